Source: an optimization exercise on an open RTL-to-GDS flow (aim: small area). Production flows keep margins and buffers that such runs may drop. At most, simulation tests tie the RTL to the original design; equivalence was not proved. The runs stand in the order in which they began. Some may have run side by side, so a run need not build on the results above it, and the first need not be the original design. The series may have gaps, and a smaller design here may also do less where the tests do not look. For runs 1, 4, 5, 13 and 15 to 17, only the layout was checked, not whether the RTL still works. No activity file was given, so power comes from the tool's default toggle rates.

$ cat flow/design.v
`timescale 1ns / 1ps
module VGA(
	input clk,					 
	input rst,					 
	input [5:0] data,			 
	output [8:0] io,			 
	output [6:0] hor_addr,	 
	output [7:0] ver_addr,	 
	output read,				 
	output write				 
    );
	 reg [9:0] ver_cntr;		 
	 reg [10:0] hor_cntr;		 
	 always @ (posedge clk)
	 begin
		if (rst) begin						 
			ver_cntr <= 10'd1;
			hor_cntr <= 11'd1;
		end
		else begin
			if (hor_cntr == 11'd1040) begin						 
				hor_cntr <= 11'd1;
				if (ver_cntr == 10'd666) ver_cntr <= 10'd1;	 
				else ver_cntr <= ver_cntr + 1'b1;				 
			end
			else hor_cntr <= hor_cntr + 1'b1;					 
		end
	 end
	 wire visible;
	 assign visible = ((ver_cntr >= 10'd1) && (ver_cntr <= 10'd600) &&	 
							 (hor_cntr >= 11'd200) && (hor_cntr <= 11'd603));	 
	 assign hor_addr = visible ? hor_cntr[8:2] : hor_cntr[6:0];
	 assign ver_addr = ver_cntr[9:2];
	 assign read = visible;
	 assign write = ((ver_cntr >= 10'd1) && (ver_cntr <= 10'd600) &&
						  (hor_cntr >= 11'd690) && (hor_cntr <= 11'd790));
	 assign io[0] = 1'b0;							 
	 assign io[1] = visible && data[0];			 
	 assign io[2] = visible && data[1];			 
	 assign io[3] = visible && data[2];			 
	 assign io[4] = visible && data[3];			 
	 assign io[5] = visible && data[4];			 
	 assign io[6] = visible && data[5];			 
	 assign io[7] = ((ver_cntr <= 10'd643) && (ver_cntr > 10'd637));	 
	 assign io[8] = ((hor_cntr <= 11'd976) && (hor_cntr > 11'd856));	 
endmodule
`timescale 1ns / 1ps
module SRAM_256kx16(
	input clk,						 
	input rst,						 
	input write,					 
	output [5:0] mem_data,		 
	input [6:0] ball_hor,		 
	input [9:0] ball_ver,		 
	input [7:0] platform0_ver,
	input [6:0] platform0_hor,
	input [5:0] platform0_width,
	input [6:0] platform1_ver,
	input [6:0] platform1_hor,
	input [4:0] platform1_width,
	input [5:0] platform2_ver,
	input [6:0] platform2_hor,
	input [4:0] platform2_width,
	input [4:0] platform3_ver,
	input [6:0] platform3_hor,
	input [4:0] platform3_width,
	input [7:0] out_platform_ver,
	input [6:0] out_platform_hor,
	input [5:0] out_platform_width,
	input over					 
	);
	reg [5:0] data;
	reg [9:0] ver_cntr;	 
	reg [6:0] hor_cntr;		 
	always @ (posedge clk)
	begin
		if (rst || ~(write)) begin			 
			hor_cntr <= 7'd1;
			if (rst) ver_cntr <= 10'd1;	 
		end
		else begin
			if (hor_cntr == 7'd101)												 
				if (ver_cntr != 10'd600) ver_cntr <= ver_cntr + 1'b1;	 
				else ver_cntr <= 10'd1;											 
			else
				hor_cntr <= hor_cntr + 1'b1;									 
		end
	end
	always @ (*)		 
	begin
		if (over) data <= 000001;	 
		else begin
			if ((ver_cntr >= 1'd0) && (ver_cntr <= 6'd39) && (hor_cntr >= 3'd6) && (hor_cntr <= 7'd96))
				data <= 6'b000000;
			else if (((ver_cntr >= {out_platform_ver, 2'b00}) && (ver_cntr <= {out_platform_ver, 2'b00} + 5'd19) && (hor_cntr >= out_platform_hor - out_platform_width) && (hor_cntr <= out_platform_hor + out_platform_width)) ||
						((ver_cntr >= {platform0_ver, 2'b00}) && (ver_cntr <= {platform0_ver, 2'b00} + 5'd19) && (hor_cntr >= platform0_hor - platform0_width) && (hor_cntr <= platform0_hor + platform0_width)) ||
						((ver_cntr >= {platform1_ver, 2'b00}) && (ver_cntr <= {platform1_ver, 2'b00} + 5'd19) && (hor_cntr >= platform1_hor - platform1_width) && (hor_cntr <= platform1_hor + platform1_width)) ||
						((ver_cntr >= {platform2_ver, 2'b00}) && (ver_cntr <= {platform2_ver, 2'b00} + 5'd19) && (hor_cntr >= platform2_hor - platform2_width) && (hor_cntr <= platform2_hor + platform2_width)) ||
						((ver_cntr >= {platform3_ver, 2'b00}) && (ver_cntr <= {platform3_ver, 2'b00} + 5'd19) && (hor_cntr >= platform3_hor - platform2_width) && (hor_cntr <= platform3_hor + platform3_width)))
				data <= 6'b001100;
			else if (((ver_cntr > ball_ver-5'd20) && (ver_cntr <= ball_ver-5'd16) && (hor_cntr >= ball_hor-1'd1) && (hor_cntr <= ball_hor+1'd1)) || 
						((ver_cntr > ball_ver-5'd16) && (ver_cntr <= ball_ver-4'd8)  && (hor_cntr >= ball_hor-2'd3) && (hor_cntr <= ball_hor+2'd3)) ||
						((ver_cntr > ball_ver-4'd8)  && (ver_cntr <= ball_ver+4'd8)  && (hor_cntr >= ball_hor-3'd4) && (hor_cntr <= ball_hor+3'd4)) ||
						((ver_cntr > ball_ver+4'd8)  && (ver_cntr <= ball_ver+5'd16) && (hor_cntr >= ball_hor-2'd3) && (hor_cntr <= ball_hor+2'd3)) ||
						((ver_cntr > ball_ver+5'd16) && (ver_cntr <= ball_ver+5'd20) && (hor_cntr >= ball_hor-1'd1) && (hor_cntr <= ball_hor+1'd1)))	
				data <= 6'b000011;
			else
				data <= 6'b110100;
		end	
	end
	assign mem_data = data;
endmodule
`timescale 1ns / 1ps
module Accelo(
	input clk,			 
	input rst,			 
	output [2:0] bo,	 
	input bi,			 
	output right,		 
	output left,		 
	output middle		 
    );
	 reg MOSI, SCLK, nCS;	 
	 reg [9:0] cntr;			 
	 reg [7:0] out;			 
	 reg [4:0] sclk_cntr;	 
	 reg sclk_en;				 
	 reg read;			 
	 reg measure;		 
	 reg range;		 
	 reg [5:0] act_address;	 
	 reg [1:0] act_data_cntr;	 
	 always @ (posedge clk)
	 begin
		if (rst) begin						 
			cntr <= 10'b0;
			SCLK <= 1'b0;
			sclk_cntr <= 5'b0;
			sclk_en <= 1'b1;				 
			act_data_cntr <= 2'b0;
			measure = 1'b1;				 
			range = 1'b0;
			act_address <= 6'h2D;		 
			read <= 1'b0;					 
			nCS <= 1'b1;					 
			MOSI <= 1'b0;
			out <= 8'b0;					 
		end
		else if (cntr == 10'd999) begin					 
			cntr <= 10'b0;
			if (SCLK) begin										 
				if (sclk_cntr == 5'd19) begin					 
					if (act_data_cntr == 2'b00) begin		 
						measure = 1'b0;							 
						range = 1'b1;								 
						act_address <= 6'h31;					 
						act_data_cntr <= act_data_cntr + 1'b1;
						end
					else if (act_data_cntr == 2'b01) begin	 
						measure = 1'b0;							 
						range = 1'b0;
						act_address <= 6'h34;					 
						act_data_cntr <= act_data_cntr + 1'b1;
						read <= 1'b1;								 
					end
					sclk_cntr <= 5'b0;
				end
				else
					sclk_cntr <= sclk_cntr + 1'b1;
				case(sclk_cntr)							 
					5'd0: nCS <= 1'b1;					 
					5'd1: nCS <= 1'b0;					 
					5'd2: begin
								MOSI <= read;				 
								sclk_en <= 1'b0;			 
							end
					5'd3: MOSI <= 1'b0; 					 
					5'd4: MOSI <= act_address[5];		 
					5'd5: MOSI <= act_address[4];
					5'd6: MOSI <= act_address[3];
					5'd7: MOSI <= act_address[2];
					5'd8: MOSI <= act_address[1];
					5'd9: MOSI <= act_address[0];
					5'd10: MOSI <= 1'b0;					 
					5'd11: MOSI <= 1'b0;					 
					5'd12: MOSI <= 1'b0;					 
					5'd13: MOSI <= 1'b0;
					5'd14: MOSI <= measure;
					5'd15: MOSI <= 1'b0;
					5'd16: MOSI <= 1'b0;
					5'd17: MOSI <= range;
					5'd19: begin
								nCS <= 1'b1;				 
								sclk_en <= 1'b1;			 
							 end
					default: begin							 
									nCS <= 1'b0;
									sclk_en <= 1'b0;
								end
				endcase
			end
			else 											 
				case (sclk_cntr)
					5'd11: out[7] <= bi && read;	 
					5'd12: out[6] <= bi && read;
					5'd13: out[5] <= bi && read;
					5'd14: out[4] <= bi && read;
					5'd15: out[3] <= bi && read;
					5'd16: out[2] <= bi && read;
					5'd17: out[1] <= bi && read;
					5'd18: out[0] <= bi && read;
				endcase
			SCLK <= ~SCLK;					 
		end
		else cntr <= cntr + 1'b1;
	 end
	 assign bo[0] = nCS;
	 assign bo[1] = MOSI;
	 assign bo[2] = sclk_en || SCLK;
	 assign left = out[7] && (out[6:0] <= 7'd96);
	 assign right = ~out[7] && (out[6:0] >= 7'd32);
	 assign middle = ~(left && right);
endmodule
`timescale 1ns / 1ps
module random(
	input [6:0] max,							 
	input trigger,								 
	input clk,									 
	input rst,									 
	output reg [6:0] out						 
    );
	 reg [6:0] cntr;					 
	 always @ (posedge clk)
	 begin
		if (rst) cntr <= 7'b0;			 
		else if (cntr == max) cntr <= 7'b0;	 
		else cntr <= cntr + 1'b1;			 
		if (trigger) out <= cntr;			 
	 end
endmodule
`timescale 1ns / 1ps
module ball_movement(
	input clk,						 
	input rst,						 
	input right,					 
	input left,						 
	input middle,					 
	output reg [9:0] ball_ver,	 
	output reg [6:0] ball_hor,	 
	output reg [7:0] platform0_ver,
	output reg [6:0] platform0_hor,
	output reg [5:0] platform0_width,
	output reg [6:0] platform1_ver,
	output reg [6:0] platform1_hor,
	output reg [4:0] platform1_width,
	output reg [5:0] platform2_ver,
	output reg [6:0] platform2_hor,
	output reg [4:0] platform2_width,
	output reg [4:0] platform3_ver,
	output reg [6:0] platform3_hor,
	output reg [4:0] platform3_width,
	output reg [7:0] out_platform_ver,
	output reg [6:0] out_platform_hor,
	output reg [5:0] out_platform_width,
	output reg over			 
    );
	 reg [12:0] cntr;					 
	 reg [1:0] upper_cntr;	 
	 reg up;								 
	 reg [19:0] score;				 
	 wire [6:0] platform4_hor;		 
	 wire [6:0] randout;
	 wire [6:0] max;
	 assign max = 7'd100 - platform3_width - platform3_width - 3'd3; 		 
	 random RAND(.clk(clk), .rst(rst), .trigger(middle), .max(max), .out(randout));	 
	 assign platform4_hor = randout + platform3_width + 3'd3;				 
	 always @ (posedge clk)
	 begin
		if (rst) begin					 
			ball_hor <= 7'd50;		 
			ball_ver <= 10'd499;
			out_platform_width <= 6'd48;
			out_platform_ver <= 8'd130;
			out_platform_hor <= 7'd51;
			platform0_width <= 6'd48;
			platform0_ver <= 8'd130;
			platform0_hor <= 7'd51;
			platform1_width <= 6'd20;
			platform1_ver <= 7'd94;
			platform1_hor <= 7'd25;
			platform2_width <= 6'd20;
			platform2_ver <= 6'd58;
			platform2_hor <= 7'd60;
			platform3_width <= 6'd20;
			platform3_ver <= 5'd22;
			platform3_hor <= 7'd30;
			over <= 1'b0;				 
			score <= 20'd0;			 
			cntr <= 13'b0;				 
			upper_cntr <= 2'b0;
			up <= 1;						 
		end
		else begin
			cntr <= cntr + 1'b1;
		end
		if (cntr[12] == 1) begin	 
			cntr <= 13'b0;
			if (up) begin				 
				if (ball_ver <= {platform0_ver, 2'b00} - 10'd213) begin			 
					if (upper_cntr == 2'b11) begin	 
						upper_cntr <= 2'b0;
						up <= 0;								 
					end
					else upper_cntr <= upper_cntr + 1'b1;
				end
				else if(ball_ver <= {platform0_ver, 2'b00} - 10'd181) ball_ver <= ball_ver - 10'd4;		 
				else if(ball_ver <= {platform0_ver, 2'b00} - 10'd117) ball_ver <= ball_ver - 10'd8;		 
				else ball_ver <= ball_ver - 10'd12;									 
				end
			else begin					 
				if (ball_ver >= 10'd600) over <= 1;	 
				else if((ball_ver == {platform1_ver, 2'b00} - 5'd21) && (ball_hor >= platform1_hor - platform1_width - 2'd2) && (ball_hor <= platform1_hor + platform1_width + 2'd2))
				begin													 
					up <= 1;											 
					score <= score + 1'd1;						 
					if (score[19] == 1) over <= 1'b1;		 
					out_platform_ver <= platform0_ver;		 
					out_platform_hor <= platform0_hor;
					out_platform_width <= platform0_width;
					platform0_ver <= platform1_ver;
					platform0_hor <= platform1_hor;
					platform0_width <= platform1_width;
					platform1_ver <= platform2_ver;
					platform1_hor <= platform2_hor;
					platform1_width <= platform2_width;
					platform2_ver <= platform3_ver;
					platform2_hor <= platform3_hor;
					platform2_width <= platform3_width;
					platform3_ver <= 5'd0;						 
					platform3_hor <= platform4_hor;			 
					if (score[1] && score[0] && (platform3_width >= 4'd10)) platform3_width <= platform3_width - 1'd1;  
				end
				else if((ball_ver == {platform0_ver, 2'b00} - 10'd21) && (ball_hor >= platform0_hor - platform0_width - 2'd2) && (ball_hor <= platform0_hor + platform0_width + 2'd2)) up <= 1;									 
				else if(ball_ver >= {platform0_ver, 2'b00} - 10'd117) ball_ver <= ball_ver + 10'd12;	 
				else if(ball_ver >= {platform0_ver, 2'b00} - 10'd181) ball_ver <= ball_ver + 10'd8;	 
				else ball_ver <= ball_ver + 10'd4;									 
			end
			if (platform0_ver <= 8'd130) begin		 
				if (out_platform_ver <= 10'd150) out_platform_ver <= out_platform_ver + 1'd1;
				platform0_ver <= platform0_ver + 1'd1;
				platform1_ver <= platform1_ver + 1'd1;
				platform2_ver <= platform2_ver + 1'd1;
				if (platform2_ver >= 8'd36) platform3_ver <= platform3_ver + 1'd1;
			end
			if (left && (ball_hor > 7'd6))  	 
				ball_hor <= ball_hor - 1'b1;
			if (right && (ball_hor < 7'd95))	 
				ball_hor <= ball_hor + 1'b1;
		end
	 end
endmodule
`timescale 1ns / 1ps
module Top_module(
	input clk,					 
	input rstbt,				 
	output [8:0] aio,			 
	output [2:0] bo,			 
	input bi,					 
	output [17:0] mem_addr,	 
	input [5:0] mem_data_in,	 
	output [5:0] mem_data_out,	 
	output mem_wen,			 
	output mem_lbn,			 
	output sram_csn,			 
	output sram_oen,			 
	output sdram_csn			 
    );
	 assign sdram_csn = 1;	 
	 wire [7:0] ver_addr;	 
	 wire [6:0] hor_addr;	 
	 wire read;					 
	 wire write;				 
	 assign mem_addr = {5'b0, ver_addr, hor_addr};	 
	 assign mem_wen = ~write;								 
	 assign mem_lbn = ~(read || write);
	 assign sram_csn = ~(read || write);
	 assign sram_oen = ~(read || write);
	 VGA VGA(
		.clk(clk),
		.rst(~rstbt),
		.data(mem_data_in),
		.io(aio),
		.hor_addr(hor_addr),
		.ver_addr(ver_addr),
		.read(read),
		.write(write)
		);
	 wire [6:0] ball_hor;
	 wire [9:0] ball_ver;
	 wire [7:0] platform0_ver;
	 wire [6:0] platform0_hor;
	 wire [5:0] platform0_width;
	 wire [6:0] platform1_ver;
	 wire [6:0] platform1_hor;
	 wire [4:0] platform1_width;
	 wire [5:0] platform2_ver;
	 wire [6:0] platform2_hor;
	 wire [4:0] platform2_width;
	 wire [4:0] platform3_ver;
	 wire [6:0] platform3_hor;
	 wire [4:0] platform3_width;
	 wire [7:0] out_platform_ver;
	 wire [6:0] out_platform_hor;
	 wire [5:0] out_platform_width;
	 wire right;
	 wire left;
	 wire middle;
	 wire over;
	 SRAM_256kx16 SRAM_256kx16(
		.clk(clk),
		.rst(~rstbt),
		.write(write),
		.mem_data(mem_data_out),
		.ball_hor(ball_hor),
		.ball_ver(ball_ver),
		.platform0_ver(platform0_ver),
		.platform0_hor(platform0_hor),
		.platform0_width(platform0_width),
		.platform1_ver(platform1_ver),
		.platform1_hor(platform1_hor),
		.platform1_width(platform1_width),
		.platform2_ver(platform2_ver),
		.platform2_hor(platform2_hor),
		.platform2_width(platform2_width),
		.platform3_ver(platform3_ver),
		.platform3_hor(platform3_hor),
		.platform3_width(platform3_width),
		.out_platform_ver(out_platform_ver),
		.out_platform_hor(out_platform_hor),
		.out_platform_width(out_platform_width),
		.over(over)
		);
	 Accelo Accelo(
		.clk(clk),
		.rst(~rstbt),
		.bo(bo),
		.bi(bi),
		.right(right),
		.left(left),
		.middle(middle)
		);
	 ball_movement ball(
		.clk(clk),
		.rst(~rstbt),
		.right(right),
		.left(left),
		.middle(middle),
		.ball_ver(ball_ver),
		.ball_hor(ball_hor),
		.platform0_ver(platform0_ver),
		.platform0_hor(platform0_hor),
		.platform0_width(platform0_width),
		.platform1_ver(platform1_ver),
		.platform1_hor(platform1_hor),
		.platform1_width(platform1_width),
		.platform2_ver(platform2_ver),
		.platform2_hor(platform2_hor),
		.platform2_width(platform2_width),
		.platform3_ver(platform3_ver),
		.platform3_hor(platform3_hor),
		.platform3_width(platform3_width),
		.out_platform_ver(out_platform_ver),
		.out_platform_hor(out_platform_hor),
		.out_platform_width(out_platform_width),
		.over(over)
		);
endmodule
$ cat flow/run.sh
#!/bin/bash
# synth_recipe.tcl (not shown) runs the flow's synth.tcl, then flattens the netlist and writes it again
# the make line also repeats each setting of config.mk as NAME=value (left out here)
make -C /OpenROAD-flow-scripts/flow DESIGN_CONFIG=/design/flow/config.mk WORK_HOME=/design/flow/orfs CLKGATE_MAP_FILE= SYNTH_SCRIPT=/design/flow/synth_recipe.tcl finish
$ cat flow/config.mk
export PLATFORM = sky130hd
export DESIGN_NAME = Top_module
export DESIGN_NICKNAME = Top_module
export VERILOG_FILES = /design/flow/design.v
export SDC_FILE = /design/flow/constraint.sdc
export NUM_CORES = 4
export LEC_CHECK = 0
export CAP_MARGIN = 20
export CORE_MARGIN = 2
export CORE_UTILIZATION = 40
export SLEW_MARGIN = 20
$ cat flow/constraint.sdc
create_clock -name core_clock -period 10.0 [get_ports {clk}]
set_input_delay 2.0000 -clock core_clock [delete_from_list [all_inputs] [get_ports {clk}]]
set_output_delay 2.0000 -clock core_clock [all_outputs]
set_load 0.01 [all_outputs]
==> results of run 1 <==
-- cells in the mapped netlist (8+ instances only) --
| library cell | n |
|---|---|
| sky130_fd_sc_hd__o21ai_0 | 173 |
| sky130_fd_sc_hd__xor2_1 | 88 |
| sky130_fd_sc_hd__mux2_2 | 9 |
| sky130_fd_sc_hd__edfxtp_1 | 20 |
| sky130_fd_sc_hd__nand4_1 | 48 |
| sky130_fd_sc_hd__fa_1 | 11 |
| sky130_fd_sc_hd__buf_4 | 18 |
| sky130_fd_sc_hd__o21bai_1 | 10 |
| sky130_fd_sc_hd__clkbuf_1 | 87 |
| sky130_fd_sc_hd__a2111oi_0 | 10 |
| sky130_fd_sc_hd__a31oi_1 | 20 |
| sky130_fd_sc_hd__and2_1 | 15 |
| sky130_fd_sc_hd__o22ai_1 | 25 |
| sky130_fd_sc_hd__nand2b_1 | 17 |
| sky130_fd_sc_hd__nor2b_1 | 26 |
| sky130_fd_sc_hd__or2_2 | 9 |
| sky130_fd_sc_hd__xnor2_1 | 142 |
| sky130_fd_sc_hd__buf_2 | 14 |
| sky130_fd_sc_hd__nor2_1 | 273 |
| sky130_fd_sc_hd__and3_1 | 52 |
| sky130_fd_sc_hd__o31ai_1 | 13 |
| sky130_fd_sc_hd__nand3_1 | 146 |
| sky130_fd_sc_hd__o211ai_1 | 17 |
| sky130_fd_sc_hd__a21oi_1 | 210 |
| sky130_fd_sc_hd__a211oi_1 | 25 |
| sky130_fd_sc_hd__a22oi_1 | 12 |
| sky130_fd_sc_hd__or3_1 | 15 |
| sky130_fd_sc_hd__nor3_1 | 72 |
| sky130_fd_sc_hd__inv_1 | 169 |
| sky130_fd_sc_hd__nand2_1 | 216 |
| sky130_fd_sc_hd__mux2i_1 | 21 |
| sky130_fd_sc_hd__a21o_1 | 48 |
| sky130_fd_sc_hd__buf_1 | 15 |
| sky130_fd_sc_hd__a211o_1 | 8 |
| sky130_fd_sc_hd__nor4_1 | 14 |
| sky130_fd_sc_hd__ha_1 | 393 |
| sky130_fd_sc_hd__dfxtp_1 | 218 |
| sky130_fd_sc_hd__o21a_1 | 22 |
-- state kept, by name, summed over array words and instances (netlist names), 6 cells and up --
register                 count
ball.score                  20
ball.cntr                   13
VGA.hor_cntr                11
Accelo.cntr                 10
SRAM_256kx16.ver_cntr       10
VGA.ver_cntr                10
ball.ball_ver               10
Accelo.out                   8
ball.out_platform_ver        8
ball.platform0_ver           8
SRAM_256kx16.hor_cntr        7
ball.RAND.cntr               7
ball.RAND.out                7
ball.ball_hor                7
ball.out_platform_hor        7
ball.platform0_hor           7
ball.platform1_hor           7
ball.platform1_ver           7
ball.platform2_hor           7
ball.platform3_hor           7
ball.out_platform_width      6
ball.platform0_width         6
ball.platform2_ver           6
-- metal layers --
| layer | GRT usage | vias to the layer above | routed length [um] |
|---|---|---|---|
| li1 | - | 9950 | - |
| met1 | 0.292 | 9567 | 29600 |
| met2 | 0.372 | 529 | 29200 |
| met3 | 0.0209 | 109 | 3050 |
| met4 | 0.0634 | 0 | 1630 |
| met5 | 0 | - | 0 |
-- cell type report --
| type | instances | area (um^2) |
|---|---|---|
| flip-flops and latches | 238 | 4960 |
| multi-input cells | 2279 | 16100 |
| well taps | 748 | 936 |
| inverters | 177 | 664 |
| clock inverters | 8 | 78.8 |
| clock buffers | 45 | 888 |
| fillers | 5453 | 30800 |
| repair buffers | 74 | 663 |
-- kinds of logic (layout without fill, tap and decap cells) --
logic type	count (synthesis)	in the layout	synth area share
AOI/OAI and AO/OA	656	656	0.181
xor gates and xnor gates	230	230	0.0904
adders and majority gates	405	405	0.231
buffers and inverters	314	304	0.0574
DFF	238	238	0.223
muxes	30	30	0.0140
other	2	12	0.000337
and+or+nand+nor	946	946	0.203
-- how the worst max path moves through the flow --
stage,end,from,cells past startpoint
after CTS,mem_data_out[4],ball.platform2_width[1]$_DFF_P_,15
after floorplan,mem_data_out[5],ball.ball_ver[8]$_DFF_P_,17
after global placement,mem_data_out[4],ball.platform2_width[1]$_DFF_P_,15
after detailed placement,mem_data_out[4],ball.platform2_width[1]$_DFF_P_,15
after global routing,mem_data_out[0],ball.ball_ver[4]$_DFF_P_,16
final,mem_data_out[0],ball.platform2_width[1]$_DFF_P_,15
-- metrics by stage --
stage / hold slack [ns] / instance area (um^2) / util / setup slack, ns / std cells
CTS: 0.418 / 24300 / 0.441 / 2.85 / 3569
floorplan: 0.384 / 22300 / - / 4.42 / 2831
global placement: 0.395 / 23300 / 0.423 / 3.54 / 3516
global route: 0.446 / 24300 / 0.441 / 2.50 / 3569
finish: 0.415 / 24300 / 0.441 / 2.81 / 3569
detailed placement: 0.404 / 23300 / 0.423 / 3.48 / 3516
-- power by group --
part	switching, W	internal, W
Combinational	0.0000701	0.0000395
Clock	0.000456	0.000634
Sequential	0.00000796	0.000969
==> reports/qor.log, run 1 <==
[worst_setup_path] dominant cell type by count on the critical path sky130_fd_sc_hd__a21o_1
[worst_setup_path] Critical Path End Type output pin
[drt] number of nets still failing antenna checks after routing 0
[run_status] status no timing/DRC/antenna violations
[layout] most frequent cells in the layout sky130_fd_sc_hd__ha_1 (393), sky130_fd_sc_hd__nor2_1 (273), sky130_fd_sc_hd__dfxtp_1 (218)
[synth] top cell type's share of synthesized area 0.221
[clock_tree] CTS root buffer sky130_fd_sc_hd__clkbuf_16
[worst_setup_path] type of the worst setup path reg2out
[clock_tree] number of sinks on the clock net 238
[global_route] global router's overall resource usage 0.218
[synth] number of flops mapped to enable cells by yosys 20
[placement] final weighted congestion in routability-driven placement 0.888
[power] Power Dens Cells 89.6 mW/mm^2
[worst_setup_path] gate family responsible for the most delay along the worst path compound AO/OA/AOI/OAI gates
[worst_setup_path] largest incremental delay on the critical path 0.78 ns
[clock_tree] register clock-pin slew on the reported worst setup and hold paths 0.06 ns
[global_route] wire length of the first global-routing pass 103000 um
[global_route] pin count of the biggest net entering global routing 75
[placement] number of buffers inserted by port buffering 44
[global_route] gr ovfl total 0
[worst_setup_path] launch point of the worst reg-to-reg path ball.platform1_width[1]$_DFF_P_
[worst_setup_path] Worst R2R Path Depth 20
[global_route] vias in the first global route 19700
[timing] pin slew with the least headroom to its limit 1.11 ns
[synth] post-synthesis instance area 0.0223 mm^2
[hold_path] beginning of the worst hold path VGA.hor_cntr[0]$_SDFF_PP1_
[clock_tree] H-tree depth 1
[drt] Pre-antenna DRT Iters 5
[timing] Worst Clk Skew 0.0173 ns
[hold_path] Hold Crit Class reg2reg
[power] total leakage power 10.5 nW
[layout] post-synthesis to final-layout area growth 8.99%
[layout] number of nets at the end of the flow 3213
[synth] Post-synth top flop sky130_fd_sc_hd__dfxtp_1
[floorplanning] Placement Rows 86
[clock_tree] total CTS buffers 30
[power] post-layout total power 0.00218 W
[timing] RSZ-0062 raised after global routing no
[worst_setup_path] slack of the worst reg-to-reg path 4.56 ns
[floorplanning] horizontal die dimension 240 um
[clock_tree] CTS tree done
[timing] total of endpoints with negative setup slack in the final report 0
[clock_tree] clock tree buffer depth 3
[floorplanning] IO Pins 50
[drt] drt first-iter violations 1268
[synth] largest area contributor in the netlist sky130_fd_sc_hd__ha_1
[drt] routed wire length 63500 um
[global_route] number of antenna violations at the first check in global routing 0
[drt] detail-routed net length per standard cell 17.8 um
[floorplanning] Die Span Y 240 um
[worst_setup_path] Critical Path Slowest Stage Cell sky130_fd_sc_hd__o311ai_0
[drt] via total after detailed routing 20200
[layout] most frequent standard cell in the layout excluding fill and tap cells sky130_fd_sc_hd__ha_1
[hold_path] number of cells on the worst hold path 1
[floorplanning] total core area 0.0551 mm^2
[worst_setup_path] worst path bufs/invs 2
[timing] clock period minus worst slack 7.19 ns
[drt] average vias per placed instance 5.65
[timing] summed negative setup slack over all endpoints 0 ns
[clock_tree] number of instances resized during post-cts repair 0
[timing] maximum clock frequency 0.139 GHz
[timing] tightest slew margin relative to the limit 0.262
[synth] share of synthesized registers carrying an async set or reset 0
[clock_tree] number of hold buffers added after CTS 0
[worst_setup_path] signal arrival time at the worst endpoint 5.19 ns
[clock_tree] clock latency (worst-skew pair) 0.59 ns
[timing] count of pins over their slew limit 0
[worst_setup_path] Reg2Reg Capture Point ball.platform2_ver[2]$_DFF_P_
[synth] top cells by area in the synthesized netlist sky130_fd_sc_hd__ha_1 (22%), sky130_fd_sc_hd__dfxtp_1 (20%), sky130_fd_sc_hd__xnor2_1 (5.6%), sky130_fd_sc_hd__a21oi_1 (4.7%), sky130_fd_sc_hd__nor2_1 (4.6%)
[placement] HPWL after DPL 45500 um
[worst_setup_path] kind of launch point of the worst setup path register
[layout] fraction of final layout cells sized beyond drive strength 1 0.0401
[timing] final critical-path share of the clock period 0.719
[synth] register area share after synthesis 0.223
[worst_setup_path] highest fanout seen on the critical path 5
[hold_path] worst min-delay path endpoint VGA.hor_cntr[0]$_SDFF_PP1_
[synth] Gate Count Post-Synth 2821
[power] worst voltage drop across the vdd grid 134 uV
[worst_setup_path] chain of cells forming the critical path inv_1 > ha_1 > a21o_1 > a21o_1 > a21o_1 > a21oi_1 > xnor2_1 > ha_1 > o21ai_0 > a21oi_1 > o311ai_0 > nand4_1 > or2_2 > o31ai_1 > clkdlybuf4s50_1
[timing] final-report hold violation count 0
[clock_tree] total setup buffers inserted after CTS 0
[synth] count of state elements after synthesis 238
[layout] antenna diode count 0
[flow_run] max-cap violations 0
[synth] Synth Area per Inst 7.90 um^2
[synth] yosys warns 5
[floorplanning] overall die area 0.0576 mm^2
[drt] final routed DRC violation total 0
[worst_setup_path] Crit path required time 8.00 ns
[synth] number of distinct library cells after synthesis 90
[floorplanning] effective utilization at floorplan 0.405
==> inputs of run 2 (changes only) <==
==> flow/design.v (replaced) <==
`timescale 1ns / 1ps
module Top_module(
	input clk,
	input rstbt,
	output [8:0] aio,
	output [2:0] bo,
	input bi,
	output [17:0] mem_addr,
	input [5:0] mem_data_in,
	output [5:0] mem_data_out,
	output mem_wen,
	output mem_lbn,
	output sram_csn,
	output sram_oen,
	output sdram_csn
    );
	wire rst = ~rstbt;
	reg [10:0] hc;		 
	reg [9:0] vc;		 
	wire hc_end = hc[10] & hc[4];					 
	wire vc_end = vc[9] & vc[7] & vc[4] & vc[3] & vc[1];	 
	always @(posedge clk)
		if (rst) begin
			hc <= 11'd1;
			vc <= 10'd1;
		end else if (hc_end) begin
			hc <= 11'd1;
			vc <= vc_end ? 10'd1 : vc + 1'b1;
		end else
			hc <= hc + 1'b1;
	wire vrow = (vc <= 10'd600);
	wire visible = vrow && (hc >= 11'd200) && (hc <= 11'd603);
	wire write = vrow && (hc >= 11'd690) && (hc <= 11'd790);
	assign aio[0] = 1'b0;
	assign aio[6:1] = visible ? mem_data_in : 6'd0;
	assign aio[7] = (vc >= 10'd638) && (vc <= 10'd643);
	assign aio[8] = (hc >= 11'd857) && (hc <= 11'd976);
	assign mem_addr = {5'b0, vc[9:2], write ? hc[6:0] : hc[8:2]};
	assign mem_wen = ~write;
	assign mem_lbn = ~(visible | write);
	assign sram_csn = ~(visible | write);
	assign sram_oen = ~(visible | write);
	assign sdram_csn = 1'b1;
	reg [9:0] acnt;		 
	reg sclk;
	reg [4:0] n;		 
	reg [1:0] act;		 
	reg [7:0] tilt;
	wire a_end = (acnt == 10'd999);
	always @(posedge clk)
		if (rst) begin
			acnt <= 10'd0;
			sclk <= 1'b0;
			n <= 5'd0;
			act <= 2'd0;
			tilt <= 8'd0;
		end else if (a_end) begin
			acnt <= 10'd0;
			sclk <= ~sclk;
			if (sclk) begin
				if (n == 5'd19) begin
					n <= 5'd0;
					if (act != 2'd3) act <= act + 1'b1;
				end else
					n <= n + 1'b1;
			end else begin
				case (n)
					5'd11: tilt[7] <= bi & act[1];
					5'd12: tilt[6] <= bi & act[1];
					5'd13: tilt[5] <= bi & act[1];
					5'd14: tilt[4] <= bi & act[1];
					5'd15: tilt[3] <= bi & act[1];
					5'd16: tilt[2] <= bi & act[1];
					5'd17: tilt[1] <= bi & act[1];
					5'd18: tilt[0] <= bi & act[1];
					default: ;
				endcase
			end
		end else
			acnt <= acnt + 1'b1;
	reg mosi;
	wire [5:0] addr = (act == 2'd0) ? 6'h2D : (act == 2'd1) ? 6'h31 : 6'h34;
	always @(*)
		case (n)
			5'd3: mosi = act[1];
			5'd5: mosi = addr[5];
			5'd6: mosi = addr[4];
			5'd7: mosi = addr[3];
			5'd8: mosi = addr[2];
			5'd9: mosi = addr[1];
			5'd10: mosi = addr[0];
			5'd15: mosi = (act == 2'd0);
			5'd18, 5'd19: mosi = (act == 2'd1);
			5'd0, 5'd1, 5'd2: mosi = (act == 2'd2);
			default: mosi = 1'b0;
		endcase
	wire ncs = (n == 5'd0) | (n == 5'd1);
	wire sclk_en = (n == 5'd0) | (n == 5'd1) | (n == 5'd2);
	assign bo = {sclk_en | sclk, mosi, ncs};
	wire left = tilt[7] & (tilt[6:0] <= 7'd96);
	wire right = ~tilt[7] & (tilt[6:0] >= 7'd32);
	reg [12:0] tcnt;		 
	wire tick = tcnt[12];
	reg [6:0] bq;			 
	reg [6:0] bh;			 
	reg up;
	reg [1:0] uc;
	reg over;
	reg [5:0] P;			 
	reg [1:0] lo;			 
	reg [3:0] Q;			 
	reg [13:0] hi;			 
	reg [6:0] Bo, B0, B1, B2, B3;	 
	reg [6:0] rc;			 
	reg [6:0] rq;			 
	wire hz = (hi == 14'd0);
	wire ge12 = ~hz | (Q >= 4'd12);
	wire s0 = hz & (Q == 4'd0) & (lo == 2'd0);
	wire s01 = hz & (Q == 4'd0) & (lo[1] == 1'b0);
	wire [3:0] m3 = ge12 ? 4'd11 : Q;
	wire rc_end = (rc == {1'b1, 1'b0, m3, 1'b0});
	always @(posedge clk) begin
		if (rst) rc <= 7'd7;
		else if (rc_end) rc <= 7'd7;
		else rc <= rc + 1'b1;
		rq <= rc;
	end
	function [3:0] mfun(input [3:0] q, input b, input g12);
		mfun = g12 ? 4'd11 : (q == 4'd0) ? 4'd0 : q - b;
	endfunction
	wire [6:0] cK = hc[6:0] + 7'd83;		 
	wire [7:0] r8 = {1'b0, vc[9:2]};
	wire [7:0] Gp = r8 - {2'b0, P};			 
	wire sel0 = (Gp >= 8'd95) && (Gp <= 8'd99);
	wire sel1 = (Gp >= 8'd59) && (Gp <= 8'd63);
	wire sel2 = (Gp >= 8'd23) && (Gp <= 8'd27);
	wire selo = ~s0 && (Gp >= 8'd131) && (Gp <= 8'd135);
	wire sel3 = (P >= 6'd13) ? ((Gp >= 8'd243) && (Gp <= 8'd247)) : (vc[9:2] <= 8'd4);
	wire [6:0] Bsel = ({7{sel0}} & B0) | ({7{sel1}} & B1) | ({7{sel2}} & B2) | ({7{selo}} & Bo) | ({7{sel3}} & B3);
	wire bsel = (sel2 & (lo < 2'd1)) | (sel1 & (lo < 2'd2)) | (sel0 & (lo < 2'd3)) | selo;
	wire [3:0] msel = mfun(Q, bsel, ge12);
	wire [1:0] kmod = sel2 ? 2'd1 : sel1 ? 2'd2 : sel0 ? 2'd3 : 2'd0;	 
	wire qok = hz & (selo ? ((Q >= 4'd2) && (Q <= 4'd12)) : ((Q >= 4'd1) && (Q <= 4'd11)));
	wire dsel = qok & (lo == kmod);			 
	wire w48 = (sel0 & s0) | (selo & s01);
	wire [5:0] wsel = w48 ? 6'd48 : 6'd20 - {2'b0, msel};
	wire [7:0] t2 = {1'b0, cK} - {1'b0, Bsel} - {7'b0, dsel & ~sel3};
	wire [6:0] lim = {wsel, dsel & sel3};
	wire green = (sel0 | sel1 | sel2 | selo | sel3) & ~t2[7] & (t2[6:0] <= lim);
	wire [7:0] g = Gp - {1'b0, bq};			 
	wire [6:0] dh = cK - bh;				 
	wire h1 = (dh == 7'd127) | (dh == 7'd0) | (dh == 7'd1);
	wire h3 = (dh >= 7'd125) | (dh <= 7'd3);
	wire h4 = (dh >= 7'd124) | (dh <= 7'd4);
	wire ball = ((g == 8'd252 || g == 8'd5) & h1) |
	            ((g == 8'd253 || g == 8'd254 || g == 8'd3 || g == 8'd4) & h3) |
	            ((g == 8'd255 || g <= 8'd2) & h4);
	wire strip = (vc <= 10'd39) && (cK >= 7'd10) && (cK <= 7'd100);
	wire nrm = ~over & ~strip;
	assign mem_data_out[0] = over | (~strip & ~green & ball);
	assign mem_data_out[1] = nrm & ~green & ball;
	assign mem_data_out[2] = nrm & (green | ~ball);
	assign mem_data_out[3] = nrm & green;
	assign mem_data_out[4] = nrm & ~green & ~ball;
	assign mem_data_out[5] = nrm & ~green & ~ball;
	wire at1 = (bq == 7'd53);
	wire at0 = (bq == 7'd89);
	wire [6:0] Bl = at1 ? B1 : B0;
	wire bl = at1 ? (lo < 2'd2) : (lo < 2'd3);
	wire [3:0] ml = mfun(Q, bl, ge12);
	wire dl = hz & (Q >= 4'd1) & (Q <= 4'd11) & (lo == (at1 ? 2'd2 : 2'd3));
	wire [5:0] wl = (~at1 & s0) ? 6'd48 : 6'd20 - {2'b0, ml};
	wire [7:0] u = {1'b0, bh} + 8'd2 - {1'b0, Bl} - {7'b0, dl};
	wire onp = ~u[7] & (u[6:0] <= {wl + 6'd2, 1'b0});
	wire land = ~up & ~(bq >= 7'd114) & at1 & onp;
	wire bounce = ~up & ~(bq >= 7'd114) & at0 & onp;
	wire scroll = (P <= 6'd35);
	wire s_top = hz & (Q == 4'd0) & (lo == 2'd0);
	reg [2:0] dsum;	 
	always @(*) begin
		if (up) begin
			if (bq <= 7'd41) dsum = 3'd0;
			else if (bq <= 7'd49) dsum = 3'b111;	 
			else if (bq <= 7'd65) dsum = 3'b110;	 
			else dsum = 3'b101;			 
		end else begin
			if (bq >= 7'd114 || land || bounce) dsum = 3'd0;
			else if (bq >= 7'd65) dsum = 3'd3;
			else if (bq >= 7'd49) dsum = 3'd2;
			else dsum = 3'd1;
		end
	end
	wire s_max = (lo == 2'd0) && (Q == 4'd0) && (hi == 14'd8192);
	always @(posedge clk) begin
		if (rst) begin
			tcnt <= 13'd0;
			bq <= 7'd89;
			bh <= 7'd54;
			up <= 1'b1;
			uc <= 2'd0;
			over <= 1'b0;
			P <= 6'd35;
			lo <= 2'd0;
			Q <= 4'd0;
			hi <= 14'd0;
			B0 <= 7'd7;
			Bo <= 7'd7;
			B1 <= 7'd9;
			B2 <= 7'd44;
			B3 <= 7'd14;
		end else if (tick) begin
			tcnt <= 13'd0;
			if (up && bq <= 7'd41) begin
				if (uc == 2'd3) begin
					uc <= 2'd0;
					up <= 1'b0;
				end else
					uc <= uc + 1'b1;
			end
			if (~up && bq >= 7'd114) over <= 1'b1;
			if (bounce) up <= 1'b1;
			if (land) begin
				up <= 1'b1;
				{hi, Q, lo} <= {hi, Q, lo} + 1'b1;
				if (s_max) over <= 1'b1;
				Bo <= B0;
				B0 <= B1;
				B1 <= B2;
				B2 <= B3;
				B3 <= rq;
				P <= 6'd0;
				bq <= 7'd89;
			end else begin
				if (scroll) P <= P + 1'b1;
				bq <= bq + {{4{dsum[2]}}, dsum} - {6'd0, scroll};
			end
			if (left && bh > 7'd10) bh <= bh - 1'b1;
			if (right && bh < 7'd99) bh <= bh + 1'b1;
		end else
			tcnt <= tcnt + 1'b1;
	end
endmodule
==> run 2 against run 1 <==
Still clean. Cell area is 50% lower. Clock-buffer cell count is 25 lower. Clock power is 37% lower. Sequential power is 35% lower. Hold slack worse by 0.027 ns. Synthesized area is 50% lower. Setup slack worse by 1.9 ns. Via count is 52% lower. Routed wire length is 58% lower. Critical path type unchanged. Largest power group unchanged.
==> reports/qor.log, run 2 <==
[synth] post-synthesis instance area 0.0111 mm^2
[worst_setup_path] signal arrival time at the worst endpoint 7.13 ns
[global_route] wire length of the first global-routing pass 45300 um
[timing] count of pins over their slew limit 0
[timing] clock period minus worst slack 9.13 ns
[timing] total of endpoints with negative setup slack in the final report 0
[synth] top cells by area in the synthesized netlist sky130_fd_sc_hd__dfxtp_1 (28%), sky130_fd_sc_hd__ha_1 (12%), sky130_fd_sc_hd__nand2_1 (5.2%), sky130_fd_sc_hd__nand3_1 (4.3%), sky130_fd_sc_hd__nor2_1 (4.0%)
[timing] pin slew with the least headroom to its limit 0.970 ns
[placement] number of buffers inserted by port buffering 44
[floorplanning] effective utilization at floorplan 0.409
[drt] number of nets still failing antenna checks after routing 0
[synth] register area share after synthesis 0.277
[layout] antenna diode count 0
[floorplanning] Placement Rows 60
[drt] final routed DRC violation total 0
[clock_tree] number of instances resized during post-cts repair 0
[placement] HPWL after DPL 19600 um
[floorplanning] total core area 0.0270 mm^2
[hold_path] Hold Crit Class reg2reg
[floorplanning] horizontal die dimension 170 um
[timing] Hold Slack 0.388 ns
[clock_tree] register clock-pin slew on the reported worst setup and hold paths 0.07 ns
[synth] largest area contributor in the netlist sky130_fd_sc_hd__dfxtp_1
[timing] summed negative setup slack over all endpoints 0 ns
[drt] Pre-antenna DRT Iters 5
[layout] number of nets at the end of the flow 1529
[synth] Gate Count Post-Synth 1412
[layout] area occupied by multi-input gates 0.00724 mm^2
[layout] number of fill cells 2687
[worst_setup_path] Crit path required time 8.00 ns
[synth] top cell type's share of synthesized area 0.277
[clock_tree] total setup buffers inserted after CTS 0
[synth] number of flops mapped to enable cells by yosys 0
[global_route] vias in the first global route 9013
[floorplanning] IO Pins 50
[worst_setup_path] Critical Path End Type output pin
[drt] average vias per placed instance 5.46
[power] Power Dens Cells 122 mW/mm^2
[global_route] pin count of the biggest net entering global routing 66
[floorplanning] overall die area 0.0290 mm^2
[worst_setup_path] worst path bufs/invs 5
[layout] combined flip-flop and latch cell area 0.00306 mm^2
[flow_run] max-cap violations 0
[layout] fraction of final layout cells sized beyond drive strength 1 0.0522
[drt] via total after detailed routing 9603
[clock_tree] CTS tree done
[placement] final weighted congestion in routability-driven placement 0.866
[synth] Post-synth top flop sky130_fd_sc_hd__dfxtp_1
[layout] register name with the most flops hi
[global_route] number of antenna violations at the first check in global routing 0
[layout] largest registers ranked by flip-flop count hi: 14 flops, tcnt: 13 flops, hc: 11 flops
[synth] Synth Area per Inst 7.83 um^2
[synth] share of synthesized registers carrying an async set or reset 0
[clock_tree] clock tree buffer depth 2
[timing] Worst Clk Skew 0.0109 ns
[worst_setup_path] highest fanout seen on the critical path 12
[timing] RSZ-0062 raised after global routing no
[placement] number of placed instances with taps included 1726
[layout] count of placed standard cells in the final layout, fillers left out 1758
[drt] met2 wire length 12100 um
[worst_setup_path] gate family responsible for the most delay along the worst path simple AND/OR/NAND/NOR gates
[drt] wire length the detailed router placed on met1 12900 um
[run_status] status no timing/DRC/antenna violations
[clock_tree] clock latency (worst-skew pair) 0.44 ns
[drt] routed wire length 26700 um
[synth] count of state elements after synthesis 153
[clock_tree] total CTS buffers 17
[worst_setup_path] type of the worst setup path reg2out
[synth] most numerous cell in the Yosys netlist sky130_fd_sc_hd__nand2_1
[worst_setup_path] kind of launch point of the worst setup path register
[drt] uppermost layer routed met4
[timing] final-report hold violation count 0
[timing] tightest slew margin relative to the limit 0.348
[layout] post-synthesis to final-layout area growth 10.8%
[synth] commonest cells in the netlist sky130_fd_sc_hd__nand2_1 (154), sky130_fd_sc_hd__dfxtp_1 (153), sky130_fd_sc_hd__nor2_1 (117)
[global_route] gr ovfl total 0
[clock_tree] number of hold buffers added after CTS 0
[synth] yosys warns 1
[layout] most frequent standard cell in the layout excluding fill and tap cells sky130_fd_sc_hd__nand2_1
[power] total leakage power 5.03 nW
[timing] final critical-path share of the clock period 0.913
[layout] most frequent cells in the layout sky130_fd_sc_hd__nand2_1 (154), sky130_fd_sc_hd__dfxtp_1 (153), sky130_fd_sc_hd__nor2_1 (117)
[clock_tree] H-tree depth 4
[timing] maximum clock frequency 0.109 GHz
[layout] number of flip-flops in the largest register 14
[clock_tree] number of sinks on the clock net 153
[clock_tree] CTS root buffer sky130_fd_sc_hd__clkbuf_16
[floorplanning] Die Span Y 170 um
[worst_setup_path] Critical Path Slowest Stage Cell sky130_fd_sc_hd__or4_1
[worst_setup_path] largest incremental delay on the critical path 0.55 ns
[drt] detail-routed net length per standard cell 15.2 um
[global_route] global router's overall resource usage 0.192
[synth] number of distinct library cells after synthesis 84
[power] worst voltage drop across the vdd grid 85.0 uV
[drt] wire length on met3 1280 um
[drt] drt first-iter violations 562
-- run 2: changes by cell type in the layout (fill, tap and decap cells not counted), moves of 65 or more --
cell / delta
sky130_fd_sc_hd__a21oi_1: -136
sky130_fd_sc_hd__o21ai_0: -108
sky130_fd_sc_hd__inv_1: -67
sky130_fd_sc_hd__ha_1: -287
sky130_fd_sc_hd__dfxtp_1: -65
sky130_fd_sc_hd__xnor2_1: -96
sky130_fd_sc_hd__nor2_1: -156
-- run 2: final timing paths --
path	from	endpoint	slack [ns]	cells after the start
max reg2reg	hi[0]$_SDFFE_PN0P_	bq[6]$_SDFFE_PN1P_	2.91	31
min	rc[6]$_SDFF_PP0_	rq[6]$_DFF_P_	0.39	0
min reg2reg	rc[6]$_SDFF_PP0_	rq[6]$_DFF_P_	0.39	0
max	P[0]$_SDFFE_PN1P_	mem_data_out[1]	0.87	30
-- run 2: layer usage --
metal,vias up,global-route usage
met4,0,0.0502
met3,27,0.0435
met5,-,0
li1,4917,-
met2,201,0.311
met1,4458,0.257
-- run 2: cell type report --
cell class                      instances  share of cell area
Sequential cell                       153               0.250
Inverter                              103              0.0316
Multi-Input combinational cell       1075               0.591
Clock buffer                           20              0.0381
Clock inverter                         12              0.0125
Timing Repair Buffer                   54              0.0417
Tap cell                              341              0.0348
-- run 2: worst reg2reg max path: cells and delay by family, from the launching register on --
kind / cells / cell delay (ns)
AOI/OAI and AO/OA: 14 / 2.56
xor gates and xnor gates: 1 / 0.16
adders and majority gates: 8 / 2.33
buffers and inverters: 1 / 0.04
DFF: 1 / 0.34
and+or+nand+nor: 7 / 1.52
-- run 2: where the power goes --
group / total (W) / internal (W) / switching [W] / leakage, nW
registers: 0.000636 / 0.000621 / 0.0000150 / 1.24
logic: 0.000167 / 0.0000695 / 0.0000973 / 3.49
clock network: 0.000688 / 0.000397 / 0.000292 / 0.300
total: 0.00149 / 0.00109 / 0.000404 / 5.03
-- run 2: metrics by stage --
| step | total power, W | utilization | instance area, um^2 | worst slack [ns] |
|---|---|---|---|---|
| floorplan | 0.000779 | - | 11100 | 2.22 |
| global placement | 0.000813 | 0.430 | 11600 | 1.52 |
| detailed placement | 0.000816 | 0.430 | 11600 | 1.36 |
| CTS | 0.00151 | 0.453 | 12200 | 0.885 |
| global route | 0.00156 | 0.453 | 12200 | 0.326 |
| finish | 0.00149 | 0.453 | 12200 | 0.866 |
-- run 2: logic make-up (layout without fill, tap and decap cells) --
group	Yosys count	count (layout)	synth area share
buffers and inverters	187	189	0.0701
adder cells (fa/ha/maj)	116	116	0.138
other	2	5	0.000680
XOR/XNOR	86	86	0.0701
multiplexers	28	28	0.0264
AO/OA/AOI/OAI	290	290	0.174
AND/OR/NAND/NOR	550	550	0.244
flip-flops	153	153	0.277
==> inputs of run 3 (changes only) <==
--- a/flow/design.v
+++ b/flow/design.v
@@ -17,2 +17,33 @@
 	wire rst = ~rstbt;
+	function [7:0] rsub8(input [7:0] a, input [7:0] b, input bin);	 
+		integer i; reg c; reg [7:0] r;
+		begin
+			c = ~bin;
+			for (i = 0; i < 8; i = i + 1) begin
+				r[i] = a[i] ^ ~b[i] ^ c;
+				c = (a[i] & ~b[i]) | (a[i] & c) | (~b[i] & c);
+			end
+			rsub8 = r;
+		end
+	endfunction
+	function [7:0] radd8(input [7:0] a, input [7:0] b, input cin);	 
+		integer i; reg c; reg [7:0] r;
+		begin
+			c = cin;
+			for (i = 0; i < 8; i = i + 1) begin
+				r[i] = a[i] ^ b[i] ^ c;
+				c = (a[i] & b[i]) | (a[i] & c) | (b[i] & c);
+			end
+			radd8 = r;
+		end
+	endfunction
+	function rle7(input [6:0] a, input [6:0] b);	 
+		integer i; reg c;
+		begin
+			c = 1'b1;
+			for (i = 0; i < 7; i = i + 1)
+				c = (~a[i] & b[i]) | (~a[i] & c) | (b[i] & c);
+			rle7 = c;
+		end
+	endfunction
 	reg [10:0] hc;		 
@@ -48,3 +79,4 @@
 	reg [7:0] tilt;
-	wire a_end = (acnt == 10'd999);
+	wire a_end = (acnt == 10'd690);	 
+	wire [9:0] acnt_nx = {acnt[8:0], ~(acnt[9] ^ acnt[6])};
 	always @(posedge clk)
@@ -79,3 +111,3 @@
 		end else
-			acnt <= acnt + 1'b1;
+			acnt <= acnt_nx;
 	reg mosi;
@@ -102,3 +134,4 @@
 	reg [12:0] tcnt;		 
-	wire tick = tcnt[12];
+	wire tick = (tcnt == 13'd5427);	 
+	wire [12:0] tcnt_nx = {tcnt[11:0], ~(tcnt[12] ^ tcnt[3] ^ tcnt[2] ^ tcnt[0])};
 	reg [6:0] bq;			 
@@ -132,3 +165,3 @@
 	wire [7:0] r8 = {1'b0, vc[9:2]};
-	wire [7:0] Gp = r8 - {2'b0, P};			 
+	wire [7:0] Gp = rsub8(r8, {2'b0, P}, 1'b0);			 
 	wire sel0 = (Gp >= 8'd95) && (Gp <= 8'd99);
@@ -146,7 +179,8 @@
 	wire [5:0] wsel = w48 ? 6'd48 : 6'd20 - {2'b0, msel};
-	wire [7:0] t2 = {1'b0, cK} - {1'b0, Bsel} - {7'b0, dsel & ~sel3};
+	wire [7:0] t2 = rsub8({1'b0, cK}, {1'b0, Bsel}, dsel & ~sel3);
 	wire [6:0] lim = {wsel, dsel & sel3};
-	wire green = (sel0 | sel1 | sel2 | selo | sel3) & ~t2[7] & (t2[6:0] <= lim);
-	wire [7:0] g = Gp - {1'b0, bq};			 
-	wire [6:0] dh = cK - bh;				 
+	wire green = (sel0 | sel1 | sel2 | selo | sel3) & ~t2[7] & rle7(t2[6:0], lim);
+	wire [7:0] g = rsub8(Gp, {1'b0, bq}, 1'b0);			 
+	wire [7:0] dh8 = rsub8({1'b0, cK}, {1'b0, bh}, 1'b0);
+	wire [6:0] dh = dh8[6:0];				 
 	wire h1 = (dh == 7'd127) | (dh == 7'd0) | (dh == 7'd1);
@@ -172,4 +206,4 @@
 	wire [5:0] wl = (~at1 & s0) ? 6'd48 : 6'd20 - {2'b0, ml};
-	wire [7:0] u = {1'b0, bh} + 8'd2 - {1'b0, Bl} - {7'b0, dl};
-	wire onp = ~u[7] & (u[6:0] <= {wl + 6'd2, 1'b0});
+	wire [7:0] u = rsub8(radd8({1'b0, bh}, 8'd2, 1'b0), {1'b0, Bl}, dl);
+	wire onp = ~u[7] & rle7(u[6:0], {wl + 6'd2, 1'b0});
 	wire land = ~up & ~(bq >= 7'd114) & at1 & onp;
@@ -192,3 +226,5 @@
 	end
-	wire s_max = (lo == 2'd0) && (Q == 4'd0) && (hi == 14'd8192);
+	wire s_max = (lo == 2'd0) && (Q == 4'd0) && (hi == 14'd11557);	 
+	wire [2:0] delta = dsum - {2'b0, scroll};		 
+	wire [7:0] bqn = radd8({1'b0, bq}, {{5{delta[2]}}, delta}, 1'b0);
 	always @(posedge clk) begin
@@ -223,3 +259,4 @@
 				up <= 1'b1;
-				{hi, Q, lo} <= {hi, Q, lo} + 1'b1;
+				{Q, lo} <= {Q, lo} + 1'b1;
+				if ({Q, lo} == 6'd63) hi <= {hi[12:0], ~(hi[13] ^ hi[4] ^ hi[2] ^ hi[0])};
 				if (s_max) over <= 1'b1;
@@ -234,3 +271,3 @@
 				if (scroll) P <= P + 1'b1;
-				bq <= bq + {{4{dsum[2]}}, dsum} - {6'd0, scroll};
+				bq <= bqn[6:0];
 			end
@@ -239,3 +276,3 @@
 		end else
-			tcnt <= tcnt + 1'b1;
+			tcnt <= tcnt_nx;
 	end
==> run 3 against run 2 <==
Clock-buffer cell count fell by 2. Clock skew is 0.0017 ns higher. Routed wire length fell by 8.8%. Synthesized cell count decreased by 15%. Sequential cell count unchanged. Combinational power is 59% lower. First-iteration DRC count grew 19%. Register-to-register slack got worse by 1.4 ns. Synthesized area is 11% lower. Hold slack worse by 0.0016 ns. Cell area is 7.2% lower. Critical endpoint is now mem_data_out[0]. Largest power group unchanged. Highest routed layer unchanged.
==> reports/qor.log, run 3 <==
[placement] final weighted congestion in routability-driven placement 0.878
[layout] number of nets at the end of the flow 1331
[placement] number of buffers inserted by port buffering 44
[clock_tree] number of sinks on the clock net 153
[drt] final routed DRC violation total 0
[timing] Worst Clk Skew 0.0126 ns
[drt] detail-routed net length per standard cell 15.5 um
[clock_tree] register clock-pin slew on the reported worst setup and hold paths 0.07 ns
[timing] final-report hold violation count 0
[layout] antenna diode count 0
[power] clock share of power 0.481
[worst_setup_path] dominant cell type by count on the critical path sky130_fd_sc_hd__fa_2
[timing] count of pins over their slew limit 0
[drt] via total after detailed routing 8471
[worst_setup_path] signal arrival time at the worst endpoint 7.81 ns
[synth] count of state elements after synthesis 153
[worst_setup_path] Crit path required time 8.00 ns
[global_route] vias in the first global route 7916
[floorplanning] horizontal die dimension 161 um
[synth] commonest cells in the netlist sky130_fd_sc_hd__nand2_1 (207), sky130_fd_sc_hd__dfxtp_1 (153), sky130_fd_sc_hd__nor2_1 (87)
[drt] average vias per placed instance 5.38
[power] total leakage power 4.55 nW
[global_route] pin count of the biggest net entering global routing 68
[power] Seq pwr share 0.468
[timing] RSZ-0062 raised after global routing yes
[synth] yosys warns 1
[layout] most frequent cells in the layout sky130_fd_sc_hd__nand2_1 (207), sky130_fd_sc_hd__dfxtp_1 (151), sky130_fd_sc_hd__nor2_1 (87)
[synth] top cells by area in the synthesized netlist sky130_fd_sc_hd__dfxtp_1 (31%), sky130_fd_sc_hd__nand2_1 (7.9%), sky130_fd_sc_hd__fa_1 (7.3%), sky130_fd_sc_hd__ha_1 (6.2%), sky130_fd_sc_hd__a21oi_1 (3.6%)
[layout] largest registers ranked by flip-flop count hi: 14 flops, tcnt: 13 flops, hc: 11 flops
[worst_setup_path] kind of launch point of the worst setup path register
[layout] fraction of final layout cells sized beyond drive strength 1 0.106
[global_route] wire length of the first global-routing pass 40100 um
[layout] number of fill cells 2364
[synth] Gate Count Post-Synth 1204
[power] Logic pwr share 0.051
[layout] number of flip-flops in the largest register 14
[synth] Post-synth top flop sky130_fd_sc_hd__dfxtp_1
[synth] share of synthesized registers carrying an async set or reset 0
[drt] routed wire length 24400 um
[synth] most numerous cell in the Yosys netlist sky130_fd_sc_hd__nand2_1
[flow_run] max-cap violations 0
[global_route] global router's overall resource usage 0.191
[layout] post-synthesis to final-layout area growth 15.4%
[worst_setup_path] largest incremental delay on the critical path 0.51 ns
[synth] register area share after synthesis 0.311
[placement] number of placed instances with taps included 1537
[clock_tree] number of hold buffers added after CTS 0
[floorplanning] Placement Rows 57
[power] worst voltage drop across the vdd grid 99.1 uV
[clock_tree] clock tree buffer depth 2
[timing] total of endpoints with negative setup slack in the final report 0
[clock_tree] clock latency (worst-skew pair) 0.43 ns
[worst_setup_path] Critical Path End Type output pin
[power] Power Dens Cells 119 mW/mm^2
[drt] Pre-antenna DRT Iters 6
[power] power dissipated by switching net loads 0.000347 W
[floorplanning] total core area 0.0242 mm^2
[synth] largest area contributor in the netlist sky130_fd_sc_hd__dfxtp_1
[synth] number of flops mapped to enable cells by yosys 0
[synth] Synth Area per Inst 8.17 um^2
[worst_setup_path] Critical Path Slowest Stage Cell sky130_fd_sc_hd__fa_1
[worst_setup_path] type of the worst setup path reg2out
[drt] drt first-iter violations 666
[floorplanning] Die Span Y 161 um
[global_route] gr ovfl total 0
[clock_tree] total CTS buffers 17
[drt] number of nets still failing antenna checks after routing 0
[hold_path] Hold Crit Class reg2reg
[layout] most frequent standard cell in the layout excluding fill and tap cells sky130_fd_sc_hd__nand2_1
[clock_tree] CTS tree done
[power] internal power summed over all cells 0.00100 W
[timing] pin slew with the least headroom to its limit 1.10 ns
[synth] post-synthesis instance area 0.00984 mm^2
[synth] top cell type's share of synthesized area 0.311
[placement] HPWL after DPL 17600 um
[floorplanning] IO Pins 50
[timing] clock period minus worst slack 9.81 ns
[timing] summed negative setup slack over all endpoints 0 ns
[worst_setup_path] highest fanout seen on the critical path 3
[timing] maximum clock frequency 0.102 GHz
[run_status] status no timing/DRC/antenna violations
[timing] final critical-path share of the clock period 0.981
[global_route] number of antenna violations at the first check in global routing 0
[floorplanning] effective utilization at floorplan 0.406
[layout] count of placed standard cells in the final layout, fillers left out 1574
[clock_tree] H-tree depth 4
[timing] tightest slew margin relative to the limit 0.257
[layout] register name with the most flops hi
[synth] number of distinct library cells after synthesis 78
[power] proportion of total power due to net switching 0.257
[floorplanning] overall die area 0.0259 mm^2
[clock_tree] CTS root buffer sky130_fd_sc_hd__clkbuf_16
run 3: final timing paths:
kind                 startpoint                  to  slack, ns  cells after the start
min            rc[6]$_SDFF_PP0_       rq[6]$_DFF_P_       0.39                      0
min reg2reg    rc[6]$_SDFF_PP0_       rq[6]$_DFF_P_       0.39                      0
max reg2reg  bq[5]$_SDFFE_PN0P_  bq[5]$_SDFFE_PN0P_       1.50                     28
max          vc[2]$_SDFFE_PN0P_     mem_data_out[0]       0.19                     28
run 3: kinds of logic after synthesis:
group           Yosys count  synth area share
other cells               2          0.000763
flops                   153             0.311
compound gates          214             0.145
mux                      33            0.0345
buf+inv                 144            0.0636
xor+xnor                 64            0.0584
simple gates            508             0.250
fa+ha+maj                86             0.137
run 3: timing repair:
item	in CTS	in global routing
endpoints found under the setup margin	6	6
pin swaps	6	8
buffers inserted	5	0
gates resized for setup	30	24
run 3: power groups by stage:
stage          combinational [W]  clock [W]  sequential [W]
6_report               0.0000686   0.000649        0.000631
5_1_grt                0.0000778   0.000687        0.000633
4_1_cts                0.0000691   0.000665        0.000631
3_5_place_dp           0.0000680          0        0.000645
3_3_place_gp           0.0000661          0        0.000645
2_1_floorplan          0.0000541          0        0.000639
run 3: final cells by class:
class,count,area (um^2),share of cell area
multi-input cells,910,6290,0.554
flip-flops and latches,153,3070,0.270
repair buffers,90,757,0.0667
clock buffers,18,429,0.0378
well taps,324,405,0.0357
inverters,65,244,0.0215
clock inverters,14,163,0.0143
run 3: layer usage:
layer,global-route usage,part of all wire,vias to the layer above
li1,-,-,4214
met1,0.251,0.46,4036
met2,0.321,0.48,185
met3,0.0318,0.044,36
met4,0.0629,0.020,0
met5,0,0,-
run 3: metrics by stage:
| step | hold slack [ns] | total power [W] | util | cell area (um^2) | worst slack [ns] |
|---|---|---|---|---|---|
| after floorplan | 0.329 | 0.000693 | - | 9860 | 0.00942 |
| after global placement | 0.379 | 0.000711 | 0.439 | 10600 | -0.528 |
| after detailed placement | 0.375 | 0.000713 | 0.439 | 10600 | -0.734 |
| after CTS | 0.386 | 0.00136 | 0.466 | 11300 | 0.00347 |
| after global routing | 0.396 | 0.00140 | 0.468 | 11400 | -0.106 |
| final | 0.387 | 0.00135 | 0.468 | 11400 | 0.188 |
run 3: critical path: cells and delay by family, from the launching register on:
family,cells,cell delay [ns]
AO/OA/AOI/OAI,7,1.39
flip-flops,1,0.32
buffers and inverters,4,0.30
AND/OR/NAND/NOR,3,0.72
adder cells (fa/ha/maj),13,4.50
XOR/XNOR,1,0.12
==> inputs of run 4 (changes only) <==
--- a/flow/design.v
+++ b/flow/design.v
@@ -52,11 +52,8 @@
 	wire vc_end = vc[9] & vc[7] & vc[4] & vc[3] & vc[1];	 
-	always @(posedge clk)
-		if (rst) begin
-			hc <= 11'd1;
-			vc <= 10'd1;
-		end else if (hc_end) begin
-			hc <= 11'd1;
-			vc <= vc_end ? 10'd1 : vc + 1'b1;
-		end else
-			hc <= hc + 1'b1;
+	wire [9:0] vc_nx = rst ? 10'd1 : hc_end ? (vc_end ? 10'd1 : vc + 1'b1) : vc;
+	always @(posedge clk) begin
+		vc <= vc_nx;
+		if (rst | hc_end) hc <= 11'd1;
+		else hc <= hc + 1'b1;
+	end
 	wire vrow = (vc <= 10'd600);
@@ -142,2 +139,3 @@
 	reg [5:0] P;			 
+	wire [5:0] P_nx;
 	reg [1:0] lo;			 
@@ -165,3 +163,3 @@
 	wire [7:0] r8 = {1'b0, vc[9:2]};
-	wire [7:0] Gp = rsub8(r8, {2'b0, P}, 1'b0);			 
+	reg [7:0] Gp;
 	wire sel0 = (Gp >= 8'd95) && (Gp <= 8'd99);
@@ -228,2 +226,7 @@
 	wire [2:0] delta = dsum - {2'b0, scroll};		 
+	assign P_nx = rst ? 6'd35 : (tick & land) ? 6'd0 : (tick & scroll) ? P + 1'b1 : P;
+	always @(posedge clk) begin
+		P <= P_nx;
+		Gp <= rsub8({1'b0, vc_nx[9:2]}, {2'b0, P_nx}, 1'b0);
+	end
 	wire [7:0] bqn = radd8({1'b0, bq}, {{5{delta[2]}}, delta}, 1'b0);
@@ -237,3 +240,2 @@
 			over <= 1'b0;
-			P <= 6'd35;
 			lo <= 2'd0;
@@ -267,6 +269,4 @@
 				B3 <= rq;
-				P <= 6'd0;
 				bq <= 7'd89;
 			end else begin
-				if (scroll) P <= P + 1'b1;
 				bq <= bqn[6:0];
==> flow/flow/run.sh (new file) <==
#!/bin/bash
# Own flow: the standard layout, with the combinational logic of the standard
# synthesis re-mapped for area by ABC. Registers (instances, names, cell types)
# are those of the standard synthesis.
set -euo pipefail
WORK=$(pwd)
R=$WORK/orfs/results/$FLOW_PLATFORM/Top_module/base
LIB=$FLOW_HOME/platforms/$FLOW_PLATFORM/lib/sky130_fd_sc_hd__tt_025C_1v80.lib
YOSYS=$FLOW_HOME/../tools/install/yosys/bin/yosys
[ -x "$YOSYS" ] || YOSYS=yosys

# 1. standard synthesis
bash standard.sh synth > $WORK/1_standard_synth.log 2>&1

# 2. re-map the combinational logic for area
mkdir -p $WORK/remap
cp $R/1_2_yosys.v $WORK/remap/standard.v
DONT_USE=""
for c in $(grep -o "\-dont_use [^ ]*" $WORK/orfs/logs/$FLOW_PLATFORM/Top_module/base/1_2_yosys.log | awk '{print $2}' | sort -u); do
  DONT_USE="$DONT_USE -dont_use $c"
done
REMAP_LIB=$LIB REMAP_DONT_USE="$DONT_USE" REMAP_IN=$WORK/remap/standard.v REMAP_TOP=$FLOW_TOP \
  REMAP_SCRIPT=$WORK/flow/remap.abc REMAP_OUT=$WORK/remap/remapped.v \
  $YOSYS -c $WORK/flow/remap.tcl > $WORK/2_remap.log 2>&1

# 3. the standard layout of the re-mapped netlist
bash standard.sh clean_synth > $WORK/3_clean_synth.log 2>&1
bash standard.sh SYNTH_NETLIST_FILES=$WORK/remap/remapped.v finish > $WORK/4_layout.log 2>&1
==> flow/flow/remap.abc (new file) <==
strash
&get -n
&deepsyn -T 30
&put
dch -f
map -a
topo
==> flow/flow/remap.tcl (new file) <==
# Re-map the combinational logic of the standard synthesis netlist for area.
# Registers stay as they are (same instances, names and cell types).
yosys -import
set lib $::env(REMAP_LIB)
set dont_use $::env(REMAP_DONT_USE)
read_liberty -ignore_miss_func $lib
read_verilog $::env(REMAP_IN)
hierarchy -check -top $::env(REMAP_TOP)
# registers and clock cells keep their hierarchy (they are not re-mapped)
foreach pat {sky130_fd_sc_hd__df* sky130_fd_sc_hd__edf* sky130_fd_sc_hd__sdf* sky130_fd_sc_hd__dl* sky130_fd_sc_hd__sedf*} {
  catch { setattr -mod -set keep_hierarchy 1 $pat }
}
flatten
opt_clean -purge
techmap
opt -fast -purge
abc -liberty $lib {*}$dont_use -script $::env(REMAP_SCRIPT)
opt_clean -purge
splitnets
opt_clean -purge
hilomap -singleton -hicell sky130_fd_sc_hd__conb_1 HI -locell sky130_fd_sc_hd__conb_1 LO
insbuf -buf sky130_fd_sc_hd__buf_4 A X
opt_clean -purge
select -module $::env(REMAP_TOP)
stat -liberty $lib
write_verilog -noattr -nohex -nodec -selected $::env(REMAP_OUT)
==> flow/standard.sh (new file) <==
#!/bin/bash
# synth_recipe.tcl (not shown) runs the flow's synth.tcl, then flattens the netlist and writes it again
# the make line also repeats each setting of config.mk as NAME=value (left out here)
make -C /OpenROAD-flow-scripts/flow DESIGN_CONFIG=/design/flow/config.mk WORK_HOME=/design/flow/orfs CLKGATE_MAP_FILE= SYNTH_SCRIPT=/design/flow/synth_recipe.tcl "${@:-finish}"
removed: flow/run.sh
==> run 4 against run 3 <==
Still clean. Sequential cell count is 8 higher. Sequential power increased by 3.8%. Clock skew hardly changed. Setup slack gained 2.1 ns.
==> reports/qor.log, run 4 <==
[run_status] status no timing/DRC/antenna violations
[clock_tree] CTS tree done
[worst_setup_path] Worst R2R Path Depth 32
[floorplanning] IO Pins 50
[layout] number of flip-flops in the largest register 14
[hold_path] worst min-delay path endpoint rq[1]$_DFF_P_
[clock_tree] total CTS buffers 17
[placement] HPWL after DPL 17000 um
[timing] maximum clock frequency 0.129 GHz
[clock_tree] clock tree buffer depth 2
[floorplanning] overall die area 0.0229 mm^2
[layout] Layout Utilization 0.471
[clock_tree] CTS root buffer sky130_fd_sc_hd__clkbuf_16
[worst_setup_path] Reg2Reg Capture Point bq[6]$_SDFFE_PN1P_
[placement] pre-CTS worst setup slack 2.71 ns
[worst_setup_path] kind of launch point of the worst setup path register
[layout] number of nets at the end of the flow 1375
[worst_setup_path] highest fanout seen on the critical path 7
[power] internal power summed over all cells 0.00102 W
[worst_setup_path] type of the worst setup path reg2out
[clock_tree] clock latency (worst-skew pair) 0.43 ns
[timing] clock period minus worst slack 7.76 ns
[floorplanning] effective utilization at floorplan 0.410
[timing] Worst Clk Skew 0.0125 ns
[timing] Worst Slack Setup Final 2.24 ns
[power] Power Dens Cells 137 mW/mm^2
[synth] Gate Count Post-Synth 1310
[synth] yosys warns 0
[worst_setup_path] Critical Path End Type output pin
[power] total leakage power 3.55 nW
[placement] number of buffers inserted by port buffering 44
[layout] antenna diode count 0
[hold_path] Hold Crit Class reg2reg
[drt] detail-routed net length per standard cell 13.6 um
[layout] post-synthesis to final-layout area growth 15.0%
[global_route] vias in the first global route 7591
[power] proportion of total power due to net switching 0.251
[global_route] pin count of the biggest net entering global routing 35
[drt] drt first-iter violations 479
[synth] Synth Area per Inst 6.62 um^2
[global_route] number of antenna violations at the first check in global routing 0
[floorplanning] Placement Rows 53
[global_route] wire length of the first global-routing pass 37100 um
[timing] final-report hold violation count 0
[power] worst voltage drop across the vdd grid 104 uV
[placement] final weighted congestion in routability-driven placement 0.884
[clock_tree] number of sinks on the clock net 161
[clock_tree] total setup buffers inserted after CTS 0
[clock_tree] number of instances resized during post-cts repair 0
[timing] tightest slew margin relative to the limit 0.313
[worst_setup_path] slack of the worst reg-to-reg path 3.82 ns
[global_route] global router's overall resource usage 0.204
[power] clock share of power 0.475
[timing] pin slew with the least headroom to its limit 1.03 ns
[layout] most frequent standard cell in the layout excluding fill and tap cells sky130_fd_sc_hd__nor2_1
[synth] post-synthesis instance area 0.00867 mm^2
[power] Seq pwr share 0.481
[worst_setup_path] Crit path required time 8.00 ns
[floorplanning] Die Span Y 151 um
[flow_run] max-cap violations 0
[timing] Hold Slack 0.373 ns
[timing] RSZ-0062 raised after global routing no
[worst_setup_path] Critical Path Slowest Stage Cell sky130_fd_sc_hd__clkdlybuf4s50_1
[drt] routed wire length 22500 um
[drt] via total after detailed routing 8477
[layout] most frequent cells in the layout sky130_fd_sc_hd__nor2_1 (243), sky130_fd_sc_hd__clkinv_1 (238), sky130_fd_sc_hd__nand2_1 (170)
[clock_tree] register clock-pin slew on the reported worst setup and hold paths 0.07 ns
[hold_path] number of cells on the worst hold path 0
[worst_setup_path] launch point of the worst reg-to-reg path bq[4]$_SDFFE_PN1P_
[timing] final critical-path share of the clock period 0.776
[worst_setup_path] signal arrival time at the worst endpoint 5.76 ns
[drt] average vias per placed instance 5.13
[global_route] gr ovfl total 0
[drt] number of nets still failing antenna checks after routing 0
[hold_path] beginning of the worst hold path rc[1]$_SDFF_PP1_
[layout] register name with the most flops hi
[timing] count of pins over their slew limit 0
[power] power dissipated by switching net loads 0.000342 W
[floorplanning] total core area 0.0212 mm^2
[clock_tree] H-tree depth 4
[layout] fraction of final layout cells sized beyond drive strength 1 0.0435
[timing] summed negative setup slack over all endpoints 0 ns
[timing] total of endpoints with negative setup slack in the final report 0
[worst_setup_path] dominant cell type by count on the critical path sky130_fd_sc_hd__clkinv_1
[power] Logic pwr share 0.044
[floorplanning] horizontal die dimension 151 um
[drt] Pre-antenna DRT Iters 5
[clock_tree] number of hold buffers added after CTS 0
[layout] largest registers ranked by flip-flop count hi: 14 flops, tcnt: 13 flops, hc: 11 flops
[drt] final routed DRC violation total 0
[worst_setup_path] largest incremental delay on the critical path 0.54 ns
==> run 4: cell type report <==
class | count | area, um^2
multi-input combinational | 898 | 4450
fill | 2177 | 11200
clock inverter | 14 | 148
sequential | 161 | 3220
clock buffer | 18 | 429
tap | 275 | 344
timing repair buffer | 50 | 485
inverter | 238 | 893
==> run 4: metal layers <==
| metal | up-vias | routed length (um) | track usage |
|---|---|---|---|
| li1 | 4487 | - | - |
| met1 | 3781 | 11000 | 0.274 |
| met2 | 178 | 10100 | 0.331 |
| met3 | 31 | 1060 | 0.0373 |
| met4 | 0 | 396 | 0.0645 |
| met5 | - | 0 | 0 |
==> run 4: critical path: cells and delay by family, from the launching register on <==
| family | cells | cell delay (ns) |
|---|---|---|
| buf+inv | 7 | 1.30 |
| compound gates | 8 | 1.17 |
| simple gates | 17 | 2.49 |
| flops | 1 | 0.36 |
==> run 4: power groups by stage <==
stage               Clock, W  Sequential (W)  Combinational (W)
floorplan                  0        0.000667          0.0000421
global placement           0        0.000670          0.0000595
detailed placement         0        0.000670          0.0000599
CTS                 0.000664        0.000655          0.0000602
global route        0.000692        0.000656          0.0000682
finish              0.000648        0.000655          0.0000601
==> run 4: metrics by stage <==
step           power (W)  instance area [um^2]  instances
2_1_floorplan   0.000710                  8680       1313
3_3_place_gp    0.000729                  9390       1622
3_5_place_dp    0.000730                  9390       1622
4_1_cts          0.00138                  9970       1654
5_1_grt          0.00142                  9970       1654
6_report         0.00136                  9970       1654
==> run 4: worst max path at each step <==
stage                 startpoint               to  slack (ns)  cells past startpoint
2_1_floorplan  Q[2]$_SDFFE_PN0P_  mem_data_out[5]        3.76                     31
3_3_place_gp   Q[2]$_SDFFE_PN0P_  mem_data_out[2]        2.91                     32
3_5_place_dp   Q[2]$_SDFFE_PN0P_  mem_data_out[4]        2.71                     32
4_1_cts        Q[2]$_SDFFE_PN0P_  mem_data_out[4]        2.22                     32
5_1_grt        Q[2]$_SDFFE_PN0P_  mem_data_out[2]        1.56                     32
6_report       Q[2]$_SDFFE_PN0P_  mem_data_out[2]        2.24                     32
==> inputs of run 5 (changes only) <==
==> flow/run.sh (new file) <==
#!/bin/bash
# synth_recipe.tcl (not shown) runs the flow's synth.tcl, then flattens the netlist and writes it again
# the make line also repeats each setting of config.mk as NAME=value (left out here)
make -C /OpenROAD-flow-scripts/flow DESIGN_CONFIG=/design/flow/config.mk WORK_HOME=/design/flow/orfs CLKGATE_MAP_FILE= SYNTH_SCRIPT=/design/flow/synth_recipe.tcl finish
removed: flow/flow/run.sh
removed: flow/flow/remap.abc
removed: flow/flow/remap.tcl
removed: flow/standard.sh
==> run 5 against run 4 <==
Critical endpoint unchanged. Synthesized cell count shrank 3.9%. Setup slack got worse by 1.3 ns. Non-clock buffer count increased by 6. Utilization shrank 1.6 points. Still clean. Routed wire length rose by 19%.
==> reports/qor.log, run 5 <==
[drt] Pre-antenna DRT Iters 8
[synth] post-synthesis instance area 0.0103 mm^2
[clock_tree] number of sinks on the clock net 161
[power] internal power summed over all cells 0.00104 W
[run_status] status no timing/DRC/antenna violations
[placement] number of buffers inserted by port buffering 44
[worst_setup_path] Crit path required time 8.00 ns
[layout] post-synthesis to final-layout area growth 11.5%
[synth] top cells by area in the synthesized netlist sky130_fd_sc_hd__dfxtp_1 (31%), sky130_fd_sc_hd__fa_1 (7.0%), sky130_fd_sc_hd__ha_1 (6.0%), sky130_fd_sc_hd__nand3_1 (4.9%), sky130_fd_sc_hd__nand2_1 (4.5%)
[clock_tree] H-tree depth 4
[layout] fraction of final layout cells sized beyond drive strength 1 0.0619
[layout] number of nets at the end of the flow 1342
[floorplanning] effective utilization at floorplan 0.408
[timing] summed negative setup slack over all endpoints 0 ns
[placement] HPWL after DPL 18900 um
[synth] top cell type's share of synthesized area 0.313
[worst_setup_path] kind of launch point of the worst setup path register
[global_route] met2 Use GR 0.320
[timing] pin slew with the least headroom to its limit 1.03 ns
[global_route] wire length of the first global-routing pass 44100 um
[power] worst voltage drop across the vdd grid 101 uV
[global_route] pin count of the biggest net entering global routing 68
[synth] share of synthesized registers carrying an async set or reset 0
[layout] antenna diode count 0
[layout] most frequent cells in the layout sky130_fd_sc_hd__dfxtp_1 (161), sky130_fd_sc_hd__nand2_1 (123), sky130_fd_sc_hd__nand3_1 (101)
[power] Seq pwr share 0.469
[clock_tree] clock latency (worst-skew pair) 0.43 ns
[timing] RSZ-0062 raised after global routing no
[synth] Synth Area per Inst 8.17 um^2
[floorplanning] Die Span Y 164 um
[clock_tree] number of instances resized during post-cts repair 0
[synth] count of state elements after synthesis 161
[clock_tree] number of hold buffers added after CTS 0
[floorplanning] horizontal die dimension 164 um
[layout] most frequent standard cell in the layout excluding fill and tap cells sky130_fd_sc_hd__dfxtp_1
[power] power dissipated by switching net loads 0.000374 W
[synth] number of flops mapped to enable cells by yosys 0
[synth] Post-synth top flop sky130_fd_sc_hd__dfxtp_1
[placement] pre-CTS worst setup slack 1.41 ns
[clock_tree] CTS tree done
[drt] number of nets still failing antenna checks after routing 0
[floorplanning] Placement Rows 58
[hold_path] Hold Crit Class reg2reg
[clock_tree] total setup buffers inserted after CTS 0
[synth] number of distinct library cells after synthesis 79
[layout] number of flip-flops in the largest register 14
[global_route] met1 demand-to-capacity share in global routing 0.282
[drt] via total after detailed routing 8954
[drt] detail-routed net length per standard cell 16.8 um
[synth] register area share after synthesis 0.313
[clock_tree] CTS root buffer sky130_fd_sc_hd__clkbuf_16
[worst_setup_path] type of the worst setup path reg2out
[floorplanning] IO Pins 50
[layout] register name with the most flops hi
[power] proportion of total power due to net switching 0.264
[floorplanning] overall die area 0.0270 mm^2
[power] clock share of power 0.480
[floorplanning] total core area 0.0252 mm^2
[placement] final weighted congestion in routability-driven placement 0.913
[synth] largest area contributor in the netlist sky130_fd_sc_hd__dfxtp_1
[global_route] gr ovfl total 0
[power] Logic pwr share 0.051
[global_route] global routing met3 resource utilization 0.0351
[clock_tree] total CTS buffers 17
[power] Power Dens Cells 123 mW/mm^2
[worst_setup_path] signal arrival time at the worst endpoint 7.07 ns
[global_route] number of antenna violations at the first check in global routing 0
[global_route] global router's overall resource usage 0.203
[timing] Worst Slack Setup Final 0.932 ns
[flow_run] max-cap violations 0
[global_route] most used routing layer met2
[timing] Worst Clk Skew 0.0155 ns
[drt] routed wire length 26800 um
[timing] count of pins over their slew limit 0
[clock_tree] clock tree buffer depth 2
[timing] final-report hold violation count 0
[worst_setup_path] Critical Path End Type output pin
[timing] clock period minus worst slack 9.07 ns
[clock_tree] register clock-pin slew on the reported worst setup and hold paths 0.07 ns
[synth] Gate Count Post-Synth 1259
[timing] final critical-path share of the clock period 0.907
[synth] most numerous cell in the Yosys netlist sky130_fd_sc_hd__dfxtp_1
[drt] average vias per placed instance 5.63
[worst_setup_path] highest fanout seen on the critical path 9
[timing] total of endpoints with negative setup slack in the final report 0
[timing] tightest slew margin relative to the limit 0.314
[drt] drt first-iter violations 809
[global_route] vias in the first global route 8513
[synth] commonest cells in the netlist sky130_fd_sc_hd__dfxtp_1 (161), sky130_fd_sc_hd__nand2_1 (123), sky130_fd_sc_hd__nand3_1 (101)
[power] total leakage power 4.43 nW
[layout] largest registers ranked by flip-flop count hi: 14 flops, tcnt: 13 flops, hc: 11 flops
[drt] final routed DRC violation total 0
[timing] maximum clock frequency 0.110 GHz
[synth] yosys warns 1
-- run 5: path summary, 6_finish.rpt --
path | startpoint | end | slack [ns] | depth (start not counted)
worst min register to register | rc[6]$_SDFF_PP0_ | rq[6]$_DFF_P_ | 0.39 | 0
worst max register to register | bq[2]$_SDFFE_PN0P_ | Gp[7]$_DFF_P_ | 1.59 | 30
worst max-delay path | P[1]$_DFF_P_ | mem_data_out[2] | 0.93 | 20
worst min-delay path | rc[6]$_SDFF_PP0_ | rq[6]$_DFF_P_ | 0.39 | 0
-- run 5: final cells by class --
class                      count  area, um^2
multi-input combinational    932        6390
sequential                   161        3220
fill                        2485       13700
clock buffer                  17         425
timing repair buffer          56         526
clock inverter                15         191
tap                          330         413
inverter                      80         300
-- run 5: metal layers --
layer  routed length (um)  vias up
met1                12500     4261
met3                 1390       42
met5                    0        -
li1                     -     4397
met2                12300      254
met4                  572        0
-- run 5: kinds of logic after synthesis --
| logic type | synth area share |
|---|---|
| XOR/XNOR | 0.0562 |
| AO/OA/AOI/OAI | 0.175 |
| AND/OR/NAND/NOR | 0.235 |
| buffers and inverters | 0.0701 |
| other | 0.000730 |
| adder cells (fa/ha/maj) | 0.132 |
| multiplexers | 0.0182 |
| flip-flops | 0.313 |
-- run 5: power by group through the flow --
| stage | combinational [W] | clock [W] | sequential, W |
|---|---|---|---|
| after floorplan | 0.0000569 | 0 | 0.000672 |
| after global placement | 0.0000702 | 0 | 0.000679 |
| after detailed placement | 0.0000708 | 0 | 0.000679 |
| after CTS | 0.0000715 | 0.000694 | 0.000664 |
| after global routing | 0.0000815 | 0.000723 | 0.000666 |
| final | 0.0000717 | 0.000679 | 0.000664 |
-- run 5: per-stage QoR --
step / hold WS (ns) / power, W / cells / cell area [um^2] / utilization
after CTS: 0.395 / 0.00143 / 1591 / 11500 / 0.455
after global routing: 0.401 / 0.00147 / 1591 / 11500 / 0.455
final: 0.394 / 0.00141 / 1591 / 11500 / 0.455
after floorplan: 0.329 / 0.000729 / 1262 / 10300 / -
after detailed placement: 0.373 / 0.000750 / 1559 / 10800 / 0.431
after global placement: 0.377 / 0.000749 / 1559 / 10800 / 0.431
-- run 5: worst max-delay path, cell delays in order, from the launching register on --
cell and delay, ns:
sky130_fd_sc_hd__dfxtp_1 0.36, sky130_fd_sc_hd__inv_1 0.08, sky130_fd_sc_hd__ha_1 0.17, sky130_fd_sc_hd__nand2b_1 0.13, sky130_fd_sc_hd__a311o_1 0.39, sky130_fd_sc_hd__nand4_1 0.09, sky130_fd_sc_hd__o31ai_1 0.08, sky130_fd_sc_hd__buf_4 0.19
sky130_fd_sc_hd__or4_1 0.55, sky130_fd_sc_hd__fa_1 0.40, sky130_fd_sc_hd__fa_1 0.39, sky130_fd_sc_hd__fa_1 0.39, sky130_fd_sc_hd__fa_1 0.38, sky130_fd_sc_hd__fa_1 0.39, sky130_fd_sc_hd__fa_1 0.38, sky130_fd_sc_hd__fa_1 0.46
sky130_fd_sc_hd__maj3_1 0.37, sky130_fd_sc_hd__a311oi_1 0.47, sky130_fd_sc_hd__o31ai_1 0.22, sky130_fd_sc_hd__a21oi_1 0.18, sky130_fd_sc_hd__clkdlybuf4s50_1 0.55
==> inputs of run 6 (changes only) <==
--- a/flow/design.v
+++ b/flow/design.v
@@ -169,13 +169,23 @@
 	wire sel3 = (P >= 6'd13) ? ((Gp >= 8'd243) && (Gp <= 8'd247)) : (vc[9:2] <= 8'd4);
-	wire [6:0] Bsel = ({7{sel0}} & B0) | ({7{sel1}} & B1) | ({7{sel2}} & B2) | ({7{selo}} & Bo) | ({7{sel3}} & B3);
-	wire bsel = (sel2 & (lo < 2'd1)) | (sel1 & (lo < 2'd2)) | (sel0 & (lo < 2'd3)) | selo;
+	wire at1 = (bq == 7'd53);
+	wire at0 = (bq == 7'd89);
+	wire gs0 = write ? sel0 : ~at1;
+	wire gs1 = write ? sel1 : at1;
+	wire gs2 = write & sel2;
+	wire gso = write & selo;
+	wire gs3 = write & sel3;
+	wire [6:0] Bsel = ({7{gs0}} & B0) | ({7{gs1}} & B1) | ({7{gs2}} & B2) | ({7{gso}} & Bo) | ({7{gs3}} & B3);
+	wire bsel = (gs2 & (lo < 2'd1)) | (gs1 & (lo < 2'd2)) | (gs0 & (lo < 2'd3)) | gso;
 	wire [3:0] msel = mfun(Q, bsel, ge12);
-	wire [1:0] kmod = sel2 ? 2'd1 : sel1 ? 2'd2 : sel0 ? 2'd3 : 2'd0;	 
-	wire qok = hz & (selo ? ((Q >= 4'd2) && (Q <= 4'd12)) : ((Q >= 4'd1) && (Q <= 4'd11)));
+	wire [1:0] kmod = gs2 ? 2'd1 : gs1 ? 2'd2 : gs0 ? 2'd3 : 2'd0;	 
+	wire qok = hz & (gso ? ((Q >= 4'd2) && (Q <= 4'd12)) : ((Q >= 4'd1) && (Q <= 4'd11)));
 	wire dsel = qok & (lo == kmod);			 
-	wire w48 = (sel0 & s0) | (selo & s01);
-	wire [5:0] wsel = w48 ? 6'd48 : 6'd20 - {2'b0, msel};
-	wire [7:0] t2 = rsub8({1'b0, cK}, {1'b0, Bsel}, dsel & ~sel3);
-	wire [6:0] lim = {wsel, dsel & sel3};
-	wire green = (sel0 | sel1 | sel2 | selo | sel3) & ~t2[7] & rle7(t2[6:0], lim);
+	wire w48 = (gs0 & s0) | (gso & s01);
+	wire [5:0] wsel = w48 ? (write ? 6'd48 : 6'd50) : (write ? 6'd20 : 6'd22) - {2'b0, msel};
+	wire [6:0] xa = write ? cK : bh;
+	wire [7:0] t2 = rsub8({1'b0, xa}, {1'b0, Bsel}, dsel & ~gs3);
+	wire [6:0] lim = {wsel, dsel & gs3};
+	wire green = (gs0 | gs1 | gs2 | gso | gs3) & ~t2[7] & rle7(t2[6:0], lim);
+	reg onp;
+	always @(posedge clk) if (~write) onp <= green;
 	wire [7:0] g = rsub8(Gp, {1'b0, bq}, 1'b0);			 
@@ -183,5 +193,5 @@
 	wire [6:0] dh = dh8[6:0];				 
-	wire h1 = (dh == 7'd127) | (dh == 7'd0) | (dh == 7'd1);
-	wire h3 = (dh >= 7'd125) | (dh <= 7'd3);
-	wire h4 = (dh >= 7'd124) | (dh <= 7'd4);
+	wire h1 = (dh >= 7'd125);
+	wire h3 = (dh >= 7'd123) | (dh <= 7'd1);
+	wire h4 = (dh >= 7'd122) | (dh <= 7'd2);
 	wire ball = ((g == 8'd252 || g == 8'd5) & h1) |
@@ -197,11 +207,2 @@
 	assign mem_data_out[5] = nrm & ~green & ~ball;
-	wire at1 = (bq == 7'd53);
-	wire at0 = (bq == 7'd89);
-	wire [6:0] Bl = at1 ? B1 : B0;
-	wire bl = at1 ? (lo < 2'd2) : (lo < 2'd3);
-	wire [3:0] ml = mfun(Q, bl, ge12);
-	wire dl = hz & (Q >= 4'd1) & (Q <= 4'd11) & (lo == (at1 ? 2'd2 : 2'd3));
-	wire [5:0] wl = (~at1 & s0) ? 6'd48 : 6'd20 - {2'b0, ml};
-	wire [7:0] u = rsub8(radd8({1'b0, bh}, 8'd2, 1'b0), {1'b0, Bl}, dl);
-	wire onp = ~u[7] & rle7(u[6:0], {wl + 6'd2, 1'b0});
 	wire land = ~up & ~(bq >= 7'd114) & at1 & onp;
@@ -236,3 +237,3 @@
 			bq <= 7'd89;
-			bh <= 7'd54;
+			bh <= 7'd56;
 			up <= 1'b1;
@@ -273,4 +274,4 @@
 			end
-			if (left && bh > 7'd10) bh <= bh - 1'b1;
-			if (right && bh < 7'd99) bh <= bh + 1'b1;
+			if (left && bh > 7'd12) bh <= bh - 1'b1;
+			if (right && bh < 7'd101) bh <= bh + 1'b1;
 		end else
==> flow/flow/run.sh (new file) <==
#!/bin/bash
# Own flow: the standard layout, with the combinational logic of the standard
# synthesis re-mapped for area by ABC. Registers (instances, names, cell types)
# are those of the standard synthesis.
set -euo pipefail
WORK=$(pwd)
R=$WORK/orfs/results/$FLOW_PLATFORM/Top_module/base
LIB=$FLOW_HOME/platforms/$FLOW_PLATFORM/lib/sky130_fd_sc_hd__tt_025C_1v80.lib
YOSYS=$FLOW_HOME/../tools/install/yosys/bin/yosys
[ -x "$YOSYS" ] || YOSYS=yosys

# 1. standard synthesis
bash standard.sh synth > $WORK/1_standard_synth.log 2>&1

# 2. re-map the combinational logic for area
mkdir -p $WORK/remap
cp $R/1_2_yosys.v $WORK/remap/standard.v
DONT_USE=""
for c in $(grep -o "\-dont_use [^ ]*" $WORK/orfs/logs/$FLOW_PLATFORM/Top_module/base/1_2_yosys.log | awk '{print $2}' | sort -u); do
  DONT_USE="$DONT_USE -dont_use $c"
done
REMAP_LIB=$LIB REMAP_DONT_USE="$DONT_USE" REMAP_IN=$WORK/remap/standard.v REMAP_TOP=$FLOW_TOP \
  REMAP_SCRIPT=$WORK/flow/remap.abc REMAP_OUT=$WORK/remap/remapped.v \
  $YOSYS -c $WORK/flow/remap.tcl > $WORK/2_remap.log 2>&1

# 3. the standard layout of the re-mapped netlist
bash standard.sh clean_synth > $WORK/3_clean_synth.log 2>&1
bash standard.sh SYNTH_NETLIST_FILES=$WORK/remap/remapped.v finish > $WORK/4_layout.log 2>&1
==> flow/flow/remap.abc (new file) <==
strash
&get -n
&deepsyn -T 30
&put
dch -f
map -a
topo
==> flow/flow/remap.tcl (new file) <==
# Re-map the combinational logic of the standard synthesis netlist for area.
# Registers stay as they are (same instances, names and cell types).
yosys -import
set lib $::env(REMAP_LIB)
set dont_use $::env(REMAP_DONT_USE)
read_liberty -ignore_miss_func $lib
read_verilog $::env(REMAP_IN)
hierarchy -check -top $::env(REMAP_TOP)
# registers and clock cells keep their hierarchy (they are not re-mapped)
foreach pat {sky130_fd_sc_hd__df* sky130_fd_sc_hd__edf* sky130_fd_sc_hd__sdf* sky130_fd_sc_hd__dl* sky130_fd_sc_hd__sedf*} {
  catch { setattr -mod -set keep_hierarchy 1 $pat }
}
flatten
opt_clean -purge
techmap
opt -fast -purge
abc -liberty $lib {*}$dont_use -script $::env(REMAP_SCRIPT)
opt_clean -purge
splitnets
opt_clean -purge
hilomap -singleton -hicell sky130_fd_sc_hd__conb_1 HI -locell sky130_fd_sc_hd__conb_1 LO
insbuf -buf sky130_fd_sc_hd__buf_4 A X
opt_clean -purge
select -module $::env(REMAP_TOP)
stat -liberty $lib
write_verilog -noattr -nohex -nodec -selected $::env(REMAP_OUT)
==> flow/standard.sh (new file) <==
#!/bin/bash
# synth_recipe.tcl (not shown) runs the flow's synth.tcl, then flattens the netlist and writes it again
# the make line also repeats each setting of config.mk as NAME=value (left out here)
make -C /OpenROAD-flow-scripts/flow DESIGN_CONFIG=/design/flow/config.mk WORK_HOME=/design/flow/orfs CLKGATE_MAP_FILE= SYNTH_SCRIPT=/design/flow/synth_recipe.tcl "${@:-finish}"
removed: flow/run.sh
==> run 6 against run 5 <==
Synthesized area shrank 20%. Clock power grew 1%. Hold slack lost 0.042 ns. Critical endpoint is now mem_data_out[4]. Highest routed layer unchanged. Cell area shrank 17%.
==> reports/qor.log, run 6 <==
[drt] average vias per placed instance 5.11
[power] worst voltage drop across the vdd grid 113 uV
[run_status] status no timing/DRC/antenna violations
[synth] Synth Area per Inst 6.83 um^2
[floorplanning] total core area 0.0202 mm^2
[placement] final weighted congestion in routability-driven placement 0.877
[timing] clock period minus worst slack 8.89 ns
[worst_setup_path] Reg2Reg Capture Point onp$_DFFE_PP_
[placement] area of placed instances 0.00888 mm^2
[power] power dissipated by switching net loads 0.000296 W
[global_route] vias in the first global route 7164
[worst_setup_path] type of the worst setup path reg2out
[power] Seq pwr share 0.473
[hold_path] number of cells on the worst hold path 0
[clock_tree] number of hold buffers added after CTS 0
[clock_tree] CTS tree done
[layout] post-synthesis to final-layout area growth 16.0%
[floorplanning] overall die area 0.0216 mm^2
[floorplanning] effective utilization at floorplan 0.406
[floorplanning] horizontal die dimension 147 um
[layout] number of flip-flops in the largest register 14
[power] internal power summed over all cells 0.00110 W
[timing] count of pins over their slew limit 0
[worst_setup_path] kind of launch point of the worst setup path register
[worst_setup_path] Worst R2R Path Depth 31
[synth] yosys warns 0
[power] clock share of power 0.494
[power] proportion of total power due to net switching 0.212
[layout] fraction of final layout cells sized beyond drive strength 1 0.0357
[layout] register name with the most flops hi
[timing] summed negative setup slack over all endpoints 0 ns
[flow_run] max-cap violations 0
[layout] antenna diode count 0
[layout] number of fill cells 2067
[clock_tree] number of sinks on the clock net 162
[clock_tree] clock latency (worst-skew pair) 0.43 ns
[worst_setup_path] Critical Path End Type output pin
[floorplanning] Placement Rows 52
[timing] Worst Clk Skew 0.0142 ns
[power] total leakage power 3.33 nW
[layout] number of nets at the end of the flow 1261
[timing] RSZ-0062 raised after global routing no
[drt] final routed DRC violation total 0
[worst_setup_path] Crit path required time 8.00 ns
[worst_setup_path] largest incremental delay on the critical path 0.58 ns
[placement] HPWL after DPL 15600 um
[synth] Gate Count Post-Synth 1198
[global_route] wire length of the first global-routing pass 35000 um
[power] post-layout total power 0.00139 W
[drt] number of nets still failing antenna checks after routing 0
[layout] most frequent standard cell in the layout excluding fill and tap cells sky130_fd_sc_hd__nor2_1
[hold_path] Hold Crit Class reg2reg
[layout] most frequent cells in the layout sky130_fd_sc_hd__nor2_1 (226), sky130_fd_sc_hd__clkinv_1 (221), sky130_fd_sc_hd__dfxtp_1 (161)
[timing] maximum clock frequency 0.113 GHz
[clock_tree] H-tree depth 4
[timing] pin slew with the least headroom to its limit 1.01 ns
[drt] detail-routed net length per standard cell 13.4 um
[timing] tightest slew margin relative to the limit 0.325
[timing] final-report hold violation count 0
[worst_setup_path] slack of the worst reg-to-reg path 4.06 ns
[worst_setup_path] signal arrival time at the worst endpoint 6.89 ns
[placement] number of placed instances with taps included 1503
[drt] drt first-iter violations 408
[worst_setup_path] launch point of the worst reg-to-reg path hc[0]$_SDFF_PP1_
[global_route] number of antenna violations at the first check in global routing 0
[placement] number of buffers inserted by port buffering 44
[layout] largest registers ranked by flip-flop count hi: 14 flops, tcnt: 13 flops, hc: 11 flops
[timing] total of endpoints with negative setup slack in the final report 0
[drt] via total after detailed routing 7835
[clock_tree] total CTS buffers 17
[floorplanning] IO Pins 50
[floorplanning] Die Span Y 147 um
[global_route] gr ovfl total 0
[clock_tree] total setup buffers inserted after CTS 0
[global_route] pin count of the biggest net entering global routing 35
[global_route] global router's overall resource usage 0.197
[drt] Pre-antenna DRT Iters 5
[hold_path] worst min-delay path endpoint rq[6]$_DFF_P_
[power] Power Dens Cells 147 mW/mm^2
[worst_setup_path] Critical Path Slowest Stage Cell sky130_fd_sc_hd__clkdlybuf4s50_1
[clock_tree] clock tree buffer depth 2
[synth] post-synthesis instance area 0.00818 mm^2
[hold_path] beginning of the worst hold path rc[6]$_SDFF_PP0_
[timing] final critical-path share of the clock period 0.889
[clock_tree] CTS root buffer sky130_fd_sc_hd__clkbuf_16
[layout] area of all placed cells without fillers 0.00949 mm^2
[layout] count of placed standard cells in the final layout, fillers left out 1532
[worst_setup_path] highest fanout seen on the critical path 28
[drt] routed wire length 20500 um
[power] Logic pwr share 0.033
[clock_tree] register clock-pin slew on the reported worst setup and hold paths 0.06 ns
[clock_tree] number of instances resized during post-cts repair 0
==> run 6: cell types whose count changed in the layout (fill, tap and decap cells not counted), moves of 21 or more <==
cell and delta:
sky130_fd_sc_hd__clkinv_1 +221, sky130_fd_sc_hd__nor2_1 +151, sky130_fd_sc_hd__inv_1 -79, sky130_fd_sc_hd__nand3_1 -63
sky130_fd_sc_hd__ha_1 -49, sky130_fd_sc_hd__fa_1 -36, sky130_fd_sc_hd__and2_1 -27, sky130_fd_sc_hd__xnor2_1 -26
sky130_fd_sc_hd__o22ai_1 +25, sky130_fd_sc_hd__nand2_1 +24, sky130_fd_sc_hd__o21ai_1 -21
==> run 6: worst max-delay path by stage <==
| stage | startpoint | end | slack (ns) | cells past startpoint |
|---|---|---|---|---|
| global placement | hc[0]$_SDFF_PP1_ | mem_data_out[5] | 1.88 | 33 |
| floorplan | hc[0]$_SDFF_PP1_ | mem_data_out[5] | 2.53 | 32 |
| global route | hc[0]$_SDFF_PP1_ | mem_data_out[5] | 0.39 | 33 |
| finish | hc[0]$_SDFF_PP1_ | mem_data_out[4] | 1.11 | 33 |
| CTS | hc[0]$_SDFF_PP1_ | mem_data_out[5] | 1.11 | 33 |
| detailed placement | hc[0]$_SDFF_PP1_ | mem_data_out[5] | 1.59 | 33 |
==> run 6: critical path: cells and delay by family (launching register included) <==
family                 cells  cell delay [ns]
AOI/OAI and AO/OA          4             1.05
and+or+nand+nor           20             2.97
DFF                        1             0.45
buffers and inverters      9             1.98
==> run 6: metrics by stage <==
| stage | util | hold WS [ns] | worst slack, ns |
|---|---|---|---|
| detailed placement | 0.440 | 0.343 | 1.59 |
| CTS | 0.471 | 0.354 | 1.11 |
| global route | 0.471 | 0.358 | 0.387 |
| floorplan | - | 0.338 | 2.53 |
| finish | 0.471 | 0.353 | 1.11 |
| global placement | 0.440 | 0.347 | 1.88 |
==> run 6: power groups by stage <==
stage	clock (W)	combinational, W	sequential (W)
after floorplan	0	0.0000306	0.000672
after global placement	0	0.0000458	0.000674
after detailed placement	0	0.0000461	0.000674
after CTS	0.000702	0.0000462	0.000659
after global routing	0.000733	0.0000520	0.000660
final	0.000688	0.0000461	0.000659
==> run 6: layer usage <==
| layer | vias up | global-route usage | routed length (um) |
|---|---|---|---|
| met5 | - | 0 | 0 |
| met4 | 0 | 0.0514 | 315 |
| met3 | 20 | 0.0388 | 777 |
| met2 | 157 | 0.316 | 9220 |
| met1 | 3542 | 0.274 | 10200 |
| li1 | 4116 | - | - |
==> run 6: final cells by class <==
class	count	area (um^2)	share of cell area
clock inverter	8	153	0.0161
sequential	162	3250	0.343
tap	270	338	0.0356
multi-input combinational	802	3990	0.420
inverter	221	830	0.0874
timing repair buffer	48	470	0.0496
clock buffer	21	460	0.0485
==> inputs of run 7 (changes only) <==
--- a/flow/config.mk
+++ b/flow/config.mk
@@ -10,2 +10,5 @@
 export CORE_UTILIZATION = 40
+export CTS_BUF_LIST = sky130_fd_sc_hd__clkbuf_8
+export CTS_CLUSTER_DIAMETER = 100
+export CTS_CLUSTER_SIZE = 30
 export SLEW_MARGIN = 20
==> run 7 against run 6 <==
Still clean. Utilization decreased by 0.95 points. Maximum frequency decreased by 0.41%. Hold slack improved by 0.0035 ns. Largest cell class unchanged. Highest routed layer unchanged.
==> reports/qor.log, run 7 <==
[drt] final routed DRC violation total 0
[placement] area of placed instances 0.00888 mm^2
[drt] number of nets still failing antenna checks after routing 0
[clock_tree] total CTS buffers 17
[global_route] pin count of the biggest net entering global routing 35
[layout] post-synthesis to final-layout area growth 13.7%
[floorplanning] Placement Rows 52
[synth] post-synthesis instance area 0.00818 mm^2
[worst_setup_path] Crit path required time 8.00 ns
[timing] final-report hold violation count 0
[clock_tree] clock latency (worst-skew pair) 0.45 ns
[clock_tree] total setup buffers inserted after CTS 0
[placement] pre-CTS worst setup slack 1.59 ns
[placement] number of buffers inserted by port buffering 44
[layout] most frequent cells in the layout sky130_fd_sc_hd__nor2_1 (226), sky130_fd_sc_hd__clkinv_1 (221), sky130_fd_sc_hd__dfxtp_1 (161)
[drt] Pre-antenna DRT Iters 5
[placement] number of placed instances with taps included 1503
[drt] detail-routed net length per standard cell 13.4 um
[timing] final critical-path share of the clock period 0.892
[timing] RSZ-0062 raised after global routing no
[timing] count of pins over their slew limit 0
[drt] via total after detailed routing 7822
[power] Power Dens Cells 132 mW/mm^2
[worst_setup_path] signal arrival time at the worst endpoint 6.92 ns
[clock_tree] H-tree depth 4
[clock_tree] CTS tree done
[power] post-layout total power 0.00122 W
[synth] yosys warns 0
[timing] summed negative setup slack over all endpoints 0 ns
[timing] pin slew with the least headroom to its limit 1.00 ns
[clock_tree] clock tree buffer depth 2
[timing] maximum clock frequency 0.112 GHz
[worst_setup_path] kind of launch point of the worst setup path register
[worst_setup_path] worst path bufs/invs 9
[timing] Worst Clk Skew 0.0167 ns
[timing] total of endpoints with negative setup slack in the final report 0
[layout] count of placed standard cells in the final layout, fillers left out 1532
[worst_setup_path] highest fanout seen on the critical path 28
[global_route] gr ovfl total 0
[clock_tree] number of instances resized during post-cts repair 0
[floorplanning] horizontal die dimension 147 um
[layout] antenna diode count 0
[flow_run] max-cap violations 0
[power] total leakage power 3.25 nW
[floorplanning] IO Pins 50
[floorplanning] overall die area 0.0216 mm^2
[placement] final weighted congestion in routability-driven placement 0.877
[worst_setup_path] gate family responsible for the most delay along the worst path simple AND/OR/NAND/NOR gates
[layout] most frequent standard cell in the layout excluding fill and tap cells sky130_fd_sc_hd__nor2_1
[layout] number of fill cells 2097
[worst_setup_path] type of the worst setup path reg2out
[global_route] number of antenna violations at the first check in global routing 0
[global_route] vias in the first global route 7138
[clock_tree] number of hold buffers added after CTS 0
[layout] register name with the most flops hi
[hold_path] Hold Crit Class reg2reg
[layout] largest registers ranked by flip-flop count hi: 14 flops, tcnt: 13 flops, hc: 11 flops
[timing] tightest slew margin relative to the limit 0.329
[floorplanning] Die Span Y 147 um
[global_route] global router's overall resource usage 0.195
[power] worst voltage drop across the vdd grid 74.1 uV
[global_route] wire length of the first global-routing pass 34800 um
[floorplanning] effective utilization at floorplan 0.406
[worst_setup_path] Critical Path Slowest Stage Cell sky130_fd_sc_hd__clkdlybuf4s50_1
[layout] number of flip-flops in the largest register 14
[layout] number of nets at the end of the flow 1261
[drt] drt first-iter violations 404
[layout] area of all placed cells without fillers 0.00930 mm^2
[floorplanning] total core area 0.0202 mm^2
[clock_tree] register clock-pin slew on the reported worst setup and hold paths 0.08 ns
[layout] fraction of final layout cells sized beyond drive strength 1 0.0357
[worst_setup_path] Critical Path End Type output pin
[drt] average vias per placed instance 5.11
[synth] Gate Count Post-Synth 1198
[timing] clock period minus worst slack 8.92 ns
[drt] routed wire length 20500 um
[clock_tree] CTS root buffer sky130_fd_sc_hd__clkbuf_8
[run_status] status no timing/DRC/antenna violations
[timing] Worst Slack Setup Final 1.08 ns
[placement] HPWL after DPL 15600 um
[clock_tree] number of sinks on the clock net 162
[synth] Synth Area per Inst 6.83 um^2
[worst_setup_path] largest incremental delay on the critical path 0.58 ns
run 7: cell types whose count changed in the layout (fill, tap and decap cells not counted):
cell,before,now
sky130_fd_sc_hd__inv_1,0,2
sky130_fd_sc_hd__clkbuf_16,17,0
sky130_fd_sc_hd__clkbuf_8,2,19
sky130_fd_sc_hd__clkbuf_1,2,0
run 7: through the flow:
stage,hold WS [ns],util
floorplan,0.338,-
global placement,0.347,0.440
detailed placement,0.343,0.440
CTS,0.358,0.461
global route,0.362,0.461
finish,0.356,0.461
run 7: per-layer routing:
metal / wire, um / share of wire / global-route usage
met5: 0 / 0 / 0
met4: 352 / 0.017 / 0.0611
met3: 829 / 0.040 / 0.0298
met1: 10100 / 0.49 / 0.272
met2: 9190 / 0.45 / 0.314
run 7: worst reg2reg max path: cells and delay by family (launching register included):
kind            cells  cell delay (ns)
simple gates       19             2.75
flops               1             0.46
buf+inv             8             1.41
compound gates      4             1.06
run 7: path summary, 6_finish.rpt:
path	startpoint	endpoint	slack, ns	cells past startpoint
min	rc[6]$_SDFF_PP0_	rq[6]$_DFF_P_	0.36	0
min reg2reg	rc[6]$_SDFF_PP0_	rq[6]$_DFF_P_	0.36	0
max reg2reg	hc[0]$_SDFF_PP1_	onp$_DFFE_PP_	4.06	31
max	hc[0]$_SDFF_PP1_	mem_data_out[4]	1.08	33
run 7: area by class of cell:
class,count,area [um^2],area share
Multi-Input combinational cell,802,3990,0.429
Sequential cell,162,3250,0.350
Inverter,221,830,0.0892
Timing Repair Buffer,48,470,0.0506
Tap cell,270,338,0.0363
Clock buffer,19,262,0.0281
Clock inverter,10,160,0.0172
run 7: report_power, final:
group | internal (W) | switching (W)
Sequential | 0.000653 | 0.00000554
Combinational | 0.0000149 | 0.0000312
Clock | 0.000281 | 0.000238
==> inputs of run 8 (changes only) <==
==> flow/flow/remap.abc (replaced) <==
strash
 &get -n
 &deepsyn -T 30
 &put
 dch -f
 amap
 topo
==> run 8 against run 7 <==
Die area shrank 3.0%. Global-route usage grew 0.37 points. Synthesized cell count shrank 9.9%. Non-clock buffer count grew 1.
==> reports/qor.log, run 8 <==
[global_route] number of antenna violations at the first check in global routing 0
[layout] post-synthesis to final-layout area growth 13.8%
[global_route] gr ovfl total 0
[timing] clock period minus worst slack 8.86 ns
[clock_tree] number of instances resized during post-cts repair 0
[synth] yosys warns 0
[layout] register name with the most flops hi
[timing] total of endpoints with negative setup slack in the final report 0
[floorplanning] overall die area 0.0210 mm^2
[power] total leakage power 3.01 nW
[placement] final weighted congestion in routability-driven placement 0.863
[layout] largest registers ranked by flip-flop count hi: 14 flops, tcnt: 13 flops, hc: 11 flops
[synth] Gate Count Post-Synth 1079
[hold_path] number of cells on the worst hold path 0
[timing] count of pins over their slew limit 0
[run_status] status no timing/DRC/antenna violations
[drt] detail-routed net length per standard cell 14.2 um
[power] worst voltage drop across the vdd grid 91.0 uV
[layout] number of fill cells 1976
[worst_setup_path] type of the worst setup path reg2out
[floorplanning] horizontal die dimension 145 um
[worst_setup_path] Critical Path Slowest Stage Cell sky130_fd_sc_hd__clkdlybuf4s50_1
[worst_setup_path] signal arrival time at the worst endpoint 6.86 ns
[global_route] pin count of the biggest net entering global routing 35
[worst_setup_path] largest incremental delay on the critical path 0.53 ns
[power] Power Dens Cells 128 mW/mm^2
[drt] via total after detailed routing 7543
[drt] average vias per placed instance 5.34
[layout] number of flip-flops in the largest register 14
[hold_path] beginning of the worst hold path rc[3]$_SDFF_PP0_
[layout] fraction of final layout cells sized beyond drive strength 1 0.0357
[worst_setup_path] Crit path required time 8.00 ns
[drt] uppermost layer routed met4
[timing] maximum clock frequency 0.113 GHz
[global_route] wire length of the first global-routing pass 33100 um
[synth] Synth Area per Inst 7.35 um^2
[worst_setup_path] Reg2Reg Capture Point onp$_DFFE_PP_
[floorplanning] IO Pins 50
[clock_tree] CTS tree done
[layout] number of nets at the end of the flow 1143
[floorplanning] effective utilization at floorplan 0.407
[worst_setup_path] highest fanout seen on the critical path 22
[placement] HPWL after DPL 15200 um
[timing] summed negative setup slack over all endpoints 0 ns
[drt] routed wire length 20100 um
[drt] Pre-antenna DRT Iters 5
[clock_tree] H-tree depth 4
[worst_setup_path] launch point of the worst reg-to-reg path hc[0]$_SDFF_PP1_
[drt] met2 wire length 9140 um
[hold_path] worst min-delay path endpoint rq[3]$_DFF_P_
[floorplanning] Die Span Y 145 um
[worst_setup_path] worst path bufs/invs 7
[flow_run] max-cap violations 0
[worst_setup_path] Critical Path End Type output pin
[worst_setup_path] Worst R2R Path Depth 32
[worst_setup_path] gate family responsible for the most delay along the worst path simple AND/OR/NAND/NOR gates
[layout] most frequent standard cell in the layout excluding fill and tap cells sky130_fd_sc_hd__nor2_1
[global_route] global router's overall resource usage 0.199
[timing] tightest slew margin relative to the limit 0.361
[synth] post-synthesis instance area 0.00793 mm^2
[drt] final routed DRC violation total 0
[clock_tree] total setup buffers inserted after CTS 0
[placement] number of placed instances with taps included 1380
[clock_tree] total CTS buffers 17
[layout] most frequent cells in the layout sky130_fd_sc_hd__nor2_1 (186), sky130_fd_sc_hd__clkinv_1 (169), sky130_fd_sc_hd__dfxtp_1 (161)
[drt] wire length on met3 1070 um
[timing] final critical-path share of the clock period 0.886
[floorplanning] total core area 0.0195 mm^2
[timing] Worst Clk Skew 0.0164 ns
[hold_path] Hold Crit Class reg2reg
[placement] number of buffers inserted by port buffering 44
[timing] pin slew with the least headroom to its limit 0.953 ns
[timing] RSZ-0062 raised after global routing no
[worst_setup_path] kind of launch point of the worst setup path register
[layout] antenna diode count 0
[global_route] vias in the first global route 6815
[clock_tree] number of sinks on the clock net 162
[drt] wire length the detailed router placed on met1 9520 um
[drt] drt first-iter violations 459
[clock_tree] number of hold buffers added after CTS 0
[floorplanning] Placement Rows 51
[clock_tree] clock tree buffer depth 2
[worst_setup_path] dominant cell type by count on the critical path sky130_fd_sc_hd__nor2_1
[clock_tree] CTS root buffer sky130_fd_sc_hd__clkbuf_8
[timing] final-report hold violation count 0
[clock_tree] register clock-pin slew on the reported worst setup and hold paths 0.09 ns
[clock_tree] clock latency (worst-skew pair) 0.47 ns
[layout] count of placed standard cells in the final layout, fillers left out 1412
[worst_setup_path] slack of the worst reg-to-reg path 4.41 ns
[drt] number of nets still failing antenna checks after routing 0
-- run 8: cell count changes in the layout (fill, tap and decap cells not counted), sizes merged, moves of 13 or more --
cell,before,now
a211oi,5,22
a21oi,80,53
nor2b,0,22
clkinv,223,175
o21ai,87,73
o22ai,29,57
nand2,147,73
or3,2,15
nor2,226,187
xor2,23,0
-- run 8: stage by stage --
stage,worst slack [ns],power [W],utilization,hold WS (ns),area [um^2]
2_1_floorplan,1.62,0.000702,-,0.338,7940
3_3_place_gp,1.55,0.000717,0.444,0.344,8630
3_5_place_dp,1.39,0.000718,0.444,0.346,8640
4_1_cts,0.849,0.00118,0.463,0.362,9010
5_1_grt,0.157,0.00121,0.464,0.374,9020
6_report,1.14,0.00116,0.464,0.360,9020
-- run 8: layout make-up --
cell class | count | area [um^2] | area share
Inverter | 170 | 642 | 0.0712
Clock inverter | 12 | 100 | 0.0111
Multi-Input combinational cell | 734 | 3940 | 0.437
Timing Repair Buffer | 49 | 478 | 0.0530
Clock buffer | 20 | 275 | 0.0305
Tap cell | 265 | 332 | 0.0368
Sequential cell | 162 | 3250 | 0.361
-- run 8: worst max-delay path by stage --
stage | from | end | cells past startpoint
after floorplan | hc[0]$_SDFF_PP1_ | mem_data_out[2] | 34
after global placement | hc[0]$_SDFF_PP1_ | mem_data_out[2] | 36
after detailed placement | hc[0]$_SDFF_PP1_ | mem_data_out[2] | 36
after CTS | hc[0]$_SDFF_PP1_ | mem_data_out[1] | 35
after global routing | hc[0]$_SDFF_PP1_ | mem_data_out[2] | 36
final | hc[0]$_SDFF_PP1_ | mem_data_out[2] | 36
-- run 8: power by group --
part | leakage (nW) | total (W) | internal, W | switching [W]
registers | 1.31 | 0.000657 | 0.000653 | 0.00000449
logic | 1.51 | 0.0000452 | 0.0000146 | 0.0000307
clock network | 0.190 | 0.000456 | 0.000197 | 0.000260
-- run 8: worst register-to-register path: cells and delay by family, from the launching register on --
family          cells  cell delay, ns
compound gates     11            2.00
simple gates       15            1.85
buf+inv             6            1.11
flops               1            0.34
-- run 8: routing by layer --
layer	vias to the layer above	track usage
li1	3951	-
met1	3412	0.256
met2	153	0.332
met3	27	0.0461
met4	0	0.0639
met5	-	0
==> inputs of run 9 (changes only) <==
--- a/flow/flow/run.sh
+++ b/flow/flow/run.sh
@@ -27,2 +27,6 @@
 bash standard.sh clean_synth > $WORK/3_clean_synth.log 2>&1
-bash standard.sh SYNTH_NETLIST_FILES=$WORK/remap/remapped.v finish > $WORK/4_layout.log 2>&1
+if [ -f $WORK/flow/cts_args ]; then
+  bash standard.sh SYNTH_NETLIST_FILES=$WORK/remap/remapped.v "CTS_ARGS=$(cat $WORK/flow/cts_args)" finish > $WORK/4_layout.log 2>&1
+else
+  bash standard.sh SYNTH_NETLIST_FILES=$WORK/remap/remapped.v finish > $WORK/4_layout.log 2>&1
+fi
==> flow/flow/cts_args (new file) <==
-sink_clustering_enable -repair_clock_nets -sink_clustering_size 30 -sink_clustering_max_diameter 100 -buf_list sky130_fd_sc_hd__clkbuf_8 -sink_buffer_max_cap_derate 3.0
==> run 9 against run 8 <==
The run now fails in 4_1_cts. Synthesized area unchanged. Synthesized cell count unchanged.
==> reports/qor.log, run 9 <==
[floorplanning] Die Span Y 145 um
[floorplanning] horizontal die dimension 145 um
[run_status] status aborted with a tool error
[floorplanning] effective utilization at floorplan 0.407
[run_status] last stage reached 4_1_cts
[placement] number of buffers inserted by port buffering 44
[synth] Gate Count Post-Synth 1079
[placement] HPWL after DPL 15200 um
[placement] final weighted congestion in routability-driven placement 0.863
[synth] Synth Area per Inst 7.35 um^2
[synth] post-synthesis instance area 0.00793 mm^2
[floorplanning] Placement Rows 51
[synth] yosys warns 0
[floorplanning] IO Pins 50
[run_status] first reported error [ERROR CTS-0109] sink_buffer_max_cap_derate needs to be between 0 and 1.0.
==> run 9: power by group through the flow <==
stage	Combinational (W)	Sequential, W	Clock [W]
after floorplan	0.0000306	0.000671	0
after global placement	0.0000449	0.000672	0
after detailed placement	0.0000450	0.000673	0
==> run 9: per-stage QoR <==
stage	hold slack, ns	std cells	worst slack (ns)	utilization	instance area (um^2)
detailed placement	0.346	1380	1.39	0.444	8640
global placement	0.344	1380	1.55	0.444	8630
floorplan	0.338	1082	1.62	-	7940
==> run 9: how the worst max path moves through the flow <==
stage                                  to  cells after the start
after floorplan           mem_data_out[2]                     34
after detailed placement  mem_data_out[2]                     36
after global placement    mem_data_out[2]                     36
==> inputs of run 10 (changes only) <==
==> flow/flow/cts_args (replaced) <==
-sink_clustering_enable -repair_clock_nets -sink_clustering_size 30 -sink_clustering_max_diameter 100 -buf_list sky130_fd_sc_hd__clkbuf_8 -sink_buffer_max_cap_derate 1.0
==> run 10 against run 9 <==
Now clean on timing, DRC and antenna. Synthesized area stayed put. Synthesized cell count stayed put.
==> reports/qor.log, run 10 <==
[run_status] status no timing/DRC/antenna violations
[layout] antenna diode count 0
[global_route] global router's overall resource usage 0.199
[clock_tree] total setup buffers inserted after CTS 0
[layout] post-synthesis to final-layout area growth 13.8%
[timing] summed negative setup slack over all endpoints 0 ns
[timing] total of endpoints with negative setup slack in the final report 0
[drt] average vias per placed instance 5.34
[placement] number of placed instances with taps included 1380
[floorplanning] total core area 0.0195 mm^2
[synth] post-synthesis instance area 0.00793 mm^2
[drt] routed wire length 20100 um
[floorplanning] Placement Rows 51
[worst_setup_path] Critical Path Slowest Stage Cell sky130_fd_sc_hd__clkdlybuf4s50_1
[placement] final weighted congestion in routability-driven placement 0.863
[timing] Worst Clk Skew 0.0164 ns
[drt] number of nets still failing antenna checks after routing 0
[synth] Gate Count Post-Synth 1079
[floorplanning] effective utilization at floorplan 0.407
[drt] detail-routed net length per standard cell 14.2 um
[clock_tree] register clock-pin slew on the reported worst setup and hold paths 0.09 ns
[layout] number of flip-flops in the largest register 14
[drt] drt first-iter violations 459
[global_route] number of antenna violations at the first check in global routing 0
[timing] clock period minus worst slack 8.86 ns
[layout] largest registers ranked by flip-flop count hi: 14 flops, tcnt: 13 flops, hc: 11 flops
[drt] final routed DRC violation total 0
[floorplanning] Die Span Y 145 um
[layout] count of placed standard cells in the final layout, fillers left out 1412
[layout] most frequent cells in the layout sky130_fd_sc_hd__nor2_1 (186), sky130_fd_sc_hd__clkinv_1 (169), sky130_fd_sc_hd__dfxtp_1 (161)
[placement] HPWL after DPL 15200 um
[clock_tree] clock latency (worst-skew pair) 0.47 ns
[timing] maximum clock frequency 0.113 GHz
[layout] number of fill cells 1976
[synth] Synth Area per Inst 7.35 um^2
[timing] RSZ-0062 raised after global routing no
[floorplanning] IO Pins 50
[worst_setup_path] dominant cell type by count on the critical path sky130_fd_sc_hd__nor2_1
[layout] most frequent standard cell in the layout excluding fill and tap cells sky130_fd_sc_hd__nor2_1
[power] worst voltage drop across the vdd grid 91.0 uV
[timing] tightest slew margin relative to the limit 0.361
[timing] count of pins over their slew limit 0
[floorplanning] overall die area 0.0210 mm^2
[drt] via total after detailed routing 7543
[flow_run] max-cap violations 0
[clock_tree] number of hold buffers added after CTS 0
[synth] yosys warns 0
[clock_tree] clock tree buffer depth 2
[hold_path] Hold Crit Class reg2reg
[global_route] gr ovfl total 0
[timing] final-report hold violation count 0
[layout] number of nets at the end of the flow 1143
[worst_setup_path] signal arrival time at the worst endpoint 6.86 ns
[layout] register name with the most flops hi
[timing] final critical-path share of the clock period 0.886
[timing] pin slew with the least headroom to its limit 0.953 ns
[clock_tree] number of instances resized during post-cts repair 0
[worst_setup_path] kind of launch point of the worst setup path register
[worst_setup_path] largest incremental delay on the critical path 0.53 ns
[placement] number of buffers inserted by port buffering 44
[timing] Hold Slack 0.360 ns
[clock_tree] number of sinks on the clock net 162
[global_route] wire length of the first global-routing pass 33100 um
[clock_tree] CTS tree done
[clock_tree] H-tree depth 4
[power] Power Dens Cells 128 mW/mm^2
[global_route] pin count of the biggest net entering global routing 35
[clock_tree] total CTS buffers 17
[worst_setup_path] Crit path required time 8.00 ns
[global_route] vias in the first global route 6815
[clock_tree] CTS root buffer sky130_fd_sc_hd__clkbuf_8
[drt] Pre-antenna DRT Iters 5
[layout] fraction of final layout cells sized beyond drive strength 1 0.0357
[floorplanning] horizontal die dimension 145 um
[power] total leakage power 3.01 nW
[layout] Layout Utilization 0.464
[worst_setup_path] type of the worst setup path reg2out
[worst_setup_path] Critical Path End Type output pin
[worst_setup_path] highest fanout seen on the critical path 22
==> run 10: layer usage <==
metal / GRT usage / up-vias / part of all wire
met1: 0.256 / 3412 / 0.47
li1: - / 3951 / -
met3: 0.0461 / 27 / 0.053
met4: 0.0639 / 0 / 0.019
met5: 0 / - / 0
met2: 0.332 / 153 / 0.45
==> run 10: path summary, 6_finish.rpt <==
check / endpoint / depth (start not counted) / from / slack, ns
worst max register to register: onp$_DFFE_PP_ / 32 / hc[0]$_SDFF_PP1_ / 4.41
worst min-delay path: rq[3]$_DFF_P_ / 0 / rc[3]$_SDFF_PP0_ / 0.36
worst min register to register: rq[3]$_DFF_P_ / 0 / rc[3]$_SDFF_PP0_ / 0.36
worst max-delay path: mem_data_out[2] / 36 / hc[0]$_SDFF_PP1_ / 1.14
==> run 10: final cells by class <==
| type | count | area, um^2 | area share |
|---|---|---|---|
| multi-input combinational | 734 | 3940 | 0.437 |
| sequential | 162 | 3250 | 0.361 |
| inverter | 170 | 642 | 0.0712 |
| timing repair buffer | 49 | 478 | 0.0530 |
| tap | 265 | 332 | 0.0368 |
| clock buffer | 20 | 275 | 0.0305 |
| clock inverter | 12 | 100 | 0.0111 |
==> run 10: critical path, delay by kind of cell, from the launching register on <==
kind	cells	cell delay, ns
AOI/OAI and AO/OA	11	1.99
buffers and inverters	7	1.64
DFF	1	0.34
and+or+nand+nor	18	2.39
==> run 10: power by group <==
group	leakage, nW	total (W)	switching [W]	internal, W
clock	0.190	0.000456	0.000260	0.000197
combinational	1.51	0.0000452	0.0000307	0.0000146
sequential	1.31	0.000657	0.00000449	0.000653
==> run 10: stage by stage <==
step                      worst slack [ns]  area [um^2]  power (W)
final                                 1.14         9020    0.00116
after global routing                 0.157         9020    0.00121
after CTS                            0.849         9010    0.00118
after detailed placement              1.39         8640   0.000718
after global placement                1.55         8630   0.000717
after floorplan                       1.62         7940   0.000702
==> inputs of run 11 (changes only) <==
==> flow/flow/cts_args (replaced) <==
-sink_clustering_enable -repair_clock_nets -sink_clustering_size 60 -sink_clustering_max_diameter 250 -buf_list sky130_fd_sc_hd__clkbuf_8
==> run 11 against run 10 <==
Largest cell class unchanged. Still clean. Clock skew is the same. Sequential share of layout area is the same. Highest routed layer unchanged. Synthesized area is the same. Clock power is essentially flat. Combinational power is essentially flat. Cell area is the same. Synthesized cell count is the same. Routed wire length is the same. Die area is the same. Sequential power is essentially flat. Clock-buffer cell count is the same.
==> reports/qor.log, run 11 <==
[drt] final routed DRC violation total 0
[global_route] pin count of the biggest net entering global routing 35
[power] Seq pwr share 0.567
[timing] clock period minus worst slack 8.86 ns
[clock_tree] clock latency (worst-skew pair) 0.47 ns
[drt] Pre-antenna DRT Iters 5
[timing] Worst Clk Skew 0.0164 ns
[power] post-layout total power 0.00116 W
[power] Power Dens Cells 128 mW/mm^2
[floorplanning] Placement Rows 51
[hold_path] Hold Crit Class reg2reg
[timing] final-report hold violation count 0
[timing] count of pins over their slew limit 0
[synth] Gate Count Post-Synth 1079
[drt] average vias per placed instance 5.34
[floorplanning] horizontal die dimension 145 um
[worst_setup_path] type of the worst setup path reg2out
[worst_setup_path] Critical Path Slowest Stage Cell sky130_fd_sc_hd__clkdlybuf4s50_1
[layout] area occupied by multi-input gates 0.00394 mm^2
[synth] Synth Area per Inst 7.35 um^2
[worst_setup_path] kind of launch point of the worst setup path register
[floorplanning] IO Pins 50
[clock_tree] register clock-pin slew on the reported worst setup and hold paths 0.09 ns
[drt] detail-routed net length per standard cell 14.2 um
[global_route] met1 demand-to-capacity share in global routing 0.256
[timing] total of endpoints with negative setup slack in the final report 0
[clock_tree] number of instances resized during post-cts repair 0
[placement] number of buffers inserted by port buffering 44
[drt] via total after detailed routing 7543
[clock_tree] number of hold buffers added after CTS 0
[worst_setup_path] largest incremental delay on the critical path 0.53 ns
[worst_setup_path] highest fanout seen on the critical path 22
[global_route] vias in the first global route 6815
[global_route] met2 Use GR 0.332
[timing] pin slew with the least headroom to its limit 0.953 ns
[clock_tree] total CTS buffers 17
[timing] RSZ-0062 raised after global routing no
[layout] register name with the most flops hi
[layout] post-synthesis to final-layout area growth 13.8%
[power] clock share of power 0.394
[layout] most frequent standard cell in the layout excluding fill and tap cells sky130_fd_sc_hd__nor2_1
[timing] final critical-path share of the clock period 0.886
[synth] post-synthesis instance area 0.00793 mm^2
[layout] number of flip-flops in the largest register 14
[floorplanning] overall die area 0.0210 mm^2
[global_route] wire length of the first global-routing pass 33100 um
[worst_setup_path] signal arrival time at the worst endpoint 6.86 ns
[floorplanning] total core area 0.0195 mm^2
[timing] Worst Slack Setup Final 1.14 ns
[clock_tree] CTS tree done
[global_route] gr ovfl total 0
[floorplanning] effective utilization at floorplan 0.407
[drt] routed wire length 20100 um
[clock_tree] clock tree buffer depth 2
[power] power dissipated by switching net loads 0.000295 W
[layout] combined flip-flop and latch cell area 0.00325 mm^2
[clock_tree] H-tree depth 4
[placement] HPWL after DPL 15200 um
[power] Logic pwr share 0.039
[timing] tightest slew margin relative to the limit 0.361
[layout] number of fill cells 1976
[power] total leakage power 3.01 nW
[timing] maximum clock frequency 0.113 GHz
[power] internal power summed over all cells 0.000864 W
[drt] drt first-iter violations 459
[layout] largest registers ranked by flip-flop count hi: 14 flops, tcnt: 13 flops, hc: 11 flops
[clock_tree] number of sinks on the clock net 162
[timing] summed negative setup slack over all endpoints 0 ns
[layout] number of nets at the end of the flow 1143
[worst_setup_path] Critical Path End Type output pin
[clock_tree] total setup buffers inserted after CTS 0
[layout] antenna diode count 0
[global_route] most used routing layer met2
[worst_setup_path] dominant cell type by count on the critical path sky130_fd_sc_hd__nor2_1
[synth] yosys warns 0
[layout] most frequent cells in the layout sky130_fd_sc_hd__nor2_1 (186), sky130_fd_sc_hd__clkinv_1 (169), sky130_fd_sc_hd__dfxtp_1 (161)
[power] worst voltage drop across the vdd grid 91.0 uV
[floorplanning] Die Span Y 145 um
[worst_setup_path] Crit path required time 8.00 ns
[layout] fraction of final layout cells sized beyond drive strength 1 0.0357
[global_route] global routing met3 resource utilization 0.0461
[placement] pre-CTS worst setup slack 1.39 ns
[flow_run] max-cap violations 0
[power] proportion of total power due to net switching 0.254
[global_route] number of antenna violations at the first check in global routing 0
[clock_tree] CTS root buffer sky130_fd_sc_hd__clkbuf_8
[run_status] status no timing/DRC/antenna violations
[drt] number of nets still failing antenna checks after routing 0
[global_route] global router's overall resource usage 0.199
[placement] final weighted congestion in routability-driven placement 0.863
run 11: cell counts in the layout (fill, tap and decap cells not counted):
No cell type changed its count.
run 11: layer usage:
metal	wire (um)	vias up
li1	-	3951
met1	9520	3412
met2	9140	153
met3	1070	27
met4	376	0
met5	0	-
run 11: path summary, 6_finish.rpt:
check	start	to	slack, ns	cells past startpoint
setup / recovery	hc[0]$_SDFF_PP1_	mem_data_out[2]	1.14	36
hold / removal	rc[3]$_SDFF_PP0_	rq[3]$_DFF_P_	0.36	0
setup reg to reg	hc[0]$_SDFF_PP1_	onp$_DFFE_PP_	4.41	32
hold reg to reg	rc[3]$_SDFF_PP0_	rq[3]$_DFF_P_	0.36	0
run 11: final cells by class:
type,count,area share
clock buffers,20,0.0305
inverters,170,0.0712
flip-flops and latches,162,0.361
clock inverters,12,0.0111
repair buffers,49,0.0530
multi-input cells,734,0.437
well taps,265,0.0368
run 11: critical path, delay by kind of cell, from the launching register on:
kind,cells,cell delay (ns)
buffers and inverters,7,1.64
flip-flops,1,0.34
AND/OR/NAND/NOR,18,2.39
AO/OA/AOI/OAI,11,1.99
run 11: metrics by stage:
stage | utilization | cell area (um^2) | hold slack, ns | cells
global route | 0.464 | 9020 | 0.374 | 1412
floorplan | - | 7940 | 0.338 | 1082
global placement | 0.444 | 8630 | 0.344 | 1380
finish | 0.464 | 9020 | 0.360 | 1412
CTS | 0.463 | 9010 | 0.362 | 1412
detailed placement | 0.444 | 8640 | 0.346 | 1380
run 11: power by group through the flow:
| stage | registers (W) | clock network [W] | logic [W] |
|---|---|---|---|
| floorplan | 0.000671 | 0 | 0.0000306 |
| global placement | 0.000672 | 0 | 0.0000449 |
| detailed placement | 0.000673 | 0 | 0.0000450 |
| CTS | 0.000657 | 0.000473 | 0.0000451 |
| global route | 0.000658 | 0.000499 | 0.0000511 |
| finish | 0.000657 | 0.000456 | 0.0000452 |
==> inputs of run 12 (changes only) <==
--- a/flow/design.v
+++ b/flow/design.v
@@ -227,2 +227,3 @@
 	wire [2:0] delta = dsum - {2'b0, scroll};		 
+	always @(posedge clk) if (tick & land) Bo <= B0;
 	assign P_nx = rst ? 6'd35 : (tick & land) ? 6'd0 : (tick & scroll) ? P + 1'b1 : P;
@@ -245,3 +246,2 @@
 			B0 <= 7'd7;
-			Bo <= 7'd7;
 			B1 <= 7'd9;
@@ -265,3 +265,2 @@
 				if (s_max) over <= 1'b1;
-				Bo <= B0;
 				B0 <= B1;
--- a/flow/flow/run.sh
+++ b/flow/flow/run.sh
@@ -27,6 +27,3 @@
 bash standard.sh clean_synth > $WORK/3_clean_synth.log 2>&1
-if [ -f $WORK/flow/cts_args ]; then
-  bash standard.sh SYNTH_NETLIST_FILES=$WORK/remap/remapped.v "CTS_ARGS=$(cat $WORK/flow/cts_args)" finish > $WORK/4_layout.log 2>&1
-else
-  bash standard.sh SYNTH_NETLIST_FILES=$WORK/remap/remapped.v finish > $WORK/4_layout.log 2>&1
-fi
+# ports get the smallest plain buffer
+bash standard.sh SYNTH_NETLIST_FILES=$WORK/remap/remapped.v "BUFFER_PORTS_ARGS=-buffer_cell sky130_fd_sc_hd__buf_1" finish > $WORK/4_layout.log 2>&1
==> flow/flow/remap.abc (replaced) <==
strash
dc2
&get -n
&deepsyn -T 30
&put
dch -f
amap -F 20 -A 50 -C 5000
topo
removed: flow/flow/cts_args
==> run 12 against run 11 <==
Clock skew is 0.0076 ns higher. Combinational power barely moved. Clock-buffer cell count shrank 3. Critical path depth fell by 2. Critical path type unchanged. Highest routed layer unchanged.
==> reports/qor.log, run 12 <==
[worst_setup_path] timing startpoint of the critical path hc[0]$_SDFF_PP1_
[worst_setup_path] signal arrival time at the worst endpoint 6.83 ns
[placement] HPWL after DPL 14800 um
[worst_setup_path] highest fanout seen on the critical path 22
[clock_tree] number of hold buffers added after CTS 0
[flow_run] max-cap violations 0
[global_route] wire length of the first global-routing pass 32500 um
[timing] total of endpoints with negative setup slack in the final report 0
[clock_tree] CTS tree done
[layout] most frequent cells in the layout sky130_fd_sc_hd__nor2_1 (172), sky130_fd_sc_hd__clkinv_1 (161), sky130_fd_sc_hd__dfxtp_1 (154)
[clock_tree] CTS root buffer sky130_fd_sc_hd__clkbuf_8
[layout] area of all placed cells without fillers 0.00871 mm^2
[clock_tree] total setup buffers inserted after CTS 0
[drt] routed wire length 19600 um
[global_route] number of antenna violations at the first check in global routing 0
[clock_tree] total CTS buffers 17
[global_route] vias in the first global route 6717
[drt] wire length the detailed router placed on met1 9590 um
[worst_setup_path] Crit path required time 8.00 ns
[clock_tree] H-tree depth 4
[worst_setup_path] Critical Path End Type output pin
[synth] yosys warns 0
[placement] final weighted congestion in routability-driven placement 0.925
[worst_setup_path] Reg2Reg Capture Point onp$_DFFE_PP_
[drt] via total after detailed routing 7387
[timing] tightest slew margin relative to the limit 0.363
[hold_path] number of cells on the worst hold path 0
[worst_setup_path] Worst R2R Path Depth 30
[clock_tree] number of instances resized during post-cts repair 0
[hold_path] Hold Crit Class reg2reg
[layout] number of flip-flops in the largest register 14
[floorplanning] total core area 0.0193 mm^2
[placement] pre-CTS worst setup slack 1.69 ns
[layout] antenna diode count 0
[timing] summed negative setup slack over all endpoints 0 ns
[layout] fraction of final layout cells sized beyond drive strength 1 0.0364
[placement] number of buffers inserted by port buffering 44
[drt] detail-routed net length per standard cell 14.4 um
[placement] area of placed instances 0.00829 mm^2
[floorplanning] Die Span Y 144 um
[timing] final critical-path share of the clock period 0.883
[floorplanning] overall die area 0.0208 mm^2
[run_status] status no timing/DRC/antenna violations
[hold_path] worst min-delay path endpoint rq[6]$_DFF_P_
[drt] uppermost layer routed met4
[layout] register name with the most flops hi
[timing] Worst Clk Skew 0.0240 ns
[global_route] gr ovfl total 0
[timing] Worst Slack Setup Final 1.17 ns
[drt] met2 wire length 8680 um
[worst_setup_path] Critical Path Slowest Stage Cell sky130_fd_sc_hd__nor2_1
[drt] average vias per placed instance 5.42
[timing] RSZ-0062 raised after global routing no
[synth] Synth Area per Inst 7.63 um^2
[hold_path] beginning of the worst hold path rc[6]$_SDFF_PP0_
[timing] pin slew with the least headroom to its limit 0.943 ns
[worst_setup_path] largest incremental delay on the critical path 0.46 ns
[power] Power Dens Cells 138 mW/mm^2
[floorplanning] Placement Rows 51
[layout] post-synthesis to final-layout area growth 11.0%
[power] worst voltage drop across the vdd grid 82.0 uV
[timing] count of pins over their slew limit 0
[layout] number of nets at the end of the flow 1095
[timing] clock period minus worst slack 8.83 ns
[worst_setup_path] dominant cell type by count on the critical path sky130_fd_sc_hd__nor2_1
[timing] maximum clock frequency 0.113 GHz
[floorplanning] effective utilization at floorplan 0.406
[worst_setup_path] kind of launch point of the worst setup path register
[clock_tree] clock tree buffer depth 2
[drt] number of nets still failing antenna checks after routing 0
[drt] wire length on met3 881 um
[synth] post-synthesis instance area 0.00785 mm^2
[power] total leakage power 2.89 nW
[drt] drt first-iter violations 598
[synth] Gate Count Post-Synth 1029
[layout] largest registers ranked by flip-flop count hi: 14 flops, tcnt: 13 flops, hc: 11 flops
[global_route] pin count of the biggest net entering global routing 37
[clock_tree] clock latency (worst-skew pair) 0.47 ns
[global_route] global router's overall resource usage 0.197
[floorplanning] horizontal die dimension 144 um
[drt] Pre-antenna DRT Iters 6
[worst_setup_path] type of the worst setup path reg2out
[timing] final-report hold violation count 0
[clock_tree] number of sinks on the clock net 162
[floorplanning] IO Pins 50
[clock_tree] register clock-pin slew on the reported worst setup and hold paths 0.09 ns
[layout] most frequent standard cell in the layout excluding fill and tap cells sky130_fd_sc_hd__nor2_1
[worst_setup_path] launch point of the worst reg-to-reg path hc[0]$_SDFF_PP1_
[worst_setup_path] slack of the worst reg-to-reg path 4.04 ns
[drt] final routed DRC violation total 0
## run 12: changes by cell type in the layout (fill, tap and decap cells not counted), sizes merged, moves of 9 or more
cell / change
buf: +45
clkdlybuf4s50: -44
nor2: -15
nor3: -13
or3: -12
clkinv: -9
nand3: -9
## run 12: worst max-delay path, delay by kind of cell (launching register included)
kind            cells  cell delay, ns
simple gates       17            3.24
compound gates     10            1.61
flops               1            0.44
buf+inv             7            1.08
## run 12: worst max-delay path by stage
stage                     cells past startpoint              end
final                                        34  mem_data_out[0]
after global routing                         34  mem_data_out[0]
after CTS                                    34  mem_data_out[0]
after detailed placement                     34  mem_data_out[0]
after global placement                       34  mem_data_out[0]
after floorplan                              32  mem_data_out[0]
## run 12: routing by layer
layer  up-vias  GRT usage
li1       3844          -
met1      3333      0.261
met2       181      0.316
met3        29     0.0361
met4         0     0.0789
met5         -          0
## run 12: per-stage QoR
step	utilization	power, W	hold WS (ns)	cells
2_1_floorplan	-	0.000709	0.338	1032
3_3_place_gp	0.429	0.000724	0.341	1332
3_5_place_dp	0.429	0.000724	0.347	1332
4_1_cts	0.451	0.00122	0.363	1364
5_1_grt	0.451	0.00125	0.372	1364
6_report	0.451	0.00121	0.362	1364
## run 12: report_power, final
group / total (W) / internal (W) / switching (W)
Sequential: 0.000664 / 0.000657 / 0.00000679
Clock: 0.000497 / 0.000214 / 0.000284
Combinational: 0.0000451 / 0.0000130 / 0.0000321
## run 12: area by class of cell
cell class                 instances  area (um^2)
clock buffer                      17          234
clock inverter                    15          188
fill                            1979        10600
inverter                         161          604
multi-input combinational        693         3810
sequential                       162         3320
tap                              265          332
timing repair buffer              51          219
==> inputs of run 13 (changes only) <==
--- a/flow/design.v
+++ b/flow/design.v
@@ -169,9 +169,10 @@
 	wire sel3 = (P >= 6'd13) ? ((Gp >= 8'd243) && (Gp <= 8'd247)) : (vc[9:2] <= 8'd4);
+	wire rmode = hc[9];
 	wire at1 = (bq == 7'd53);
 	wire at0 = (bq == 7'd89);
-	wire gs0 = write ? sel0 : ~at1;
-	wire gs1 = write ? sel1 : at1;
-	wire gs2 = write & sel2;
-	wire gso = write & selo;
-	wire gs3 = write & sel3;
+	wire gs0 = rmode ? sel0 : ~at1;
+	wire gs1 = rmode ? sel1 : at1;
+	wire gs2 = rmode & sel2;
+	wire gso = rmode & selo;
+	wire gs3 = rmode & sel3;
 	wire [6:0] Bsel = ({7{gs0}} & B0) | ({7{gs1}} & B1) | ({7{gs2}} & B2) | ({7{gso}} & Bo) | ({7{gs3}} & B3);
@@ -183,4 +184,4 @@
 	wire w48 = (gs0 & s0) | (gso & s01);
-	wire [5:0] wsel = w48 ? (write ? 6'd48 : 6'd50) : (write ? 6'd20 : 6'd22) - {2'b0, msel};
-	wire [6:0] xa = write ? cK : bh;
+	wire [5:0] wsel = w48 ? (rmode ? 6'd48 : 6'd50) : (rmode ? 6'd20 : 6'd22) - {2'b0, msel};
+	wire [6:0] xa = rmode ? cK : bh;
 	wire [7:0] t2 = rsub8({1'b0, xa}, {1'b0, Bsel}, dsel & ~gs3);
@@ -189,3 +190,3 @@
 	reg onp;
-	always @(posedge clk) if (~write) onp <= green;
+	always @(posedge clk) if (~rmode) onp <= green;
 	wire [7:0] g = rsub8(Gp, {1'b0, bq}, 1'b0);			 
==> run 13 against run 12 <==
Largest cell class unchanged. Clock power up 1%. Sequential power about the same. Die area grew 0.31%. Still clean. Maximum frequency up 10%. Critical path depth decreased by 4. Highest routed layer unchanged. Total power increased by 0.22%. Synthesized cell count increased by 0.29%.
==> reports/qor.log, run 13 <==
[drt] number of nets still failing antenna checks after routing 0
[layout] number of fill cells 2009
[worst_setup_path] worst path bufs/invs 4
[power] total leakage power 2.96 nW
[layout] post-synthesis to final-layout area growth 10.9%
[floorplanning] Placement Rows 51
[placement] number of buffers inserted by port buffering 44
[timing] clock period minus worst slack 8.01 ns
[hold_path] Hold Crit Class reg2reg
[global_route] gr ovfl total 0
[worst_setup_path] largest incremental delay on the critical path 0.47 ns
[timing] total of endpoints with negative setup slack in the final report 0
[global_route] wire length of the first global-routing pass 32200 um
[clock_tree] clock tree buffer depth 2
[placement] HPWL after DPL 14600 um
[layout] most frequent cells in the layout sky130_fd_sc_hd__nor2_1 (163), sky130_fd_sc_hd__clkinv_1 (160), sky130_fd_sc_hd__dfxtp_1 (154)
[timing] maximum clock frequency 0.125 GHz
[drt] average vias per placed instance 5.41
[layout] number of nets at the end of the flow 1098
[clock_tree] number of instances resized during post-cts repair 0
[clock_tree] number of hold buffers added after CTS 0
[synth] yosys warns 0
[timing] pin slew with the least headroom to its limit 0.769 ns
[layout] fraction of final layout cells sized beyond drive strength 1 0.0372
[drt] routed wire length 19700 um
[synth] post-synthesis instance area 0.00788 mm^2
[floorplanning] Die Span Y 144 um
[global_route] number of antenna violations at the first check in global routing 0
[layout] area of all placed cells without fillers 0.00873 mm^2
[power] Power Dens Cells 138 mW/mm^2
[worst_setup_path] Critical Path Slowest Stage Cell sky130_fd_sc_hd__o41ai_1
[clock_tree] CTS root buffer sky130_fd_sc_hd__clkbuf_8
[worst_setup_path] dominant cell type by count on the critical path sky130_fd_sc_hd__nor2_1
[timing] final-report hold violation count 0
[clock_tree] CTS tree done
[worst_setup_path] kind of launch point of the worst setup path register
[clock_tree] register clock-pin slew on the reported worst setup and hold paths 0.10 ns
[drt] detail-routed net length per standard cell 14.4 um
[power] worst voltage drop across the vdd grid 103 uV
[flow_run] max-cap violations 0
[drt] drt first-iter violations 596
[layout] antenna diode count 0
[worst_setup_path] signal arrival time at the worst endpoint 6.01 ns
[floorplanning] overall die area 0.0208 mm^2
[global_route] global router's overall resource usage 0.195
[synth] Gate Count Post-Synth 1032
[worst_setup_path] highest fanout seen on the critical path 9
[drt] final routed DRC violation total 0
[clock_tree] total setup buffers inserted after CTS 0
[floorplanning] total core area 0.0194 mm^2
[drt] via total after detailed routing 7395
[timing] Worst Clk Skew 0.0174 ns
[timing] final critical-path share of the clock period 0.801
[power] post-layout total power 0.00121 W
[timing] tightest slew margin relative to the limit 0.481
[clock_tree] total CTS buffers 17
[worst_setup_path] Crit path required time 8.00 ns
[placement] area of placed instances 0.00832 mm^2
[floorplanning] IO Pins 50
[layout] most frequent standard cell in the layout excluding fill and tap cells sky130_fd_sc_hd__nor2_1
[clock_tree] H-tree depth 4
[placement] final weighted congestion in routability-driven placement 0.888
[global_route] vias in the first global route 6499
[worst_setup_path] type of the worst setup path reg2out
[worst_setup_path] Critical Path End Type output pin
[clock_tree] clock latency (worst-skew pair) 0.47 ns
[layout] register name with the most flops hi
[layout] number of flip-flops in the largest register 14
[layout] largest registers ranked by flip-flop count hi: 14 flops, tcnt: 13 flops, hc: 11 flops
[floorplanning] horizontal die dimension 144 um
[timing] count of pins over their slew limit 0
[synth] Synth Area per Inst 7.63 um^2
[global_route] pin count of the biggest net entering global routing 42
[run_status] status no timing/DRC/antenna violations
[timing] summed negative setup slack over all endpoints 0 ns
[worst_setup_path] gate family responsible for the most delay along the worst path compound AO/OA/AOI/OAI gates
[drt] Pre-antenna DRT Iters 7
[timing] RSZ-0062 raised after global routing no
[floorplanning] effective utilization at floorplan 0.406
[clock_tree] number of sinks on the clock net 162
[run 13: cell count changes in the layout (fill, tap and decap cells not counted), sizes merged, moves of 7 or more]
cell,delta
o22a,+8
nand2,+15
o32ai,+9
a211oi,-9
nor4,+9
nor2,-9
nor2b,-7
o221ai,-7
[run 13: stage by stage]
step	util	hold slack (ns)	worst slack, ns	std cells
after floorplan	-	0.352	3.00	1035
after global placement	0.429	0.370	2.66	1335
after detailed placement	0.429	0.370	2.61	1335
after CTS	0.450	0.382	2.06	1367
after global routing	0.450	0.383	1.31	1367
final	0.450	0.374	1.99	1367
[run 13: report_power, final]
group | switching [W] | internal, W
logic | 0.0000307 | 0.0000139
registers | 0.00000607 | 0.000657
clock network | 0.000262 | 0.000240
total | 0.000298 | 0.000911
[run 13: path summary, 6_finish.rpt]
kind,start,to,slack (ns),cells after the start
min reg2reg,rc[4]$_SDFF_PP0_,rq[4]$_DFF_P_,0.37,0
min,rc[4]$_SDFF_PP0_,rq[4]$_DFF_P_,0.37,0
max reg2reg,Gp[3]$_DFF_P_,onp$_DFFE_PN_,4.86,26
max,Gp[3]$_DFF_P_,mem_data_out[0],1.99,30
[run 13: metal layers]
metal,track usage,wire [um],up-vias
li1,-,-,3854
met1,0.280,9900,3336
met2,0.297,8570,186
met3,0.0404,1030,19
met4,0.0537,243,0
met5,0,0,-
[run 13: area by class of cell]
| cell class | count | area, um^2 | share of cell area |
|---|---|---|---|
| Inverter | 160 | 601 | 0.0688 |
| Sequential cell | 162 | 3320 | 0.381 |
| Tap cell | 265 | 332 | 0.0380 |
| Multi-Input combinational cell | 697 | 3850 | 0.441 |
| Clock inverter | 13 | 148 | 0.0169 |
| Timing Repair Buffer | 51 | 219 | 0.0251 |
| Clock buffer | 19 | 262 | 0.0299 |
==> inputs of run 14 (changes only) <==
--- a/flow/design.v
+++ b/flow/design.v
@@ -163,3 +163,3 @@
 	wire [7:0] r8 = {1'b0, vc[9:2]};
-	reg [7:0] Gp;
+	wire [7:0] Gp = rsub8(r8, {2'b0, P}, 1'b0);		 
 	wire sel0 = (Gp >= 8'd95) && (Gp <= 8'd99);
@@ -232,3 +232,2 @@
 		P <= P_nx;
-		Gp <= rsub8({1'b0, vc_nx[9:2]}, {2'b0, P_nx}, 1'b0);
 	end
==> run 14 against run 13 <==
Setup slack got worse by 1.1 ns. Sequential power decreased by 4.4%. Via count about the same. Routed wire length increased by 0.49%. Critical path depth increased by 5. Utilization increased by 0.16 points. Combinational power increased by 14%. Clock-buffer cell count decreased by 2. Die area decreased by 2.3%. Synthesized cell count decreased by 1.1%. Register-to-register slack got worse by 1.0 ns. Global-route usage increased by 0.67 points.
==> reports/qor.log, run 14 <==
[timing] Worst Clk Skew 0.0128 ns
[floorplanning] horizontal die dimension 143 um
[clock_tree] H-tree depth 4
[drt] drt first-iter violations 568
[timing] summed negative setup slack over all endpoints 0 ns
[layout] antenna diode count 0
[clock_tree] total setup buffers inserted after CTS 0
[worst_setup_path] kind of launch point of the worst setup path register
[drt] routed wire length 19800 um
[timing] maximum clock frequency 0.110 GHz
[synth] yosys warns 0
[placement] final weighted congestion in routability-driven placement 0.943
[hold_path] Hold Crit Class reg2reg
[run_status] status no timing/DRC/antenna violations
[layout] post-synthesis to final-layout area growth 10.2%
[clock_tree] number of sinks on the clock net 154
[clock_tree] clock tree buffer depth 2
[timing] final critical-path share of the clock period 0.906
[floorplanning] overall die area 0.0204 mm^2
[worst_setup_path] Critical Path End Type output pin
[clock_tree] total CTS buffers 17
[worst_setup_path] Crit path required time 8.00 ns
[layout] register name with the most flops hi
[layout] number of flip-flops in the largest register 14
[layout] largest registers ranked by flip-flop count hi: 14 flops, tcnt: 13 flops, hc: 11 flops
[drt] detail-routed net length per standard cell 14.9 um
[worst_setup_path] timing startpoint of the critical path P[0]$_SDFFE_PN1P_
[clock_tree] register clock-pin slew on the reported worst setup and hold paths 0.09 ns
[layout] fraction of final layout cells sized beyond drive strength 1 0.0384
[layout] most frequent standard cell in the layout excluding fill and tap cells sky130_fd_sc_hd__nor2_1
[timing] total of endpoints with negative setup slack in the final report 0
[timing] count of pins over their slew limit 0
[timing] final-report hold violation count 0
[power] worst voltage drop across the vdd grid 90.9 uV
[clock_tree] CTS root buffer sky130_fd_sc_hd__clkbuf_8
[placement] number of buffers inserted by port buffering 44
[drt] number of nets still failing antenna checks after routing 0
[layout] count of placed standard cells in the final layout, fillers left out 1327
[clock_tree] number of instances resized during post-cts repair 0
[power] Power Dens Cells 133 mW/mm^2
[layout] area of all placed cells without fillers 0.00848 mm^2
[layout] most frequent cells in the layout sky130_fd_sc_hd__nor2_1 (165), sky130_fd_sc_hd__clkinv_1 (159), sky130_fd_sc_hd__dfxtp_1 (146)
[worst_setup_path] launch point of the worst reg-to-reg path P[0]$_SDFFE_PN1P_
[floorplanning] IO Pins 50
[placement] number of placed instances with taps included 1295
[synth] Gate Count Post-Synth 1021
[global_route] wire length of the first global-routing pass 33100 um
[placement] area of placed instances 0.00811 mm^2
[drt] average vias per placed instance 5.57
[drt] Pre-antenna DRT Iters 7
[synth] post-synthesis instance area 0.00769 mm^2
[global_route] gr ovfl total 0
[layout] number of nets at the end of the flow 1089
[floorplanning] total core area 0.0188 mm^2
[hold_path] beginning of the worst hold path rc[6]$_SDFF_PP0_
[synth] Synth Area per Inst 7.53 um^2
[clock_tree] CTS tree done
[floorplanning] Die Span Y 143 um
[global_route] vias in the first global route 6676
[flow_run] max-cap violations 0
[layout] number of fill cells 1918
[global_route] number of antenna violations at the first check in global routing 0
[worst_setup_path] type of the worst setup path reg2out
[drt] via total after detailed routing 7397
[floorplanning] effective utilization at floorplan 0.410
[worst_setup_path] signal arrival time at the worst endpoint 7.06 ns
[global_route] global router's overall resource usage 0.202
[power] total leakage power 2.80 nW
[worst_setup_path] dominant cell type by count on the critical path sky130_fd_sc_hd__clkinv_1
[worst_setup_path] largest incremental delay on the critical path 0.47 ns
[global_route] pin count of the biggest net entering global routing 47
[floorplanning] Placement Rows 50
[timing] pin slew with the least headroom to its limit 0.965 ns
[clock_tree] number of hold buffers added after CTS 0
[timing] clock period minus worst slack 9.06 ns
[worst_setup_path] Critical Path Slowest Stage Cell sky130_fd_sc_hd__or4_1
[clock_tree] clock latency (worst-skew pair) 0.46 ns
[timing] tightest slew margin relative to the limit 0.349
[timing] RSZ-0062 raised after global routing no
[placement] HPWL after DPL 14600 um
[drt] final routed DRC violation total 0
[worst_setup_path] highest fanout seen on the critical path 8
[run 14: cell type report]
cell class                      instances  area [um^2]  share of cell area
Inverter                              159          597              0.0704
Clock buffer                           17          234              0.0276
Multi-Input combinational cell        695         3820               0.451
Tap cell                              234          293              0.0345
Sequential cell                       154         3160               0.373
Clock inverter                         15          135              0.0159
Timing Repair Buffer                   53          234              0.0276
[run 14: layer usage]
layer,vias up,global-route usage,share of wire
li1,3835,-,-
met1,3377,0.284,0.50
met2,154,0.311,0.44
met3,31,0.0339,0.038
met4,0,0.0750,0.022
met5,-,0,0
[run 14: worst paths after layout]
kind	end	slack [ns]	depth (start not counted)
worst max register to register	onp$_DFFE_PN_	3.86	31
worst max-delay path	mem_data_out[5]	0.94	35
worst min register to register	rq[6]$_DFF_P_	0.36	0
worst min-delay path	rq[6]$_DFF_P_	0.36	0
[run 14: per-stage QoR]
stage | util | total power, W | setup slack [ns] | hold slack (ns)
after floorplan | - | 0.000682 | 2.06 | 0.338
after global placement | 0.432 | 0.000698 | 1.82 | 0.344
after detailed placement | 0.432 | 0.000698 | 1.57 | 0.342
after CTS | 0.452 | 0.00114 | 1.02 | 0.358
after global routing | 0.452 | 0.00118 | 0.117 | 0.377
final | 0.452 | 0.00113 | 0.938 | 0.356
[run 14: power breakdown]
part	leakage, nW	internal, W	total, W	switching [W]
Clock	0.183	0.000180	0.000443	0.000263
Sequential	1.25	0.000626	0.000634	0.00000813
Combinational	1.36	0.0000160	0.0000509	0.0000348
Total	2.80	0.000822	0.00113	0.000306
[run 14: critical path, delay by kind of cell, from the launching register on]
family,cells,cell delay (ns)
AO/OA/AOI/OAI,14,2.57
flip-flops,1,0.34
buffers and inverters,9,1.27
AND/OR/NAND/NOR,12,2.43
==> inputs of run 15 (changes only) <==
--- a/flow/design.v
+++ b/flow/design.v
@@ -144,4 +144,4 @@
 	reg [6:0] Bo, B0, B1, B2, B3;	 
-	reg [6:0] rc;			 
 	reg [6:0] rq;			 
+	reg jl;				 
 	wire hz = (hi == 14'd0);
@@ -151,8 +151,10 @@
 	wire [3:0] m3 = ge12 ? 4'd11 : Q;
-	wire rc_end = (rc == {1'b1, 1'b0, m3, 1'b0});
-	always @(posedge clk) begin
-		if (rst) rc <= 7'd7;
-		else if (rc_end) rc <= 7'd7;
-		else rc <= rc + 1'b1;
-		rq <= rc;
+	wire [6:0] rc_max = {1'b1, 1'b0, m3, 1'b0};
+	wire dec3 = hz & (lo == 2'd0) & (Q >= 4'd1) & (Q <= 4'd11);
+	wire rc_end = (rq == rc_max) | (jl & dec3 & (rq == rc_max - 7'd2));
+	always @(posedge clk) begin
+		if (rst) rq <= 7'd64;
+		else if (rc_end) rq <= 7'd7;
+		else rq <= rq + 1'b1;
+		jl <= tick & land;
 	end
==> run 15 against run 14 <==
Combinational power shrank 9.6%. Critical path depth did not move. Via count down 0.89%. Largest cell class unchanged.
==> reports/qor.log, run 15 <==
[run_status] status no timing/DRC/antenna violations
[timing] total of endpoints with negative setup slack in the final report 0
[global_route] vias in the first global route 6596
[worst_setup_path] largest incremental delay on the critical path 0.43 ns
[flow_run] max-cap violations 0
[layout] post-synthesis to final-layout area growth 11.5%
[layout] fraction of final layout cells sized beyond drive strength 1 0.0455
[drt] Pre-antenna DRT Iters 7
[drt] routed wire length 19700 um
[timing] maximum clock frequency 0.108 GHz
[layout] largest registers ranked by flip-flop count hi: 14 flops, tcnt: 13 flops, hc: 11 flops
[drt] detail-routed net length per standard cell 14.7 um
[floorplanning] total core area 0.0186 mm^2
[layout] area of all placed cells without fillers 0.00846 mm^2
[worst_setup_path] Crit path required time 8.00 ns
[timing] final critical-path share of the clock period 0.922
[clock_tree] number of hold buffers added after CTS 0
[layout] register name with the most flops hi
[power] total leakage power 2.80 nW
[power] worst voltage drop across the vdd grid 70.8 uV
[timing] RSZ-0062 raised after global routing no
[floorplanning] Placement Rows 50
[drt] final routed DRC violation total 0
[power] internal power summed over all cells 0.000847 W
[floorplanning] Die Span Y 142 um
[worst_setup_path] kind of launch point of the worst setup path register
[placement] HPWL after DPL 14500 um
[global_route] global router's overall resource usage 0.201
[timing] final-report hold violation count 0
[clock_tree] clock tree buffer depth 2
[power] clock share of power 0.416
[clock_tree] clock latency (worst-skew pair) 0.46 ns
[timing] clock period minus worst slack 9.22 ns
[power] Logic pwr share 0.041
[synth] Gate Count Post-Synth 1028
[floorplanning] effective utilization at floorplan 0.407
[clock_tree] total setup buffers inserted after CTS 0
[timing] pin slew with the least headroom to its limit 0.905 ns
[placement] area of placed instances 0.00801 mm^2
[global_route] wire length of the first global-routing pass 32700 um
[drt] number of nets still failing antenna checks after routing 0
[worst_setup_path] highest fanout seen on the critical path 7
[synth] yosys warns 0
[clock_tree] number of sinks on the clock net 148
[timing] Worst Clk Skew 0.0129 ns
[timing] count of pins over their slew limit 0
[power] post-layout total power 0.00111 W
[synth] post-synthesis instance area 0.00759 mm^2
[global_route] gr ovfl total 0
[drt] average vias per placed instance 5.50
[floorplanning] horizontal die dimension 142 um
[global_route] pin count of the biggest net entering global routing 36
[hold_path] Hold Crit Class reg2reg
[power] power dissipated by switching net loads 0.000266 W
[power] Seq pwr share 0.543
[timing] tightest slew margin relative to the limit 0.395
[layout] most frequent cells in the layout sky130_fd_sc_hd__nor2_1 (185), sky130_fd_sc_hd__clkinv_1 (151), sky130_fd_sc_hd__dfxtp_1 (140)
[layout] number of flip-flops in the largest register 14
[worst_setup_path] dominant cell type by count on the critical path sky130_fd_sc_hd__a21oi_1
[synth] Synth Area per Inst 7.38 um^2
[timing] summed negative setup slack over all endpoints 0 ns
[layout] number of nets at the end of the flow 1096
[floorplanning] overall die area 0.0201 mm^2
[worst_setup_path] signal arrival time at the worst endpoint 7.22 ns
[layout] most frequent standard cell in the layout excluding fill and tap cells sky130_fd_sc_hd__nor2_1
[power] proportion of total power due to net switching 0.239
[drt] drt first-iter violations 475
[clock_tree] CTS root buffer sky130_fd_sc_hd__clkbuf_8
[worst_setup_path] Critical Path End Type output pin
[clock_tree] total CTS buffers 17
[layout] antenna diode count 0
[floorplanning] IO Pins 50
[clock_tree] H-tree depth 4
[clock_tree] register clock-pin slew on the reported worst setup and hold paths 0.08 ns
[clock_tree] CTS tree done
[global_route] number of antenna violations at the first check in global routing 0
[placement] number of buffers inserted by port buffering 44
[worst_setup_path] Critical Path Slowest Stage Cell sky130_fd_sc_hd__dfxtp_1
[placement] final weighted congestion in routability-driven placement 0.871
[drt] via total after detailed routing 7331
[power] Power Dens Cells 132 mW/mm^2
[worst_setup_path] type of the worst setup path reg2out
==> run 15: cell count changes in the layout (fill, tap and decap cells not counted), moves of 5 or more <==
cell	before	now
sky130_fd_sc_hd__a211oi_1	32	26
sky130_fd_sc_hd__a21oi_1	59	74
sky130_fd_sc_hd__a31oi_1	13	8
sky130_fd_sc_hd__a32o_1	11	1
sky130_fd_sc_hd__clkinv_1	159	151
sky130_fd_sc_hd__dfxtp_1	146	140
sky130_fd_sc_hd__nand2_1	71	62
sky130_fd_sc_hd__nor2_1	165	185
sky130_fd_sc_hd__nor4_1	10	15
==> run 15: critical path: cells and delay by family (launching register included) <==
family / cells / cell delay, ns
AOI/OAI and AO/OA: 17 / 3.74
and+or+nand+nor: 14 / 1.85
buffers and inverters: 4 / 0.75
DFF: 1 / 0.43
==> run 15: final timing paths <==
path / startpoint / end / slack [ns] / cells after the start
setup / recovery: vc[3]$_SDFFE_PN0P_ / mem_data_out[2] / 0.78 / 35
hold / removal: tcnt[9]$_SDFF_PP0_ / tcnt[10]$_SDFF_PP0_ / 0.42 / 2
setup reg to reg: vc[3]$_SDFFE_PN0P_ / onp$_DFFE_PN_ / 3.72 / 31
hold reg to reg: tcnt[9]$_SDFF_PP0_ / tcnt[10]$_SDFF_PP0_ / 0.42 / 2
==> run 15: power groups by stage <==
| stage | logic, W | registers, W | clock network [W] |
|---|---|---|---|
| final | 0.0000460 | 0.000604 | 0.000463 |
| after global routing | 0.0000526 | 0.000605 | 0.000499 |
| after detailed placement | 0.0000461 | 0.000618 | 0 |
| after global placement | 0.0000460 | 0.000618 | 0 |
| after floorplan | 0.0000338 | 0.000617 | 0 |
| after CTS | 0.0000463 | 0.000604 | 0.000473 |
==> run 15: metrics by stage <==
stage | hold slack, ns | util | worst slack [ns] | instances
2_1_floorplan | 0.397 | - | 1.77 | 1031
4_1_cts | 0.420 | 0.451 | 0.200 | 1334
3_3_place_gp | 0.402 | 0.430 | 1.03 | 1302
6_report | 0.418 | 0.454 | 0.780 | 1334
5_1_grt | 0.435 | 0.454 | 0.0622 | 1334
3_5_place_dp | 0.410 | 0.430 | 0.768 | 1302
==> run 15: layout make-up <==
cell class,count,area (um^2)
Clock buffer,19,262
Clock inverter,13,133
Fill cell,1888,10200
Inverter,151,567
Multi-Input combinational cell,716,3930
Sequential cell,148,3040
Tap cell,234,293
Timing Repair Buffer,53,233
==> run 15: what timing repair did <==
item,CTS,global route
hold endpoints to repair,0,0
gates resized for setup,0,13
setup endpoints to repair,0,6
==> run 15: routing by layer <==
layer | track usage | wire (um) | up-vias
met2 | 0.313 | 8700 | 163
li1 | - | - | 3842
met5 | 0 | 0 | -
met3 | 0.0364 | 706 | 34
met4 | 0.0853 | 497 | 0
met1 | 0.276 | 9770 | 3292
==> inputs of run 16 (changes only) <==
--- a/flow/design.v
+++ b/flow/design.v
@@ -84,3 +84,2 @@
 			act <= 2'd0;
-			tilt <= 8'd0;
 		end else if (a_end) begin
@@ -128,4 +127,4 @@
 	assign bo = {sclk_en | sclk, mosi, ncs};
-	wire left = tilt[7] & (tilt[6:0] <= 7'd96);
-	wire right = ~tilt[7] & (tilt[6:0] >= 7'd32);
+	wire left = (act != 2'd0) & tilt[7] & (tilt[6:0] <= 7'd96);
+	wire right = (act != 2'd0) & ~tilt[7] & (tilt[6:0] >= 7'd32);
 	reg [12:0] tcnt;		 
==> run 16 against run 15 <==
Clock-buffer cell count decreased by 2. First-iteration DRC count up 50%. Sequential cell count is the same. Largest power group unchanged. Routed wire length up 1.1%. Still clean. Final cell count down 1.7%. Via count grew 0.45%. Largest cell class unchanged.
==> reports/qor.log, run 16 <==
[run_status] status no timing/DRC/antenna violations
[layout] number of flip-flops in the largest register 14
[clock_tree] number of sinks on the clock net 148
[worst_setup_path] Crit path required time 8.00 ns
[worst_setup_path] kind of launch point of the worst setup path register
[clock_tree] number of hold buffers added after CTS 0
[layout] antenna diode count 0
[drt] number of nets still failing antenna checks after routing 0
[drt] drt first-iter violations 713
[global_route] global router's overall resource usage 0.204
[power] Seq pwr share 0.561
[placement] final weighted congestion in routability-driven placement 0.944
[placement] area of placed instances 0.00800 mm^2
[floorplanning] Placement Rows 50
[clock_tree] clock latency (worst-skew pair) 0.47 ns
[worst_setup_path] largest incremental delay on the critical path 0.41 ns
[clock_tree] H-tree depth 4
[layout] number of nets at the end of the flow 1073
[clock_tree] register clock-pin slew on the reported worst setup and hold paths 0.08 ns
[layout] combined flip-flop and latch cell area 0.00312 mm^2
[worst_setup_path] type of the worst setup path reg2out
[timing] tightest slew margin relative to the limit 0.354
[worst_setup_path] Critical Path Slowest Stage Cell sky130_fd_sc_hd__dfxtp_1
[drt] average vias per placed instance 5.62
[flow_run] max-cap violations 0
[synth] yosys warns 0
[layout] register name with the most flops hi
[global_route] number of antenna violations at the first check in global routing 0
[worst_setup_path] Worst R2R Path Depth 32
[timing] total of endpoints with negative setup slack in the final report 0
[clock_tree] clock tree buffer depth 2
[power] Logic pwr share 0.042
[power] clock share of power 0.397
[clock_tree] CTS root buffer sky130_fd_sc_hd__clkbuf_8
[worst_setup_path] dominant cell type by count on the critical path sky130_fd_sc_hd__nor2_1
[power] internal power summed over all cells 0.000796 W
[clock_tree] total CTS buffers 17
[layout] area occupied by multi-input gates 0.00382 mm^2
[floorplanning] overall die area 0.0201 mm^2
[global_route] vias in the first global route 6639
[floorplanning] total core area 0.0186 mm^2
[timing] maximum clock frequency 0.108 GHz
[synth] Gate Count Post-Synth 1004
[power] worst voltage drop across the vdd grid 86.1 uV
[clock_tree] CTS tree done
[timing] pin slew with the least headroom to its limit 0.966 ns
[power] post-layout total power 0.00109 W
[synth] post-synthesis instance area 0.00758 mm^2
[hold_path] Hold Crit Class reg2reg
[power] Power Dens Cells 129 mW/mm^2
[worst_setup_path] Critical Path End Type output pin
[timing] clock period minus worst slack 9.23 ns
[layout] largest registers ranked by flip-flop count hi: 14 flops, tcnt: 13 flops, hc: 11 flops
[global_route] wire length of the first global-routing pass 32600 um
[drt] routed wire length 19900 um
[drt] Pre-antenna DRT Iters 5
[floorplanning] effective utilization at floorplan 0.407
[drt] final routed DRC violation total 0
[timing] Hold Slack 0.419 ns
[layout] area of all placed cells without fillers 0.00840 mm^2
[power] proportion of total power due to net switching 0.268
[synth] Synth Area per Inst 7.55 um^2
[floorplanning] Die Span Y 142 um
[power] power dissipated by switching net loads 0.000291 W
[placement] HPWL after DPL 14700 um
[timing] final-report hold violation count 0
[layout] post-synthesis to final-layout area growth 10.8%
[worst_setup_path] signal arrival time at the worst endpoint 7.23 ns
[timing] final critical-path share of the clock period 0.923
[drt] via total after detailed routing 7364
[drt] detail-routed net length per standard cell 15.2 um
[placement] number of buffers inserted by port buffering 44
[layout] most frequent standard cell in the layout excluding fill and tap cells sky130_fd_sc_hd__nor2_1
[power] total leakage power 2.75 nW
[floorplanning] horizontal die dimension 142 um
[timing] count of pins over their slew limit 0
[global_route] pin count of the biggest net entering global routing 37
[timing] Worst Clk Skew 0.0162 ns
[hold_path] number of cells on the worst hold path 2
[floorplanning] IO Pins 50
[layout] most frequent cells in the layout sky130_fd_sc_hd__nor2_1 (167), sky130_fd_sc_hd__clkinv_1 (151), sky130_fd_sc_hd__dfxtp_1 (132)
[layout] fraction of final layout cells sized beyond drive strength 1 0.0427
[worst_setup_path] highest fanout seen on the critical path 6
[layout] number of fill cells 1899
[global_route] gr ovfl total 0
==> run 16: cell types whose count changed in the layout (fill, tap and decap cells not counted), moves of 8 or more <==
cell / delta
sky130_fd_sc_hd__a21oi_1: -21
sky130_fd_sc_hd__nor2_1: -18
sky130_fd_sc_hd__nor3_1: +12
sky130_fd_sc_hd__dfxtp_1: -8
sky130_fd_sc_hd__edfxtp_1: +8
sky130_fd_sc_hd__o32ai_1: -8
==> run 16: layer usage <==
| metal | global-route usage | up-vias | wire (um) |
|---|---|---|---|
| li1 | - | 3767 | - |
| met1 | 0.266 | 3375 | 9370 |
| met2 | 0.328 | 182 | 9210 |
| met3 | 0.0402 | 40 | 802 |
| met4 | 0.0900 | 0 | 515 |
| met5 | 0 | - | 0 |
==> run 16: worst max-delay path, delay by kind of cell, from the launching register on <==
family | cells | cell delay (ns)
simple gates | 14 | 2.07
flops | 1 | 0.41
buf+inv | 3 | 0.67
compound gates | 18 | 3.60
==> run 16: cell type report <==
type                            count  area share
Timing Repair Buffer               54      0.0286
Inverter                          151      0.0675
Tap cell                          234      0.0349
Clock inverter                     15      0.0149
Multi-Input combinational cell    692       0.454
Sequential cell                   148       0.372
Clock buffer                       17      0.0279
==> run 16: worst paths after layout <==
path	start	slack [ns]	to
worst max register to register	vc[3]$_SDFFE_PN0P_	3.74	onp$_DFFE_PN_
worst max-delay path	vc[3]$_SDFFE_PN0P_	0.77	mem_data_out[5]
worst min-delay path	tcnt[10]$_SDFF_PP0_	0.42	tcnt[11]$_SDFF_PP0_
worst min register to register	tcnt[10]$_SDFF_PP0_	0.42	tcnt[11]$_SDFF_PP0_
==> run 16: power by group through the flow <==
stage / registers (W) / clock network [W] / logic (W)
3_3_place_gp: 0.000624 / 0 / 0.0000455
3_5_place_dp: 0.000624 / 0 / 0.0000458
2_1_floorplan: 0.000622 / 0 / 0.0000336
5_1_grt: 0.000611 / 0.000466 / 0.0000521
6_report: 0.000610 / 0.000431 / 0.0000456
4_1_cts: 0.000610 / 0.000442 / 0.0000459
==> run 16: per-stage QoR <==
step	setup slack, ns	std cells	setup TNS, ns	utilization
2_1_floorplan	1.73	1007	0	-
3_3_place_gp	1.15	1279	0	0.429
3_5_place_dp	0.900	1279	0	0.429
4_1_cts	0.344	1311	0	0.449
5_1_grt	-0.00611	1311	-0.00611	0.450
6_report	0.767	1311	0	0.450
==> run 16: what timing repair did <==
item / 4_1_cts / 5_1_grt
buffers inserted: 0 / 0
gates resized for setup: 0 / 6
endpoints found under the setup margin: 0 / 6
==> inputs of run 17 (changes only) <==
--- a/flow/config.mk
+++ b/flow/config.mk
@@ -13,2 +13,3 @@
 export CTS_CLUSTER_SIZE = 30
+export GPL_TIMING_DRIVEN = 0
 export SLEW_MARGIN = 20
==> run 17 against run 16 <==
Hold slack lost 0.0059 ns. Register-to-register slack gained 0.07 ns. Sequential power is essentially flat. Final cell count grew 1.2%. Critical path type unchanged. Synthesized area is the same. Still clean. Total power grew 6.8%. Largest cell class unchanged. Critical endpoint unchanged.
==> reports/qor.log, run 17 <==
[layout] combined flip-flop and latch cell area 0.00312 mm^2
[timing] Hold Slack 0.414 ns
[clock_tree] CTS tree done
[drt] detail-routed net length per standard cell 14.7 um
[hold_path] Hold Crit Class reg2reg
[worst_setup_path] dominant cell type by count on the critical path sky130_fd_sc_hd__nor2_1
[synth] yosys warns 0
[placement] pre-CTS worst setup slack -0.294 ns
[drt] average vias per placed instance 5.55
[floorplanning] Die Span Y 142 um
[worst_setup_path] count of cell instances traversed by the critical path 40
[timing] tightest slew margin relative to the limit 0.348
[worst_setup_path] highest fanout seen on the critical path 6
[placement] number of buffers inserted by port buffering 44
[worst_setup_path] Crit path required time 8.00 ns
[drt] Pre-antenna DRT Iters 5
[worst_setup_path] largest incremental delay on the critical path 0.45 ns
[layout] most frequent standard cell in the layout excluding fill and tap cells sky130_fd_sc_hd__nor2_1
[layout] fraction of final layout cells sized beyond drive strength 1 0.0695
[drt] final routed DRC violation total 0
[floorplanning] total core area 0.0186 mm^2
[drt] number of nets still failing antenna checks after routing 0
[floorplanning] effective utilization at floorplan 0.407
[layout] number of flip-flops in the largest register 14
[clock_tree] clock tree buffer depth 2
[timing] final-report hold violation count 0
[timing] pin slew with the least headroom to its limit 0.972 ns
[worst_setup_path] type of the worst setup path reg2out
[floorplanning] overall die area 0.0201 mm^2
[drt] routed wire length 19500 um
[worst_setup_path] Critical Path Slowest Stage Cell sky130_fd_sc_hd__dfxtp_1
[power] Power Dens Cells 134 mW/mm^2
[timing] total of endpoints with negative setup slack in the final report 0
[timing] count of pins over their slew limit 0
[timing] Worst Slack Setup Final 0.797 ns
[power] total leakage power 2.91 nW
[drt] drt first-iter violations 571
[global_route] wire length of the first global-routing pass 31700 um
[global_route] pin count of the biggest net entering global routing 37
[power] worst voltage drop across the vdd grid 103 uV
[placement] final weighted congestion in routability-driven placement 0.900
[worst_setup_path] gate family responsible for the most delay along the worst path compound AO/OA/AOI/OAI gates
[clock_tree] register clock-pin slew on the reported worst setup and hold paths 0.09 ns
[synth] Synth Area per Inst 7.55 um^2
[floorplanning] IO Pins 50
[synth] post-synthesis instance area 0.00758 mm^2
[synth] Gate Count Post-Synth 1004
[clock_tree] total CTS buffers 17
[drt] via total after detailed routing 7370
[floorplanning] horizontal die dimension 142 um
[timing] summed negative setup slack over all endpoints 0 ns
[worst_setup_path] kind of launch point of the worst setup path register
[worst_setup_path] Worst R2R Path Depth 36
[global_route] vias in the first global route 6441
[run_status] status no timing/DRC/antenna violations
[layout] number of nets at the end of the flow 1089
[layout] area occupied by multi-input gates 0.00388 mm^2
[timing] final critical-path share of the clock period 0.920
[layout] most frequent cells in the layout sky130_fd_sc_hd__nor2_1 (165), sky130_fd_sc_hd__clkinv_1 (147), sky130_fd_sc_hd__dfxtp_1 (131)
[timing] Worst Clk Skew 0.0122 ns
[global_route] global router's overall resource usage 0.197
[timing] maximum clock frequency 0.109 GHz
[floorplanning] Placement Rows 50
[global_route] number of antenna violations at the first check in global routing 0
[timing] clock period minus worst slack 9.20 ns
[clock_tree] number of sinks on the clock net 148
[global_route] gr ovfl total 0
[clock_tree] H-tree depth 4
[layout] antenna diode count 0
[layout] register name with the most flops hi
[worst_setup_path] signal arrival time at the worst endpoint 7.20 ns
[layout] largest registers ranked by flip-flop count hi: 14 flops, tcnt: 13 flops, hc: 11 flops
[clock_tree] CTS root buffer sky130_fd_sc_hd__clkbuf_8
[placement] HPWL after DPL 14200 um
[clock_tree] clock latency (worst-skew pair) 0.46 ns
[layout] post-synthesis to final-layout area growth 14.0%
[worst_setup_path] worst path bufs/invs 5
[worst_setup_path] Critical Path End Type output pin
[hold_path] number of cells on the worst hold path 2
[layout] number of fill cells 1931
[flow_run] max-cap violations 0
[run 17: changes by cell type in the layout (fill, tap and decap cells not counted), sizes merged]
| cell | change |
|---|---|
| clkbuf | +1 |
| buf | +16 |
| clkinvlp | -3 |
| clkinv | -4 |
| inv | +3 |
| bufinv | +3 |
[run 17: metrics by stage]
step | cells | cell area [um^2] | utilization | total power [W]
global placement | 1285 | 8050 | 0.432 | 0.000669
detailed placement | 1287 | 8080 | 0.433 | 0.000670
finish | 1327 | 8640 | 0.464 | 0.00116
global route | 1327 | 8640 | 0.464 | 0.00120
CTS | 1319 | 8520 | 0.457 | 0.00117
floorplan | 1007 | 7590 | - | 0.000656
[run 17: area by class of cell]
class,count,share of cell area
Sequential cell,148,0.361
Clock inverter,14,0.0203
Buffer,16,0.0139
Inverter,151,0.0657
Clock buffer,18,0.0287
Multi-Input combinational cell,692,0.448
Timing Repair Buffer,54,0.0276
Tap cell,234,0.0339
[run 17: report_power, final]
part	leakage, nW	internal [W]	switching (W)
Clock	0.218	0.000257	0.000248
Sequential	1.21	0.000603	0.00000679
Combinational	1.48	0.0000156	0.0000300
[run 17: worst paths after layout]
check	from	to	slack [ns]
max reg2reg	vc[3]$_SDFFE_PN0P_	onp$_DFFE_PN_	3.81
min	tcnt[9]$_SDFF_PP0_	tcnt[10]$_SDFF_PP0_	0.41
max	vc[3]$_SDFFE_PN0P_	mem_data_out[5]	0.80
min reg2reg	tcnt[9]$_SDFF_PP0_	tcnt[10]$_SDFF_PP0_	0.41
[run 17: metal layers]
layer,vias up,wire length (um),global-route usage
met5,-,0,0
met4,0,281,0.0679
met3,23,814,0.0395
met2,164,8930,0.317
met1,3382,9490,0.264
li1,3801,-,-
[run 17: worst min-delay path: stages, from the launching register on]
cell	delay (ns)
sky130_fd_sc_hd__dfxtp_1	0.31
sky130_fd_sc_hd__clkinv_1	0.05
sky130_fd_sc_hd__nor2_1	0.03
[run 17: what timing repair did]
item                       CTS  global route
setup endpoints to repair    6             6
pin swaps                    0             3
resized for setup            4            15
buffers inserted             0             8
hold buffers                 0             0
==> inputs of run 18 (changes only) <==
--- a/flow/design.v
+++ b/flow/design.v
@@ -71,3 +71,3 @@
 	assign sdram_csn = 1'b1;
-	reg [9:0] acnt;		 
+	reg [6:0] acnt;
 	reg sclk;
@@ -76,7 +76,10 @@
 	reg [7:0] tilt;
-	wire a_end = (acnt == 10'd690);	 
-	wire [9:0] acnt_nx = {acnt[8:0], ~(acnt[9] ^ acnt[6])};
+	wire a124 = (acnt == 7'd80);		 
+	wire a_end = a124 & (hc[2:0] == 3'd0);	 
+	wire [6:0] acnt_nx = {acnt[5:0], ~(acnt[6] ^ acnt[5])};
+	always @(posedge clk)
+		if (rst | a124) acnt <= 7'd0;
+		else acnt <= acnt_nx;
 	always @(posedge clk)
 		if (rst) begin
-			acnt <= 10'd0;
 			sclk <= 1'b0;
@@ -85,3 +88,2 @@
 		end else if (a_end) begin
-			acnt <= 10'd0;
 			sclk <= ~sclk;
@@ -106,4 +108,3 @@
 			end
-		end else
-			acnt <= acnt_nx;
+		end
 	reg mosi;
--- a/flow/config.mk
+++ b/flow/config.mk
@@ -13,3 +13,2 @@
 export CTS_CLUSTER_SIZE = 30
-export GPL_TIMING_DRIVEN = 0
 export SLEW_MARGIN = 20
==> run 18 against run 17 <==
Clock power fell by 8.9%. Synthesized cell count rose by 0.50%. Combinational power rose by 22%. Clock skew barely moved. Critical path depth fell by 4. Die area fell by 0.87%. First-iteration DRC count fell by 25%. Total power fell by 4.0%. Largest power group unchanged.
==> reports/qor.log, run 18 <==
[run_status] status no timing/DRC/antenna violations
[worst_setup_path] Critical Path Slowest Stage Cell sky130_fd_sc_hd__o21ai_0
[layout] fraction of final layout cells sized beyond drive strength 1 0.0344
[power] post-layout total power 0.00112 W
[worst_setup_path] dominant cell type by count on the critical path sky130_fd_sc_hd__nor2_1
[clock_tree] register clock-pin slew on the reported worst setup and hold paths 0.09 ns
[timing] final critical-path share of the clock period 0.897
[global_route] wire length of the first global-routing pass 32000 um
[power] Seq pwr share 0.538
[power] worst voltage drop across the vdd grid 72.0 uV
[drt] drt first-iter violations 431
[drt] final routed DRC violation total 0
[global_route] gr ovfl total 0
[synth] Synth Area per Inst 7.45 um^2
[timing] summed negative setup slack over all endpoints 0 ns
[hold_path] beginning of the worst hold path acnt[3]$_SDFF_PP0_
[clock_tree] CTS root buffer sky130_fd_sc_hd__clkbuf_8
[power] Power Dens Cells 135 mW/mm^2
[layout] number of fill cells 1898
[synth] Gate Count Post-Synth 1009
[synth] post-synthesis instance area 0.00751 mm^2
[floorplanning] effective utilization at floorplan 0.404
[floorplanning] total core area 0.0186 mm^2
[layout] most frequent standard cell in the layout excluding fill and tap cells sky130_fd_sc_hd__nor2_1
[flow_run] max-cap violations 0
[clock_tree] total setup buffers inserted after CTS 0
[power] power dissipated by switching net loads 0.000294 W
[hold_path] Hold Crit Class reg2reg
[floorplanning] overall die area 0.0199 mm^2
[drt] average vias per placed instance 5.56
[global_route] vias in the first global route 6535
[layout] number of nets at the end of the flow 1072
[layout] largest registers ranked by flip-flop count hi: 14 flops, tcnt: 13 flops, hc: 11 flops
[worst_setup_path] signal arrival time at the worst endpoint 6.97 ns
[drt] Pre-antenna DRT Iters 5
[power] total leakage power 2.66 nW
[floorplanning] IO Pins 50
[worst_setup_path] largest incremental delay on the critical path 0.41 ns
[placement] pre-CTS worst setup slack 1.48 ns
[worst_setup_path] kind of launch point of the worst setup path register
[worst_setup_path] Crit path required time 8.00 ns
[timing] maximum clock frequency 0.111 GHz
[timing] total of endpoints with negative setup slack in the final report 0
[placement] number of buffers inserted by port buffering 44
[clock_tree] H-tree depth 4
[worst_setup_path] highest fanout seen on the critical path 8
[placement] number of placed instances with taps included 1278
[hold_path] worst min-delay path endpoint acnt[4]$_SDFF_PP0_
[global_route] global router's overall resource usage 0.198
[hold_path] number of cells on the worst hold path 2
[timing] clock period minus worst slack 8.97 ns
[layout] antenna diode count 0
[layout] post-synthesis to final-layout area growth 10.4%
[drt] number of nets still failing antenna checks after routing 0
[timing] pin slew with the least headroom to its limit 0.922 ns
[worst_setup_path] Critical Path End Type output pin
[drt] detail-routed net length per standard cell 14.6 um
[clock_tree] clock tree buffer depth 2
[worst_setup_path] slack of the worst reg-to-reg path 3.63 ns
[placement] final weighted congestion in routability-driven placement 0.865
[power] clock share of power 0.412
[timing] Worst Clk Skew 0.0123 ns
[timing] final-report hold violation count 0
[placement] HPWL after DPL 14100 um
[worst_setup_path] Worst R2R Path Depth 33
[layout] count of placed standard cells in the final layout, fillers left out 1310
[clock_tree] total CTS buffers 17
[clock_tree] number of sinks on the clock net 145
[global_route] pin count of the biggest net entering global routing 35
[worst_setup_path] type of the worst setup path reg2out
[layout] most frequent cells in the layout sky130_fd_sc_hd__nor2_1 (172), sky130_fd_sc_hd__clkinv_1 (165), sky130_fd_sc_hd__dfxtp_1 (129)
[power] Logic pwr share 0.050
[drt] via total after detailed routing 7280
[layout] number of flip-flops in the largest register 14
[global_route] number of antenna violations at the first check in global routing 0
[worst_setup_path] launch point of the worst reg-to-reg path vc[3]$_SDFFE_PN0P_
[timing] RSZ-0062 raised after global routing no
[floorplanning] horizontal die dimension 141 um
[power] internal power summed over all cells 0.000821 W
[clock_tree] CTS tree done
[timing] tightest slew margin relative to the limit 0.379
[drt] routed wire length 19100 um
[synth] yosys warns 0
[clock_tree] clock latency (worst-skew pair) 0.46 ns
[floorplanning] Die Span Y 141 um
[power] proportion of total power due to net switching 0.264
[worst_setup_path] Reg2Reg Capture Point onp$_DFFE_PN_
[layout] register name with the most flops hi
[timing] count of pins over their slew limit 0
[timing] Worst Slack Setup Final 1.03 ns
[floorplanning] Placement Rows 50
-- run 18: cell count changes in the layout (fill, tap and decap cells not counted), sizes merged, moves of 4 or more --
cell / delta
nor2b: -6
clkinv: +15
a21oi: +4
nand4: +4
o21ai: -9
buf: -22
nor2: +5
o21a: -7
a211oi: +9
or2: -6
-- run 18: worst max-delay path: cells and delay by family, from the launching register on --
| kind | cells | cell delay (ns) |
|---|---|---|
| buf+inv | 5 | 0.93 |
| compound gates | 18 | 3.85 |
| simple gates | 13 | 1.34 |
| flops | 1 | 0.38 |
-- run 18: worst max-delay path by stage --
stage	from	endpoint	cells after the start
6_report	vc[3]$_SDFFE_PN0P_	mem_data_out[0]	36
5_1_grt	vc[3]$_SDFFE_PN0P_	mem_data_out[0]	36
4_1_cts	vc[3]$_SDFFE_PN0P_	mem_data_out[0]	36
3_5_place_dp	vc[3]$_SDFFE_PN0P_	mem_data_out[0]	36
3_3_place_gp	vc[3]$_SDFFE_PN0P_	mem_data_out[0]	36
2_1_floorplan	vc[3]$_SDFFE_PN0P_	mem_data_out[5]	35
-- run 18: cell type report --
type                    instances  area, um^2  area share
repair buffers                 48         195      0.0235
well taps                     234         293      0.0353
flip-flops and latches        145        3060       0.369
multi-input cells             687        3730       0.450
clock buffers                  18         248      0.0299
inverters                     164         616      0.0743
clock inverters                14         141      0.0171
-- run 18: timing repair --
item                                    4_1_cts  5_1_grt
hold buffers                                  0        0
hold endpoints to repair                      0        0
resized for setup                             0        1
endpoints found under the setup margin        0        4
-- run 18: layer usage --
layer,global-route usage,wire length (um),up-vias
met5,0,0,-
met1,0.269,9320,3281
li1,-,-,3784
met2,0.309,8470,183
met4,0.0747,376,0
met3,0.0435,961,32
-- run 18: per-stage QoR --
stage / area, um^2 / utilization / hold WS, ns
6_report: 8290 / 0.446 / 0.427
5_1_grt: 8290 / 0.446 / 0.456
4_1_cts: 8290 / 0.446 / 0.432
3_5_place_dp: 7900 / 0.425 / 0.419
3_3_place_gp: 7900 / 0.425 / 0.411
2_1_floorplan: 7520 / - / 0.398
-- run 18: power by group through the flow --
stage               logic (W)  clock network, W  registers, W
floorplan           0.0000411                 0      0.000611
global placement    0.0000555                 0      0.000613
detailed placement  0.0000554                 0      0.000613
CTS                 0.0000557          0.000473      0.000600
global route        0.0000632          0.000501      0.000601
finish              0.0000558          0.000460      0.000600
==> inputs of run 19 (changes only) <==
--- a/flow/design.v
+++ b/flow/design.v
@@ -188,3 +188,3 @@
 	wire [6:0] xa = rmode ? cK : bh;
-	wire [7:0] t2 = rsub8({1'b0, xa}, {1'b0, Bsel}, dsel & ~gs3);
+	wire [7:0] t2 = rsub8({1'b0, xa}, {1'b0, ~Bsel}, dsel & ~gs3);
 	wire [6:0] lim = {wsel, dsel & gs3};
@@ -247,6 +247,6 @@
 			hi <= 14'd0;
-			B0 <= 7'd7;
-			B1 <= 7'd9;
-			B2 <= 7'd44;
-			B3 <= 7'd14;
+			B0 <= ~7'd7;
+			B1 <= ~7'd9;
+			B2 <= ~7'd44;
+			B3 <= ~7'd14;
 		end else if (tick) begin
@@ -270,3 +270,3 @@
 				B2 <= B3;
-				B3 <= rq;
+				B3 <= ~rq;
 				bq <= 7'd89;
==> run 19 against run 18 <==
Die area down 0.66%. Highest routed layer unchanged. Combinational power up 4.7%. Routed wire length about the same. Final cell count down 0.99%. Critical path type unchanged. Critical endpoint unchanged.
==> reports/qor.log, run 19 <==
[power] worst voltage drop across the vdd grid 83.9 uV
[global_route] number of antenna violations at the first check in global routing 0
[placement] HPWL after DPL 14000 um
[floorplanning] horizontal die dimension 141 um
[power] post-layout total power 0.00113 W
[hold_path] Hold Crit Class reg2reg
[floorplanning] effective utilization at floorplan 0.411
[clock_tree] CTS tree done
[layout] most frequent cells in the layout sky130_fd_sc_hd__nor2_1 (165), sky130_fd_sc_hd__clkinv_1 (148), sky130_fd_sc_hd__dfxtp_1 (129)
[clock_tree] clock tree buffer depth 2
[worst_setup_path] type of the worst setup path reg2out
[synth] post-synthesis instance area 0.00746 mm^2
[synth] Synth Area per Inst 7.46 um^2
[floorplanning] total core area 0.0181 mm^2
[synth] Gate Count Post-Synth 1000
[worst_setup_path] Crit path required time 8.00 ns
[drt] routed wire length 19100 um
[timing] final-report hold violation count 0
[drt] Pre-antenna DRT Iters 5
[timing] Worst Clk Skew 0.0124 ns
[floorplanning] Placement Rows 49
[global_route] pin count of the biggest net entering global routing 41
[layout] combined flip-flop and latch cell area 0.00306 mm^2
[drt] wire length on met3 670 um
[drt] met2 wire length 8570 um
[layout] largest registers ranked by flip-flop count hi: 14 flops, tcnt: 13 flops, hc: 11 flops
[worst_setup_path] dominant cell type by count on the critical path sky130_fd_sc_hd__nor2_1
[drt] detail-routed net length per standard cell 14.8 um
[worst_setup_path] largest incremental delay on the critical path 0.44 ns
[drt] drt first-iter violations 417
[timing] total of endpoints with negative setup slack in the final report 0
[timing] clock period minus worst slack 9.17 ns
[drt] wire length the detailed router placed on met1 9650 um
[worst_setup_path] highest fanout seen on the critical path 8
[floorplanning] Die Span Y 141 um
[run_status] status no timing/DRC/antenna violations
[clock_tree] total CTS buffers 17
[timing] tightest slew margin relative to the limit 0.343
[layout] register name with the most flops hi
[clock_tree] H-tree depth 4
[worst_setup_path] kind of launch point of the worst setup path register
[drt] final routed DRC violation total 0
[global_route] gr ovfl total 0
[power] Power Dens Cells 137 mW/mm^2
[layout] area occupied by multi-input gates 0.00375 mm^2
[layout] post-synthesis to final-layout area growth 10.9%
[drt] via total after detailed routing 7152
[synth] yosys warns 0
[power] total leakage power 2.74 nW
[global_route] vias in the first global route 6571
[clock_tree] number of sinks on the clock net 145
[layout] most frequent standard cell in the layout excluding fill and tap cells sky130_fd_sc_hd__nor2_1
[flow_run] max-cap violations 0
[timing] count of pins over their slew limit 0
[placement] final weighted congestion in routability-driven placement 0.888
[worst_setup_path] Critical Path Slowest Stage Cell sky130_fd_sc_hd__dfxtp_1
[drt] average vias per placed instance 5.51
[clock_tree] clock latency (worst-skew pair) 0.47 ns
[floorplanning] IO Pins 50
[timing] final critical-path share of the clock period 0.917
[clock_tree] register clock-pin slew on the reported worst setup and hold paths 0.10 ns
[timing] pin slew with the least headroom to its limit 0.983 ns
[layout] number of flip-flops in the largest register 14
[drt] uppermost layer routed met4
[clock_tree] CTS root buffer sky130_fd_sc_hd__clkbuf_8
[layout] number of nets at the end of the flow 1064
[layout] fraction of final layout cells sized beyond drive strength 1 0.0375
[timing] summed negative setup slack over all endpoints 0 ns
[floorplanning] overall die area 0.0198 mm^2
[layout] number of fill cells 1854
[global_route] global router's overall resource usage 0.198
[clock_tree] total setup buffers inserted after CTS 0
[layout] antenna diode count 0
[worst_setup_path] signal arrival time at the worst endpoint 7.17 ns
[placement] number of buffers inserted by port buffering 44
[timing] maximum clock frequency 0.109 GHz
[worst_setup_path] Critical Path End Type output pin
[drt] number of nets still failing antenna checks after routing 0
[global_route] wire length of the first global-routing pass 32100 um
-- run 19: layout make-up --
class / instances / area share
clock buffer: 17 / 0.0283
clock inverter: 15 / 0.0219
inverter: 148 / 0.0672
multi-input combinational: 694 / 0.453
sequential: 145 / 0.370
tap: 229 / 0.0346
timing repair buffer: 49 / 0.0245
-- run 19: repair_timing --
item	CTS	global route
resized for setup	0	2
endpoints found under the setup margin	0	3
hold buffers	0	0
-- run 19: routing by layer --
layer	GRT usage	vias to the layer above
li1	-	3719
met1	0.277	3288
met2	0.316	124
met3	0.0404	21
met4	0.0479	0
met5	0	-
-- run 19: through the flow --
step	setup WS, ns	hold slack (ns)	instance area (um^2)	utilization	cells
global placement	1.73	0.408	7850	0.432	1265
CTS	0.780	0.423	8260	0.455	1297
detailed placement	1.42	0.407	7850	0.432	1265
floorplan	2.15	0.397	7470	-	1003
finish	0.829	0.422	8270	0.456	1297
global route	-0.0189	0.433	8270	0.456	1297
-- run 19: final timing paths --
path	start	end	slack, ns	cells after the start
setup / recovery	vc[3]$_SDFFE_PN0P_	mem_data_out[0]	0.83	38
hold / removal	acnt[3]$_SDFF_PP0_	acnt[4]$_SDFF_PP0_	0.42	2
setup reg to reg	vc[3]$_SDFFE_PN0P_	onp$_DFFE_PN_	3.72	34
hold reg to reg	acnt[3]$_SDFF_PP0_	acnt[4]$_SDFF_PP0_	0.42	2
-- run 19: critical path, delay by kind of cell, from the launching register on --
| kind | cells | cell delay, ns |
|---|---|---|
| AND/OR/NAND/NOR | 18 | 2.80 |
| AO/OA/AOI/OAI | 16 | 2.77 |
| buffers and inverters | 4 | 0.69 |
| flip-flops | 1 | 0.44 |
-- run 19: where the power goes --
part	internal, W	switching (W)	leakage (nW)	total [W]
Sequential	0.000593	0.00000793	1.18	0.000601
Combinational	0.0000190	0.0000394	1.34	0.0000584
Clock	0.000194	0.000279	0.211	0.000473
==> inputs of run 20 (changes only) <==
--- a/flow/flow/run.sh
+++ b/flow/flow/run.sh
@@ -21,5 +21,18 @@
 done
-REMAP_LIB=$LIB REMAP_DONT_USE="$DONT_USE" REMAP_IN=$WORK/remap/standard.v REMAP_TOP=$FLOW_TOP \
-  REMAP_SCRIPT=$WORK/flow/remap.abc REMAP_OUT=$WORK/remap/remapped.v \
-  $YOSYS -c $WORK/flow/remap.tcl > $WORK/2_remap.log 2>&1
+# three runs with different ABC seeds; the smallest netlist is kept
+for SEED in 1 2 3; do
+  sed "s/&deepsyn -T 30/\&deepsyn -T 30 -S $SEED/" $WORK/flow/remap.abc > $WORK/remap/remap_$SEED.abc
+  REMAP_LIB=$LIB REMAP_DONT_USE="$DONT_USE" REMAP_IN=$WORK/remap/standard.v REMAP_TOP=$FLOW_TOP \
+    REMAP_SCRIPT=$WORK/remap/remap_$SEED.abc REMAP_OUT=$WORK/remap/remapped_$SEED.v \
+    $YOSYS -c $WORK/flow/remap.tcl > $WORK/2_remap_$SEED.log 2>&1 &
+done
+wait
+BEST=""; BESTA=""
+for SEED in 1 2 3; do
+  A=$(grep -i "chip area" $WORK/2_remap_$SEED.log | tail -1 | awk '{print $NF}')
+  [ -n "$A" ] && [ -s $WORK/remap/remapped_$SEED.v ] || continue
+  if [ -z "$BEST" ] || awk "BEGIN{exit !($A < $BESTA)}"; then BEST=$SEED; BESTA=$A; fi
+done
+echo "remap: seed $BEST, area $BESTA" > $WORK/2_remap_choice.log
+cp $WORK/remap/remapped_$BEST.v $WORK/remap/remapped.v
 
==> run 20 against run 19 <==
Non-clock buffer count is 1 higher. Sequential cell count stayed put. Combinational power fell by about 20%. Total power up 3.5%. Cell area is 0.64% higher. Clock-buffer cell count unchanged. Largest cell class unchanged. Routed wire length grew 2.8%. Clock skew up 0.0031 ns. Via count is 0.96% higher. Clock power grew 11%. Maximum frequency hardly changed.
==> reports/qor.log, run 20 <==
[run_status] status no timing/DRC/antenna violations
[power] proportion of total power due to net switching 0.247
[power] Logic pwr share 0.040
[worst_setup_path] Critical Path Slowest Stage Cell sky130_fd_sc_hd__nor4_1
[floorplanning] overall die area 0.0198 mm^2
[timing] tightest slew margin relative to the limit 0.383
[timing] final-report hold violation count 0
[global_route] pin count of the biggest net entering global routing 44
[flow_run] max-cap violations 0
[timing] Worst Clk Skew 0.0155 ns
[clock_tree] total CTS buffers 17
[clock_tree] CTS root buffer sky130_fd_sc_hd__clkbuf_8
[drt] average vias per placed instance 5.63
[layout] area of all placed cells without fillers 0.00832 mm^2
[placement] number of buffers inserted by port buffering 44
[layout] number of flip-flops in the largest register 14
[worst_setup_path] type of the worst setup path reg2out
[layout] register name with the most flops hi
[drt] Pre-antenna DRT Iters 5
[drt] number of nets still failing antenna checks after routing 0
[layout] post-synthesis to final-layout area growth 11.3%
[floorplanning] effective utilization at floorplan 0.404
[clock_tree] total setup buffers inserted after CTS 0
[timing] summed negative setup slack over all endpoints 0 ns
[worst_setup_path] dominant cell type by count on the critical path sky130_fd_sc_hd__nor2_1
[placement] area of placed instances 0.00788 mm^2
[global_route] gr ovfl total 0
[layout] largest registers ranked by flip-flop count hi: 14 flops, tcnt: 13 flops, hc: 11 flops
[layout] number of nets at the end of the flow 1045
[drt] routed wire length 19700 um
[timing] total of endpoints with negative setup slack in the final report 0
[timing] RSZ-0062 raised after global routing no
[layout] most frequent cells in the layout sky130_fd_sc_hd__nor2_1 (157), sky130_fd_sc_hd__clkinv_1 (139), sky130_fd_sc_hd__dfxtp_1 (129)
[power] power dissipated by switching net loads 0.000290 W
[clock_tree] register clock-pin slew on the reported worst setup and hold paths 0.09 ns
[power] clock share of power 0.449
[floorplanning] total core area 0.0185 mm^2
[worst_setup_path] Critical Path End Type output pin
[timing] clock period minus worst slack 9.17 ns
[drt] via total after detailed routing 7221
[worst_setup_path] Crit path required time 8.00 ns
[clock_tree] clock latency (worst-skew pair) 0.47 ns
[worst_setup_path] worst path bufs/invs 3
[clock_tree] H-tree depth 4
[floorplanning] IO Pins 50
[global_route] wire length of the first global-routing pass 32400 um
[timing] count of pins over their slew limit 0
[synth] Gate Count Post-Synth 980
[drt] detail-routed net length per standard cell 15.3 um
[timing] final critical-path share of the clock period 0.917
[clock_tree] CTS tree done
[layout] fraction of final layout cells sized beyond drive strength 1 0.0362
[clock_tree] number of hold buffers added after CTS 0
[power] internal power summed over all cells 0.000882 W
[worst_setup_path] signal arrival time at the worst endpoint 7.17 ns
[global_route] vias in the first global route 6391
[synth] post-synthesis instance area 0.00748 mm^2
[layout] number of fill cells 1869
[clock_tree] number of instances resized during post-cts repair 0
[power] post-layout total power 0.00117 W
[worst_setup_path] kind of launch point of the worst setup path register
[layout] antenna diode count 0
[global_route] global router's overall resource usage 0.203
[power] worst voltage drop across the vdd grid 111 uV
[floorplanning] Die Span Y 141 um
[clock_tree] clock tree buffer depth 2
[timing] pin slew with the least headroom to its limit 0.923 ns
[drt] drt first-iter violations 634
[floorplanning] horizontal die dimension 141 um
[power] Power Dens Cells 141 mW/mm^2
[placement] HPWL after DPL 14400 um
[global_route] number of antenna violations at the first check in global routing 0
[floorplanning] Placement Rows 50
[worst_setup_path] largest incremental delay on the critical path 0.63 ns
[hold_path] Hold Crit Class reg2reg
[clock_tree] number of sinks on the clock net 145
[worst_setup_path] gate family responsible for the most delay along the worst path simple AND/OR/NAND/NOR gates
[placement] final weighted congestion in routability-driven placement 0.877
[layout] most frequent standard cell in the layout excluding fill and tap cells sky130_fd_sc_hd__nor2_1
[power] Seq pwr share 0.510
[power] total leakage power 2.69 nW
[synth] yosys warns 0
[worst_setup_path] highest fanout seen on the critical path 9
[drt] final routed DRC violation total 0
[synth] Synth Area per Inst 7.63 um^2
[timing] maximum clock frequency 0.109 GHz
## run 20: per-stage QoR
stage	util	setup WS, ns	instances	hold slack, ns
final	0.449	0.828	1283	0.413
after global routing	0.449	0.00494	1283	0.444
after CTS	0.449	0.892	1283	0.415
after detailed placement	0.426	1.43	1251	0.403
after global placement	0.426	1.75	1251	0.399
after floorplan	-	1.64	983	0.389
## run 20: layout make-up
type                       count  area, um^2  share of cell area
clock inverter                15         205              0.0247
timing repair buffer          50         210              0.0253
tap                          234         293              0.0352
inverter                     139         522              0.0627
sequential                   145        3060               0.368
multi-input combinational    683        3800               0.456
clock buffer                  17         234              0.0281
## run 20: final timing paths
kind | from | slack [ns] | depth (start not counted) | to
max | vc[3]$_SDFFE_PN0P_ | 0.83 | 35 | mem_data_out[0]
min | rq[0]$_SDFF_PN0_ | 0.41 | 1 | rq[0]$_SDFF_PN0_
max reg2reg | vc[3]$_SDFFE_PN0P_ | 3.59 | 31 | onp$_DFFE_PN_
min reg2reg | rq[0]$_SDFF_PN0_ | 0.41 | 1 | rq[0]$_SDFF_PN0_
## run 20: layer usage
| metal | vias up | routed length [um] | global-route usage |
|---|---|---|---|
| li1 | 3723 | - | - |
| met1 | 3275 | 9680 | 0.291 |
| met2 | 192 | 8580 | 0.303 |
| met3 | 31 | 987 | 0.0448 |
| met4 | 0 | 413 | 0.0684 |
| met5 | - | 0 | 0 |
## run 20: power by group through the flow
stage                     logic [W]  clock network, W  registers [W]
after global routing      0.0000536          0.000558       0.000599
after global placement    0.0000468                 0       0.000612
final                     0.0000470          0.000527       0.000598
after CTS                 0.0000470          0.000533       0.000598
after detailed placement  0.0000467                 0       0.000612
after floorplan           0.0000349                 0       0.000610
==> inputs of run 21 (changes only) <==
==> flow/flow/run.sh (replaced) <==
#!/bin/bash
# Own flow: the standard layout, with the combinational logic of the standard
# synthesis re-mapped for area by ABC. Registers (instances, names, cell types)
# are those of the standard synthesis.
set -euo pipefail
WORK=$(pwd)
R=$WORK/orfs/results/$FLOW_PLATFORM/Top_module/base
LIB=$FLOW_HOME/platforms/$FLOW_PLATFORM/lib/sky130_fd_sc_hd__tt_025C_1v80.lib
YOSYS=$FLOW_HOME/../tools/install/yosys/bin/yosys
[ -x "$YOSYS" ] || YOSYS=yosys

# 1. standard synthesis
bash standard.sh synth > $WORK/1_standard_synth.log 2>&1

# 2. re-map the combinational logic for area
mkdir -p $WORK/remap
cp $R/1_2_yosys.v $WORK/remap/standard.v
DONT_USE=""
for c in $(grep -o "\-dont_use [^ ]*" $WORK/orfs/logs/$FLOW_PLATFORM/Top_module/base/1_2_yosys.log | awk '{print $2}' | sort -u); do
  DONT_USE="$DONT_USE -dont_use $c"
done
REMAP_LIB=$LIB REMAP_DONT_USE="$DONT_USE" REMAP_IN=$WORK/remap/standard.v REMAP_TOP=$FLOW_TOP \
  REMAP_SCRIPT=$WORK/flow/remap.abc REMAP_OUT=$WORK/remap/remapped.v \
  $YOSYS -c $WORK/flow/remap.tcl > $WORK/2_remap.log 2>&1

# 3. the standard layout of the re-mapped netlist
bash standard.sh clean_synth > $WORK/3_clean_synth.log 2>&1
# ports get the smallest plain buffer
# clock tree: the settings of config.mk, without dummy loads (flow/cts_args)
bash standard.sh SYNTH_NETLIST_FILES=$WORK/remap/remapped.v "BUFFER_PORTS_ARGS=-buffer_cell sky130_fd_sc_hd__buf_1" \
  "CTS_ARGS=$(cat $WORK/flow/cts_args)" finish > $WORK/4_layout.log 2>&1
==> flow/flow/cts_args (new file) <==
-sink_clustering_enable -repair_clock_nets -sink_clustering_size 30 -sink_clustering_max_diameter 100 -buf_list sky130_fd_sc_hd__clkbuf_8 -dont_use_dummy_load
--- a/flow/config.mk
+++ b/flow/config.mk
@@ -9,3 +9,3 @@
 export CORE_MARGIN = 2
-export CORE_UTILIZATION = 40
+export CORE_UTILIZATION = 55
 export CTS_BUF_LIST = sky130_fd_sc_hd__clkbuf_8
==> run 21 against run 20 <==
Total power down 15%. Hold slack better by 0.0018 ns. Non-clock buffer count unchanged. Synthesized area down 0.23%. Clock skew up 0.0095 ns. Clock-buffer cell count unchanged. Largest cell class unchanged. Global-route usage up 6.0 points. Still clean on timing, DRC and antenna. Synthesized cell count up 2.0%. Sequential power about the same. Critical path depth up 1. Maximum frequency up 2.1%.
==> reports/qor.log, run 21 <==
[run_status] status no timing/DRC/antenna violations
[timing] Hold Slack 0.415 ns
[drt] drt first-iter violations 651
[worst_setup_path] Crit path required time 8.00 ns
[floorplanning] effective utilization at floorplan 0.563
[clock_tree] CTS root buffer sky130_fd_sc_hd__clkbuf_8
[layout] antenna diode count 0
[layout] most frequent standard cell in the layout excluding fill and tap cells sky130_fd_sc_hd__nor2_1
[layout] fraction of final layout cells sized beyond drive strength 1 0.0237
[global_route] gr ovfl total 0
[hold_path] beginning of the worst hold path tcnt[5]$_SDFF_PP0_
[global_route] global routing met3 resource utilization 0.0443
[floorplanning] overall die area 0.0145 mm^2
[layout] largest registers ranked by flip-flop count hi: 14 flops, tcnt: 13 flops, hc: 11 flops
[clock_tree] clock latency (worst-skew pair) 0.44 ns
[layout] register name with the most flops hi
[worst_setup_path] largest incremental delay on the critical path 0.47 ns
[layout] number of fill cells 1259
[floorplanning] Placement Rows 42
[power] worst voltage drop across the vdd grid 127 uV
[synth] Synth Area per Inst 7.46 um^2
[timing] clock period minus worst slack 8.98 ns
[layout] most frequent cells in the layout sky130_fd_sc_hd__nor2_1 (165), sky130_fd_sc_hd__clkinv_1 (148), sky130_fd_sc_hd__dfxtp_1 (129)
[clock_tree] number of hold buffers added after CTS 0
[timing] maximum clock frequency 0.111 GHz
[layout] number of flip-flops in the largest register 14
[worst_setup_path] launch point of the worst reg-to-reg path vc[3]$_SDFFE_PN0P_
[flow_run] max-cap violations 0
[synth] post-synthesis instance area 0.00746 mm^2
[timing] count of pins over their slew limit 0
[clock_tree] CTS tree done
[timing] total of endpoints with negative setup slack in the final report 0
[worst_setup_path] Critical Path Slowest Stage Cell sky130_fd_sc_hd__a31oi_1
[worst_setup_path] signal arrival time at the worst endpoint 6.98 ns
[global_route] number of antenna violations at the first check in global routing 0
[worst_setup_path] kind of launch point of the worst setup path register
[synth] yosys warns 0
[worst_setup_path] timing startpoint of the critical path vc[3]$_SDFFE_PN0P_
[layout] number of nets at the end of the flow 1065
[timing] pin slew with the least headroom to its limit 0.963 ns
[timing] summed negative setup slack over all endpoints 0 ns
[drt] average vias per placed instance 5.84
[drt] final routed DRC violation total 0
[drt] detail-routed net length per standard cell 14.9 um
[clock_tree] total CTS buffers 17
[power] Power Dens Cells 124 mW/mm^2
[placement] HPWL after DPL 13700 um
[layout] post-synthesis to final-layout area growth 7.55%
[clock_tree] number of sinks on the clock net 145
[clock_tree] clock tree buffer depth 2
[clock_tree] total setup buffers inserted after CTS 0
[clock_tree] register clock-pin slew on the reported worst setup and hold paths 0.05 ns
[global_route] wire length of the first global-routing pass 30700 um
[worst_setup_path] Critical Path End Type output pin
[drt] via total after detailed routing 7187
[global_route] pin count of the biggest net entering global routing 40
[placement] number of buffers inserted by port buffering 44
[global_route] vias in the first global route 6392
[drt] number of nets still failing antenna checks after routing 0
[floorplanning] Die Span Y 120 um
[global_route] met1 demand-to-capacity share in global routing 0.368
[timing] RSZ-0062 raised after global routing no
[worst_setup_path] dominant cell type by count on the critical path sky130_fd_sc_hd__nor2_1
[layout] Layout Utilization 0.606
[timing] final-report hold violation count 0
[hold_path] Hold Crit Class reg2reg
[floorplanning] horizontal die dimension 120 um
[clock_tree] H-tree depth 4
[synth] Gate Count Post-Synth 1000
[power] post-layout total power 0.000991 W
[drt] Pre-antenna DRT Iters 5
[global_route] global router's overall resource usage 0.263
[timing] Worst Clk Skew 0.0250 ns
[floorplanning] total core area 0.0132 mm^2
[global_route] met2 Use GR 0.416
[power] total leakage power 2.65 nW
[worst_setup_path] highest fanout seen on the critical path 6
[worst_setup_path] type of the worst setup path reg2out
[global_route] most used routing layer met2
[floorplanning] IO Pins 50
[timing] tightest slew margin relative to the limit 0.357
[timing] final critical-path share of the clock period 0.898
[placement] final weighted congestion in routability-driven placement 0.898
[drt] routed wire length 18400 um
[run 21: critical path: cells and delay by family (launching register included)]
family	cells	cell delay, ns
DFF	1	0.43
and+or+nand+nor	17	1.95
AOI/OAI and AO/OA	16	3.49
buffers and inverters	3	0.67
[run 21: final timing paths]
kind                                           end  slack, ns  depth (start not counted)
worst max-delay path               mem_data_out[2]       1.02                         36
worst min-delay path            tcnt[6]$_SDFF_PP0_       0.41                          2
worst max register to register       onp$_DFFE_PN_       3.84                         32
worst min register to register  tcnt[6]$_SDFF_PP0_       0.41                          2
[run 21: per-stage QoR]
stage          std cells  cell area (um^2)  worst slack [ns]
2_1_floorplan       1003              7470              2.15
3_3_place_gp        1213              7790              1.80
3_5_place_dp        1213              7790              1.47
4_1_cts             1230              8020             0.982
5_1_grt             1230              8020            0.0125
6_report            1230              8020              1.02
[run 21: power by group]
group	switching, W	internal (W)
registers	0.00000780	0.000593
clock network	0.000182	0.000149
logic	0.0000395	0.0000193
[run 21: per-layer routing]
layer	wire length [um]	up-vias
li1	-	3723
met1	8830	3228
met2	8220	216
met3	1060	20
met4	256	0
met5	0	-
[run 21: layout make-up]
cell class	instances	area (um^2)	share of cell area
clock buffers	17	234	0.0292
inverters	148	556	0.0692
multi-input cells	694	3740	0.466
flip-flops and latches	145	3060	0.382
well taps	176	220	0.0274
repair buffers	50	210	0.0262
[run 21: what timing repair did]
item                       in CTS  in global routing
setup endpoints to repair       0                  2
gates resized for setup         0                  1
hold endpoints to repair        0                  0
==> inputs of run 22 (changes only) <==
--- a/flow/config.mk
+++ b/flow/config.mk
@@ -9,3 +9,3 @@
 export CORE_MARGIN = 2
-export CORE_UTILIZATION = 55
+export CORE_UTILIZATION = 40
 export CTS_BUF_LIST = sky130_fd_sc_hd__clkbuf_8
==> run 22 against run 21 <==
Still clean on timing, DRC and antenna. Routed wire length increased by 3.9%. Critical path depth unchanged. First-iteration DRC count decreased by 28%. Register-to-register slack got worse by 0.17 ns. Synthesized area unchanged. Die area increased by 36%. Setup slack got worse by 0.15 ns. Combinational power about the same. Largest cell class unchanged. Largest power group unchanged.
==> reports/qor.log, run 22 <==
[run_status] status no timing/DRC/antenna violations
[drt] average vias per placed instance 5.53
[global_route] wire length of the first global-routing pass 32000 um
[worst_setup_path] signal arrival time at the worst endpoint 7.13 ns
[worst_setup_path] largest incremental delay on the critical path 0.53 ns
[floorplanning] overall die area 0.0198 mm^2
[timing] final critical-path share of the clock period 0.913
[timing] RSZ-0062 raised after global routing no
[timing] final-report hold violation count 0
[worst_setup_path] kind of launch point of the worst setup path register
[clock_tree] register clock-pin slew on the reported worst setup and hold paths 0.07 ns
[clock_tree] total setup buffers inserted after CTS 0
[worst_setup_path] Crit path required time 8.00 ns
[floorplanning] total core area 0.0181 mm^2
[placement] area of placed instances 0.00785 mm^2
[drt] routed wire length 19100 um
[layout] number of fill cells 1872
[timing] Worst Clk Skew 0.0484 ns
[drt] drt first-iter violations 469
[layout] most frequent cells in the layout sky130_fd_sc_hd__nor2_1 (165), sky130_fd_sc_hd__clkinv_1 (148), sky130_fd_sc_hd__dfxtp_1 (129)
[timing] pin slew with the least headroom to its limit 0.967 ns
[clock_tree] total CTS buffers 17
[worst_setup_path] Critical Path Slowest Stage Cell sky130_fd_sc_hd__a31oi_1
[global_route] pin count of the biggest net entering global routing 41
[global_route] global router's overall resource usage 0.198
[power] total leakage power 2.65 nW
[layout] fraction of final layout cells sized beyond drive strength 1 0.0228
[synth] post-synthesis instance area 0.00746 mm^2
[hold_path] Hold Crit Class reg2reg
[layout] number of nets at the end of the flow 1064
[timing] summed negative setup slack over all endpoints 0 ns
[clock_tree] number of sinks on the clock net 145
[global_route] vias in the first global route 6534
[drt] detail-routed net length per standard cell 14.9 um
[layout] number of flip-flops in the largest register 14
[placement] number of buffers inserted by port buffering 44
[timing] maximum clock frequency 0.109 GHz
[clock_tree] H-tree depth 4
[timing] total of endpoints with negative setup slack in the final report 0
[layout] antenna diode count 0
[floorplanning] Die Span Y 141 um
[placement] HPWL after DPL 14000 um
[clock_tree] clock latency (worst-skew pair) 0.46 ns
[timing] clock period minus worst slack 9.13 ns
[worst_setup_path] highest fanout seen on the critical path 6
[drt] uppermost layer routed met4
[worst_setup_path] Critical Path End Type output pin
[global_route] gr ovfl total 0
[clock_tree] clock tree buffer depth 2
[synth] Gate Count Post-Synth 1000
[worst_setup_path] dominant cell type by count on the critical path sky130_fd_sc_hd__nor2_1
[worst_setup_path] slack of the worst reg-to-reg path 3.67 ns
[drt] Pre-antenna DRT Iters 5
[floorplanning] effective utilization at floorplan 0.411
[layout] register name with the most flops hi
[synth] Synth Area per Inst 7.46 um^2
[drt] met2 wire length 8490 um
[layout] area of all placed cells without fillers 0.00808 mm^2
[placement] final weighted congestion in routability-driven placement 0.888
[global_route] number of antenna violations at the first check in global routing 0
[drt] via total after detailed routing 7091
[clock_tree] CTS root buffer sky130_fd_sc_hd__clkbuf_8
[layout] post-synthesis to final-layout area growth 8.33%
[power] Power Dens Cells 124 mW/mm^2
[floorplanning] horizontal die dimension 141 um
[layout] largest registers ranked by flip-flop count hi: 14 flops, tcnt: 13 flops, hc: 11 flops
[drt] final routed DRC violation total 0
[worst_setup_path] type of the worst setup path reg2out
[power] worst voltage drop across the vdd grid 85.7 uV
[timing] count of pins over their slew limit 0
[floorplanning] IO Pins 50
[drt] wire length on met3 844 um
[clock_tree] CTS tree done
[flow_run] max-cap violations 0
[timing] tightest slew margin relative to the limit 0.354
[drt] wire length the detailed router placed on met1 9550 um
[floorplanning] Placement Rows 49
[layout] most frequent standard cell in the layout excluding fill and tap cells sky130_fd_sc_hd__nor2_1
[synth] yosys warns 0
[drt] number of nets still failing antenna checks after routing 0
==> run 22: cell types whose count changed in the layout (fill, tap and decap cells not counted) <==
cell and delta:
sky130_fd_sc_hd__buf_4 -1
==> run 22: power by group <==
part           internal [W]  switching [W]
logic             0.0000190      0.0000395
clock network      0.000150       0.000189
registers          0.000593     0.00000787
==> run 22: stage by stage <==
stage | hold slack (ns) | power, W | setup slack (ns) | utilization | instances
after detailed placement | 0.407 | 0.000672 | 1.42 | 0.432 | 1265
after global placement | 0.408 | 0.000672 | 1.73 | 0.432 | 1265
final | 0.418 | 0.000998 | 0.866 | 0.445 | 1282
after CTS | 0.421 | 0.00101 | 0.848 | 0.445 | 1282
after floorplan | 0.397 | 0.000655 | 2.15 | - | 1003
after global routing | 0.433 | 0.00104 | 0.0162 | 0.445 | 1282
==> run 22: repair_timing <==
item,CTS,global route
endpoints found under the setup margin,0,2
hold buffers,0,0
gates resized for setup,0,1
==> run 22: worst max-delay path: cells and delay by family (launching register included) <==
kind	cells	cell delay, ns
compound gates	16	3.58
simple gates	17	1.99
buf+inv	3	0.69
flops	1	0.43
==> run 22: layout make-up <==
cell class | count | area, um^2 | share of cell area
Clock buffer | 17 | 234 | 0.0289
Inverter | 148 | 556 | 0.0687
Multi-Input combinational cell | 694 | 3740 | 0.463
Sequential cell | 145 | 3060 | 0.379
Tap cell | 229 | 287 | 0.0354
Timing Repair Buffer | 49 | 203 | 0.0251
==> run 22: worst paths after layout <==
check                           cells past startpoint          startpoint            endpoint
worst max-delay path                               36  vc[3]$_SDFFE_PN0P_     mem_data_out[2]
worst min-delay path                                2  tcnt[6]$_SDFF_PP0_  tcnt[7]$_SDFF_PP0_
worst max register to register                     32  vc[3]$_SDFFE_PN0P_       onp$_DFFE_PN_
worst min register to register                      2  tcnt[6]$_SDFF_PP0_  tcnt[7]$_SDFF_PP0_
==> run 22: metal layers <==
metal,up-vias,global-route usage
met5,-,0
met4,0,0.0479
met3,11,0.0425
met2,141,0.314
met1,3248,0.278
li1,3691,-

re-timing with driven ports:
The flow's constraints put no driver on any port. The routed layouts listed below were extracted and timed again, unchanged, in two steps. Step 1 sets driving cells, clkbuf_16 on the clock port and buf_2 on the other inputs (assumed; they add their load-dependent delay and slew). Step 2 adds t to the input delays and takes it off the output delays; t is the mean of the earliest and latest rising clock arrival at the registers after step 1. Input paths then give back, and output paths get back, about the clock's delay inside the block. Three values: ideal, step 1, step 2; two values: the first two.
| run | shift t [ns] | setup slack, ns | worst setup path after step 2 | latest minus earliest clock arrival (ns) | pins driven straight from the clock port |
|---|---|---|---|---|---|
| run 1 | 0.641 | 2.806 / 2.750 / 3.390 | register to output | 0.017 / 0.017 | 1 |
| run 2 | 0.477 | 0.866 / 0.819 / 1.297 | register to output | 0.012 / 0.011 | 1 |
| run 3 | 0.477 | 0.188 / 0.138 / 0.615 | register to output | 0.013 / 0.012 | 1 |
| run 4 | 0.475 | 2.241 / 2.193 / 2.668 | register to output | 0.013 / 0.013 | 1 |
| run 5 | 0.473 | 0.932 / 0.886 / 1.358 | register to output | 0.015 / 0.015 | 1 |
| run 6 | 0.466 | 1.112 / 1.068 / 1.534 | register to output | 0.017 / 0.017 | 1 |
| run 7 | 0.484 | 1.076 / 1.036 / 1.520 | register to output | 0.017 / 0.017 | 1 |
| run 8 | 0.495 | 1.141 / 1.104 / 1.599 | register to output | 0.016 / 0.016 | 1 |
| run 10 | 0.495 | 1.141 / 1.104 / 1.599 | register to output | 0.016 / 0.016 | 1 |
| run 11 | 0.495 | 1.141 / 1.104 / 1.599 | register to output | 0.016 / 0.016 | 1 |
| run 12 | 0.498 | 1.168 / 1.128 / 1.626 | register to output | 0.024 / 0.024 | 1 |
| run 13 | 0.506 | 1.991 / 1.949 / 2.455 | register to output | 0.024 / 0.024 | 1 |
| run 14 | 0.502 | 0.938 / 0.893 / 1.395 | register to output | 0.013 / 0.013 | 1 |
| run 15 | 0.497 | 0.780 / 0.740 / 1.237 | register to output | 0.013 / 0.013 | 1 |
| run 16 | 0.506 | 0.767 / 0.725 / 1.232 | register to output | 0.017 / 0.017 | 1 |
| run 17 | 0.496 | 0.797 / 0.757 / 1.253 | register to output | 0.012 / 0.012 | 1 |
| run 18 | 0.493 | 1.025 / 0.985 / 1.478 | register to output | 0.014 / 0.014 | 1 |
| run 19 | 0.499 | 0.829 / 0.791 / 1.290 | register to output | 0.013 / 0.014 | 1 |
| run 20 | 0.502 | 0.828 / 0.787 / 1.290 | register to output | 0.018 / 0.017 | 1 |
| run 21 | 0.473 | 1.020 / 0.979 / 1.452 | register to output | 0.025 / 0.025 | 1 |
| run 22 | 0.480 | 0.866 / 0.826 / 1.306 | register to output | 0.049 / 0.049 | 1 |
After both steps every run listed still meets setup and hold.
